This is an optimization exercise on Yosys and OpenROAD, whose aim is small area and a short achievable clock period, not a production implementation.
Where RTL was checked, it was by simulation tests only, not by an equivalence proof against the original.
The runs stand in the order in which they began. Some may have run side by side, so a run need not build on the results above it, and the first need not be the original design.
Not every run is shown, and edits may drop behaviour that the tests do not exercise.
Function not checked in runs 2 to 6, 14 and 15: the RTL went through the layout flow alone.
The clock cells of runs 19 to 34 come from the design's own scripts or RTL, not from TritonCTS.
The clock port is modelled as an ideal driver, which makes a skipped or thinned clock tree look cheaper than it is; a real chip needs a root buffer or a tree.
Power is estimated from default activity; no workload was simulated.

$ cat run.sh
#!/bin/bash
# synth_recipe.tcl (not shown) runs the flow's synth.tcl, then flattens the netlist and writes it again
# the make line also repeats each setting of config.mk as NAME=value (left out here)
make -C /OpenROAD-flow-scripts/flow DESIGN_CONFIG=/design/flow/config.mk WORK_HOME=/design/flow/orfs CLKGATE_MAP_FILE= SYNTH_SCRIPT=/design/flow/synth_recipe.tcl finish
$ cat config.mk
export PLATFORM = sky130hd
export DESIGN_NAME = fifo
export DESIGN_NICKNAME = fifo
export VERILOG_FILES = /design/flow/design.v
export SDC_FILE = /design/flow/constraint.sdc
export NUM_CORES = 4
export LEC_CHECK = 0
export CAP_MARGIN = 20
export CORE_MARGIN = 2
export CORE_UTILIZATION = 40
export SLEW_MARGIN = 20
$ cat constraint.sdc
create_clock -name core_clock -period 3.0 [get_ports {clK}]
set_input_delay 0.6000 -clock core_clock [delete_from_list [all_inputs] [get_ports {clK}]]
set_output_delay 0.6000 -clock core_clock [all_outputs]
set_load 0.01 [all_outputs]
$ cat design.v
module dpram (
    clK, 
    a_port_WR,
    a_port_ADDR,
    a_port_data_IN,
    a_port_data_OUT,
    b_port_WR,
    b_port_ADDR,
    b_port_data_IN,
    b_port_data_OUT
    );
    parameter DATA = 16;
    parameter ADDR = 5;    input clK;
    input  wire              a_port_WR;
    input  wire [ADDR-1:0]   a_port_ADDR;
    input  wire [DATA-1:0]   a_port_data_IN;
    output reg  [DATA-1:0]   a_port_data_OUT;
    input  wire              b_port_WR;
    input  wire [ADDR-1:0]   b_port_ADDR;
    input  wire [DATA-1:0]   b_port_data_IN;
    output reg  [DATA-1:0]   b_port_data_OUT;
    reg [DATA-1:0] Memory [0:2**ADDR-1];
    always @(posedge clK) begin
        if (a_port_WR) begin
            Memory[a_port_ADDR] <= a_port_data_IN;
        end
    end
    always @(posedge clK) begin
        if (b_port_WR) begin
            Memory[b_port_ADDR] <= b_port_data_IN;
        end
    end
    always @(posedge clK) begin
        a_port_data_OUT <= Memory[a_port_ADDR];
        b_port_data_OUT <= Memory[b_port_ADDR];
    end
endmodule
module fifo (
    clK, 
    fifo_WR,
    fifo_IN,
    fifo_RD,
    fifo_OUT,
    rsT,
    statuS
    );
    parameter DATA = 16;
    parameter ADDR = 5;
    input clK;
    input  wire              fifo_WR;
    input  wire [DATA-1:0]   fifo_IN;
    input  wire              fifo_RD;
    output wire [DATA-1:0]   fifo_OUT;
    input  wire              rsT;
    output wire [1:0]        statuS;
    reg         [ADDR-1:0]   Address_In;
    reg         [ADDR-1:0]   Address_Out;
    reg         [ADDR-1:0]   Diff;
    dpram Fifomem (
        .clK(clK), 
        .a_port_WR(fifo_WR),
        .a_port_ADDR(Address_In),
        .a_port_data_IN(fifo_IN),
        .a_port_data_OUT(),
        .b_port_WR(1'b0),
        .b_port_ADDR(Address_Out),
        .b_port_data_IN({DATA{1'b0}}),
        .b_port_data_OUT(fifo_OUT)
        );
    defparam Fifomem.DATA = DATA;
    defparam Fifomem.ADDR = ADDR;
    assign statuS = Diff;
    always @(posedge clK) begin
        if (rsT) begin
            Address_Out <= 0;
            Address_In  <= 0;
            Diff        <= 0;
        end
        else if (fifo_WR & fifo_RD) begin            
            Address_In <= Address_In + 1;
            Address_Out <= Address_Out + 1;
        end
        else if (fifo_WR) begin
            Address_In <= Address_In + 1;
            Diff       <= Diff + 1;
        end        
        else if (fifo_RD) begin
            Address_Out <= Address_Out + 1;
            Diff        <= Diff - 1;
        end   
    end
endmodule
==> results.yml, run 1 <==
outcome:
  status: "timing/DRC/antenna clean"
setup_path:
  reg2reg_depth: 4
  cp_slowest_cell: "mux4_2"
  path_delay_family: "compound AO/OA/AOI/OAI gates"
  crit_cells: 4
  worst_ep_arrival_time_ps: 2970
  cp-start-kind: "flop"
  cpPeakStageDelay_ps: 580
  critPathKind: "reg2reg"
  crit_chain: "buf_12 -> mux4_2 -> a22oi_1 -> a21oi_1"
  end_kind: "flop"
  critPathMaxFanout: 82
  required_ps: 3450
  critPathBufInv: 1
floorplanning:
  initial_core_util_pct: 40.6
  core_um2: 50400
  die_area_um2: 53000
  ios: 38
  die_h_um: 230
  die_w_um: 230
  row_count: 82
sta:
  setup_viol: 0
  slew_headroom_pct: 43.6
  finalCritPeriodShare_pct: 84.1
  hold_violations: 0
  tns_ps: 0
  fmax_ghz: 0.396
  min_period_ps: 2520
  grt_setup_unrepaired: "no"
  tightest_slew_ps: 843
  fin_ws_ps: 477
  slew_viol_final: 0
  skew_ps: 30.6
drt:
  wl_met2_mm: 20.6
  totalWireLength_mm: 45.4
  wl_met3_mm: 2.60
  top_layer: "met4"
  vias: 9834
  viasPerCell: 5.49
  ant_nets: 0
  wl_met1_mm: 21.4
  drc: 0
  wl_per_cell_um: 25.4
  drt_iter0_drc: 1054
  drtPass1Iterations: 5
placed_design:
  port-buffer-count: 37
  hpwl_mm: 26.8
  placed_cell_area_um2: 22000
  gp_congestion: 0.779
  place_ws_ps: 405
global_routing:
  grt.overflow.total: 0
  grt_util_all_layers_pct: 17.4
  grt_pass1_wl_mm: 67.2
  grt_pass1_vias: 9837
  grt_max_degree: 83
  antenna_found_initial: 0
hold_path:
  whs_path_depth: 2
  hold_path_class: "reg2reg"
cells_and_area:
  area_growth_pct: 16.2
  diodes: 0
  nNetsFinal: 1100
  mostFrequentLayoutCells: "512 x edfxtp_1, 96 x mux4_2, 71 x buf_4"
  fin_area_um2: 23800
  utilization_pct: 47.2
  fillers: 4110
  drive_above_1_share_pct: 24.6
  seq_area_um2: 15900
  layout_commonest_cell: "edfxtp_1"
  multi_input_area_um2: 4260
yosys:
  synthCells: 960
  ys_top_cells_by_area: "edfxtp_1 75%, mux4_2 11%, mux2i_1 3.1%"
  synth_top_cell_by_area: "edfxtp_1"
  synth-simple-area-share_pct: 1.47
  synth_mux_area_share_pct: 13.9
  synth_top_area_share_pct: 75.1
  synth-compound-area-share_pct: 4.47
  ys_ff_latch: 540
  synthesis.nets: 987
  ys_seq_area_share_pct: 77.8
  synth_top_family_by_area: "multiplexers"
  synth-main-ff-cell: "edfxtp_1"
  synth-edff-count: 512
  async_reset_ff_share_pct: 0
  synth_fa_ha_area_share_pct: 0.428
  syn_area_um2: 20500
  ys_warn_count: 2
  syn_area_per_cell_um2: 21.3
  synth_xor_area_share_pct: 0.385
  synth_cell_types: 34
clocking:
  clkSinkCount: 540
  cts_made_buffers: 53
  hold_buffers: 0
  clock-root-buffer: "clkbuf_16"
  htree_levels: 2
  clkSlewWorstSetupHoldPaths_ps: 60
  clk_latency_ps: 610
  cts_tree: "yes"
  cts_resized: 0
  cts_setup_buffers: 0
  cts_max_path_buffers: 3
power_and_ir_drop:
  p_leak_nw: 7.40
  peakVddDrop_uv: 415
  clkPwrFrac_pct: 40.6
  p_sw_share_pct: 21.1
  total_power_w: 0.0162
  power.internal_w: 0.0128
  switching_power_w: 0.00343
  comb_power_share_pct: 7.5
  p_seq_share_pct: 51.9
  power.density_nw_per_um2: 683
run:
  drv_cap: 0
-- per-layer routing --
layer / vias up / global-route usage [%]
met5: - / 0
met1: 5264 / 27.0
li1: 4239 / -
met4: 0 / 4.35
met2: 282 / 25.7
met3: 49 / 2.98
-- cells by family (layout without fill, tap and decap cells) --
group,after synthesis,count (layout)
flip-flops,540,540
multiplexers,161,161
AO/OA/AOI/OAI,118,118
AND/OR/NAND/NOR,68,68
buffers and inverters,57,215
XOR/XNOR,9,9
adder cells (fa/ha/maj),7,7
-- worst reg2reg max path: cells and delay by family, from the launching register on --
kind / cells / cell delay [ps]
AOI/OAI and AO/OA: 2 / 690
muxes: 1 / 650
buffers and inverters: 1 / 530
DFF: 1 / 520
-- synth_stat cells, types with 4 or more instances --
| library cell | n |
|---|---|
| ha_1 | 7 |
| a2111oi_2 | 13 |
| a22o_1 | 15 |
| xor2_1 | 7 |
| a22oi_1 | 16 |
| nand2_1 | 7 |
| buf_2 | 9 |
| o22ai_1 | 15 |
| dfxtp_1 | 28 |
| mux4_2 | 96 |
| edfxtp_1 | 512 |
| o221ai_1 | 16 |
| buf_6 | 4 |
| buf_4 | 8 |
| o21ai_0 | 4 |
| clkbuf_1 | 28 |
| mux2i_1 | 63 |
| nand3b_1 | 4 |
| a21oi_1 | 35 |
| nor2_1 | 45 |
-- sequential cells by signal, indices dropped and copies added, names as in the netlist --
signal                   flops
Fifomem.Memory             512
Diff                         2
Fifomem.b_port_data_OUT     16
Address_In                   5
Address_Out                  5
-- final cells by class --
cell class / instances / share of cell area (%)
Timing Repair Buffer: 112 / 4.13
Tap cell: 672 / 3.53
Multi-Input combinational cell: 363 / 17.9
Sequential cell: 540 / 67.0
Clock inverter: 15 / 0.826
Inverter: 3 / 0.0473
Clock buffer: 85 / 6.54
-- worst paths after layout --
| kind | startpoint | end | slack, ps |
|---|---|---|---|
| min reg2reg | Diff[1]$_SDFFE_PP0P_ | Diff[1]$_SDFFE_PP0P_ | 500 |
| min | Diff[1]$_SDFFE_PP0P_ | Diff[1]$_SDFFE_PP0P_ | 500 |
| max | Address_Out[0]$_SDFFE_PP0P_ | Fifomem.b_port_data_OUT[4]$_DFF_P_ | 480 |
| max reg2reg | Address_Out[0]$_SDFFE_PP0P_ | Fifomem.b_port_data_OUT[4]$_DFF_P_ | 480 |
-- stage by stage --
step,hold WS [ps],std cells
final,504,1790
after detailed placement,492,1690
after CTS,509,1790
after global placement,480,1690
after global routing,540,1790
after floorplan,471,960
-- power groups by stage --
| stage | clock, W | sequential (W) | combinational [W] |
|---|---|---|---|
| finish | 0.00660 | 0.00844 | 0.00121 |
| global route | 0.00703 | 0.00844 | 0.00130 |
| CTS | 0.00675 | 0.00844 | 0.00124 |
| detailed placement | 0 | 0.00860 | 0.00123 |
| global placement | 0 | 0.00860 | 0.00122 |
| floorplan | 0 | 0.00857 | 0.000709 |
==> run 2: changes to the inputs <==
==> design.v (replaced) <==
module dpram (
    clK,
    wr_EN,
    wr_ADDR,
    wr_DATA,
    rd_SEL,
    rd_DATA
    );
    parameter DATA = 16;
    parameter ADDR = 5;
    localparam DEPTH = 1 << ADDR;
    input  wire              clK;
    input  wire              wr_EN;
    input  wire [ADDR-1:0]   wr_ADDR;
    input  wire [DATA-1:0]   wr_DATA;
    input  wire [DEPTH-1:0]  rd_SEL;
    output reg  [DATA-1:0]   rd_DATA;
    reg [DATA-1:0] Memory [0:DEPTH-1];
    integer i;
    always @(posedge clK) begin
        for (i = 0; i < DEPTH; i = i + 1)
            if (wr_EN && wr_ADDR == i)
                Memory[i] <= wr_DATA;
    end
    reg [DATA-1:0] rd_mux;
    always @(*) begin
        rd_mux = {DATA{1'b0}};
        for (i = 0; i < DEPTH; i = i + 1)
            rd_mux = rd_mux | (Memory[i] & {DATA{rd_SEL[i]}});
    end
    always @(posedge clK)
        rd_DATA <= rd_mux;
endmodule
module fifo (
    clK,
    fifo_WR,
    fifo_IN,
    fifo_RD,
    fifo_OUT,
    rsT,
    statuS
    );
    parameter DATA = 16;
    parameter ADDR = 5;
    localparam DEPTH = 1 << ADDR;
    input clK;
    input  wire              fifo_WR;
    input  wire [DATA-1:0]   fifo_IN;
    input  wire              fifo_RD;
    output wire [DATA-1:0]   fifo_OUT;
    input  wire              rsT;
    output wire [1:0]        statuS;
    reg         [ADDR-1:0]   Address_In;
    reg         [DEPTH-1:0]  Read_Sel;
    reg         [1:0]        Diff;
    dpram #(.DATA(DATA), .ADDR(ADDR)) Fifomem (
        .clK(clK),
        .wr_EN(fifo_WR),
        .wr_ADDR(Address_In),
        .wr_DATA(fifo_IN),
        .rd_SEL(Read_Sel),
        .rd_DATA(fifo_OUT)
        );
    assign statuS = Diff;
    always @(posedge clK) begin
        if (rsT) begin
            Address_In <= 0;
            Read_Sel   <= {{(DEPTH-1){1'b0}}, 1'b1};
            Diff       <= 0;
        end
        else begin
            if (fifo_WR)
                Address_In <= Address_In + 1'b1;
            if (fifo_RD)
                Read_Sel <= {Read_Sel[DEPTH-2:0], Read_Sel[DEPTH-1]};
            if (fifo_WR & ~fifo_RD)
                Diff <= Diff + 1'b1;
            else if (fifo_RD & ~fifo_WR)
                Diff <= Diff - 1'b1;
        end
    end
endmodule
--- a/config.mk
+++ b/config.mk
@@ -9,3 +9,3 @@
 export CORE_MARGIN = 2
-export CORE_UTILIZATION = 40
+export CORE_UTILIZATION = 65
 export SLEW_MARGIN = 20
==> results.yml, run 2 <==
outcome:
  status: "timing/DRC/antenna clean"
yosys:
  ys_seq_area_share_pct: 80.9
  synthCells: 1119
  yosysMostFrequentCell: "edfxtp_1"
  synthesis.nets: 1146
  syn_area_per_cell_um2: 18.2
  ys_ff_latch: 567
  synth-edff-count: 512
  synth_top_cell_by_area: "edfxtp_1"
  ys_top_cells_by_area: "edfxtp_1 76%, a22oi_1 9.4%, dfxtp_1 5.4%"
  synth_commonest_cells: "512 x edfxtp_1, 254 x a22oi_1, 65 x nand4_1, 61 x nor2_1, 55 x dfxtp_1"
  ys_warn_count: 3
  synth_top_area_share_pct: 75.5
  synth_cell_types: 31
  syn_area_um2: 20400
  async_reset_ff_share_pct: 0
  synth-main-ff-cell: "edfxtp_1"
power_and_ir_drop:
  power.density_nw_per_um2: 686
  power.internal_w: 0.0125
  p_leak_nw: 7.29
  p_seq_share_pct: 56.0
  p_sw_share_pct: 19.7
  total_power_w: 0.0156
  clkPwrFrac_pct: 40.8
  peakVddDrop_uv: 615
  comb_power_share_pct: 3.2
  switching_power_w: 0.00308
clocking:
  cts_tree: "yes"
  clkSinkCount: 567
  cts_setup_buffers: 0
  htree_levels: 2
  clock-root-buffer: "clkbuf_16"
  cts_made_buffers: 54
  clk_latency_ps: 570
  cts_resized: 0
  hold_buffers: 0
  clkSlewWorstSetupHoldPaths_ps: 60
  cts_max_path_buffers: 3
setup_path:
  crit_chain: "clkdlybuf4s50_1"
  critPathMaxFanout: 3
  end_kind: "primary output"
  cp_slowest_cell: "clkdlybuf4s50_1"
  path_delay_family: "buffers and inverters"
  required_ps: 2400
  worst_ep_arrival_time_ps: 1580
  cpPeakStageDelay_ps: 580
  cp-start-kind: "flop"
  critPathKind: "reg2out"
  critPathBufInv: 1
sta:
  tns_ps: 0
  tightest_slew_ps: 961
  slew_headroom_pct: 35.9
  fmax_ghz: 0.459
  hold_violations: 0
  setup_viol: 0
  whs_ps: 567
  finalCritPeriodShare_pct: 72.6
  grt_setup_unrepaired: "no"
  min_period_ps: 2180
  slew_viol_final: 0
  fin_ws_ps: 821
  skew_ps: 20.6
global_routing:
  antenna_found_initial: 10
  grt.overflow.total: 0
  grt_pass1_wl_mm: 71.4
  grt_max_degree: 40
  grt_pass1_vias: 10600
  grt_util_all_layers_pct: 31.0
cells_and_area:
  reg_top3: "Fifomem.Memory x512, Read_Sel x32, Fifomem.rd_DATA x16"
  mostFrequentLayoutCells: "512 x edfxtp_1, 254 x a22oi_1, 65 x nand4_1"
  largest-register: "Fifomem.Memory"
  layout_commonest_cell: "edfxtp_1"
  drive_above_1_share_pct: 10.0
  nNetsFinal: 1216
  multi_input_area_um2: 3310
  fillers: 1910
  largest_register_ffs: 512
  area_growth_pct: 11.7
  seq_area_um2: 16500
  fin_area_um2: 22700
floorplanning:
  core_um2: 30700
  die_area_um2: 32800
  die_h_um: 181
  initial_core_util_pct: 66.2
  row_count: 64
  ios: 38
  die_w_um: 181
drt:
  vias: 11000
  drt_iter0_drc: 1461
  drtPass1Iterations: 5
  drc: 0
  viasPerCell: 6.76
  totalWireLength_mm: 50.0
  ant_nets: 0
  wl_per_cell_um: 30.7
run:
  drv_cap: 0
placed_design:
  hpwl_mm: 31.7
  gp_congestion: 0.832
  placed_cell_area_um2: 21100
  port-buffer-count: 37
  place_ws_ps: 432
hold_path:
  hold_path_class: "reg2reg"
[run 2: cell types whose count changed in the layout (fill, tap and decap cells not counted), moves of 19 or more]
cell / previous run / this run
a21oi_1: 35 / 1
a22oi_1: 16 / 254
buf_4: 71 / 52
dfxtp_1: 24 / 55
mux2i_1: 63 / 32
mux4_2: 96 / 0
nand4_1: 2 / 65
nor2_1: 38 / 61
[run 2: kinds of logic (layout without fill, tap and decap cells)]
group,after synthesis,count (layout),share of synthesized area [%]
fa+ha+maj,7,7,0.430
simple gates,168,168,4.44
other cells,0,1,0
compound gates,260,260,9.62
buf+inv,80,195,2.80
mux,32,32,1.57
xor+xnor,5,5,0.215
flops,567,567,80.9
[run 2: layer usage]
metal | track usage [%] | vias up | part of all wire [%]
met4 | 9.53 | 4 | 2.9
met1 | 43.1 | 5665 | 38
met3 | 7.14 | 81 | 9.7
met2 | 49.8 | 535 | 49
met5 | 0 | - | 0.064
li1 | - | 4733 | -
[run 2: path summary, 6_finish.rpt]
path                                  start                    endpoint  slack (ps)  depth (start not counted)
setup / recovery       Diff[0]$_SDFFE_PP0P_                   statuS[0]         820                          1
hold / removal         Diff[1]$_SDFFE_PP0P_        Diff[1]$_SDFFE_PP0P_         570                          2
setup reg to reg  Read_Sel[10]$_SDFFE_PP0P_  Fifomem.rd_DATA[9]$_DFF_P_         870                          3
hold reg to reg        Diff[1]$_SDFFE_PP0P_        Diff[1]$_SDFFE_PP0P_         570                          2
[run 2: final cells by class]
type                       instances  area share (%)
clock buffer                      89            6.98
tap                              396            2.18
sequential                       567            72.5
multi-input combinational        472            14.6
inverter                           4          0.0660
clock inverter                    12           0.336
antenna                            1          0.0110
timing repair buffer              90            3.39
[run 2: worst reg2reg max path: cells and delay by family, from the launching register on]
kind	cells	cell delay (ps)
AO/OA/AOI/OAI	1	450
flip-flops	1	530
AND/OR/NAND/NOR	2	1020
[run 2: power by group through the flow]
stage                     clock, W  sequential (W)  combinational (W)
after floorplan                  0         0.00890           0.000155
after global placement           0         0.00891           0.000479
after detailed placement         0         0.00891           0.000486
after CTS                  0.00640         0.00874           0.000487
after global routing       0.00672         0.00875           0.000514
final                      0.00637         0.00874           0.000492
[run 2: per-stage QoR]
step | std cells | utilization, %
after global routing | 1630 | 73.9
final | 1631 | 73.9
after detailed placement | 1529 | 68.5
after global placement | 1529 | 68.5
after CTS | 1630 | 73.9
after floorplan | 1119 | -
==> run 3: changes to the inputs <==
--- a/config.mk
+++ b/config.mk
@@ -9,3 +9,3 @@
 export CORE_MARGIN = 2
-export CORE_UTILIZATION = 65
+export CORE_UTILIZATION = 40
 export SLEW_MARGIN = 20
==> results.yml, run 3 <==
outcome:
  status: "timing/DRC/antenna clean"
drt:
  drtPass1Iterations: 5
  totalWireLength_mm: 52.9
  viasPerCell: 5.71
  wl_per_cell_um: 27.6
  ant_nets: 0
  top_layer: "met5"
  drc: 0
  drt_iter0_drc: 1346
  wl_met2_mm: 24.4
  wl_met1_mm: 22.6
  wl_met3_mm: 4.41
  vias: 10900
sta:
  min_period_ps: 2160
  tns_ps: 0
  slew_headroom_pct: 40.1
  setup_viol: 0
  fmax_ghz: 0.463
  hold_violations: 0
  finalCritPeriodShare_pct: 72.0
  grt_setup_unrepaired: "no"
  slew_viol_final: 0
  skew_ps: 15.5
  tightest_slew_ps: 899
cells_and_area:
  nNetsFinal: 1222
  largest-register: "Fifomem.Memory"
  instances_no_fill: 1916
  reg_top3: "Fifomem.Memory x512, Read_Sel x32, Fifomem.rd_DATA x16"
  drive_above_1_share_pct: 11.3
  largest_register_ffs: 512
  layout_commonest_cell: "edfxtp_1"
  mostFrequentLayoutCells: "512 x edfxtp_1, 254 x a22oi_1, 65 x nand4_1"
  area_growth_pct: 14.2
setup_path:
  worst_ep_arrival_time_ps: 1560
  end_kind: "primary output"
  cp_slowest_cell: "clkdlybuf4s50_1"
  required_ps: 2400
  critPathBufInv: 1
  critPathKind: "reg2out"
  path_delay_family: "buffers and inverters"
  critPathMaxFanout: 3
  crit_chain: "clkdlybuf4s50_1"
  cp-start-kind: "flop"
  cpPeakStageDelay_ps: 560
clocking:
  cts_made_buffers: 56
  hold_buffers: 0
  cts_max_path_buffers: 3
  htree_levels: 2
  clkSinkCount: 567
  cts_resized: 0
  cts_tree: "yes"
  clock-root-buffer: "clkbuf_16"
  cts_setup_buffers: 0
  clkSlewWorstSetupHoldPaths_ps: 60
  clk_latency_ps: 610
yosys:
  ys_top_cells_by_area: "edfxtp_1 76%, a22oi_1 9.4%, dfxtp_1 5.4%"
  synth-edff-count: 512
  synth_cell_types: 31
  synth_top_area_share_pct: 75.5
  yosysMostFrequentCell: "edfxtp_1"
  ys_warn_count: 3
  synth_commonest_cells: "512 x edfxtp_1, 254 x a22oi_1, 65 x nand4_1, 61 x nor2_1, 55 x dfxtp_1"
  syn_area_um2: 20400
  ys_seq_area_share_pct: 80.9
  async_reset_ff_share_pct: 0
  synthCells: 1119
  ys_ff_latch: 567
  synth_top_cell_by_area: "edfxtp_1"
  syn_area_per_cell_um2: 18.2
  synth-main-ff-cell: "edfxtp_1"
  synthesis.nets: 1146
global_routing:
  grt_pass1_wl_mm: 75.5
  grt_max_degree: 40
  grt_util_all_layers_pct: 19.9
  antenna_found_initial: 8
  grt_pass1_vias: 10600
  grt.overflow.total: 0
floorplanning:
  row_count: 82
  ios: 38
  die_w_um: 230
  core_um2: 50200
  initial_core_util_pct: 40.6
  die_h_um: 230
  die_area_um2: 52700
placed_design:
  placed_cells: 1809
  gp_congestion: 0.853
  hpwl_mm: 33.3
  port-buffer-count: 37
run:
  drv_cap: 0
power_and_ir_drop:
  peakVddDrop_uv: 488
  p_leak_nw: 7.37
  power.density_nw_per_um2: 692
hold_path:
  hold_path_class: "in2reg"
## run 3: changes by cell type in the layout (fill, tap and decap cells not counted), sizes merged
| cell | change |
|---|---|
| inv | +2 |
| bufinv | +2 |
| diode | +2 |
| clkbuf | -4 |
| clkinv | +2 |
| clkinvlp | +1 |
| buf | +4 |
## run 3: path summary, 6_finish.rpt
| kind | startpoint | to | slack, ps | cells after the start |
|---|---|---|---|---|
| worst max-delay path | Diff[0]$_SDFFE_PP0P_ | statuS[0] | 840 | 1 |
| worst min-delay path | fifo_RD | Read_Sel[25]$_SDFFE_PP0P_ | 440 | 3 |
| worst max register to register | Read_Sel[15]$_SDFFE_PP0P_ | Fifomem.rd_DATA[7]$_DFF_P_ | 870 | 3 |
| worst min register to register | Diff[1]$_SDFFE_PP0P_ | Diff[1]$_SDFFE_PP0P_ | 510 | 2 |
## run 3: per-layer routing
layer / vias up / track usage [%]
met5: - / 0
met2: 474 / 30.8
met1: 5632 / 28.7
li1: 4744 / -
met4: 6 / 5.84
met3: 79 / 3.95
## run 3: where the power goes
| part | internal, W | switching (W) | total, W |
|---|---|---|---|
| combinational | 0.000165 | 0.000359 | 0.000524 |
| clock | 0.00391 | 0.00292 | 0.00683 |
| sequential | 0.00869 | 0.0000446 | 0.00874 |
## run 3: through the flow
step,hold WS [ps],instance area (um2),total power (W),setup WS (ps),utilization [%]
floorplan,503,20400,0.00906,857,-
global placement,484,21500,0.00942,400,42.8
detailed placement,491,21500,0.00943,413,42.8
CTS,408,23200,0.0162,811,46.3
global route,443,23200,0.0165,778,46.3
finish,437,23300,0.0161,839,46.3
## run 3: final cells by class
cell class / instances / area, um2
Tap cell: 672 / 841
Multi-Input combinational cell: 472 / 3320
Antenna cell: 3 / 7.51
Timing Repair Buffer: 94 / 813
Clock buffer: 85 / 1580
Clock inverter: 19 / 201
Sequential cell: 567 / 16500
Fill cell: 4272 / 26900
Inverter: 4 / 15.0
## run 3: logic make-up after synthesis
logic type | share of synthesized area, %
AO/OA/AOI/OAI | 9.62
adder cells (fa/ha/maj) | 0.430
flip-flops | 80.9
multiplexers | 1.57
buffers and inverters | 2.80
XOR/XNOR | 0.215
AND/OR/NAND/NOR | 4.44
==> run 4: changes to the inputs <==
--- a/design.v
+++ b/design.v
@@ -5,3 +5,3 @@
     wr_DATA,
-    rd_SEL,
+    rd_SELn,
     rd_DATA
@@ -15,19 +15,52 @@
     input  wire [DATA-1:0]   wr_DATA;
-    input  wire [DEPTH-1:0]  rd_SEL;
+    input  wire [DEPTH-1:0]  rd_SELn;
     output reg  [DATA-1:0]   rd_DATA;
-    reg [DATA-1:0] Memory [0:DEPTH-1];
-    integer i;
+    reg  [DATA*DEPTH-1:0] Memory;
+    wire [DATA*DEPTH-1:0] Memory_nxt;
+    wire [DATA-1:0]       rd_mux;
+    genvar r, b;
+    generate
+        for (r = 0; r < DEPTH; r = r + 1) begin : row
+            wire we = wr_EN & (wr_ADDR == r);
+            for (b = 0; b < DATA; b = b + 1) begin : bt
+                dpram_wbit wbit (
+                    .we(we),
+                    .hold(~we),
+                    .d(wr_DATA[b]),
+                    .q(Memory[r*DATA + b]),
+                    .nxt(Memory_nxt[r*DATA + b])
+                    );
+            end
+        end
+        for (b = 0; b < DATA; b = b + 1) begin : col
+            wire [DEPTH-1:0] bits;
+            for (r = 0; r < DEPTH; r = r + 1) begin : pick
+                assign bits[r] = Memory[r*DATA + b];
+            end
+            dpram_rcol #(.DEPTH(DEPTH)) rcol (
+                .bits(bits),
+                .seln(rd_SELn),
+                .y(rd_mux[b])
+                );
+        end
+    endgenerate
     always @(posedge clK) begin
-        for (i = 0; i < DEPTH; i = i + 1)
-            if (wr_EN && wr_ADDR == i)
-                Memory[i] <= wr_DATA;
+        Memory  <= Memory_nxt;
+        rd_DATA <= rd_mux;
     end
-    reg [DATA-1:0] rd_mux;
-    always @(*) begin
-        rd_mux = {DATA{1'b0}};
-        for (i = 0; i < DEPTH; i = i + 1)
-            rd_mux = rd_mux | (Memory[i] & {DATA{rd_SEL[i]}});
-    end
-    always @(posedge clK)
-        rd_DATA <= rd_mux;
+endmodule
+module dpram_wbit (we, hold, d, q, nxt);
+    input  wire we;
+    input  wire hold;
+    input  wire d;
+    input  wire q;
+    output wire nxt;
+    assign nxt = (d & we) | (q & hold);
+endmodule
+module dpram_rcol (bits, seln, y);
+    parameter DEPTH = 32;
+    input  wire [DEPTH-1:0] bits;
+    input  wire [DEPTH-1:0] seln;
+    output wire             y;
+    assign y = &(bits | seln);
 endmodule
@@ -53,3 +86,3 @@
     reg         [ADDR-1:0]   Address_In;
-    reg         [DEPTH-1:0]  Read_Sel;
+    reg         [DEPTH-1:0]  Read_Sel_n;    
     reg         [1:0]        Diff;
@@ -60,3 +93,3 @@
         .wr_DATA(fifo_IN),
-        .rd_SEL(Read_Sel),
+        .rd_SELn(Read_Sel_n),
         .rd_DATA(fifo_OUT)
@@ -67,3 +100,3 @@
             Address_In <= 0;
-            Read_Sel   <= {{(DEPTH-1){1'b0}}, 1'b1};
+            Read_Sel_n <= {{(DEPTH-1){1'b1}}, 1'b0};
             Diff       <= 0;
@@ -74,3 +107,3 @@
             if (fifo_RD)
-                Read_Sel <= {Read_Sel[DEPTH-2:0], Read_Sel[DEPTH-1]};
+                Read_Sel_n <= {Read_Sel_n[DEPTH-2:0], Read_Sel_n[DEPTH-1]};
             if (fifo_WR & ~fifo_RD)
--- a/config.mk
+++ b/config.mk
@@ -9,3 +9,5 @@
 export CORE_MARGIN = 2
-export CORE_UTILIZATION = 40
+export CORE_UTILIZATION = 65
+export SETUP_SLACK_MARGIN = 1.3
 export SLEW_MARGIN = 20
+export SYNTH_HIERARCHICAL = 1
==> results.yml, run 4 <==
outcome:
  status: "timing/DRC/antenna clean"
placed_design:
  port-buffer-count: 37
  hpwl_mm: 37.5
  gp_congestion: 0.981
yosys:
  synth_top_area_share_pct: 58.4
  synthCells: 1709
  ys_warn_count: 8
  yosysMostFrequentCell: "dfxtp_1"
  synth_commonest_cells: "567 x dfxtp_1, 512 x a22o_1, 256 x o22ai_1, 177 x nor2_1, 35 x nand4_1"
  ys_seq_area_share_pct: 58.4
  syn_area_um2: 19400
  synth-main-ff-cell: "dfxtp_1"
  ys_ff_latch: 567
  synthesis.nets: 1731
  async_reset_ff_share_pct: 0
  syn_area_per_cell_um2: 11.4
  synth_cell_types: 33
  synth-edff-count: 0
  synth_top_cell_by_area: "dfxtp_1"
  ys_top_cells_by_area: "dfxtp_1 58%, a22o_1 23%, o22ai_1 8.2%"
clocking:
  clk_latency_ps: 580
  clkSinkCount: 567
  cts_max_path_buffers: 3
  cts_tree: "yes"
  clock-root-buffer: "clkbuf_16"
  cts_made_buffers: 54
  clkSlewWorstSetupHoldPaths_ps: 60
  hold_buffers: 0
  htree_levels: 2
global_routing:
  grt_pass1_wl_mm: 95.7
  antenna_found_initial: 0
  grt_util_all_layers_pct: 39.7
  grt_max_degree: 40
  grt.overflow.total: 0
  grt_pass1_vias: 16200
setup_path:
  cp-start-kind: "flop"
  reg2reg_depth: 4
  cp_slowest_cell: "dfxtp_2"
  crit_cells: 4
  required_ps: 3500
  cpPeakStageDelay_ps: 570
  worst_ep_arrival_time_ps: 2190
  crit_chain: "o22ai_1 -> nor2_1 -> nand4_1 -> nor2_1"
  end_kind: "flop"
  r2r_slack_ps: 1310
  critPathMaxFanout: 18
  cpMostUsedCell: "nor2_1"
  critPathKind: "reg2reg"
  critPathBufInv: 0
  path_delay_family: "simple AND/OR/NAND/NOR gates"
drt:
  totalWireLength_mm: 63.0
  vias: 16900
  wl_per_cell_um: 27.2
  wl_met1_mm: 24.3
  drt_iter0_drc: 1815
  wl_met2_mm: 28.2
  ant_nets: 0
  top_layer: "met4"
  drc: 0
  viasPerCell: 7.28
  wl_met3_mm: 5.72
  drtPass1Iterations: 6
floorplanning:
  core_um2: 29600
  row_count: 63
  ios: 38
  initial_core_util_pct: 65.8
  die_w_um: 177
  die_h_um: 177
  die_area_um2: 31300
cells_and_area:
  largest_register_ffs: 512
  reg_top3: "Fifomem.Memory x512, Read_Sel_n x32, Fifomem.rd_DATA x16"
  diodes: 0
  area_growth_pct: 19.0
  largest-register: "Fifomem.Memory"
  drive_above_1_share_pct: 15.5
  nNetsFinal: 1906
  mostFrequentLayoutCells: "527 x dfxtp_1, 512 x a22o_1, 256 x o22ai_1"
  layout_commonest_cell: "dfxtp_1"
power_and_ir_drop:
  power.density_nw_per_um2: 742
  peakVddDrop_uv: 555
  p_leak_nw: 9.28
sta:
  whs_ps: 474
  slew_viol_final: 0
  tns_ps: 0
  tightest_slew_ps: 513
  skew_ps: 17.0
  min_period_ps: 1690
  fmax_ghz: 0.591
  hold_violations: 0
  grt_setup_unrepaired: "yes"
  slew_headroom_pct: 65.8
  setup_viol: 0
  finalCritPeriodShare_pct: 56.4
hold_path:
  whs_path_depth: 1
  hold_path_class: "reg2reg"
run:
  drv_cap: 0
[run 4: cell types whose count changed after synthesis, moves of 30 or more]
| cell | change |
|---|---|
| a22oi_1 | -254 |
| a211o_1 | +30 |
| nor2_1 | +116 |
| edfxtp_1 | -512 |
| a22o_1 | +512 |
| nand4_1 | -30 |
| o22ai_1 | +256 |
| mux2i_1 | -30 |
| dfxtp_1 | +512 |
[run 4: path summary, 6_finish.rpt]
| kind | startpoint | to |
|---|---|---|
| max | Read_Sel_n[26]$_SDFFE_PP1P_ | Fifomem.rd_DATA[5]$_DFF_P_ |
| min | Fifomem.Memory[477]$_DFF_P_ | Fifomem.Memory[477]$_DFF_P_ |
| max reg2reg | Read_Sel_n[26]$_SDFFE_PP1P_ | Fifomem.rd_DATA[5]$_DFF_P_ |
| min reg2reg | Fifomem.Memory[477]$_DFF_P_ | Fifomem.Memory[477]$_DFF_P_ |
[run 4: repair_timing]
item / CTS / global route
endpoints found under the setup margin: 548 / 180
resized for setup: 124 / 34
buffers inserted: 13 / 1
gates cloned: 2 / 1
pin swaps: 4 / 3
[run 4: cell families (layout without fill, tap and decap cells)]
family / count (synthesis) / in the layout / share of synthesized area, %
buffers and inverters: 21 / 241 / 0.708
XOR/XNOR: 6 / 6 / 0.270
multiplexers: 2 / 2 / 0.103
flip-flops: 567 / 567 / 58.4
AND/OR/NAND/NOR: 310 / 310 / 7.64
AO/OA/AOI/OAI: 801 / 801 / 32.8
adder cells (fa/ha/maj): 2 / 2 / 0.129
[run 4: modules after synthesis, one instance, submodules excluded, excerpt]
module      cells inside  copies in the design  area [um2]  flops+latches
fifo                 135                     1        1490             39
dpram_wbit             1                   512        8.76              0
[run 4: routing by layer]
| layer | vias up | track usage (%) |
|---|---|---|
| met3 | 267 | 7.02 |
| li1 | 7307 | - |
| met5 | - | 0 |
| met2 | 1035 | 59.8 |
| met1 | 8278 | 51.9 |
| met4 | 0 | 27.4 |
[run 4: metrics by stage]
stage / area, um2 / power [W] / worst slack [ps] / instances / util (%)
2_1_floorplan: 19600 / 0.00919 / 1090 / 1709 / -
3_3_place_gp: 20900 / 0.00978 / 304 / 2201 / 70.8
3_5_place_dp: 20900 / 0.00983 / 290 / 2201 / 70.8
4_1_cts: 23100 / 0.0171 / 1300 / 2317 / 78.1
5_1_grt: 23100 / 0.0176 / 1290 / 2319 / 78.3
6_report: 23100 / 0.0172 / 1310 / 2319 / 78.3
[run 4: cell type report]
class | instances | area [um2]
inverter | 1 | 8.76
fill | 1904 | 6430
multi-input combinational | 1121 | 8160
timing repair buffer | 139 | 1120
clock inverter | 25 | 384
sequential | 567 | 11400
tap | 390 | 488
clock buffer | 76 | 1560
[run 4: power by group]
group | switching (W) | leakage, nW | internal, W | total, W
clock network | 0.00290 | 0.956 | 0.00447 | 0.00738
logic | 0.000788 | 3.72 | 0.000640 | 0.00143
registers | 0.000397 | 4.60 | 0.00796 | 0.00836
==> run 5: changes to the inputs <==
--- a/config.mk
+++ b/config.mk
@@ -10,3 +10,3 @@
 export CORE_UTILIZATION = 65
-export SETUP_SLACK_MARGIN = 1.3
+export SETUP_SLACK_MARGIN = 1.6
 export SLEW_MARGIN = 20
==> results.yml, run 5 <==
outcome:
  status: "timing/DRC/antenna clean"
yosys:
  synth-simple-area-share_pct: 7.64
  ys_seq_area_share_pct: 58.4
  synth_fa_ha_area_share_pct: 0.129
  synth_commonest_cells: "567 x dfxtp_1, 512 x a22o_1, 256 x o22ai_1, 177 x nor2_1, 35 x nand4_1"
  synth_top_cell_by_area: "dfxtp_1"
  synth-main-ff-cell: "dfxtp_1"
  syn_area_um2: 19400
  syn_area_per_cell_um2: 11.4
  synthCells: 1709
  synth-compound-area-share_pct: 32.8
  yosysMostFrequentCell: "dfxtp_1"
  ys_top_cells_by_area: "dfxtp_1 58%, a22o_1 23%, o22ai_1 8.2%"
  ys_ff_latch: 567
  synth_xor_area_share_pct: 0.270
  synthesis.nets: 1731
  synth_top_family_by_area: "compound AO/OA/AOI/OAI gates"
  synth_mux_area_share_pct: 0.103
  synth_cell_types: 33
  async_reset_ff_share_pct: 0
  synth-edff-count: 0
  synth_top_area_share_pct: 58.4
  ys_warn_count: 8
power_and_ir_drop:
  p_leak_nw: 10.2
  peakVddDrop_uv: 627
  power.density_nw_per_um2: 675
clocking:
  htree_levels: 2
  clk_latency_ps: 600
  clkSlewWorstSetupHoldPaths_ps: 70
  clkSinkCount: 567
  cts_made_buffers: 54
  clock-root-buffer: "clkbuf_16"
  hold_buffers: 0
  cts_max_path_buffers: 3
  cts_tree: "yes"
sta:
  slew_viol_final: 0
  grt_setup_unrepaired: "yes"
  fmax_ghz: 0.525
  skew_ps: 31.4
  slew_headroom_pct: 35.2
  setup_viol: 0
  finalCritPeriodShare_pct: 63.4
  tns_ps: 0
  min_period_ps: 1900
  hold_violations: 0
  tightest_slew_ps: 972
placed_design:
  hpwl_mm: 38.2
  port-buffer-count: 37
  gp_congestion: 0.951
  placed_cells: 2172
  placed_cell_area_um2: 21000
global_routing:
  grt_pass1_vias: 17000
  grt.overflow.total: 0
  grt_max_degree: 40
  grt_util_all_layers_pct: 44.0
  antenna_found_initial: 4
  grt_pass1_wl_mm: 105
cells_and_area:
  largest_register_ffs: 512
  utilization_pct: 87.0
  mostFrequentLayoutCells: "521 x dfxtp_1, 512 x a22o_1, 241 x o22ai_1"
  layout_commonest_cell: "dfxtp_1"
  reg_top3: "Fifomem.Memory x512, Read_Sel_n x32, Fifomem.rd_DATA x16"
  fin_area_um2: 25700
  area_growth_pct: 32.2
  drive_above_1_share_pct: 25.3
  nNetsFinal: 2028
  instances_no_fill: 2441
  largest-register: "Fifomem.Memory"
drt:
  vias: 19600
  ant_nets: 0
  drc: 0
  wl_per_cell_um: 34.3
  totalWireLength_mm: 83.7
  drtPass1Iterations: 9
  drt_iter0_drc: 3554
  viasPerCell: 8.03
setup_path:
  crit_chain: "buf_12 -> nand4_1 -> buf_6 -> nor2_4 -> clkbuf_16 -> a22o_1"
  cpPeakStageDelay_ps: 420
  required_ps: 3520
  critPathKind: "reg2reg"
  critPathMaxFanout: 8
  critPathBufInv: 3
  path_delay_family: "buffers and inverters"
  cp-start-kind: "flop"
  end_kind: "flop"
  cp_slowest_cell: "dfxtp_4"
  worst_ep_arrival_time_ps: 2420
floorplanning:
  die_h_um: 177
  initial_core_util_pct: 65.8
  row_count: 63
  core_um2: 29600
  ios: 38
  die_w_um: 177
  die_area_um2: 31300
hold_path:
  hold_path_class: "reg2reg"
run:
  drv_cap: 0
==> run 5: changes by cell type in the layout (fill, tap and decap cells not counted), sizes merged <==
cell           change
clkinv             -8
bufinv             -7
buf              +108
clkbuf            +20
inv                -1
clkinvlp           -2
nand2              +5
diode              +5
clkdlybuf4s50      -2
nand3              +4
==> run 5: path summary, 6_finish.rpt <==
kind	from	end	slack (ps)	cells after the start
setup / recovery	Address_In[3]$_SDFFE_PP0P_	Fifomem.Memory[465]$_DFF_P_	1100	6
hold / removal	Fifomem.Memory[409]$_DFF_P_	Fifomem.Memory[409]$_DFF_P_	470	1
setup reg to reg	Address_In[3]$_SDFFE_PP0P_	Fifomem.Memory[465]$_DFF_P_	1100	6
hold reg to reg	Fifomem.Memory[409]$_DFF_P_	Fifomem.Memory[409]$_DFF_P_	470	1
==> run 5: worst reg2reg max path, stage by stage, from the launching register on <==
cell and delay [ps]:
dfxtp_4 420, buf_12 140, nand4_1 370, buf_6 310, nor2_4 230, clkbuf_16 210, a22o_1 160
==> run 5: kinds of logic (layout without fill, tap and decap cells) <==
family / count (synthesis) / count (layout)
buf+inv: 21 / 349
other cells: 0 / 5
compound gates: 801 / 801
fa+ha+maj: 2 / 2
flops: 567 / 567
mux: 2 / 2
simple gates: 310 / 319
xor+xnor: 6 / 6
==> run 5: what timing repair did <==
action / in CTS / in global routing
cloned: 13 / 14
gates resized for setup: 281 / 163
setup endpoints to repair: 584 / 549
pin swaps: 61 / 84
buffers inserted: 62 / 79
==> run 5: layout make-up <==
type | count | area [um2]
repair buffers | 252 | 2820
flip-flops and latches | 567 | 11500
fillers | 1355 | 3850
multi-input cells | 1130 | 9100
inverters | 1 | 30.0
clock inverters | 7 | 88.8
diodes | 5 | 12.5
well taps | 390 | 488
clock buffers | 89 | 1660
==> run 5: stage by stage <==
step	worst slack [ps]	hold WS, ps	total power [W]
floorplan	1260	443	0.00922
global placement	299	456	0.00982
detailed placement	237	455	0.00987
CTS	1270	477	0.0166
global route	1050	488	0.0176
finish	1100	474	0.0174
==> run 5: routing by layer <==
layer | wire (um) | global-route usage (%) | part of all wire (%)
met1 | 28600 | 60.2 | 34
met2 | 34500 | 63.7 | 41
met3 | 13800 | 14.0 | 16
met4 | 6910 | 19.9 | 8.3
met5 | 0 | 0 | 0
==> run 5: power by group <==
group          total, W  internal (W)  switching, W
Sequential      0.00836       0.00795      0.000413
Clock           0.00694       0.00393       0.00301
Combinational   0.00206      0.000869       0.00119
==> run 5: modules after synthesis (local to each module, per instance), a selection <==
module | times used | cell area (um2) | flops+latches
fifo | 1 | 1490 | 39
dpram_wbit | 512 | 8.76 | 0
==> run 6: changes to the inputs <==
--- a/design.v
+++ b/design.v
@@ -86,4 +86,12 @@
     reg         [ADDR-1:0]   Address_In;
-    reg         [DEPTH-1:0]  Read_Sel_n;    
+    reg         [3:0]        Read_Lo;
+    reg         [DEPTH/4-1:0] Read_Hi;
     reg         [1:0]        Diff;
+    wire        [DEPTH-1:0]  read_sel_n;
+    genvar r;
+    generate
+        for (r = 0; r < DEPTH; r = r + 1) begin : rsel
+            assign read_sel_n[r] = ~(Read_Lo[r % 4] & Read_Hi[r / 4]);
+        end
+    endgenerate
     dpram #(.DATA(DATA), .ADDR(ADDR)) Fifomem (
@@ -93,3 +101,3 @@
         .wr_DATA(fifo_IN),
-        .rd_SELn(Read_Sel_n),
+        .rd_SELn(read_sel_n),
         .rd_DATA(fifo_OUT)
@@ -100,3 +108,4 @@
             Address_In <= 0;
-            Read_Sel_n <= {{(DEPTH-1){1'b1}}, 1'b0};
+            Read_Lo    <= 4'b0001;
+            Read_Hi    <= {{(DEPTH/4-1){1'b0}}, 1'b1};
             Diff       <= 0;
@@ -106,4 +115,7 @@
                 Address_In <= Address_In + 1'b1;
-            if (fifo_RD)
-                Read_Sel_n <= {Read_Sel_n[DEPTH-2:0], Read_Sel_n[DEPTH-1]};
+            if (fifo_RD) begin
+                Read_Lo <= {Read_Lo[2:0], Read_Lo[3]};
+                if (Read_Lo[3])
+                    Read_Hi <= {Read_Hi[DEPTH/4-2:0], Read_Hi[DEPTH/4-1]};
+            end
             if (fifo_WR & ~fifo_RD)
--- a/config.mk
+++ b/config.mk
@@ -10,3 +10,3 @@
 export CORE_UTILIZATION = 65
-export SETUP_SLACK_MARGIN = 1.6
+export SETUP_SLACK_MARGIN = 1.3
 export SLEW_MARGIN = 20
==> results.yml, run 6 <==
outcome:
  status: "timing/DRC/antenna clean"
floorplanning:
  die_area_um2: 30300
  initial_core_util_pct: 65.7
  core_um2: 28600
  ios: 38
  die_h_um: 174
  die_w_um: 174
  row_count: 62
setup_path:
  cp-start-kind: "flop"
  critPathMaxFanout: 16
  rr_startpoint: "Read_Hi[1]$_SDFFE_PP0P_"
  reg2reg_depth: 5
  critPathKind: "reg2reg"
  worst_ep_arrival_time_ps: 2270
  required_ps: 3500
  end_kind: "flop"
  r2r_slack_ps: 1230
  reg2reg_to: "Fifomem.rd_DATA[0]$_DFF_P_"
drt:
  drtPass1Iterations: 5
  top_layer: "met5"
  wl_met1_mm: 23.9
  ant_nets: 0
  wl_met2_mm: 28.7
  drt_iter0_drc: 1755
  wl_per_cell_um: 27.5
  viasPerCell: 7.32
  drc: 0
  vias: 16700
  wl_met3_mm: 5.69
  totalWireLength_mm: 62.7
global_routing:
  antenna_found_initial: 0
  grt_pass1_wl_mm: 94.6
  grt_util_all_layers_pct: 39.9
  grt.overflow.total: 0
  grt_max_degree: 33
  grt_pass1_vias: 16100
cells_and_area:
  drive_above_1_share_pct: 16.4
  fillers: 1807
  diodes: 0
  fin_area_um2: 22600
  layout_commonest_cell: "dfxtp_1"
  multi_input_area_um2: 8300
  mostFrequentLayoutCells: "527 x dfxtp_1, 512 x a22o_1, 256 x o22ai_1"
  largest_register_ffs: 512
  nNetsFinal: 1876
  area_growth_pct: 20.2
  reg_top3: "Fifomem.Memory x512, Fifomem.rd_DATA x16, Read_Hi x8"
  seq_area_um2: 11000
  largest-register: "Fifomem.Memory"
yosys:
  synthCells: 1689
  ys_warn_count: 8
  synth_top_cell_by_area: "dfxtp_1"
  synthesis.nets: 1711
  syn_area_per_cell_um2: 11.1
  ys_seq_area_share_pct: 58.3
  yosysMostFrequentCell: "dfxtp_1"
  syn_area_um2: 18800
  ys_ff_latch: 547
  async_reset_ff_share_pct: 0
  synth-main-ff-cell: "dfxtp_1"
  ys_top_cells_by_area: "dfxtp_1 58%, a22o_1 24%, o22ai_1 8.5%"
  synth_cell_types: 31
  synth_top_area_share_pct: 58.3
  synth-edff-count: 0
  synth_commonest_cells: "547 x dfxtp_1, 512 x a22o_1, 256 x o22ai_1, 179 x nor2_1, 77 x nand2_1"
placed_design:
  port-buffer-count: 37
  hpwl_mm: 36.9
  placed_cell_area_um2: 20100
  gp_congestion: 1.04
clocking:
  clkSinkCount: 547
  clk_latency_ps: 590
  clkSlewWorstSetupHoldPaths_ps: 60
  cts_made_buffers: 52
  clock-root-buffer: "clkbuf_16"
  cts_tree: "yes"
  cts_max_path_buffers: 3
  htree_levels: 2
power_and_ir_drop:
  power.density_nw_per_um2: 692
  peakVddDrop_uv: 601
  p_leak_nw: 9.49
sta:
  tightest_slew_ps: 824
  hold_violations: 0
  skew_ps: 22.2
  setup_viol: 0
  slew_viol_final: 0
  finalCritPeriodShare_pct: 59.1
  fmax_ghz: 0.564
  grt_setup_unrepaired: "yes"
  min_period_ps: 1770
  slew_headroom_pct: 45.1
  tns_ps: 0
hold_path:
  hold_path.startpoint: "Fifomem.Memory[455]$_DFF_P_"
  whs_endpoint: "Fifomem.Memory[455]$_DFF_P_"
  hold_path_class: "reg2reg"
  whs_path_depth: 1
run:
  drv_cap: 0
==> run 6: layout make-up <==
cell class	instances	area share (%)
sequential	547	48.7
multi-input combinational	1123	36.7
clock buffer	77	6.76
timing repair buffer	129	4.97
tap	384	2.13
clock inverter	16	0.753
inverter	1	0.0166
==> run 6: how the worst max path moves through the flow <==
stage / start / to / slack, ps / cells past startpoint
floorplan: fifo_WR / Fifomem.Memory[128]$_DFF_P_ / 1090 / 3
CTS: Address_In[1]$_SDFFE_PP0P_ / Fifomem.Memory[2]$_DFF_P_ / 1280 / 5
global placement: fifo_WR / Fifomem.Memory[74]$_DFF_P_ / 360 / 5
detailed placement: fifo_WR / Fifomem.Memory[68]$_DFF_P_ / 370 / 5
finish: Read_Hi[1]$_SDFFE_PP0P_ / Fifomem.rd_DATA[0]$_DFF_P_ / 1230 / 5
global route: Address_In[2]$_SDFFE_PP0P_ / Fifomem.Memory[96]$_DFF_P_ / 1210 / 3
==> run 6: per-stage QoR <==
stage / hold slack [ps] / cells / util, % / total power (W) / setup WS, ps
6_report: 475 / 2277 / 78.9 / 0.0156 / 1230
5_1_grt: 485 / 2277 / 78.9 / 0.0160 / 1210
4_1_cts: 477 / 2273 / 78.4 / 0.0156 / 1280
3_5_place_dp: 455 / 2154 / 70.3 / 0.00914 / 367
3_3_place_gp: 456 / 2154 / 70.3 / 0.00910 / 365
2_1_floorplan: 443 / 1689 / - / 0.00863 / 1090
==> run 6: what timing repair did <==
item / CTS / global route
setup buffers: 21 / 3
hold buffers: 0 / 0
pin swaps: 8 / 4
endpoints found under the setup margin: 546 / 267
cloned: 5 / 1
resized for setup: 196 / 44
==> run 6: cells by family (layout without fill, tap and decap cells) <==
logic type | after synthesis | count (layout) | synth area share, %
xor+xnor | 6 | 6 | 0.280
mux | 4 | 4 | 0.213
fa+ha+maj | 2 | 2 | 0.133
compound gates | 778 | 778 | 32.6
flops | 547 | 547 | 58.3
simple gates | 333 | 333 | 7.98
buf+inv | 19 | 223 | 0.493
==> run 6: metal layers <==
metal / up-vias / GRT usage (%)
li1: 7175 / -
met1: 8088 / 50.6
met2: 1137 / 63.3
met3: 261 / 6.36
met4: 2 / 26.3
met5: - / 2.56
==> run 6: critical path: stages (launching register included) <==
cell and delay [ps]:
dfxtp_2 440, nand2_4 260, o22ai_1 140, nor2_1 360, nand4_1 320, nor2_1 180
==> run 6: report_power, final <==
group          internal (W)  switching [W]  leakage (nW)
sequential          0.00771       0.000270          4.46
combinational      0.000509       0.000598          4.19
clock               0.00377        0.00278         0.842
==> run 6: per-module statistics from Yosys, one instance, submodules excluded, excerpt <==
module / cells / copies in the design / cell area [um2] / flip-flops and latches
fifo: 115 / 1 / 848 / 19
dpram_wbit: 1 / 512 / 8.76 / 0
==> run 7: changes to the inputs <==
--- a/design.v
+++ b/design.v
@@ -3,5 +3,7 @@
     wr_EN,
-    wr_ADDR,
+    wr_LO,
+    wr_HI,
     wr_DATA,
-    rd_SELn,
+    rd_LO,
+    rd_HI,
     rd_DATA
@@ -11,7 +13,10 @@
     localparam DEPTH = 1 << ADDR;
+    localparam GROUPS = DEPTH / 4;
     input  wire              clK;
     input  wire              wr_EN;
-    input  wire [ADDR-1:0]   wr_ADDR;
+    input  wire [3:0]        wr_LO;
+    input  wire [GROUPS-1:0] wr_HI;
     input  wire [DATA-1:0]   wr_DATA;
-    input  wire [DEPTH-1:0]  rd_SELn;
+    input  wire [3:0]        rd_LO;
+    input  wire [GROUPS-1:0] rd_HI;
     output reg  [DATA-1:0]   rd_DATA;
@@ -20,2 +25,3 @@
     wire [DATA-1:0]       rd_mux;
+    wire [DEPTH-1:0]      rd_SELn;      
     genvar r, b;
@@ -23,3 +29,5 @@
         for (r = 0; r < DEPTH; r = r + 1) begin : row
-            wire we = wr_EN & (wr_ADDR == r);
+            wire we   = wr_EN & wr_LO[r % 4] & wr_HI[r / 4];
+            wire hold = ~we;
+            assign rd_SELn[r] = ~(rd_LO[r % 4] & rd_HI[r / 4]);
             for (b = 0; b < DATA; b = b + 1) begin : bt
@@ -27,3 +35,3 @@
                     .we(we),
-                    .hold(~we),
+                    .hold(hold),
                     .d(wr_DATA[b]),
@@ -78,2 +86,3 @@
     localparam DEPTH = 1 << ADDR;
+    localparam GROUPS = DEPTH / 4;
     input clK;
@@ -85,13 +94,7 @@
     output wire [1:0]        statuS;
-    reg         [ADDR-1:0]   Address_In;
+    reg         [3:0]        Write_Lo;
+    reg         [GROUPS-1:0] Write_Hi;
     reg         [3:0]        Read_Lo;
-    reg         [DEPTH/4-1:0] Read_Hi;
+    reg         [GROUPS-1:0] Read_Hi;
     reg         [1:0]        Diff;
-    wire        [DEPTH-1:0]  read_sel_n;
-    genvar r;
-    generate
-        for (r = 0; r < DEPTH; r = r + 1) begin : rsel
-            assign read_sel_n[r] = ~(Read_Lo[r % 4] & Read_Hi[r / 4]);
-        end
-    endgenerate
     dpram #(.DATA(DATA), .ADDR(ADDR)) Fifomem (
@@ -99,5 +102,7 @@
         .wr_EN(fifo_WR),
-        .wr_ADDR(Address_In),
+        .wr_LO(Write_Lo),
+        .wr_HI(Write_Hi),
         .wr_DATA(fifo_IN),
-        .rd_SELn(read_sel_n),
+        .rd_LO(Read_Lo),
+        .rd_HI(Read_Hi),
         .rd_DATA(fifo_OUT)
@@ -107,10 +112,14 @@
         if (rsT) begin
-            Address_In <= 0;
-            Read_Lo    <= 4'b0001;
-            Read_Hi    <= {{(DEPTH/4-1){1'b0}}, 1'b1};
-            Diff       <= 0;
+            Write_Lo <= 4'b0001;
+            Write_Hi <= {{(GROUPS-1){1'b0}}, 1'b1};
+            Read_Lo  <= 4'b0001;
+            Read_Hi  <= {{(GROUPS-1){1'b0}}, 1'b1};
+            Diff     <= 0;
         end
         else begin
-            if (fifo_WR)
-                Address_In <= Address_In + 1'b1;
+            if (fifo_WR) begin
+                Write_Lo <= {Write_Lo[2:0], Write_Lo[3]};
+                if (Write_Lo[3])
+                    Write_Hi <= {Write_Hi[GROUPS-2:0], Write_Hi[GROUPS-1]};
+            end
             if (fifo_RD) begin
@@ -118,3 +127,3 @@
                 if (Read_Lo[3])
-                    Read_Hi <= {Read_Hi[DEPTH/4-2:0], Read_Hi[DEPTH/4-1]};
+                    Read_Hi <= {Read_Hi[GROUPS-2:0], Read_Hi[GROUPS-1]};
             end
==> results.yml, run 7 <==
floorplanning:
  core_um2: 28700
  initial_core_util_pct: 66.0
  die_area_um2: 30500
  die_h_um: 175
  ios: 38
  row_count: 62
  die_w_um: 175
setup_path:
  crit_chain: "nand2_4 -> o22ai_1 -> nor2_1 -> nand4_1 -> nor2_1"
  worst_ep_arrival_time_ps: 2270
  cp_slowest_cell: "dfxtp_4"
  end_kind: "flop"
  cpPeakStageDelay_ps: 430
  path_delay_family: "simple AND/OR/NAND/NOR gates"
  required_ps: 3480
  cp-start-kind: "flop"
  cpMostUsedCell: "nor2_1"
  critPathBufInv: 0
  critPathKind: "reg2reg"
  critPathMaxFanout: 16
placed_design:
  placed_cell_area_um2: 19700
  hpwl_mm: 35.1
  place_ws_ps: 761
  port-buffer-count: 37
  placed_cells: 2108
  gp_congestion: 0.895
global_routing:
  grt.overflow.total: 0
  grt_pass1_wl_mm: 90.3
  grt_max_degree: 59
  grt_pass1_vias: 15400
  grt_util_all_layers_pct: 37.7
  antenna_found_initial: 1
yosys:
  ys_warn_count: 8
  synth_top_area_share_pct: 58.6
  synthCells: 1693
  ys_seq_area_share_pct: 58.6
  ys_top_cells_by_area: "dfxtp_1 59%, a22o_1 24%, o22ai_1 8.5%"
  synth-edff-count: 0
  async_reset_ff_share_pct: 0
  synth_commonest_cells: "554 x dfxtp_1, 512 x a22o_1, 256 x o22ai_1, 151 x nor2_1, 68 x nand2_1"
  yosysMostFrequentCell: "dfxtp_1"
  syn_area_per_cell_um2: 11.2
  synthesis.nets: 1714
  synth_cell_types: 21
  syn_area_um2: 18900
  ys_ff_latch: 554
  synth-main-ff-cell: "dfxtp_1"
  synth_top_cell_by_area: "dfxtp_1"
cells_and_area:
  reg_top3: "Fifomem.Memory x512, Fifomem.rd_DATA x16"
  instances_no_fill: 2216
  area_growth_pct: 15.5
  layout_commonest_cell: "dfxtp_1"
  nNetsFinal: 1812
  fillers: 1927
  diodes: 0
  largest_register_ffs: 512
  multi_input_area_um2: 8120
  largest-register: "Fifomem.Memory"
  fin_area_um2: 21900
  seq_area_um2: 11100
  drive_above_1_share_pct: 13.8
  mostFrequentLayoutCells: "536 x dfxtp_1, 512 x a22o_1, 256 x o22ai_1"
drt:
  drc: 0
  wl_per_cell_um: 26.9
  wl_met2_mm: 27.0
  vias: 16300
  totalWireLength_mm: 59.7
  top_layer: "met4"
  drt_iter0_drc: 2123
  wl_met3_mm: 5.09
  wl_met1_mm: 24.2
  ant_nets: 0
  drtPass1Iterations: 8
  viasPerCell: 7.34
sta:
  fmax_ghz: 0.558
  slew_viol_final: 0
  tns_ps: 0
  tightest_slew_ps: 1020
  setup_viol: 0
  finalCritPeriodShare_pct: 59.8
  fin_ws_ps: 1210
  hold_violations: 0
  min_period_ps: 1790
  skew_ps: 17.4
  grt_setup_unrepaired: "yes"
  slew_headroom_pct: 31.8
hold_path:
  hold_path_class: "reg2reg"
power_and_ir_drop:
  peakVddDrop_uv: 575
  power.density_nw_per_um2: 693
  p_leak_nw: 9.08
clocking:
  cts_tree: "yes"
  htree_levels: 2
  clkSinkCount: 554
  cts_max_path_buffers: 3
  cts_made_buffers: 53
  hold_buffers: 0
  clock-root-buffer: "clkbuf_16"
  clk_latency_ps: 580
  clkSlewWorstSetupHoldPaths_ps: 60
run:
  drv_cap: 0
outcome:
  status: "timing/DRC/antenna clean"
run 7: changes by cell type in the layout (fill, tap and decap cells not counted), moves of 10 or more:
cell | previous run | this run
and3_1 | 0 | 11
nand2_2 | 17 | 5
nand3_2 | 0 | 29
buf_4 | 73 | 26
nor2_1 | 156 | 141
clkdlybuf4s50_1 | 16 | 6
and3_2 | 0 | 21
run 7: final timing paths:
check                              from                          end  slack (ps)  cells past startpoint
max             Read_Lo[1]$_SDFFE_PP0P_  Fifomem.rd_DATA[15]$_DFF_P_        1210                      5
min          Fifomem.Memory[67]$_DFF_P_   Fifomem.Memory[67]$_DFF_P_         470                      1
max reg2reg     Read_Lo[1]$_SDFFE_PP0P_  Fifomem.rd_DATA[15]$_DFF_P_        1210                      5
min reg2reg  Fifomem.Memory[67]$_DFF_P_   Fifomem.Memory[67]$_DFF_P_         470                      1
run 7: what timing repair did:
item / 4_1_cts / 5_1_grt
gates cloned: 0 / 1
gates resized for setup: 162 / 48
setup buffers: 3 / 8
endpoints found under the setup margin: 546 / 181
pin swaps: 5 / 9
run 7: final cells by class:
cell class	count	share of cell area, %
clock buffer	74	6.98
clock inverter	22	0.818
inverter	2	0.0343
multi-input combinational	1116	37.1
sequential	554	50.8
tap	384	2.20
timing repair buffer	64	2.03
run 7: metrics by stage:
step / hold slack (ps) / utilization, % / total power (W)
floorplan: 443 / - / 0.00833
global placement: 456 / 68.6 / 0.00871
detailed placement: 455 / 68.6 / 0.00873
CTS: 476 / 75.8 / 0.0151
global route: 482 / 76.2 / 0.0155
finish: 474 / 76.2 / 0.0152
run 7: modules after synthesis, one instance, submodules excluded, a selection:
module      copies in the design  cell area, um2  cells
dpram_wbit                   512            8.76      1
fifo                           1             942    110
run 7: power breakdown:
| part | leakage, nW | internal (W) | total (W) | switching (W) |
|---|---|---|---|---|
| sequential | 4.50 | 0.00765 | 0.00783 | 0.000188 |
| clock | 0.833 | 0.00372 | 0.00655 | 0.00283 |
| combinational | 3.75 | 0.000311 | 0.000767 | 0.000456 |
run 7: per-layer routing:
layer | vias up | GRT usage (%)
met5 | - | 0
met4 | 0 | 19.7
met3 | 205 | 5.68
met2 | 942 | 59.1
met1 | 8070 | 50.8
li1 | 7057 | -
run 7: cells by family after synthesis:
group | after synthesis | synth area share [%]
flip-flops | 554 | 58.6
AND/OR/NAND/NOR | 320 | 7.48
buffers and inverters | 24 | 0.859
XOR/XNOR | 2 | 0.0925
multiplexers | 6 | 0.317
AO/OA/AOI/OAI | 786 | 32.6
adder cells (fa/ha/maj) | 1 | 0.0661
==> run 8: changes to the inputs <==
--- a/config.mk
+++ b/config.mk
@@ -9,3 +9,3 @@
 export CORE_MARGIN = 2
-export CORE_UTILIZATION = 65
+export CORE_UTILIZATION = 75
 export SETUP_SLACK_MARGIN = 1.3
==> results.yml, run 8 <==
global_routing:
  use_met1_pct: 58.3
  grt_util_all_layers_pct: 46.2
  grt_pass1_wl_mm: 95.1
  grt.overflow.total: 0
  antenna_found_initial: 0
  grt_pass1_vias: 16500
  met3_usage_pct: 8.45
  grt_use_met2_pct: 71.9
  grt_max_degree: 33
  top_usage_layer: "met2"
outcome:
  status: "timing/DRC/antenna clean"
floorplanning:
  die_area_um2: 26500
  ios: 38
  initial_core_util_pct: 75.9
  row_count: 58
  die_w_um: 163
  core_um2: 25000
  die_h_um: 163
drt:
  viasPerCell: 7.95
  vias: 17100
  totalWireLength_mm: 62.3
  ant_nets: 0
  wl_per_cell_um: 29.0
  drt_iter0_drc: 2612
  drc: 0
  drtPass1Iterations: 8
yosys:
  synth_xor_area_share_pct: 0.0925
  synth-edff-count: 0
  ys_seq_area_share_pct: 58.6
  synthCells: 1693
  async_reset_ff_share_pct: 0
  syn_area_um2: 18900
  synth_cell_types: 21
  synth-compound-area-share_pct: 32.6
  synth_top_family_by_area: "compound AO/OA/AOI/OAI gates"
  synth-simple-area-share_pct: 7.48
  ys_warn_count: 8
  synth_top_cell_by_area: "dfxtp_1"
  syn_area_per_cell_um2: 11.2
  synth_commonest_cells: "554 x dfxtp_1, 512 x a22o_1, 256 x o22ai_1, 151 x nor2_1, 68 x nand2_1"
  synth_top_area_share_pct: 58.6
  synth_mux_area_share_pct: 0.317
  ys_top_cells_by_area: "dfxtp_1 59%, a22o_1 24%, o22ai_1 8.5%"
  synth_fa_ha_area_share_pct: 0.0661
  yosysMostFrequentCell: "dfxtp_1"
  ys_ff_latch: 554
  synthesis.nets: 1714
  synth-main-ff-cell: "dfxtp_1"
sta:
  whs_ps: 475
  tns_ps: 0
  fmax_ghz: 0.577
  slew_headroom_pct: 36.6
  skew_ps: 19.9
  min_period_ps: 1730
  tightest_slew_ps: 948
  slew_viol_final: 0
  setup_viol: 0
  finalCritPeriodShare_pct: 57.7
  hold_violations: 0
  grt_setup_unrepaired: "no"
clocking:
  cts_made_buffers: 52
  cts_max_path_buffers: 3
  cts_tree: "yes"
  clkSinkCount: 554
  clock-root-buffer: "clkbuf_16"
  clk_latency_ps: 570
  clkSlewWorstSetupHoldPaths_ps: 60
  htree_levels: 2
cells_and_area:
  largest_register_ffs: 512
  diodes: 0
  fin_area_um2: 21800
  area_growth_pct: 15.2
  reg_top3: "Fifomem.Memory x512, Fifomem.rd_DATA x16"
  drive_above_1_share_pct: 12.9
  largest-register: "Fifomem.Memory"
  nNetsFinal: 1802
  mostFrequentLayoutCells: "536 x dfxtp_1, 512 x a22o_1, 256 x o22ai_1"
  layout_commonest_cell: "dfxtp_1"
  utilization_pct: 87.4
power_and_ir_drop:
  p_leak_nw: 9.03
  power.density_nw_per_um2: 707
  peakVddDrop_uv: 682
  total_power_w: 0.0154
setup_path:
  end_kind: "flop"
  required_ps: 3480
  critPathMaxFanout: 16
  worst_ep_arrival_time_ps: 2220
  critPathKind: "reg2reg"
  cp-start-kind: "flop"
placed_design:
  gp_congestion: 0.959
  port-buffer-count: 37
  placed_cell_area_um2: 19700
  hpwl_mm: 34.9
run:
  drv_cap: 0
hold_path:
  hold_path_class: "reg2reg"
## run 8: metrics by stage
| step | instances | setup slack, ps |
|---|---|---|
| after floorplan | 1693 | 1410 |
| after global placement | 2056 | 712 |
| after detailed placement | 2056 | 621 |
| after CTS | 2147 | 1230 |
| after global routing | 2147 | 1290 |
| final | 2147 | 1270 |
## run 8: routing by layer
| metal | part of all wire, % | routed length [um] | vias to the layer above |
|---|---|---|---|
| met3 | 11 | 7040 | 354 |
| met1 | 36 | 22300 | 8207 |
| met2 | 45 | 27800 | 1477 |
| li1 | - | - | 7040 |
| met5 | 0 | 0 | - |
| met4 | 8.3 | 5170 | 0 |
## run 8: logic make-up (layout without fill, tap and decap cells)
kind of cell,count (synthesis),after routing
AND/OR/NAND/NOR,320,320
flip-flops,554,554
AO/OA/AOI/OAI,786,786
adder cells (fa/ha/maj),1,1
multiplexers,6,6
buffers and inverters,24,148
XOR/XNOR,2,2
## run 8: final cells by class
class / count / area [um2]
sequential: 554 / 11100
multi-input combinational: 1115 / 8100
fill: 1214 / 3150
timing repair buffer: 56 / 429
clock buffer: 76 / 1560
inverter: 2 / 7.51
tap: 330 / 413
clock inverter: 14 / 179
## run 8: worst paths after layout
| check | to | cells after the start | slack, ps | startpoint |
|---|---|---|---|---|
| worst min register to register | Fifomem.Memory[369]$_DFF_P_ | 1 | 480 | Fifomem.Memory[369]$_DFF_P_ |
| worst min-delay path | Fifomem.Memory[369]$_DFF_P_ | 1 | 480 | Fifomem.Memory[369]$_DFF_P_ |
| worst max-delay path | Fifomem.rd_DATA[12]$_DFF_P_ | 5 | 1270 | Read_Lo[1]$_SDFFE_PP0P_ |
| worst max register to register | Fifomem.rd_DATA[12]$_DFF_P_ | 5 | 1270 | Read_Lo[1]$_SDFFE_PP0P_ |
## run 8: worst max-delay path, stage by stage (launching register included)
cell and delay, ps:
dfxtp_4 440, nand2_4 210, o22ai_1 140, nor2_1 330
nand4_1 350, nor2_1 160
## run 8: repair_timing
item | 4_1_cts | 5_1_grt
setup buffers | 1 | 0
gates resized for setup | 174 | 39
gates cloned | 0 | 0
endpoints found under the setup margin | 546 | 275
pin swaps | 0 | 3
hold buffers | 0 | 0
## run 8: power breakdown
part	internal (W)	total, W	switching, W	leakage, nW
registers	0.00765	0.00785	0.000209	4.50
logic	0.000327	0.000803	0.000477	3.68
clock network	0.00394	0.00676	0.00282	0.859
total	0.0119	0.0154	0.00351	9.03
## run 8: modules after synthesis, one instance, submodules excluded, excerpt
module	flip-flops and latches	cells inside
dpram_wbit	0	1
fifo	26	110
==> run 9: changes to the inputs <==
--- a/config.mk
+++ b/config.mk
@@ -9,3 +9,5 @@
 export CORE_MARGIN = 2
-export CORE_UTILIZATION = 75
+export CORE_UTILIZATION = 65
+export CTS_CLUSTER_DIAMETER = 50
+export CTS_CLUSTER_SIZE = 20
 export SETUP_SLACK_MARGIN = 1.3
==> results.yml, run 9 <==
power_and_ir_drop:
  clkPwrFrac_pct: 40.8
  p_leak_nw: 8.86
  p_sw_share_pct: 23.2
  switching_power_w: 0.00338
  comb_power_share_pct: 5.3
  p_seq_share_pct: 53.8
  peakVddDrop_uv: 547
  power.density_nw_per_um2: 674
  power.internal_w: 0.0112
yosys:
  synth_top_area_share_pct: 58.6
  synth_top_cell_by_area: "dfxtp_1"
  synth-main-ff-cell: "dfxtp_1"
  syn_area_um2: 18900
  ys_warn_count: 8
  synth_commonest_cells: "554 x dfxtp_1, 512 x a22o_1, 256 x o22ai_1, 151 x nor2_1, 68 x nand2_1"
  ys_seq_area_share_pct: 58.6
  synth_cell_types: 21
  synthCells: 1693
  syn_area_per_cell_um2: 11.2
  ys_top_cells_by_area: "dfxtp_1 59%, a22o_1 24%, o22ai_1 8.5%"
  synthesis.nets: 1714
  synth-edff-count: 0
  async_reset_ff_share_pct: 0
  ys_ff_latch: 554
  yosysMostFrequentCell: "dfxtp_1"
cells_and_area:
  diodes: 0
  drive_above_1_share_pct: 12.2
  nNetsFinal: 1793
  area_growth_pct: 13.9
  largest_register_ffs: 512
  mostFrequentLayoutCells: "536 x dfxtp_1, 512 x a22o_1, 256 x o22ai_1"
  largest-register: "Fifomem.Memory"
  reg_top3: "Fifomem.Memory x512, Fifomem.rd_DATA x16"
  layout_commonest_cell: "dfxtp_1"
sta:
  grt_setup_unrepaired: "yes"
  setup_viol: 0
  hold_violations: 0
  whs_ps: 477
  tightest_slew_ps: 985
  finalCritPeriodShare_pct: 58.2
  slew_viol_final: 0
  skew_ps: 15.2
  slew_headroom_pct: 34.3
  fmax_ghz: 0.572
  tns_ps: 0
  min_period_ps: 1750
floorplanning:
  initial_core_util_pct: 66.0
  ios: 38
  die_w_um: 175
  row_count: 62
  die_h_um: 175
  die_area_um2: 30500
  core_um2: 28700
global_routing:
  antenna_found_initial: 0
  grt_max_degree: 59
  grt_util_all_layers_pct: 37.3
  grt_pass1_vias: 15200
  grt_pass1_wl_mm: 89.4
  grt.overflow.total: 0
setup_path:
  end_kind: "flop"
  critPathKind: "reg2reg"
  reg2reg_to: "Fifomem.rd_DATA[7]$_DFF_P_"
  required_ps: 3480
  rr_startpoint: "Read_Lo[0]$_SDFFE_PP1P_"
  r2r_slack_ps: 1250
  reg2reg_depth: 6
  critPathMaxFanout: 16
  worst_ep_arrival_time_ps: 2220
  cp-start-kind: "flop"
drt:
  drt_iter0_drc: 1993
  ant_nets: 0
  drc: 0
  totalWireLength_mm: 58.6
  wl_per_cell_um: 26.8
  viasPerCell: 7.41
  drtPass1Iterations: 7
  vias: 16200
clocking:
  clkSlewWorstSetupHoldPaths_ps: 70
  hold_buffers: 0
  clk_latency_ps: 550
  cts_tree: "yes"
  htree_levels: 2
  cts_max_path_buffers: 3
  clkSinkCount: 554
  cts_made_buffers: 41
  clock-root-buffer: "clkbuf_16"
hold_path:
  whs_endpoint: "Fifomem.Memory[31]$_DFF_P_"
  hold_path_class: "reg2reg"
  hold_path.startpoint: "Fifomem.Memory[31]$_DFF_P_"
  whs_path_depth: 1
outcome:
  status: "timing/DRC/antenna clean"
placed_design:
  gp_congestion: 0.895
  port-buffer-count: 37
  hpwl_mm: 35.1
run:
  drv_cap: 0
==> run 9: changes by cell type in the layout (fill, tap and decap cells not counted), sizes merged <==
cell | previous run | this run
clkbuf | 80 | 48
buf | 33 | 35
bufinv | 4 | 7
clkdlybuf4s50 | 17 | 6
nand2 | 68 | 69
inv | 3 | 9
clkinv | 7 | 8
clkinvlp | 2 | 6
clkdlybuf4s15 | 1 | 10
==> run 9: how the worst max path moves through the flow <==
stage                                   from                          end  slack (ps)  cells past startpoint
global route                         fifo_WR   Fifomem.Memory[16]$_DFF_P_        1260                      4
CTS                 Write_Lo[2]$_SDFFE_PP0P_  Fifomem.Memory[109]$_DFF_P_        1050                      2
global placement                     fifo_RD         Diff[1]$_SDFFE_PP0P_         800                      5
finish               Read_Lo[0]$_SDFFE_PP1P_   Fifomem.rd_DATA[7]$_DFF_P_        1250                      6
floorplan                            fifo_RD         Diff[1]$_SDFFE_PP0P_        1410                      5
detailed placement                   fifo_WR   Fifomem.Memory[91]$_DFF_P_         760                      4
==> run 9: modules after synthesis (local to each module, per instance), excerpt <==
module	times used	flops+latches
fifo	1	26
dpram_wbit	512	0
==> run 9: kinds of logic after synthesis <==
kind of cell    after synthesis  synth area share, %
buf+inv                      24                0.859
flops                       554                 58.6
xor+xnor                      2               0.0925
fa+ha+maj                     1               0.0661
mux                           6                0.317
compound gates              786                 32.6
simple gates                320                 7.48
==> run 9: power by group through the flow <==
| stage | clock, W | combinational [W] | sequential [W] |
|---|---|---|---|
| 6_report | 0.00594 | 0.000776 | 0.00782 |
| 5_1_grt | 0.00622 | 0.000816 | 0.00785 |
| 4_1_cts | 0.00591 | 0.000756 | 0.00781 |
| 3_5_place_dp | 0 | 0.000766 | 0.00797 |
| 3_3_place_gp | 0 | 0.000745 | 0.00797 |
| 2_1_floorplan | 0 | 0.000390 | 0.00794 |
==> run 9: metrics by stage <==
stage	instance area [um2]	std cells	util, %	setup WS (ps)	total power, W
3_5_place_dp	19700	2108	68.6	761	0.00873
6_report	21600	2184	75.1	1250	0.0145
3_3_place_gp	19700	2108	68.6	802	0.00871
2_1_floorplan	18900	1693	-	1410	0.00833
4_1_cts	21500	2182	74.8	1050	0.0145
5_1_grt	21600	2184	75.1	1260	0.0149
==> run 9: final cells by class <==
cell class	instances	area (um2)
Sequential cell	554	11100
Clock buffer	43	1040
Multi-Input combinational cell	1116	8100
Fill cell	1970	7140
Inverter	2	7.51
Tap cell	384	480
Clock inverter	28	380
Timing Repair Buffer	57	435
==> run 9: per-layer routing <==
| metal | track usage [%] | wire, um | vias up |
|---|---|---|---|
| li1 | - | - | 6997 |
| met1 | 50.9 | 23800 | 8027 |
| met2 | 58.6 | 26400 | 985 |
| met3 | 4.98 | 5160 | 173 |
| met4 | 18.6 | 3190 | 0 |
| met5 | 0 | 0 | - |
==> run 9: critical path: stages (launching register included) <==
cell and delay, ps:
dfxtp_4 430, nand2_1 110, buf_4 250, o22ai_1 140, nor2_1 230, nand4_1 310
nor2_1 200
==> run 9: timing repair <==
item | in CTS | in global routing
endpoints found under the setup margin | 546 | 220
pin swaps | 5 | 4
cloned | 1 | 0
buffers inserted | 2 | 2
gates resized for setup | 141 | 46
==> run 10: changes to the inputs <==
--- a/config.mk
+++ b/config.mk
@@ -9,3 +9,3 @@
 export CORE_MARGIN = 2
-export CORE_UTILIZATION = 65
+export CORE_UTILIZATION = 75
 export CTS_CLUSTER_DIAMETER = 50
@@ -13,3 +13,3 @@
 export SETUP_SLACK_MARGIN = 1.3
-export SLEW_MARGIN = 20
+export SLEW_MARGIN = 75
 export SYNTH_HIERARCHICAL = 1
==> results.yml, run 10 <==
yosys:
  ys_warn_count: 8
  synth_mux_area_share_pct: 0.317
  yosysMostFrequentCell: "dfxtp_1"
  syn_area_per_cell_um2: 11.2
  synth-edff-count: 0
  ys_ff_latch: 554
  synth_top_area_share_pct: 58.6
  synthCells: 1693
  synth-main-ff-cell: "dfxtp_1"
  synth_top_family_by_area: "compound AO/OA/AOI/OAI gates"
  synth_commonest_cells: "554 x dfxtp_1, 512 x a22o_1, 256 x o22ai_1, 151 x nor2_1, 68 x nand2_1"
  async_reset_ff_share_pct: 0
  ys_seq_area_share_pct: 58.6
  ys_top_cells_by_area: "dfxtp_1 59%, a22o_1 24%, o22ai_1 8.5%"
  synth_cell_types: 21
  synth-simple-area-share_pct: 7.48
  synthesis.nets: 1714
  syn_area_um2: 18900
  synth_fa_ha_area_share_pct: 0.0661
  synth-compound-area-share_pct: 32.6
  synth_top_cell_by_area: "dfxtp_1"
  synth_xor_area_share_pct: 0.0925
drt:
  viasPerCell: 7.97
  drt_iter0_drc: 2858
  ant_nets: 0
  vias: 17000
  totalWireLength_mm: 61.7
  drtPass1Iterations: 8
  wl_per_cell_um: 29.0
  drc: 0
outcome:
  status: "timing/DRC/antenna clean"
cells_and_area:
  nNetsFinal: 1795
  layout_commonest_cell: "dfxtp_1"
  fillers: 1180
  drive_above_1_share_pct: 13.6
  utilization_pct: 87.6
  largest-register: "Fifomem.Memory"
  mostFrequentLayoutCells: "525 x dfxtp_1, 512 x a22o_1, 255 x o22ai_1"
  diodes: 0
  reg_top3: "Fifomem.Memory x512, Fifomem.rd_DATA x16"
  largest_register_ffs: 512
  area_growth_pct: 15.5
sta:
  min_period_ps: 1810
  setup_viol: 0
  tightest_slew_ps: 464
  whs_ps: 403
  slew_viol_final: 0
  tns_ps: 0
  finalCritPeriodShare_pct: 60.2
  hold_violations: 0
  fmax_ghz: 0.553
  grt_setup_unrepaired: "yes"
  fin_ws_ps: 1190
  skew_ps: 19.9
  slew_headroom_pct: 68.9
floorplanning:
  row_count: 58
  die_area_um2: 26500
  ios: 38
  die_w_um: 163
  core_um2: 25000
  initial_core_util_pct: 75.9
  die_h_um: 163
setup_path:
  crit_start: "Read_Lo[2]$_SDFFE_PP0P_"
  cpMostUsedCell: "nor2_1"
  required_ps: 3480
  cp_slowest_cell: "dfxtp_4"
  worst_ep_arrival_time_ps: 2290
  r2r_slack_ps: 1190
  critPathKind: "reg2reg"
  endpoint: "Fifomem.rd_DATA[4]$_DFF_P_"
  reg2reg_to: "Fifomem.rd_DATA[4]$_DFF_P_"
  reg2reg_depth: 5
  critPathMaxFanout: 16
  cp-start-kind: "flop"
  crit_chain: "nand2_4 -> o22ai_1 -> nor2_1 -> nand4_1 -> nor2_1"
  end_kind: "flop"
  cpPeakStageDelay_ps: 440
  rr_startpoint: "Read_Lo[2]$_SDFFE_PP0P_"
global_routing:
  grt_pass1_wl_mm: 92.5
  antenna_found_initial: 0
  grt_util_all_layers_pct: 44.8
  grt_max_degree: 33
  grt.overflow.total: 0
  grt_pass1_vias: 16100
clocking:
  htree_levels: 2
  cts_tree: "yes"
  clock-root-buffer: "clkbuf_16"
  clkSlewWorstSetupHoldPaths_ps: 80
  cts_max_path_buffers: 3
  hold_buffers: 0
  clkSinkCount: 554
  clk_latency_ps: 560
  cts_made_buffers: 39
power_and_ir_drop:
  peakVddDrop_uv: 634
  power.density_nw_per_um2: 656
  p_leak_nw: 8.91
  total_power_w: 0.0143
placed_design:
  gp_congestion: 0.959
  port-buffer-count: 37
  place_ws_ps: 725
  hpwl_mm: 35.4
run:
  drv_cap: 0
hold_path:
  hold_path.startpoint: "rsT"
  hold_path_class: "in2reg"
run 10: cell count changes in the layout (fill, tap and decap cells not counted), moves of 4 or more:
| cell | delta |
|---|---|
| nand3_4 | +32 |
| nand3_2 | -29 |
| buf_6 | +19 |
| buf_4 | -13 |
| dfxtp_1 | -11 |
| and3_1 | -10 |
| clkdlybuf4s15_1 | -10 |
| dfxtp_4 | +10 |
| and3_4 | +9 |
| clkdlybuf4s50_1 | +9 |
| buf_2 | -6 |
| nand2_4 | +5 |
| bufinv_16 | -4 |
run 10: what timing repair did:
action	CTS	global route
pin swaps	1	4
hold endpoints to repair	0	0
gates cloned	0	0
resized for setup	73	19
endpoints found under the setup margin	30	20
buffers inserted	1	0
run 10: how the worst min path moves through the flow:
stage	end	slack, ps	cells after the start
after floorplan	Fifomem.Memory[16]$_DFF_P_	440	1
after global placement	Fifomem.Memory[311]$_DFF_P_	460	1
after detailed placement	Fifomem.Memory[394]$_DFF_P_	460	1
after CTS	Read_Hi[6]$_SDFFE_PP0P_	390	2
after global routing	Write_Lo[1]$_SDFFE_PP0P_	430	2
final	Diff[0]$_SDFFE_PP0P_	400	2
run 10: kinds of logic after synthesis:
logic type / Yosys count
compound gates: 786
flops: 554
simple gates: 320
buf+inv: 24
mux: 6
xor+xnor: 2
fa+ha+maj: 1
run 10: routing by layer:
metal / wire [um] / part of all wire (%) / track usage, %
met3: 6950 / 11 / 9.07
met1: 22000 / 36 / 56.2
met2: 27200 / 44 / 68.6
met4: 5590 / 9.0 / 33.7
met5: 23 / 0.037 / 0
run 10: Yosys stat by module (local to each module, per instance), a selection:
| module | times used | flops+latches |
|---|---|---|
| dpram_wbit | 512 | 0 |
| fifo | 1 | 26 |
run 10: stage by stage:
| stage | instances | instance area, um2 |
|---|---|---|
| after floorplan | 1693 | 18900 |
| after global routing | 2129 | 21900 |
| after CTS | 2123 | 21700 |
| after detailed placement | 2056 | 20300 |
| after global placement | 2056 | 19700 |
| final | 2129 | 21900 |
run 10: area by class of cell:
type                       instances  area [um2]  area share [%]
inverter                           2        7.51          0.0343
clock inverter                    18         221            1.01
timing repair buffer              62         562            2.57
multi-input combinational       1115        8400            38.4
sequential                       554       11200            51.0
tap                              330         413            1.89
clock buffer                      48        1100            5.05
run 10: power by group:
part / internal [W] / leakage [nW] / total, W / switching (W)
Sequential: 0.00763 / 4.50 / 0.00783 / 0.000203
Clock: 0.00294 / 0.640 / 0.00566 / 0.00272
Combinational: 0.000346 / 3.77 / 0.000845 / 0.000498
run 10: worst max-delay path, delay by kind of cell (launching register included):
family          cells  cell delay [ps]
simple gates        4             1150
flops               1              440
compound gates      1              140
==> run 11: changes to the inputs <==
--- a/config.mk
+++ b/config.mk
@@ -13,3 +13,3 @@
 export SETUP_SLACK_MARGIN = 1.3
-export SLEW_MARGIN = 75
+export SLEW_MARGIN = 20
 export SYNTH_HIERARCHICAL = 1
==> results.yml, run 11 <==
floorplanning:
  core_um2: 25000
  die_w_um: 163
  die_h_um: 163
  initial_core_util_pct: 75.9
  die_area_um2: 26500
  ios: 38
  row_count: 58
yosys:
  syn_area_um2: 18900
  async_reset_ff_share_pct: 0
  ys_ff_latch: 554
  synth-edff-count: 0
  syn_area_per_cell_um2: 11.2
  synth-main-ff-cell: "dfxtp_1"
  ys_warn_count: 8
  ys_top_cells_by_area: "dfxtp_1 59%, a22o_1 24%, o22ai_1 8.5%"
  synth_top_area_share_pct: 58.6
  ys_seq_area_share_pct: 58.6
  synth_top_cell_by_area: "dfxtp_1"
  synth_cell_types: 21
  synthCells: 1693
  synthesis.nets: 1714
  synth_commonest_cells: "554 x dfxtp_1, 512 x a22o_1, 256 x o22ai_1, 151 x nor2_1, 68 x nand2_1"
  yosysMostFrequentCell: "dfxtp_1"
setup_path:
  required_ps: 3450
  critPathBufInv: 0
  critPathMaxFanout: 16
  cpPeakStageDelay_ps: 440
  path_delay_family: "simple AND/OR/NAND/NOR gates"
  cp_slowest_cell: "dfxtp_4"
  crit_chain: "nand2_4 -> o22ai_1 -> nor2_1 -> nand4_1 -> nor2_1"
  end_kind: "flop"
  critPathKind: "reg2reg"
  cp-start-kind: "flop"
  worst_ep_arrival_time_ps: 2210
  cpMostUsedCell: "nor2_1"
hold_path:
  hold_path_class: "reg2reg"
power_and_ir_drop:
  peakVddDrop_uv: 623
  power.internal_w: 0.0111
  clkPwrFrac_pct: 39.9
  comb_power_share_pct: 5.6
  p_leak_nw: 8.81
  p_seq_share_pct: 54.5
  p_sw_share_pct: 23.0
  switching_power_w: 0.00331
  power.density_nw_per_um2: 670
  total_power_w: 0.0144
sta:
  finalCritPeriodShare_pct: 58.6
  tns_ps: 0
  min_period_ps: 1760
  hold_violations: 0
  setup_viol: 0
  skew_ps: 15.8
  slew_headroom_pct: 39.8
  tightest_slew_ps: 900
  whs_ps: 477
  grt_setup_unrepaired: "no"
  fmax_ghz: 0.568
  slew_viol_final: 0
drt:
  drc: 0
  vias: 16600
  drtPass1Iterations: 6
  drt_iter0_drc: 2656
  totalWireLength_mm: 59.6
  viasPerCell: 7.82
  wl_per_cell_um: 28.1
  ant_nets: 0
placed_design:
  port-buffer-count: 37
  hpwl_mm: 34.9
  gp_congestion: 0.959
cells_and_area:
  area_growth_pct: 13.3
  nNetsFinal: 1788
  mostFrequentLayoutCells: "536 x dfxtp_1, 512 x a22o_1, 256 x o22ai_1"
  drive_above_1_share_pct: 11.8
  reg_top3: "Fifomem.Memory x512, Fifomem.rd_DATA x16"
  largest-register: "Fifomem.Memory"
  utilization_pct: 85.9
  layout_commonest_cell: "dfxtp_1"
  largest_register_ffs: 512
  diodes: 0
global_routing:
  grt_util_all_layers_pct: 43.5
  antenna_found_initial: 0
  grt_pass1_vias: 15700
  grt_max_degree: 33
  grt_pass1_wl_mm: 89.9
  grt.overflow.total: 0
clocking:
  clock-root-buffer: "clkbuf_16"
  cts_tree: "yes"
  clk_latency_ps: 550
  cts_max_path_buffers: 3
  clkSinkCount: 554
  htree_levels: 2
  clkSlewWorstSetupHoldPaths_ps: 80
  cts_made_buffers: 38
outcome:
  status: "timing/DRC/antenna clean"
run:
  drv_cap: 0
==> run 11: cell counts after synthesis <==
No cell type changed its count.
==> run 11: worst paths after layout <==
path	depth (start not counted)	from	slack [ps]	end
setup / recovery	5	Read_Lo[2]$_SDFFE_PP0P_	1240	Fifomem.rd_DATA[0]$_DFF_P_
hold reg to reg	1	Fifomem.Memory[64]$_DFF_P_	480	Fifomem.Memory[64]$_DFF_P_
hold / removal	1	Fifomem.Memory[64]$_DFF_P_	480	Fifomem.Memory[64]$_DFF_P_
setup reg to reg	5	Read_Lo[2]$_SDFFE_PP0P_	1240	Fifomem.rd_DATA[0]$_DFF_P_
==> run 11: worst register-to-register path: stages (launching register included) <==
cell and delay, ps:
dfxtp_4 440, nand2_4 230, o22ai_1 130, nor2_1 310, nand4_1 300, nor2_1 260
==> run 11: through the flow <==
| stage | cell area, um2 | worst slack, ps | cells |
|---|---|---|---|
| 2_1_floorplan | 18900 | 1410 | 1693 |
| 3_3_place_gp | 19700 | 712 | 2056 |
| 3_5_place_dp | 19700 | 621 | 2056 |
| 4_1_cts | 21400 | 1040 | 2123 |
| 5_1_grt | 21500 | 1280 | 2123 |
| 6_report | 21500 | 1240 | 2123 |
==> run 11: timing repair <==
item,4_1_cts,5_1_grt
pin swaps,1,2
gates resized for setup,141,59
hold buffers,0,0
endpoints found under the setup margin,547,373
buffers inserted,1,0
==> run 11: layer usage <==
layer  wire [um]  up-vias  part of all wire [%]  global-route usage [%]
li1            -     6999                     -                       -
met1       21900     8009                    37                    56.7
met2       26300     1305                    44                    65.5
met3        6560      286                    11                    7.26
met4        4770        0                   8.0                    32.1
met5           0        -                     0                       0
==> run 11: kinds of logic (layout without fill, tap and decap cells) <==
logic type,count (synthesis),in the layout,synth area share [%]
compound gates,786,786,32.6
fa+ha+maj,1,1,0.0661
mux,6,6,0.317
buf+inv,24,124,0.859
simple gates,320,320,7.48
xor+xnor,2,2,0.0925
flops,554,554,58.6
==> run 11: cell type report <==
type | count | area (um2)
clock inverter | 16 | 246
clock buffer | 50 | 1110
inverter | 2 | 7.51
timing repair buffer | 56 | 452
multi-input combinational | 1115 | 8100
tap | 330 | 413
fill | 1333 | 3510
sequential | 554 | 11100
==> run 11: power groups by stage <==
stage / combinational (W) / sequential [W] / clock [W]
5_1_grt: 0.000830 / 0.00786 / 0.00594
4_1_cts: 0.000779 / 0.00783 / 0.00566
6_report: 0.000802 / 0.00784 / 0.00573
3_3_place_gp: 0.000746 / 0.00796 / 0
3_5_place_dp: 0.000778 / 0.00798 / 0
2_1_floorplan: 0.000390 / 0.00794 / 0
==> run 11: Yosys stat by module, one instance, submodules excluded, a selection <==
module	cells	flops+latches	cell area, um2	copies in the design
fifo	110	26	942	1
dpram_wbit	1	0	8.76	512
==> run 12: changes to the inputs <==
--- a/config.mk
+++ b/config.mk
@@ -12,3 +12,3 @@
 export CTS_CLUSTER_SIZE = 20
-export SETUP_SLACK_MARGIN = 1.3
+export SETUP_SLACK_MARGIN = 1.38
 export SLEW_MARGIN = 20
==> results.yml, run 12 <==
outcome:
  status: "timing/DRC/antenna clean"
yosys:
  synth_commonest_cells: "554 x dfxtp_1, 512 x a22o_1, 256 x o22ai_1, 151 x nor2_1, 68 x nand2_1"
  yosysMostFrequentCell: "dfxtp_1"
  syn_area_um2: 18900
  async_reset_ff_share_pct: 0
  synthesis.nets: 1714
  synth_top_cell_by_area: "dfxtp_1"
  syn_area_per_cell_um2: 11.2
  synthCells: 1693
  ys_seq_area_share_pct: 58.6
  synth_top_area_share_pct: 58.6
  synth-edff-count: 0
  synth_cell_types: 21
  ys_top_cells_by_area: "dfxtp_1 59%, a22o_1 24%, o22ai_1 8.5%"
  ys_warn_count: 8
  ys_ff_latch: 554
  synth-main-ff-cell: "dfxtp_1"
floorplanning:
  die_area_um2: 26500
  initial_core_util_pct: 75.9
  ios: 38
  row_count: 58
  die_w_um: 163
  core_um2: 25000
  die_h_um: 163
power_and_ir_drop:
  p_leak_nw: 8.82
  peakVddDrop_uv: 627
  power.density_nw_per_um2: 669
  total_power_w: 0.0144
cells_and_area:
  drive_above_1_share_pct: 12.5
  area_growth_pct: 13.5
  fin_area_um2: 21500
  nNetsFinal: 1789
  layout_commonest_cell: "dfxtp_1"
  largest-register: "Fifomem.Memory"
  reg_top3: "Fifomem.Memory x512, Fifomem.rd_DATA x16"
  largest_register_ffs: 512
  mostFrequentLayoutCells: "531 x dfxtp_1, 512 x a22o_1, 256 x o22ai_1"
  fillers: 1312
sta:
  finalCritPeriodShare_pct: 57.0
  hold_violations: 0
  setup_viol: 0
  skew_ps: 25.2
  fmax_ghz: 0.585
  slew_viol_final: 0
  slew_headroom_pct: 40.3
  tns_ps: 0
  tightest_slew_ps: 893
  min_period_ps: 1710
  grt_setup_unrepaired: "yes"
clocking:
  htree_levels: 2
  cts_made_buffers: 38
  clock-root-buffer: "clkbuf_16"
  cts_max_path_buffers: 3
  cts_tree: "yes"
  hold_buffers: 0
  clk_latency_ps: 550
  clkSinkCount: 554
  clkSlewWorstSetupHoldPaths_ps: 80
drt:
  vias: 16700
  drtPass1Iterations: 7
  drt_iter0_drc: 2654
  ant_nets: 0
  totalWireLength_mm: 60.0
  drc: 0
  viasPerCell: 7.83
  wl_per_cell_um: 28.2
run:
  drv_cap: 0
placed_design:
  placed_cell_area_um2: 19700
  gp_congestion: 0.959
  port-buffer-count: 37
  hpwl_mm: 34.9
setup_path:
  critPathKind: "reg2reg"
  crit_chain: "nand2_4 -> buf_12 -> o22ai_1 -> nor2_1 -> nand4_1 -> nor2_1"
  cp_slowest_cell: "dfxtp_4"
  cp-start-kind: "flop"
  cpPeakStageDelay_ps: 450
  cpMostUsedCell: "nor2_1"
  worst_ep_arrival_time_ps: 2160
  end_kind: "flop"
  required_ps: 3460
  critPathMaxFanout: 11
global_routing:
  top_usage_layer: "met2"
  met3_usage_pct: 8.51
  grt_max_degree: 33
  grt.overflow.total: 0
  use_met1_pct: 56.9
  grt_pass1_vias: 15800
  grt_use_met2_pct: 67.6
  grt_pass1_wl_mm: 91.1
  antenna_found_initial: 2
  grt_util_all_layers_pct: 44.1
hold_path:
  hold_path_class: "reg2reg"
==> run 12: changes by cell type in the layout (fill, tap and decap cells not counted), sizes merged <==
cell,previous run,this run
diode,0,2
dlymetal6s2s,0,1
clkbuf,59,50
clkdlybuf4s50,17,16
buf,23,39
clkdlybuf4s15,6,0
==> run 12: cell families (layout without fill, tap and decap cells) <==
| logic type | Yosys count | count (layout) | synth area share, % |
|---|---|---|---|
| AO/OA/AOI/OAI | 786 | 786 | 32.6 |
| XOR/XNOR | 2 | 2 | 0.0925 |
| adder cells (fa/ha/maj) | 1 | 1 | 0.0661 |
| buffers and inverters | 24 | 125 | 0.859 |
| flip-flops | 554 | 554 | 58.6 |
| multiplexers | 6 | 6 | 0.317 |
| other | 0 | 2 | 0 |
| AND/OR/NAND/NOR | 320 | 320 | 7.48 |
==> run 12: metal layers <==
metal	up-vias	routed length, um
met3	318	6630
met2	1255	26600
met4	0	4720
li1	7005	-
met5	-	0
met1	8077	22000
==> run 12: report_power, final <==
group,switching [W],total [W],internal [W]
combinational,0.000470,0.000798,0.000328
clock,0.00265,0.00574,0.00309
sequential,0.000203,0.00784,0.00764
total,0.00333,0.0144,0.0111
==> run 12: final timing paths <==
kind	to	from	slack, ps	cells after the start
worst max-delay path	Fifomem.rd_DATA[13]$_DFF_P_	Read_Lo[3]$_SDFFE_PP0P_	1290	6
worst min-delay path	Fifomem.Memory[363]$_DFF_P_	Fifomem.Memory[363]$_DFF_P_	480	1
worst max register to register	Fifomem.rd_DATA[13]$_DFF_P_	Read_Lo[3]$_SDFFE_PP0P_	1290	6
worst min register to register	Fifomem.Memory[363]$_DFF_P_	Fifomem.Memory[363]$_DFF_P_	480	1
==> run 12: stage by stage <==
stage,setup slack [ps],utilization (%),std cells,hold WS (ps)
floorplan,1410,-,1693,443
global placement,712,78.9,2056,456
detailed placement,621,78.9,2056,456
CTS,1380,85.8,2124,480
global route,1280,86.1,2124,489
finish,1290,86.1,2126,478
==> run 12: critical path, delay by kind of cell (launching register included) <==
family	cells	cell delay, ps
flops	1	450
compound gates	1	80
buf+inv	1	140
simple gates	4	930
==> run 12: per-module statistics from Yosys (local to each module, per instance), excerpt <==
module	cells	copies in the design	cell area [um2]	flip-flops and latches
dpram_wbit	1	512	8.76	0
fifo	110	1	942	26
==> run 12: repair_timing <==
action	4_1_cts	5_1_grt
setup endpoints to repair	547	259
endpoints found under the hold margin	0	0
pin swaps	2	1
setup buffers	2	0
resized for setup	215	18
==> run 12: area by class of cell <==
type	instances	area, um2	area share (%)
Sequential cell	554	11100	51.8
Multi-Input combinational cell	1115	8130	37.8
Clock buffer	50	1110	5.16
Timing Repair Buffer	57	448	2.08
Tap cell	330	413	1.92
Clock inverter	16	246	1.15
Inverter	2	7.51	0.0349
Antenna cell	2	5.00	0.0233
==> run 13: changes to the inputs <==
--- a/config.mk
+++ b/config.mk
@@ -10,5 +10,6 @@
 export CORE_UTILIZATION = 75
+export CTS_BUF_LIST = sky130_fd_sc_hd__clkbuf_8
 export CTS_CLUSTER_DIAMETER = 50
 export CTS_CLUSTER_SIZE = 20
-export SETUP_SLACK_MARGIN = 1.38
+export SETUP_SLACK_MARGIN = 1.3
 export SLEW_MARGIN = 20
==> results.yml, run 13 <==
drt:
  drtPass1Iterations: 6
  vias: 16500
  viasPerCell: 7.73
  drt_iter0_drc: 2724
  wl_per_cell_um: 27.5
  ant_nets: 0
  drc: 0
  totalWireLength_mm: 58.5
run:
  drv_cap: 0
setup_path:
  reg2reg_depth: 5
  worst_ep_arrival_time_ps: 2280
  critPathMaxFanout: 16
  required_ps: 3500
  end_kind: "flop"
  critPathKind: "reg2reg"
  cp-start-kind: "flop"
power_and_ir_drop:
  p_leak_nw: 8.64
  peakVddDrop_uv: 577
  power.density_nw_per_um2: 619
sta:
  finalCritPeriodShare_pct: 59.2
  slew_viol_final: 0
  hold_violations: 0
  fmax_ghz: 0.563
  skew_ps: 27.1
  grt_setup_unrepaired: "yes"
  slew_headroom_pct: 40.3
  setup_viol: 0
  min_period_ps: 1780
  tightest_slew_ps: 893
  tns_ps: 0
yosys:
  syn_area_um2: 18900
  ys_warn_count: 8
  synthesis.nets: 1714
  ys_top_cells_by_area: "dfxtp_1 59%, a22o_1 24%, o22ai_1 8.5%"
  async_reset_ff_share_pct: 0
  syn_area_per_cell_um2: 11.2
  ys_ff_latch: 554
  synthCells: 1693
  ys_seq_area_share_pct: 58.6
  synth-edff-count: 0
  synth-main-ff-cell: "dfxtp_1"
  synth_top_cell_by_area: "dfxtp_1"
  synth_cell_types: 21
  synth_top_area_share_pct: 58.6
  synth_commonest_cells: "554 x dfxtp_1, 512 x a22o_1, 256 x o22ai_1, 151 x nor2_1, 68 x nand2_1"
  yosysMostFrequentCell: "dfxtp_1"
global_routing:
  grt.overflow.total: 0
  grt_pass1_wl_mm: 88.9
  grt_util_all_layers_pct: 42.9
  antenna_found_initial: 0
  grt_pass1_vias: 15500
  grt_max_degree: 33
floorplanning:
  die_w_um: 163
  core_um2: 25000
  die_area_um2: 26500
  ios: 38
  die_h_um: 163
  initial_core_util_pct: 75.9
  row_count: 58
cells_and_area:
  drive_above_1_share_pct: 12.6
  multi_input_area_um2: 8080
  fillers: 1447
  area_growth_pct: 10.9
  seq_area_um2: 11100
  layout_commonest_cell: "dfxtp_1"
  instances_no_fill: 2128
  largest-register: "Fifomem.Memory"
  reg_top3: "Fifomem.Memory x512, Fifomem.rd_DATA x16"
  diodes: 0
  largest_register_ffs: 512
  mostFrequentLayoutCells: "529 x dfxtp_1, 512 x a22o_1, 256 x o22ai_1"
  nNetsFinal: 1793
clocking:
  clkSlewWorstSetupHoldPaths_ps: 120
  cts_made_buffers: 38
  cts_max_path_buffers: 3
  hold_buffers: 0
  htree_levels: 2
  clk_latency_ps: 610
  clkSinkCount: 554
  cts_tree: "yes"
  clock-root-buffer: "clkbuf_8"
placed_design:
  placed_cells: 2056
  gp_congestion: 0.959
  hpwl_mm: 34.9
  port-buffer-count: 37
hold_path:
  whs_path_depth: 3
  hold_path_class: "in2reg"
outcome:
  status: "timing/DRC/antenna clean"
==> run 13: cell types whose count changed in the layout (fill, tap and decap cells not counted), moves of 3 or more <==
cell	before	now
and3_1	0	3
buf_4	20	24
nand3_4	7	1
clkbuf_8	5	46
clkbuf_16	41	0
nand3_2	25	31
dfxtp_2	18	21
clkbuf_1	4	0
inv_1	2	6
==> run 13: per-layer routing <==
| metal | wire length, um | up-vias | part of all wire [%] | track usage, % |
|---|---|---|---|---|
| li1 | - | 7006 | - | - |
| met1 | 21700 | 7911 | 37 | 56.6 |
| met2 | 26200 | 1225 | 45 | 65.5 |
| met3 | 6130 | 309 | 10 | 7.03 |
| met4 | 4480 | 0 | 7.7 | 28.4 |
| met5 | 0 | - | 0 | 0 |
==> run 13: area by class of cell <==
type / instances / area share (%)
clock inverters: 20 / 1.25
repair buffers: 61 / 2.22
clock buffers: 46 / 3.02
multi-input cells: 1115 / 38.5
flip-flops and latches: 554 / 53.0
well taps: 330 / 1.97
inverters: 2 / 0.0358
==> run 13: worst max-delay path, cell delays in order, from the launching register on <==
cell     delay [ps]
dfxtp_4         450
nand2_4         230
o22ai_1         130
nor2_1          300
nand4_1         310
nor2_1          240
==> run 13: Yosys stat by module (local to each module, per instance), a selection <==
module,cell area (um2),cells,times used,flops+latches
dpram_wbit,8.76,1,512,0
fifo,942,110,1,26
==> run 13: cell families (layout without fill, tap and decap cells) <==
logic type      Yosys count  in the layout  synth area share [%]
compound gates          786            786                  32.6
xor+xnor                  2              2                0.0925
fa+ha+maj                 1              1                0.0661
buf+inv                  24            129                 0.859
flops                   554            554                  58.6
mux                       6              6                 0.317
simple gates            320            320                  7.48
==> run 13: worst paths after layout <==
path                                                  start                          end  slack [ps]
worst min-delay path                                fifo_RD      Read_Lo[3]$_SDFFE_PP0P_         470
worst max register to register      Read_Lo[3]$_SDFFE_PP0P_   Fifomem.rd_DATA[0]$_DFF_P_        1220
worst min register to register  Fifomem.Memory[323]$_DFF_P_  Fifomem.Memory[323]$_DFF_P_         480
worst max-delay path                Read_Lo[3]$_SDFFE_PP0P_   Fifomem.rd_DATA[0]$_DFF_P_        1220
==> run 13: stage by stage <==
stage               util [%]  total power [W]  cell area, um2  hold slack (ps)  setup WS (ps)
finish                  84.1           0.0130           21000              475           1220
global route            84.1           0.0133           21000              498           1290
CTS                     83.4           0.0129           20800              487           1070
detailed placement      78.9          0.00875           19700              456            621
global placement        78.9          0.00871           19700              456            712
floorplan                  -          0.00833           18900              443           1410
==> run 13: report_power, final <==
part / leakage [nW] / internal, W / switching (W)
combinational: 3.67 / 0.000329 / 0.000463
sequential: 4.50 / 0.00764 / 0.000197
clock: 0.471 / 0.00189 / 0.00247
==> run 13: timing repair <==
action | CTS | global route
resized for setup | 170 | 53
endpoints found under the setup margin | 546 | 436
pin swaps | 0 | 4
setup buffers | 0 | 6
==> run 14: changes to the inputs <==
--- a/design.v
+++ b/design.v
@@ -26,6 +26,14 @@
     wire [DEPTH-1:0]      rd_SELn;      
-    genvar r, b;
+    wire [GROUPS-1:0]     wr_grp;
+    genvar r, b, g;
     generate
+        for (g = 0; g < GROUPS; g = g + 1) begin : grp
+            dpram_wgrp wgrp (
+                .en(wr_EN),
+                .sel(wr_HI[g]),
+                .we(wr_grp[g])
+                );
+        end
         for (r = 0; r < DEPTH; r = r + 1) begin : row
-            wire we   = wr_EN & wr_LO[r % 4] & wr_HI[r / 4];
+            wire we   = wr_grp[r / 4] & wr_LO[r % 4];
             wire hold = ~we;
@@ -58,2 +66,8 @@
     end
+endmodule
+module dpram_wgrp (en, sel, we);
+    input  wire en;
+    input  wire sel;
+    output wire we;
+    assign we = en & sel;
 endmodule
--- a/config.mk
+++ b/config.mk
@@ -10,3 +10,2 @@
 export CORE_UTILIZATION = 75
-export CTS_BUF_LIST = sky130_fd_sc_hd__clkbuf_8
 export CTS_CLUSTER_DIAMETER = 50
==> results.yml, run 14 <==
outcome:
  status: "timing/DRC/antenna clean"
placed_design:
  place_ws_ps: 406
  hpwl_mm: 35.0
  port-buffer-count: 37
  gp_congestion: 0.970
floorplanning:
  core_um2: 25000
  die_area_um2: 26500
  ios: 38
  initial_core_util_pct: 75.7
  die_w_um: 163
  die_h_um: 163
  row_count: 58
cells_and_area:
  drive_above_1_share_pct: 12.4
  layout_commonest_cell: "dfxtp_1"
  largest-register: "Fifomem.Memory"
  mostFrequentLayoutCells: "538 x dfxtp_1, 512 x a22o_1, 256 x o22ai_1"
  nNetsFinal: 1833
  utilization_pct: 86.7
  largest_register_ffs: 512
  fillers: 1250
  reg_top3: "Fifomem.Memory x512, Fifomem.rd_DATA x16"
  area_growth_pct: 14.5
setup_path:
  path_delay_family: "simple AND/OR/NAND/NOR gates"
  required_ps: 3470
  critPathKind: "reg2reg"
  critPathBufInv: 0
  worst_ep_arrival_time_ps: 2250
  cp_slowest_cell: "dfxtp_1"
  crit_chain: "nand2_4 -> o22ai_1 -> nor2_2 -> nand4_1 -> nor2_1"
  cp-start-kind: "flop"
  cpPeakStageDelay_ps: 440
  end_kind: "flop"
  critPathMaxFanout: 16
sta:
  hold_violations: 0
  tns_ps: 0
  fmax_ghz: 0.562
  fin_ws_ps: 1220
  grt_setup_unrepaired: "yes"
  tightest_slew_ps: 873
  skew_ps: 17.7
  slew_viol_final: 0
  setup_viol: 0
  min_period_ps: 1780
  slew_headroom_pct: 41.6
  finalCritPeriodShare_pct: 59.3
power_and_ir_drop:
  peakVddDrop_uv: 602
  p_leak_nw: 9.10
  power.density_nw_per_um2: 653
yosys:
  synth_top_area_share_pct: 58.7
  async_reset_ff_share_pct: 0
  synthCells: 1694
  ys_top_cells_by_area: "dfxtp_1 59%, a22o_1 24%, o22ai_1 8.5%"
  synth-main-ff-cell: "dfxtp_1"
  synthesis.nets: 1715
  ys_seq_area_share_pct: 58.7
  ys_ff_latch: 554
  synth-edff-count: 0
  syn_area_um2: 18900
  ys_warn_count: 8
  yosysMostFrequentCell: "dfxtp_1"
  syn_area_per_cell_um2: 11.2
  synth_commonest_cells: "554 x dfxtp_1, 512 x a22o_1, 256 x o22ai_1, 151 x nor2_1, 100 x nand2_1"
  synth_cell_types: 20
  synth_top_cell_by_area: "dfxtp_1"
drt:
  totalWireLength_mm: 61.2
  vias: 16800
  drc: 0
  viasPerCell: 7.78
  wl_per_cell_um: 28.3
  ant_nets: 0
  drtPass1Iterations: 6
  drt_iter0_drc: 2696
run:
  drv_cap: 0
global_routing:
  grt.overflow.total: 0
  grt_pass1_vias: 16000
  antenna_found_initial: 0
  grt_max_degree: 33
  grt_pass1_wl_mm: 91.1
  grt_util_all_layers_pct: 44.0
hold_path:
  hold_path_class: "in2reg"
clocking:
  clk_latency_ps: 560
  htree_levels: 2
  clkSinkCount: 554
  clock-root-buffer: "clkbuf_16"
  clkSlewWorstSetupHoldPaths_ps: 80
  cts_tree: "yes"
  cts_made_buffers: 39
  cts_max_path_buffers: 3
==> run 14: cell types whose count changed after synthesis, sizes merged <==
cell and delta:
nand2 +32, and2 +40, buf -3, and3 -32
nand3 -32, clkbuf -4
==> run 14: cell families (layout without fill, tap and decap cells) <==
family,after synthesis,count (layout),synth area share [%]
flops,554,554,58.7
fa+ha+maj,1,1,0.0662
buf+inv,17,157,0.589
xor+xnor,2,2,0.0927
simple gates,328,328,7.57
mux,6,6,0.318
other cells,0,1,0
compound gates,786,786,32.7
==> run 14: final timing paths <==
check	startpoint	end	slack, ps	depth (start not counted)
setup / recovery	Read_Hi[7]$_SDFFE_PP0P_	Fifomem.rd_DATA[14]$_DFF_P_	1220	5
hold / removal	fifo_WR	Write_Lo[0]$_SDFFE_PP1P_	450	4
setup reg to reg	Read_Hi[7]$_SDFFE_PP0P_	Fifomem.rd_DATA[14]$_DFF_P_	1220	5
hold reg to reg	Write_Hi[5]$_SDFFE_PP0P_	Write_Hi[6]$_SDFFE_PP0P_	480	2
==> run 14: layout make-up <==
type	instances	area, um2	share of cell area (%)
multi-input combinational	1123	8050	37.2
timing repair buffer	92	773	3.57
sequential	554	11100	51.4
antenna	1	2.50	0.0116
inverter	2	7.51	0.0347
clock buffer	45	1070	4.95
tap	330	413	1.91
clock inverter	18	199	0.920
==> run 14: report_power, final <==
part	total (W)	internal, W	switching, W
clock	0.00549	0.00280	0.00269
combinational	0.000791	0.000331	0.000460
sequential	0.00784	0.00764	0.000205
==> run 14: modules after synthesis, one instance, submodules excluded, a selection <==
module | cells inside | cell area, um2
dpram_wgrp | 1 | 6.26
dpram_wbit | 1 | 8.76
fifo | 110 | 942
==> run 14: per-layer routing <==
| metal | wire (um) | vias up | part of all wire, % | track usage (%) |
|---|---|---|---|---|
| met5 | 0 | - | 0 | 0 |
| met4 | 4800 | 0 | 7.8 | 30.9 |
| met3 | 6700 | 323 | 11 | 8.17 |
| met2 | 27600 | 1366 | 45 | 67.7 |
| met1 | 22100 | 8115 | 36 | 56.4 |
| li1 | - | 7035 | - | - |
==> run 14: repair_timing <==
action / in CTS / in global routing
resized for setup: 163 / 50
setup endpoints to repair: 540 / 383
buffers inserted: 1 / 4
pin swaps: 1 / 3
cloned: 0 / 1
hold buffers: 0 / 0
==> run 14: worst reg2reg max path: cells and delay by family (launching register included) <==
family             cells  cell delay [ps]
DFF                    1              440
AOI/OAI and AO/OA      1              170
and+or+nand+nor        4             1090
==> run 14: per-stage QoR <==
step	instance area (um2)	instances	hold WS (ps)	total power (W)
after floorplan	18900	1694	440	0.00832
after global placement	19900	2095	452	0.00870
after detailed placement	19900	2095	455	0.00874
after CTS	21500	2159	479	0.0140
after global routing	21600	2164	476	0.0144
final	21600	2165	446	0.0141
==> run 15: changes to the inputs <==
--- a/config.mk
+++ b/config.mk
@@ -9,6 +9,6 @@
 export CORE_MARGIN = 2
-export CORE_UTILIZATION = 75
+export CORE_UTILIZATION = 70
 export CTS_CLUSTER_DIAMETER = 50
 export CTS_CLUSTER_SIZE = 20
-export SETUP_SLACK_MARGIN = 1.3
+export SETUP_SLACK_MARGIN = 1.35
 export SLEW_MARGIN = 20
==> results.yml, run 15 <==
cells_and_area:
  nNetsFinal: 1844
  seq_area_um2: 11100
  fillers: 1623
  mostFrequentLayoutCells: "536 x dfxtp_1, 512 x a22o_1, 256 x o22ai_1"
  reg_top3: "Fifomem.Memory x512, Fifomem.rd_DATA x16"
  largest_register_ffs: 512
  area_growth_pct: 14.7
  multi_input_area_um2: 8030
  largest-register: "Fifomem.Memory"
  drive_above_1_share_pct: 12.8
  diodes: 0
  instances_no_fill: 2192
  layout_commonest_cell: "dfxtp_1"
yosys:
  syn_area_um2: 18900
  synth-compound-area-share_pct: 32.7
  synth_top_area_share_pct: 58.7
  async_reset_ff_share_pct: 0
  synth_xor_area_share_pct: 0.0927
  synth-simple-area-share_pct: 7.57
  synth_fa_ha_area_share_pct: 0.0662
  synth_top_family_by_area: "compound AO/OA/AOI/OAI gates"
  synthesis.nets: 1715
  ys_top_cells_by_area: "dfxtp_1 59%, a22o_1 24%, o22ai_1 8.5%"
  synth-edff-count: 0
  yosysMostFrequentCell: "dfxtp_1"
  synth-main-ff-cell: "dfxtp_1"
  synth_mux_area_share_pct: 0.318
  synth_top_cell_by_area: "dfxtp_1"
  ys_warn_count: 8
  synth_commonest_cells: "554 x dfxtp_1, 512 x a22o_1, 256 x o22ai_1, 151 x nor2_1, 100 x nand2_1"
  synthCells: 1694
  synth_cell_types: 20
  ys_ff_latch: 554
  syn_area_per_cell_um2: 11.2
  ys_seq_area_share_pct: 58.7
floorplanning:
  initial_core_util_pct: 70.7
  row_count: 60
  die_w_um: 168
  ios: 38
  die_h_um: 168
  core_um2: 26700
  die_area_um2: 28300
drt:
  drt_iter0_drc: 2036
  drc: 0
  wl_per_cell_um: 27.0
  vias: 16300
  ant_nets: 0
  drtPass1Iterations: 7
  viasPerCell: 7.44
  totalWireLength_mm: 59.2
sta:
  whs_ps: 473
  fmax_ghz: 0.585
  skew_ps: 19.8
  hold_violations: 0
  grt_setup_unrepaired: "yes"
  finalCritPeriodShare_pct: 57.0
  setup_viol: 0
  slew_viol_final: 0
  fin_ws_ps: 1290
  tightest_slew_ps: 987
  tns_ps: 0
  slew_headroom_pct: 34.2
  min_period_ps: 1710
hold_path:
  whs_endpoint: "Write_Hi[1]$_SDFFE_PP0P_"
  hold_path_class: "reg2reg"
  whs_path_depth: 2
  hold_path.startpoint: "Write_Hi[1]$_SDFFE_PP0P_"
clocking:
  clkSinkCount: 554
  htree_levels: 2
  cts_max_path_buffers: 3
  hold_buffers: 0
  clkSlewWorstSetupHoldPaths_ps: 80
  clk_latency_ps: 550
  cts_made_buffers: 39
  cts_tree: "yes"
  clock-root-buffer: "clkbuf_16"
setup_path:
  critPathMaxFanout: 16
  required_ps: 3440
  end_kind: "flop"
  rr_startpoint: "Read_Lo[2]$_SDFFE_PP0P_"
  worst_ep_arrival_time_ps: 2150
  reg2reg_depth: 5
  reg2reg_to: "Fifomem.rd_DATA[5]$_DFF_P_"
  r2r_slack_ps: 1290
  cp-start-kind: "flop"
  critPathKind: "reg2reg"
global_routing:
  grt_pass1_wl_mm: 90.0
  grt_pass1_vias: 15300
  grt_max_degree: 33
  grt.overflow.total: 0
  grt_util_all_layers_pct: 40.7
  antenna_found_initial: 0
outcome:
  status: "timing/DRC/antenna clean"
power_and_ir_drop:
  peakVddDrop_uv: 695
  power.density_nw_per_um2: 655
  p_leak_nw: 9.03
placed_design:
  place_ws_ps: 452
  placed_cells: 2119
  hpwl_mm: 35.2
  port-buffer-count: 37
  gp_congestion: 0.915
run:
  drv_cap: 0
-- run 15: cell families (layout without fill, tap and decap cells) --
group	after synthesis	in the layout
fa+ha+maj	1	1
buf+inv	17	173
simple gates	328	329
mux	6	6
compound gates	786	786
flops	554	554
xor+xnor	2	2
-- run 15: worst max path at each step --
stage	from	end	slack, ps	cells after the start
5_1_grt	Read_Hi[3]$_SDFFE_PP0P_	Fifomem.rd_DATA[3]$_DFF_P_	1250	5
4_1_cts	Read_Lo[3]$_SDFFE_PP0P_	Fifomem.rd_DATA[3]$_DFF_P_	1310	5
3_3_place_gp	fifo_WR	Fifomem.Memory[439]$_DFF_P_	490	4
3_5_place_dp	fifo_WR	Fifomem.Memory[439]$_DFF_P_	450	4
6_report	Read_Lo[2]$_SDFFE_PP0P_	Fifomem.rd_DATA[5]$_DFF_P_	1290	5
2_1_floorplan	fifo_RD	Diff[1]$_SDFFE_PP0P_	1410	5
-- run 15: timing repair --
| action | in CTS | in global routing |
|---|---|---|
| setup buffers | 1 | 2 |
| pin swaps | 0 | 4 |
| gates cloned | 1 | 0 |
| resized for setup | 157 | 37 |
| setup endpoints to repair | 536 | 203 |
-- run 15: stage by stage --
step | util, % | instance area (um2) | power (W)
5_1_grt | 81.1 | 21700 | 0.0145
2_1_floorplan | - | 18900 | 0.00832
4_1_cts | 80.6 | 21600 | 0.0141
6_report | 81.1 | 21700 | 0.0142
3_5_place_dp | 75.0 | 20000 | 0.00875
3_3_place_gp | 75.0 | 20000 | 0.00872
-- run 15: final cells by class --
type	count	area share, %
clock buffer	50	5.12
clock inverter	19	1.04
inverter	2	0.0346
multi-input combinational	1124	37.0
sequential	554	51.3
tap	341	1.97
timing repair buffer	102	3.50
-- run 15: critical path, stage by stage, from the launching register on --
cell and delay (ps):
dfxtp_4 450, nand2_4 220, o22ai_1 120, nor2_1 250
nand4_1 250, nor2_1 300
-- run 15: Yosys stat by module (local to each module, per instance), a selection --
module | copies in the design | area (um2) | flip-flops and latches
dpram_wgrp | 8 | 6.26 | 0
dpram_wbit | 512 | 8.76 | 0
fifo | 1 | 942 | 26
-- run 15: layer usage --
metal	track usage, %	wire (um)	vias up
met2	62.0	26300	1151
met1	54.3	22400	7830
met3	7.43	6240	243
li1	-	-	7074
met4	24.9	4240	0
met5	0	0	-
-- run 15: power breakdown --
part,total (W),switching (W),internal (W)
Clock,0.00559,0.00265,0.00294
Combinational,0.000799,0.000472,0.000327
Sequential,0.00782,0.000186,0.00764
==> run 16: changes to the inputs <==
--- a/design.v
+++ b/design.v
@@ -6,4 +6,3 @@
     wr_DATA,
-    rd_LO,
-    rd_HI,
+    rd_SELn,
     rd_DATA
@@ -19,4 +18,3 @@
     input  wire [DATA-1:0]   wr_DATA;
-    input  wire [3:0]        rd_LO;
-    input  wire [GROUPS-1:0] rd_HI;
+    input  wire [DEPTH-1:0]  rd_SELn;      
     output reg  [DATA-1:0]   rd_DATA;
@@ -25,3 +23,2 @@
     wire [DATA-1:0]       rd_mux;
-    wire [DEPTH-1:0]      rd_SELn;      
     wire [GROUPS-1:0]     wr_grp;
@@ -39,3 +36,2 @@
             wire hold = ~we;
-            assign rd_SELn[r] = ~(rd_LO[r % 4] & rd_HI[r / 4]);
             for (b = 0; b < DATA; b = b + 1) begin : bt
@@ -110,4 +106,3 @@
     reg         [GROUPS-1:0] Write_Hi;
-    reg         [3:0]        Read_Lo;
-    reg         [GROUPS-1:0] Read_Hi;
+    reg         [DEPTH-1:0]  Read_Sel_n;
     reg         [1:0]        Diff;
@@ -119,4 +114,3 @@
         .wr_DATA(fifo_IN),
-        .rd_LO(Read_Lo),
-        .rd_HI(Read_Hi),
+        .rd_SELn(Read_Sel_n),
         .rd_DATA(fifo_OUT)
@@ -128,4 +122,3 @@
             Write_Hi <= {{(GROUPS-1){1'b0}}, 1'b1};
-            Read_Lo  <= 4'b0001;
-            Read_Hi  <= {{(GROUPS-1){1'b0}}, 1'b1};
+            Read_Sel_n <= {{(DEPTH-1){1'b1}}, 1'b0};
             Diff     <= 0;
@@ -138,7 +131,4 @@
             end
-            if (fifo_RD) begin
-                Read_Lo <= {Read_Lo[2:0], Read_Lo[3]};
-                if (Read_Lo[3])
-                    Read_Hi <= {Read_Hi[GROUPS-2:0], Read_Hi[GROUPS-1]};
-            end
+            if (fifo_RD)
+                Read_Sel_n <= {Read_Sel_n[DEPTH-2:0], Read_Sel_n[DEPTH-1]};
             if (fifo_WR & ~fifo_RD)
==> results.yml, run 16 <==
floorplanning:
  core_um2: 27600
  initial_core_util_pct: 70.6
  ios: 38
  row_count: 61
  die_h_um: 171
  die_area_um2: 29200
  die_w_um: 171
cells_and_area:
  layout_commonest_cell: "dfxtp_1"
  largest_register_ffs: 512
  fin_area_um2: 22400
  mostFrequentLayoutCells: "538 x dfxtp_1, 512 x a22o_1, 256 x o22ai_1"
  area_growth_pct: 15.0
  drive_above_1_share_pct: 12.4
  nNetsFinal: 1884
  diodes: 0
  instances_no_fill: 2271
  largest-register: "Fifomem.Memory"
  reg_top3: "Fifomem.Memory x512, Read_Sel_n x32, Fifomem.rd_DATA x16"
placed_design:
  placed_cells: 2187
  placed_cell_area_um2: 20800
  gp_congestion: 0.914
  hpwl_mm: 35.4
  place_ws_ps: 518
  port-buffer-count: 37
yosys:
  synth_commonest_cells: "574 x dfxtp_1, 512 x a22o_1, 256 x o22ai_1, 149 x nor2_1, 70 x and2_1"
  synth-edff-count: 0
  synthCells: 1714
  ys_warn_count: 8
  synthesis.nets: 1735
  ys_top_cells_by_area: "dfxtp_1 59%, a22o_1 23%, o22ai_1 8.2%"
  ys_seq_area_share_pct: 59.0
  synth_cell_types: 21
  ys_ff_latch: 574
  yosysMostFrequentCell: "dfxtp_1"
  syn_area_um2: 19500
  synth_top_area_share_pct: 59.0
  async_reset_ff_share_pct: 0
  syn_area_per_cell_um2: 11.4
  synth-main-ff-cell: "dfxtp_1"
  synth_top_cell_by_area: "dfxtp_1"
power_and_ir_drop:
  p_seq_share_pct: 53.7
  peakVddDrop_uv: 496
  p_leak_nw: 9.00
  switching_power_w: 0.00384
  power.internal_w: 0.0114
  p_sw_share_pct: 25.1
  clkPwrFrac_pct: 38.8
  comb_power_share_pct: 7.4
  power.density_nw_per_um2: 682
drt:
  ant_nets: 0
  drtPass1Iterations: 6
  drt_iter0_drc: 1881
  viasPerCell: 7.33
  totalWireLength_mm: 59.9
  drc: 0
  wl_per_cell_um: 26.4
  vias: 16600
hold_path:
  hold_path_class: "reg2reg"
  whs_path_depth: 2
  whs_endpoint: "Write_Hi[2]$_SDFFE_PP0P_"
  hold_path.startpoint: "Write_Hi[2]$_SDFFE_PP0P_"
sta:
  tightest_slew_ps: 845
  fin_ws_ps: 1290
  slew_headroom_pct: 43.7
  min_period_ps: 1710
  hold_violations: 0
  tns_ps: 0
  skew_ps: 16.4
  slew_viol_final: 0
  finalCritPeriodShare_pct: 56.9
  setup_viol: 0
  whs_ps: 476
  grt_setup_unrepaired: "no"
  fmax_ghz: 0.586
setup_path:
  critPathKind: "reg2reg"
  worst_ep_arrival_time_ps: 2160
  cp-start-kind: "flop"
  required_ps: 3450
  crit_chain: "o22ai_1 -> nor2_1 -> nand4_1 -> nor2_1"
  reg2reg_depth: 4
  critPathMaxFanout: 18
  r2r_slack_ps: 1290
  end_kind: "flop"
  rr_startpoint: "Read_Sel_n[18]$_SDFFE_PP1P_"
  cpMostUsedCell: "nor2_1"
  cpPeakStageDelay_ps: 500
  cp_slowest_cell: "dfxtp_4"
  reg2reg_to: "Fifomem.rd_DATA[2]$_DFF_P_"
clocking:
  cts_max_path_buffers: 3
  clkSlewWorstSetupHoldPaths_ps: 80
  clkSinkCount: 574
  clk_latency_ps: 560
  cts_tree: "yes"
  clock-root-buffer: "clkbuf_16"
  cts_made_buffers: 42
  htree_levels: 2
run:
  drv_cap: 0
global_routing:
  grt.overflow.total: 0
  grt_pass1_wl_mm: 90.2
  grt_util_all_layers_pct: 39.9
  grt_max_degree: 47
  antenna_found_initial: 1
  grt_pass1_vias: 15800
outcome:
  status: "timing/DRC/antenna clean"
[run 16: through the flow]
step | utilization, % | total power (W)
after floorplan | - | 0.00890
after global placement | 75.2 | 0.00940
after detailed placement | 75.2 | 0.00944
after CTS | 80.7 | 0.0152
after global routing | 81.1 | 0.0156
final | 81.1 | 0.0153
[run 16: layer usage]
metal  global-route usage (%)  wire, um  vias up
li1                         -         -     7227
met1                     50.8     23000     8158
met2                     63.5     27700     1020
met3                     6.36      5100      229
met4                     25.9      4110        2
met5                        0        13        -
[run 16: worst max-delay path by stage]
stage	start	slack [ps]	to	cells past startpoint
detailed placement	fifo_WR	520	Fifomem.Memory[280]$_DFF_P_	5
global route	Write_Lo[0]$_SDFFE_PP1P_	1350	Fifomem.Memory[261]$_DFF_P_	2
global placement	fifo_WR	590	Fifomem.Memory[21]$_DFF_P_	5
finish	Read_Sel_n[18]$_SDFFE_PP1P_	1290	Fifomem.rd_DATA[2]$_DFF_P_	4
floorplan	fifo_RD	1390	Diff[1]$_SDFFE_PP0P_	5
CTS	Diff[0]$_SDFFE_PP0P_	1290	statuS[0]	1
[run 16: layout make-up]
type	instances	area [um2]
fill	1706	5220
clock buffer	53	1230
sequential	574	11600
multi-input combinational	1121	7950
inverter	2	21.3
tap	378	473
timing repair buffer	121	963
timing repair inverter	1	6.26
clock inverter	21	216
[run 16: kinds of logic (layout without fill, tap and decap cells)]
| family | after synthesis | in the layout | share of synthesized area (%) |
|---|---|---|---|
| AOI/OAI and AO/OA | 809 | 809 | 32.9 |
| xor gates and xnor gates | 2 | 2 | 0.0899 |
| adders and majority gates | 1 | 1 | 0.0642 |
| buffers and inverters | 19 | 198 | 0.578 |
| DFF | 574 | 574 | 59.0 |
| muxes | 4 | 4 | 0.205 |
| and+or+nand+nor | 305 | 305 | 7.24 |
[run 16: modules after synthesis (local to each module, per instance), a selection]
module / flops+latches / cell area, um2
fifo: 46 / 1680
dpram_wbit: 0 / 8.76
dpram_wgrp: 0 / 6.26
[run 16: timing repair]
action,in CTS,in global routing
resized for setup,143,20
gates cloned,1,2
hold buffers,0,0
setup buffers,1,6
pin swaps,0,3
endpoints found under the setup margin,515,160
[run 16: worst max-delay path, delay by kind of cell, from the launching register on]
family          cells  cell delay, ps
compound gates      1             140
simple gates        3             950
flops               1             500
[run 16: power groups by stage]
stage	logic (W)	clock network, W	registers [W]
after global placement	0.00104	0	0.00836
after detailed placement	0.00107	0	0.00837
final	0.00113	0.00594	0.00822
after CTS	0.00109	0.00590	0.00821
after global routing	0.00118	0.00619	0.00825
after floorplan	0.000642	0	0.00825
==> run 17: changes to the inputs <==
--- a/config.mk
+++ b/config.mk
@@ -12,3 +12,3 @@
 export CTS_CLUSTER_SIZE = 20
-export SETUP_SLACK_MARGIN = 1.35
+export SETUP_SLACK_MARGIN = 1.45
 export SLEW_MARGIN = 20
==> results.yml, run 17 <==
outcome:
  status: "timing/DRC/antenna clean"
floorplanning:
  initial_core_util_pct: 70.6
  die_h_um: 171
  ios: 38
  die_w_um: 171
  core_um2: 27600
  row_count: 61
  die_area_um2: 29200
clocking:
  cts_max_path_buffers: 3
  htree_levels: 2
  hold_buffers: 0
  clkSinkCount: 574
  clock-root-buffer: "clkbuf_16"
  clkSlewWorstSetupHoldPaths_ps: 80
  clk_latency_ps: 560
  cts_made_buffers: 42
  cts_tree: "yes"
yosys:
  yosysMostFrequentCell: "dfxtp_1"
  synth_top_cell_by_area: "dfxtp_1"
  ys_ff_latch: 574
  ys_seq_area_share_pct: 59.0
  async_reset_ff_share_pct: 0
  syn_area_um2: 19500
  synth_commonest_cells: "574 x dfxtp_1, 512 x a22o_1, 256 x o22ai_1, 149 x nor2_1, 70 x and2_1"
  synth_top_area_share_pct: 59.0
  syn_area_per_cell_um2: 11.4
  synth-edff-count: 0
  ys_top_cells_by_area: "dfxtp_1 59%, a22o_1 23%, o22ai_1 8.2%"
  synth_cell_types: 21
  ys_warn_count: 8
  synth-main-ff-cell: "dfxtp_1"
  synthCells: 1714
  synthesis.nets: 1735
setup_path:
  end_kind: "flop"
  reg2reg_depth: 4
  worst_ep_arrival_time_ps: 2070
  reg2reg_to: "Fifomem.rd_DATA[3]$_DFF_P_"
  critPathKind: "reg2reg"
  r2r_slack_ps: 1400
  rr_startpoint: "Read_Sel_n[21]$_SDFFE_PP1P_"
  critPathMaxFanout: 18
  cp-start-kind: "flop"
  required_ps: 3470
power_and_ir_drop:
  peakVddDrop_uv: 552
  power.internal_w: 0.0114
  p_sw_share_pct: 25.1
  switching_power_w: 0.00382
  total_power_w: 0.0152
  p_seq_share_pct: 54.0
  power.density_nw_per_um2: 680
  p_leak_nw: 8.91
  clkPwrFrac_pct: 38.4
  comb_power_share_pct: 7.7
sta:
  finalCritPeriodShare_pct: 53.3
  hold_violations: 0
  tightest_slew_ps: 845
  skew_ps: 21.8
  tns_ps: 0
  min_period_ps: 1600
  grt_setup_unrepaired: "yes"
  fmax_ghz: 0.626
  setup_viol: 0
  slew_headroom_pct: 43.7
  slew_viol_final: 0
drt:
  totalWireLength_mm: 59.2
  drtPass1Iterations: 5
  drc: 0
  wl_met3_mm: 4.83
  wl_met2_mm: 26.7
  wl_met1_mm: 23.1
  top_layer: "met4"
  drt_iter0_drc: 1765
  ant_nets: 0
  viasPerCell: 7.24
  vias: 16400
  wl_per_cell_um: 26.1
cells_and_area:
  fillers: 1758
  largest_register_ffs: 512
  layout_commonest_cell: "dfxtp_1"
  reg_top3: "Fifomem.Memory x512, Read_Sel_n x32, Fifomem.rd_DATA x16"
  diodes: 0
  area_growth_pct: 14.7
  largest-register: "Fifomem.Memory"
  mostFrequentLayoutCells: "528 x dfxtp_1, 512 x a22o_1, 256 x o22ai_1"
  drive_above_1_share_pct: 12.6
  nNetsFinal: 1881
  utilization_pct: 80.9
hold_path:
  whs_path_depth: 2
  hold_path_class: "reg2reg"
  whs_endpoint: "Write_Hi[2]$_SDFFE_PP0P_"
  hold_path.startpoint: "Write_Hi[1]$_SDFFE_PP0P_"
global_routing:
  grt_pass1_vias: 15500
  antenna_found_initial: 0
  grt_pass1_wl_mm: 89.8
  grt_util_all_layers_pct: 39.9
  grt.overflow.total: 0
  grt_max_degree: 47
placed_design:
  hpwl_mm: 35.9
  port-buffer-count: 37
  gp_congestion: 0.892
run:
  drv_cap: 0
[run 17: per-module statistics from Yosys (local to each module, per instance), excerpt]
| module | cell area [um2] | times used | flops+latches |
|---|---|---|---|
| dpram_wbit | 8.76 | 512 | 0 |
| dpram_wgrp | 6.26 | 8 | 0 |
| fifo | 1680 | 1 | 46 |
[run 17: worst max-delay path, stage by stage, from the launching register on]
cell and delay, ps:
dfxtp_2 590, o22ai_1 150, nor2_1 250, nand4_1 320, nor2_1 190
[run 17: how the worst max path moves through the flow]
stage | from | end | slack, ps | depth (start not counted)
after floorplan | fifo_RD | Diff[1]$_SDFFE_PP0P_ | 1460 | 6
after global placement | fifo_WR | Fifomem.Memory[260]$_DFF_P_ | 350 | 4
after detailed placement | fifo_WR | Fifomem.Memory[271]$_DFF_P_ | 310 | 4
after CTS | Fifomem.rd_DATA[10]$_DFF_P_ | fifo_OUT[10] | 1380 | 1
after global routing | Diff[1]$_SDFFE_PP0P_ | statuS[1] | 1390 | 1
final | Read_Sel_n[21]$_SDFFE_PP1P_ | Fifomem.rd_DATA[3]$_DFF_P_ | 1400 | 4
[run 17: cells by family (layout without fill, tap and decap cells)]
group | after synthesis | after routing | synth area share [%]
multiplexers | 4 | 4 | 0.205
buffers and inverters | 19 | 194 | 0.578
XOR/XNOR | 2 | 2 | 0.0899
flip-flops | 574 | 574 | 59.0
AO/OA/AOI/OAI | 809 | 809 | 32.9
AND/OR/NAND/NOR | 305 | 305 | 7.24
adder cells (fa/ha/maj) | 1 | 1 | 0.0642
[run 17: layer usage]
| layer | GRT usage [%] | vias to the layer above |
|---|---|---|
| li1 | - | 7194 |
| met1 | 52.7 | 7987 |
| met2 | 62.4 | 988 |
| met3 | 5.18 | 239 |
| met4 | 25.7 | 0 |
| met5 | 0 | - |
[run 17: metrics by stage]
stage	area, um2	hold WS, ps	std cells	setup WS (ps)
finish	22400	466	2267	1400
global route	22400	485	2267	1390
CTS	22300	467	2267	1380
detailed placement	20800	456	2192	308
global placement	20800	453	2192	355
floorplan	19500	440	1714	1460
[run 17: final cells by class]
type	count	area (um2)	area share (%)
flip-flops and latches	574	11600	51.9
multi-input cells	1121	7930	35.5
clock buffers	46	1110	4.95
repair buffers	119	956	4.28
well taps	378	473	2.12
clock inverters	27	284	1.27
inverters	2	7.51	0.0336
[run 17: repair_timing]
item,in CTS,in global routing
resized for setup,144,29
setup buffers,2,0
endpoints found under the setup margin,579,34
[run 17: power groups by stage]
stage                     sequential [W]  clock [W]  combinational (W)
after detailed placement         0.00837          0            0.00111
after global placement           0.00836          0            0.00108
after global routing             0.00824    0.00612            0.00122
after CTS                        0.00820    0.00582            0.00113
final                            0.00820    0.00583            0.00117
after floorplan                  0.00825          0           0.000644
==> run 18: changes to the inputs <==
--- a/config.mk
+++ b/config.mk
@@ -12,3 +12,3 @@
 export CTS_CLUSTER_SIZE = 20
-export SETUP_SLACK_MARGIN = 1.45
+export SETUP_SLACK_MARGIN = 1.6
 export SLEW_MARGIN = 20
==> results.yml, run 18 <==
clocking:
  cts_tree: "yes"
  cts_made_buffers: 42
  clock-root-buffer: "clkbuf_16"
  htree_levels: 2
  clkSinkCount: 574
  cts_max_path_buffers: 3
  clkSlewWorstSetupHoldPaths_ps: 80
  clk_latency_ps: 560
yosys:
  synth_top_area_share_pct: 59.0
  synth-main-ff-cell: "dfxtp_1"
  ys_seq_area_share_pct: 59.0
  async_reset_ff_share_pct: 0
  synth_cell_types: 21
  ys_top_cells_by_area: "dfxtp_1 59%, a22o_1 23%, o22ai_1 8.2%"
  syn_area_um2: 19500
  synth_top_cell_by_area: "dfxtp_1"
  yosysMostFrequentCell: "dfxtp_1"
  ys_ff_latch: 574
  synth_commonest_cells: "574 x dfxtp_1, 512 x a22o_1, 256 x o22ai_1, 149 x nor2_1, 70 x and2_1"
  synth-edff-count: 0
  syn_area_per_cell_um2: 11.4
  synthesis.nets: 1735
  synthCells: 1714
  ys_warn_count: 8
global_routing:
  antenna_found_initial: 0
  grt_util_all_layers_pct: 40.0
  grt_max_degree: 47
  grt.overflow.total: 0
  grt_pass1_wl_mm: 89.6
  grt_pass1_vias: 15400
floorplanning:
  initial_core_util_pct: 70.6
  core_um2: 27600
  die_area_um2: 29200
  die_h_um: 171
  ios: 38
  die_w_um: 171
  row_count: 61
sta:
  grt_setup_unrepaired: "yes"
  setup_viol: 0
  slew_headroom_pct: 45.3
  min_period_ps: 1610
  tightest_slew_ps: 820
  fmax_ghz: 0.622
  skew_ps: 27.3
  hold_violations: 0
  finalCritPeriodShare_pct: 53.6
  slew_viol_final: 0
  tns_ps: 0
placed_design:
  port-buffer-count: 37
  placed_cells: 2144
  gp_congestion: 0.916
  hpwl_mm: 35.4
setup_path:
  reg2reg_to: "Fifomem.rd_DATA[15]$_DFF_P_"
  critPathMaxFanout: 3
  r2r_slack_ps: 1500
  end_kind: "primary output"
  required_ps: 2400
  path_delay_family: "flip-flops"
  cp_slowest_cell: "dfxtp_2"
  cpPeakStageDelay_ps: 350
  cp-start-kind: "flop"
  critPathKind: "reg2out"
  crit_chain: "buf_6"
  worst_ep_arrival_time_ps: 1010
  rr_startpoint: "Read_Sel_n[21]$_SDFFE_PP1P_"
  reg2reg_depth: 4
  critPathBufInv: 1
cells_and_area:
  nNetsFinal: 1869
  largest_register_ffs: 512
  diodes: 0
  mostFrequentLayoutCells: "530 x dfxtp_1, 512 x a22o_1, 256 x o22ai_1"
  layout_commonest_cell: "dfxtp_1"
  reg_top3: "Fifomem.Memory x512, Read_Sel_n x32, Fifomem.rd_DATA x16"
  area_growth_pct: 15.7
  largest-register: "Fifomem.Memory"
  instances_no_fill: 2255
  drive_above_1_share_pct: 15.5
drt:
  viasPerCell: 7.40
  vias: 16700
  drtPass1Iterations: 5
  ant_nets: 0
  drt_iter0_drc: 1983
  wl_per_cell_um: 27.2
  drc: 0
  totalWireLength_mm: 61.3
outcome:
  status: "timing/DRC/antenna clean"
hold_path:
  hold_path.startpoint: "Write_Hi[3]$_SDFFE_PP0P_"
  whs_path_depth: 2
  whs_endpoint: "Write_Hi[4]$_SDFFE_PP0P_"
  hold_path_class: "reg2reg"
power_and_ir_drop:
  power.density_nw_per_um2: 678
  peakVddDrop_uv: 596
  p_leak_nw: 9.01
run:
  drv_cap: 0
-- run 18: cells by family (layout without fill, tap and decap cells) --
logic type,Yosys count,after routing,share of synthesized area (%)
DFF,574,574,59.0
muxes,4,4,0.205
xor gates and xnor gates,2,2,0.0899
adders and majority gates,1,1,0.0642
AOI/OAI and AO/OA,809,809,32.9
buffers and inverters,19,179,0.578
and+or+nand+nor,305,308,7.24
-- run 18: worst reg2reg max path: cells and delay by family, from the launching register on --
family | cells | cell delay (ps)
compound gates | 1 | 190
flops | 1 | 520
simple gates | 3 | 700
-- run 18: worst max path at each step --
stage	end	slack, ps	cells after the start	startpoint
floorplan	Diff[1]$_SDFFE_PP0P_	1500	6	fifo_RD
global placement	Fifomem.Memory[491]$_DFF_P_	550	4	fifo_WR
detailed placement	Fifomem.Memory[492]$_DFF_P_	510	4	fifo_WR
CTS	statuS[1]	1390	1	Diff[1]$_SDFFE_PP0P_
global route	statuS[1]	1360	1	Diff[1]$_SDFFE_PP0P_
finish	statuS[1]	1390	1	Diff[1]$_SDFFE_PP0P_
-- run 18: area by class of cell --
class	count	area [um2]
well taps	378	473
clock inverters	27	298
flip-flops and latches	574	11600
repair inverters	1	6.26
multi-input cells	1124	8170
fillers	1700	5070
clock buffers	46	1100
inverters	2	15.0
repair buffers	103	863
-- run 18: metal layers --
metal / GRT usage, % / wire [um] / vias up
li1: - / - / 7165
met1: 52.7 / 23500 / 8075
met2: 61.0 / 27100 / 1166
met3: 6.22 / 5650 / 287
met4: 27.7 / 4990 / 0
met5: 0 / 0 / -
-- run 18: Yosys stat by module (local to each module, per instance), excerpt --
| module | cell area (um2) | times used | flip-flops and latches |
|---|---|---|---|
| dpram_wbit | 8.76 | 512 | 0 |
| dpram_wgrp | 6.26 | 8 | 0 |
| fifo | 1680 | 1 | 46 |
-- run 18: report_power, final --
group	total, W	leakage, nW	internal (W)	switching, W
Sequential	0.00818	4.66	0.00788	0.000301
Clock	0.00584	0.672	0.00300	0.00284
Combinational	0.00127	3.68	0.000538	0.000733
-- run 18: timing repair --
action | CTS | global route
gates cloned | 1 | 3
hold buffers | 0 | 0
setup endpoints to repair | 557 | 251
pin swaps | 7 | 11
setup buffers | 22 | 12
gates resized for setup | 181 | 40
-- run 18: stage by stage --
step | hold slack (ps) | power [W] | util (%) | instance area, um2 | setup slack, ps
5_1_grt | 489 | 0.0157 | 81.6 | 22600 | 1360
2_1_floorplan | 440 | 0.00891 | - | 19600 | 1500
3_3_place_gp | 452 | 0.00943 | 74.6 | 20600 | 551
4_1_cts | 468 | 0.0152 | 80.7 | 22300 | 1390
6_report | 475 | 0.0153 | 81.6 | 22600 | 1390
3_5_place_dp | 455 | 0.00947 | 74.6 | 20600 | 512
==> run 19: changes to the inputs <==
==> flow/run.sh (new file) <==
#!/bin/bash
# Layout flow: the standard flow (standard.sh), except that the clock
# tree is the fixed two-stage tree of flow/clocktree.tcl (clock port -> one
# clkbuf_16 per quadrant -> one clkbuf_16 per cluster of about 23
# flip-flops) instead of TritonCTS's three-stage tree. flow/pre_cts.tcl puts
# it in place of clock_tree_synthesis inside ORFS's CTS step.
set -euo pipefail
W=$(pwd)
export PRE_CTS_TCL="$W/flow/pre_cts.tcl"
bash standard.sh PRE_CTS_TCL="$W/flow/pre_cts.tcl" finish > "$W/standard_flow.log" 2>&1
==> flow/clocktree.tcl (new file) <==
# Two-stage clock tree: clK -> 4 root clkbufs (one per quadrant of the
# flip-flops) -> leaf clkbufs (a grid of nx by ny per quadrant) -> flip-flops.
# Each group is split by x into nx columns of equal count, then each column
# by y into ny groups of equal count; buffers sit at their group centroid.
proc grid_split {pts nx ny} {
  set pts [lsort -integer -index 1 $pts]
  set n [llength $pts]
  set out {}
  for {set c 0} {$c < $nx} {incr c} {
    set col [lrange $pts [expr {$c*$n/$nx}] [expr {($c+1)*$n/$nx - 1}]]
    set col [lsort -integer -index 2 $col]
    set m [llength $col]
    for {set r 0} {$r < $ny} {incr r} {
      lappend out [lrange $col [expr {$r*$m/$ny}] [expr {($r+1)*$m/$ny - 1}]]
    }
  }
  return $out
}
proc centroid {cl} {
  set x 0; set y 0
  foreach p $cl { set x [expr {$x + [lindex $p 1]}]; set y [expr {$y + [lindex $p 2]}] }
  return [list [expr {$x / [llength $cl]}] [expr {$y / [llength $cl]}]]
}
proc build_tree {nx ny rootm leafm} {
  set block [ord::get_db_block]
  set db [ord::get_db]
  set clk [$block findNet clK]
  set pts {}
  foreach it [$clk getITerms] {
    set bb [[$it getInst] getBBox]
    lappend pts [list $it [expr {([$bb xMin]+[$bb xMax])/2}] [expr {([$bb yMin]+[$bb yMax])/2}]]
  }
  set lm [$db findMaster $leafm]
  set rm [$db findMaster $rootm]
  set q 0; set k 0
  foreach quad [grid_split $pts 2 2] {
    set root [odb::dbInst_create $block $rm clkroot_$q]
    set rnet [odb::dbNet_create $block clknet_root_$q]
    $rnet setSigType CLOCK
    [$root findITerm A] connect $clk
    [$root findITerm X] connect $rnet
    set c [centroid $quad]
    $root setLocation [lindex $c 0] [lindex $c 1]
    $root setPlacementStatus PLACED
    foreach cl [grid_split $quad $nx $ny] {
      set c [centroid $cl]
      set b [odb::dbInst_create $block $lm clkleaf_$k]
      $b setLocation [lindex $c 0] [lindex $c 1]
      $b setPlacementStatus PLACED
      set net [odb::dbNet_create $block clknet_leaf_$k]
      $net setSigType CLOCK
      [$b findITerm A] connect $rnet
      [$b findITerm X] connect $net
      foreach p $cl {
        set it [lindex $p 0]
        $it disconnect
        $it connect $net
      }
      incr k
    }
    incr q
  }
}
==> flow/pre_cts.tcl (new file) <==
# Sourced by ORFS's cts.tcl before it calls clock_tree_synthesis: replaces
# that command with a fixed two-stage clock tree (clocktree.tcl). Everything
# else in the CTS step (legalisation, timing repair) runs as usual.
source [file join [file dirname [info script]] clocktree.tcl]
rename clock_tree_synthesis tritoncts_clock_tree_synthesis
proc clock_tree_synthesis {args} {
  build_tree 2 3 sky130_fd_sc_hd__clkbuf_16 sky130_fd_sc_hd__clkbuf_16
  catch {global_connect}
  set_propagated_clock [all_clocks]
}
==> standard.sh (new file) <==
#!/bin/bash
# synth_recipe.tcl (not shown) runs the flow's synth.tcl, then flattens the netlist and writes it again
# the make line also repeats each setting of config.mk as NAME=value (left out here)
make -C /OpenROAD-flow-scripts/flow DESIGN_CONFIG=/design/flow/config.mk WORK_HOME=/design/flow/orfs CLKGATE_MAP_FILE= SYNTH_SCRIPT=/design/flow/synth_recipe.tcl "${@:-finish}"
--- a/config.mk
+++ b/config.mk
@@ -10,5 +10,3 @@
 export CORE_UTILIZATION = 70
-export CTS_CLUSTER_DIAMETER = 50
-export CTS_CLUSTER_SIZE = 20
-export SETUP_SLACK_MARGIN = 1.6
+export SETUP_SLACK_MARGIN = 1.45
 export SLEW_MARGIN = 20
removed: run.sh
==> results.yml, run 19 <==
hold_path:
  whs_endpoint: "Write_Hi[2]$_SDFFE_PP0P_"
  whs_path_depth: 2
  hold_path_class: "reg2reg"
  hold_path.startpoint: "Write_Hi[2]$_SDFFE_PP0P_"
floorplanning:
  die_w_um: 171
  die_area_um2: 29200
  initial_core_util_pct: 70.6
  row_count: 61
  die_h_um: 171
  ios: 38
  core_um2: 27600
power_and_ir_drop:
  peakVddDrop_uv: 414
  p_leak_nw: 8.56
  p_sw_share_pct: 23.8
  clkPwrFrac_pct: 29.2
  total_power_w: 0.0132
  switching_power_w: 0.00315
  comb_power_share_pct: 8.7
  p_seq_share_pct: 62.2
  power.density_nw_per_um2: 610
  power.internal_w: 0.0101
drt:
  wl_per_cell_um: 26.1
  drt_iter0_drc: 1740
  ant_nets: 0
  vias: 16100
  drtPass1Iterations: 5
  viasPerCell: 7.27
  drc: 0
  totalWireLength_mm: 57.9
setup_path:
  cpMostUsedCell: "nor2_1"
  cp-start-kind: "flop"
  critPathKind: "reg2reg"
  r2r_slack_ps: 1400
  cpPeakStageDelay_ps: 600
  reg2reg_to: "Fifomem.rd_DATA[11]$_DFF_P_"
  cp_slowest_cell: "dfxtp_2"
  required_ps: 3270
  worst_ep_arrival_time_ps: 1880
  crit_chain: "o22ai_1 -> nor2_1 -> nand4_1 -> nor2_1"
  end_kind: "flop"
  rr_startpoint: "Read_Sel_n[11]$_SDFFE_PP1P_"
  critPathMaxFanout: 18
  reg2reg_depth: 4
global_routing:
  grt_pass1_vias: 15000
  grt.overflow.total: 0
  grt_pass1_wl_mm: 87.3
  grt_max_degree: 47
  antenna_found_initial: 0
  grt_util_all_layers_pct: 38.4
yosys:
  ys_seq_area_share_pct: 59.0
  syn_area_um2: 19500
  ys_warn_count: 8
  yosysMostFrequentCell: "dfxtp_1"
  synthCells: 1714
  syn_area_per_cell_um2: 11.4
  synth-main-ff-cell: "dfxtp_1"
  synth_top_area_share_pct: 59.0
  synth-edff-count: 0
  ys_ff_latch: 574
  ys_top_cells_by_area: "dfxtp_1 59%, a22o_1 23%, o22ai_1 8.2%"
  synth_commonest_cells: "574 x dfxtp_1, 512 x a22o_1, 256 x o22ai_1, 149 x nor2_1, 70 x and2_1"
  async_reset_ff_share_pct: 0
  synth_cell_types: 21
  synth_top_cell_by_area: "dfxtp_1"
  synthesis.nets: 1735
cells_and_area:
  drive_above_1_share_pct: 9.17
  area_growth_pct: 10.9
  largest_register_ffs: 512
  fin_area_um2: 21600
  layout_commonest_cell: "dfxtp_1"
  fillers: 1894
  nNetsFinal: 1865
  diodes: 0
  reg_top3: "Fifomem.Memory x512, Read_Sel_n x32, Fifomem.rd_DATA x16"
  mostFrequentLayoutCells: "539 x dfxtp_1, 512 x a22o_1, 256 x o22ai_1"
  largest-register: "Fifomem.Memory"
  utilization_pct: 78.3
clocking:
  cts_resized: 94
  cts_setup_buffers: 0
  clkSlewWorstSetupHoldPaths_ps: 90
  hold_buffers: 0
  clk_latency_ps: 340
outcome:
  status: "timing/DRC/antenna clean"
placed_design:
  hpwl_mm: 35.9
  gp_congestion: 0.892
  port-buffer-count: 37
  placed_cell_area_um2: 20800
sta:
  tightest_slew_ps: 833
  finalCritPeriodShare_pct: 53.4
  tns_ps: 0
  slew_viol_final: 0
  slew_headroom_pct: 44.4
  hold_violations: 0
  setup_viol: 0
  min_period_ps: 1600
  fmax_ghz: 0.624
  skew_ps: 11.7
  grt_setup_unrepaired: "yes"
run:
  drv_cap: 0
-- run 19: changes by cell type in the layout (fill, tap and decap cells not counted), sizes merged --
cell / previous run / this run
clkbuf: 46 / 33
inv: 14 / 2
clkinv: 8 / 0
dlygate4sd2: 0 / 6
clkdlybuf4s15: 2 / 7
clkinvlp: 5 / 0
and2: 73 / 70
bufinv: 3 / 0
buf: 85 / 83
-- run 19: worst max-delay path by stage --
| stage | endpoint | slack [ps] | from | depth (start not counted) |
|---|---|---|---|---|
| 2_1_floorplan | Diff[1]$_SDFFE_PP0P_ | 1460 | fifo_RD | 6 |
| 5_1_grt | Fifomem.rd_DATA[11]$_DFF_P_ | 1390 | Read_Sel_n[11]$_SDFFE_PP1P_ | 4 |
| 6_report | Fifomem.rd_DATA[11]$_DFF_P_ | 1400 | Read_Sel_n[11]$_SDFFE_PP1P_ | 4 |
| 3_5_place_dp | Fifomem.Memory[271]$_DFF_P_ | 310 | fifo_WR | 4 |
| 4_1_cts | Fifomem.Memory[368]$_DFF_P_ | 1440 | fifo_WR | 5 |
| 3_3_place_gp | Fifomem.Memory[260]$_DFF_P_ | 350 | fifo_WR | 4 |
-- run 19: cell type report --
type | instances | area, um2 | share of cell area [%]
Sequential cell | 574 | 11600 | 53.6
Multi-Input combinational cell | 1121 | 7940 | 36.7
Timing Repair Buffer | 117 | 923 | 4.27
Buffer | 28 | 701 | 3.24
Tap cell | 378 | 473 | 2.19
Inverter | 2 | 7.51 | 0.0347
-- run 19: critical path: cells and delay by family, from the launching register on --
kind	cells	cell delay [ps]
flip-flops	1	600
AO/OA/AOI/OAI	1	160
AND/OR/NAND/NOR	3	760
-- run 19: cells by family after synthesis --
| logic type | after synthesis | synth area share [%] |
|---|---|---|
| adder cells (fa/ha/maj) | 1 | 0.0642 |
| multiplexers | 4 | 0.205 |
| AND/OR/NAND/NOR | 305 | 7.24 |
| AO/OA/AOI/OAI | 809 | 32.9 |
| buffers and inverters | 19 | 0.578 |
| flip-flops | 574 | 59.0 |
| XOR/XNOR | 2 | 0.0899 |
-- run 19: power groups by stage --
stage	registers [W]	logic (W)	clock network, W
3_3_place_gp	0.00836	0.00108	0
3_5_place_dp	0.00837	0.00111	0
5_1_grt	0.00824	0.00120	0.00411
2_1_floorplan	0.00825	0.000644	0
6_report	0.00820	0.00115	0.00385
4_1_cts	0.00820	0.00112	0.00385
-- run 19: modules after synthesis, one instance, submodules excluded, a selection --
module | cell area (um2) | times used
fifo | 1680 | 1
dpram_wbit | 8.76 | 512
dpram_wgrp | 6.26 | 8
-- run 19: routing by layer --
| layer | track usage, % | wire length, um | part of all wire [%] | up-vias |
|---|---|---|---|---|
| met2 | 61.1 | 26200 | 45 | 1011 |
| met4 | 22.0 | 4080 | 7.1 | 0 |
| li1 | - | - | - | 7137 |
| met3 | 3.38 | 4940 | 8.5 | 202 |
| met1 | 51.9 | 22600 | 39 | 7793 |
| met5 | 0 | 0 | 0 | - |
-- run 19: stage by stage --
| step | worst slack, ps | instances | hold WS (ps) |
|---|---|---|---|
| CTS | 1440 | 2220 | 476 |
| floorplan | 1460 | 1714 | 440 |
| finish | 1400 | 2220 | 476 |
| global route | 1390 | 2220 | 488 |
| detailed placement | 308 | 2192 | 456 |
| global placement | 355 | 2192 | 453 |
==> run 20: changes to the inputs <==
--- a/config.mk
+++ b/config.mk
@@ -10,3 +10,3 @@
 export CORE_UTILIZATION = 70
-export SETUP_SLACK_MARGIN = 1.45
+export SETUP_SLACK_MARGIN = 1.6
 export SLEW_MARGIN = 20
==> results.yml, run 20 <==
yosys:
  ys_seq_area_share_pct: 59.0
  ys_top_cells_by_area: "dfxtp_1 59%, a22o_1 23%, o22ai_1 8.2%"
  synth-main-ff-cell: "dfxtp_1"
  yosysMostFrequentCell: "dfxtp_1"
  synth_top_cell_by_area: "dfxtp_1"
  synth_top_area_share_pct: 59.0
  syn_area_um2: 19500
  syn_area_per_cell_um2: 11.4
  ys_ff_latch: 574
  synth-edff-count: 0
  synthesis.nets: 1735
  ys_warn_count: 8
  synth_cell_types: 21
  async_reset_ff_share_pct: 0
  synth_commonest_cells: "574 x dfxtp_1, 512 x a22o_1, 256 x o22ai_1, 149 x nor2_1, 70 x and2_1"
  synthCells: 1714
cells_and_area:
  reg_top3: "Fifomem.Memory x512, Read_Sel_n x32, Fifomem.rd_DATA x16"
  area_growth_pct: 12.7
  largest_register_ffs: 512
  layout_commonest_cell: "dfxtp_1"
  drive_above_1_share_pct: 13.6
  nNetsFinal: 1857
  largest-register: "Fifomem.Memory"
  mostFrequentLayoutCells: "531 x dfxtp_1, 512 x a22o_1, 256 x o22ai_1"
sta:
  slew_viol_final: 0
  fmax_ghz: 0.680
  tightest_slew_ps: 839
  skew_ps: 15.5
  min_period_ps: 1470
  setup_viol: 0
  hold_violations: 0
  grt_setup_unrepaired: "yes"
  slew_headroom_pct: 44.1
  whs_ps: 479
  tns_ps: 0
  finalCritPeriodShare_pct: 49.0
drt:
  ant_nets: 0
  viasPerCell: 7.42
  totalWireLength_mm: 59.4
  drc: 0
  drtPass1Iterations: 5
  wl_per_cell_um: 26.8
  vias: 16400
  drt_iter0_drc: 1808
setup_path:
  critPathKind: "reg2reg"
  cpPeakStageDelay_ps: 470
  cpMostUsedCell: "nor2_1"
  cp_slowest_cell: "dfxtp_4"
  required_ps: 3280
  end_kind: "flop"
  critPathMaxFanout: 7
  worst_ep_arrival_time_ps: 1750
  crit_chain: "buf_8 -> o22ai_1 -> nor2_1 -> nand4_1 -> nor2_1"
  cp-start-kind: "flop"
floorplanning:
  row_count: 61
  die_area_um2: 29200
  initial_core_util_pct: 70.6
  die_h_um: 171
  ios: 38
  core_um2: 27600
  die_w_um: 171
global_routing:
  grt_max_degree: 47
  grt.overflow.total: 0
  grt_pass1_wl_mm: 88.4
  grt_pass1_vias: 15300
  grt_util_all_layers_pct: 38.9
  antenna_found_initial: 2
clocking:
  clkSlewWorstSetupHoldPaths_ps: 100
  clk_latency_ps: 350
  hold_buffers: 0
power_and_ir_drop:
  power.density_nw_per_um2: 608
  peakVddDrop_uv: 491
  p_leak_nw: 8.80
hold_path:
  hold_path_class: "reg2reg"
placed_design:
  port-buffer-count: 37
  gp_congestion: 0.916
  hpwl_mm: 35.4
run:
  drv_cap: 0
outcome:
  status: "timing/DRC/antenna clean"
run 20: cell count changes in the layout (fill, tap and decap cells not counted), sizes merged:
cell,delta
buf,+6
inv,+1
clkdlybuf4s15,-7
clkbuf,-3
and2,+1
dlygate4sd2,-6
diode,+1
run 20: routing by layer:
metal	vias to the layer above	global-route usage, %	part of all wire (%)
li1	7119	-	-
met1	8046	51.8	39
met2	1022	61.1	45
met3	226	5.23	8.5
met4	0	23.0	7.1
met5	-	0	0
run 20: logic make-up (layout without fill, tap and decap cells):
group                    Yosys count  count (layout)  share of synthesized area [%]
AO/OA/AOI/OAI                    809             809                           32.9
flip-flops                       574             574                           59.0
AND/OR/NAND/NOR                  305             306                           7.24
buffers and inverters             19             138                          0.578
multiplexers                       4               4                          0.205
XOR/XNOR                           2               2                         0.0899
adder cells (fa/ha/maj)            1               1                         0.0642
other                              0               1                              0
run 20: worst paths after layout:
check	end	start	depth (start not counted)	slack (ps)
worst max register to register	Fifomem.rd_DATA[12]$_DFF_P_	Read_Sel_n[24]$_SDFFE_PP1P_	5	1530
worst min register to register	Write_Hi[5]$_SDFFE_PP0P_	Write_Hi[4]$_SDFFE_PP0P_	2	480
worst min-delay path	Write_Hi[5]$_SDFFE_PP0P_	Write_Hi[4]$_SDFFE_PP0P_	2	480
worst max-delay path	Fifomem.rd_DATA[12]$_DFF_P_	Read_Sel_n[24]$_SDFFE_PP1P_	5	1530
run 20: through the flow:
| step | util, % | instance area [um2] | worst slack (ps) | std cells | power (W) |
|---|---|---|---|---|---|
| floorplan | - | 19600 | 1500 | 1714 | 0.00891 |
| global route | 79.5 | 22000 | 1550 | 2212 | 0.0137 |
| detailed placement | 74.6 | 20600 | 512 | 2144 | 0.00947 |
| finish | 79.5 | 22000 | 1530 | 2213 | 0.0134 |
| global placement | 74.6 | 20600 | 551 | 2144 | 0.00943 |
| CTS | 78.4 | 21700 | 1600 | 2189 | 0.0132 |
run 20: layout make-up:
cell class,instances,area (um2)
buffer,28,701
timing repair inverter,1,6.26
timing repair buffer,107,935
tap,378,473
antenna,1,2.50
multi-input combinational,1122,8210
fill,1786,5650
sequential,574,11600
inverter,2,15.0
run 20: per-module statistics from Yosys (local to each module, per instance), a selection:
module / times used / cells inside
fifo: 1 / 166
dpram_wbit: 512 / 1
dpram_wgrp: 8 / 1
run 20: report_power, final:
part	switching, W	internal [W]	total (W)
registers	0.000300	0.00788	0.00818
clock network	0.00222	0.00169	0.00390
logic	0.000720	0.000551	0.00127
total	0.00324	0.0101	0.0134
run 20: critical path: cells and delay by family (launching register included):
kind / cells / cell delay [ps]
AO/OA/AOI/OAI: 1 / 90
buffers and inverters: 1 / 180
flip-flops: 1 / 470
AND/OR/NAND/NOR: 3 / 650
run 20: repair_timing:
item,4_1_cts,5_1_grt
gates cloned,2,0
resized for setup,221,40
pin swaps,6,15
buffers inserted,15,23
setup endpoints to repair,592,146
==> run 21: changes to the inputs <==
--- a/config.mk
+++ b/config.mk
@@ -10,3 +10,3 @@
 export CORE_UTILIZATION = 70
-export SETUP_SLACK_MARGIN = 1.6
+export SETUP_SLACK_MARGIN = 1.75
 export SLEW_MARGIN = 20
==> results.yml, run 21 <==
outcome:
  status: "timing/DRC/antenna clean"
drt:
  ant_nets: 0
  wl_per_cell_um: 35.3
  vias: 19000
  totalWireLength_mm: 81.7
  drt_iter0_drc: 3427
  drtPass1Iterations: 7
  viasPerCell: 8.20
  drc: 0
global_routing:
  grt_pass1_wl_mm: 102
  antenna_found_initial: 2
  grt_util_all_layers_pct: 46.4
  grt_pass1_vias: 16700
  grt.overflow.total: 0
  grt_max_degree: 47
cells_and_area:
  largest-register: "Fifomem.Memory"
  drive_above_1_share_pct: 21.8
  layout_commonest_cell: "dfxtp_1"
  largest_register_ffs: 512
  multi_input_area_um2: 8880
  area_growth_pct: 23.5
  seq_area_um2: 11600
  mostFrequentLayoutCells: "526 x dfxtp_1, 512 x a22o_1, 229 x o22ai_1"
  nNetsFinal: 1957
  fillers: 1295
  reg_top3: "Fifomem.Memory x512, Read_Sel_n x32, Fifomem.rd_DATA x16"
power_and_ir_drop:
  p_leak_nw: 9.92
  comb_power_share_pct: 13.1
  p_seq_share_pct: 58.2
  clkPwrFrac_pct: 28.7
  switching_power_w: 0.00367
  power.internal_w: 0.0104
  p_sw_share_pct: 26.2
  peakVddDrop_uv: 459
  total_power_w: 0.0141
  power.density_nw_per_um2: 584
sta:
  skew_ps: 28.3
  finalCritPeriodShare_pct: 60.5
  slew_viol_final: 0
  slew_headroom_pct: 41.6
  setup_viol: 0
  tightest_slew_ps: 876
  grt_setup_unrepaired: "yes"
  hold_violations: 0
  tns_ps: 0
  fmax_ghz: 0.551
  min_period_ps: 1810
yosys:
  ys_top_cells_by_area: "dfxtp_1 59%, a22o_1 23%, o22ai_1 8.2%"
  synth_top_area_share_pct: 59.0
  ys_seq_area_share_pct: 59.0
  ys_warn_count: 8
  ys_ff_latch: 574
  syn_area_per_cell_um2: 11.4
  synthCells: 1714
  yosysMostFrequentCell: "dfxtp_1"
  synth_commonest_cells: "574 x dfxtp_1, 512 x a22o_1, 256 x o22ai_1, 149 x nor2_1, 70 x and2_1"
  synth-main-ff-cell: "dfxtp_1"
  synthesis.nets: 1735
  synth_top_cell_by_area: "dfxtp_1"
  synth-edff-count: 0
  async_reset_ff_share_pct: 0
  syn_area_um2: 19500
  synth_cell_types: 21
floorplanning:
  core_um2: 27600
  die_w_um: 171
  die_area_um2: 29200
  row_count: 61
  ios: 38
  initial_core_util_pct: 70.6
  die_h_um: 171
setup_path:
  cp-start-kind: "flop"
  critPathMaxFanout: 4
  end_kind: "flop"
  required_ps: 3280
  cpPeakStageDelay_ps: 470
  worst_ep_arrival_time_ps: 2090
  critPathKind: "reg2reg"
  cp_slowest_cell: "dfxtp_4"
  crit_chain: "buf_4 -> o22ai_1 -> nor2_2 -> nand4_1 -> nor2_1"
hold_path:
  hold_path_class: "reg2reg"
placed_design:
  hpwl_mm: 35.3
  gp_congestion: 0.875
  port-buffer-count: 37
clocking:
  clkSlewWorstSetupHoldPaths_ps: 100
  hold_buffers: 0
  clk_latency_ps: 370
run:
  drv_cap: 0
run 21: modules after synthesis, one instance, submodules excluded, excerpt:
module | flops+latches | cells | area [um2] | copies in the design
dpram_wbit | 0 | 1 | 8.76 | 512
fifo | 46 | 166 | 1680 | 1
dpram_wgrp | 0 | 1 | 6.26 | 8
run 21: layer usage:
layer	GRT usage [%]	up-vias	part of all wire, %
met3	10.1	708	15
met1	56.9	8940	33
met4	37.9	2	12
met5	0	-	0.013
li1	-	7382	-
met2	70.6	1960	40
run 21: power groups by stage:
| stage | Sequential, W | Combinational (W) | Clock [W] |
|---|---|---|---|
| after floorplan | 0.00826 | 0.000660 | 0 |
| after global placement | 0.00835 | 0.00106 | 0 |
| after detailed placement | 0.00837 | 0.00109 | 0 |
| after CTS | 0.00815 | 0.00148 | 0.00387 |
| after global routing | 0.00820 | 0.00184 | 0.00418 |
| final | 0.00818 | 0.00184 | 0.00403 |
run 21: layout make-up:
type	instances	area share, %
antenna	3	0.0312
buffer	28	2.91
inverter	2	0.0832
multi-input combinational	1151	36.9
sequential	574	48.3
tap	378	1.96
timing repair buffer	179	9.79
run 21: cell families (layout without fill, tap and decap cells):
kind of cell / count (synthesis) / after routing / synth area share, %
multiplexers: 4 / 4 / 0.205
XOR/XNOR: 2 / 2 / 0.0899
adder cells (fa/ha/maj): 1 / 1 / 0.0642
flip-flops: 574 / 574 / 59.0
buffers and inverters: 19 / 209 / 0.578
AND/OR/NAND/NOR: 305 / 335 / 7.24
AO/OA/AOI/OAI: 809 / 809 / 32.9
other: 0 / 3 / 0
run 21: worst paths after layout:
check / from / end / slack [ps] / depth (start not counted)
worst max register to register: Read_Sel_n[14]$_SDFFE_PP1P_ / Fifomem.rd_DATA[10]$_DFF_P_ / 1190 / 5
worst min register to register: Fifomem.Memory[270]$_DFF_P_ / Fifomem.Memory[270]$_DFF_P_ / 480 / 1
worst min-delay path: Fifomem.Memory[270]$_DFF_P_ / Fifomem.Memory[270]$_DFF_P_ / 480 / 1
worst max-delay path: Read_Sel_n[14]$_SDFFE_PP1P_ / Fifomem.rd_DATA[10]$_DFF_P_ / 1190 / 5
run 21: worst max-delay path, delay by kind of cell (launching register included):
family	cells	cell delay, ps
AOI/OAI and AO/OA	1	130
and+or+nand+nor	3	970
buffers and inverters	1	160
DFF	1	470
run 21: repair_timing:
action	in CTS	in global routing
buffers inserted	51	50
cloned	19	29
gates resized for setup	324	105
setup endpoints to repair	592	401
pin swaps	35	83
run 21: through the flow:
| step | util, % | instance area (um2) | setup WS [ps] | hold WS [ps] | cells |
|---|---|---|---|---|---|
| 6_report | 87.1 | 24100 | 1190 | 481 | 2315 |
| 5_1_grt | 87.1 | 24100 | 1250 | 493 | 2313 |
| 4_1_cts | 83.3 | 23000 | 1600 | 482 | 2233 |
| 3_5_place_dp | 74.7 | 20600 | 682 | 455 | 2135 |
| 3_3_place_gp | 74.7 | 20600 | 680 | 456 | 2135 |
| 2_1_floorplan | - | 19800 | 1520 | 443 | 1714 |
==> run 22: changes to the inputs <==
--- a/flow/clocktree.tcl
+++ b/flow/clocktree.tcl
@@ -23,3 +23,6 @@
 }
-proc build_tree {nx ny rootm leafm} {
+# Flip-flops whose instance name matches early_pat are wired to their
+# quadrant's root buffer instead of to a leaf buffer, so their clock comes one
+# stage earlier (useful skew for paths between registers that they start).
+proc build_tree {nx ny rootm leafm {early_pat ""}} {
   set block [ord::get_db_block]
@@ -44,3 +47,13 @@
     $root setPlacementStatus PLACED
-    foreach cl [grid_split $quad $nx $ny] {
+    set late {}
+    foreach p $quad {
+      set it [lindex $p 0]
+      if {$early_pat ne "" && [string match $early_pat [[$it getInst] getName]]} {
+        $it disconnect
+        $it connect $rnet
+      } else {
+        lappend late $p
+      }
+    }
+    foreach cl [grid_split $late $nx $ny] {
       set c [centroid $cl]
--- a/flow/pre_cts.tcl
+++ b/flow/pre_cts.tcl
@@ -6,3 +6,3 @@
 proc clock_tree_synthesis {args} {
-  build_tree 2 3 sky130_fd_sc_hd__clkbuf_16 sky130_fd_sc_hd__clkbuf_16
+  build_tree 2 3 sky130_fd_sc_hd__clkbuf_16 sky130_fd_sc_hd__clkbuf_16 {Read_Sel_n*}
   catch {global_connect}
--- a/config.mk
+++ b/config.mk
@@ -10,3 +10,3 @@
 export CORE_UTILIZATION = 70
-export SETUP_SLACK_MARGIN = 1.75
+export SETUP_SLACK_MARGIN = 1.6
 export SLEW_MARGIN = 20
==> results.yml, run 22 <==
yosys:
  synth_top_area_share_pct: 59.0
  synth_commonest_cells: "574 x dfxtp_1, 512 x a22o_1, 256 x o22ai_1, 149 x nor2_1, 70 x and2_1"
  synth_cell_types: 21
  ys_warn_count: 8
  synth_top_cell_by_area: "dfxtp_1"
  synth-main-ff-cell: "dfxtp_1"
  ys_top_cells_by_area: "dfxtp_1 59%, a22o_1 23%, o22ai_1 8.2%"
  syn_area_um2: 19500
  syn_area_per_cell_um2: 11.4
  synthesis.nets: 1735
  synth-edff-count: 0
  synthCells: 1714
  yosysMostFrequentCell: "dfxtp_1"
  ys_ff_latch: 574
  ys_seq_area_share_pct: 59.0
  async_reset_ff_share_pct: 0
cells_and_area:
  reg_top3: "Fifomem.Memory x512, Read_Sel_n x32, Fifomem.rd_DATA x16"
  drive_above_1_share_pct: 11.4
  largest_register_ffs: 512
  area_growth_pct: 11.0
  fin_area_um2: 21600
  largest-register: "Fifomem.Memory"
  fillers: 1840
  nNetsFinal: 1825
  diodes: 0
  seq_area_um2: 11600
  mostFrequentLayoutCells: "529 x dfxtp_1, 512 x a22o_1, 256 x o22ai_1"
  multi_input_area_um2: 8200
  layout_commonest_cell: "dfxtp_1"
floorplanning:
  row_count: 61
  initial_core_util_pct: 70.6
  die_h_um: 171
  ios: 38
  core_um2: 27600
  die_w_um: 171
  die_area_um2: 29200
power_and_ir_drop:
  total_power_w: 0.0133
  power.internal_w: 0.0101
  clkPwrFrac_pct: 29.5
  comb_power_share_pct: 8.8
  power.density_nw_per_um2: 615
  p_sw_share_pct: 24.3
  p_leak_nw: 8.63
  peakVddDrop_uv: 530
  p_seq_share_pct: 61.7
  switching_power_w: 0.00324
sta:
  slew_viol_final: 0
  setup_viol: 0
  min_period_ps: 1470
  tns_ps: 0
  tightest_slew_ps: 845
  fin_ws_ps: 1530
  finalCritPeriodShare_pct: 49.0
  fmax_ghz: 0.680
  skew_ps: 202
  grt_setup_unrepaired: "yes"
  slew_headroom_pct: 43.7
  hold_violations: 0
outcome:
  status: "timing/DRC/antenna clean"
drt:
  wl_per_cell_um: 27.0
  viasPerCell: 7.43
  vias: 16200
  drt_iter0_drc: 1943
  ant_nets: 0
  totalWireLength_mm: 58.8
  drc: 0
  drtPass1Iterations: 6
setup_path:
  path_delay_family: "simple AND/OR/NAND/NOR gates"
  cpPeakStageDelay_ps: 600
  cpMostUsedCell: "nor2_1"
  crit_chain: "o22ai_1 -> nor2_1 -> nand4_1 -> nor2_1"
  critPathMaxFanout: 18
  critPathBufInv: 0
  worst_ep_arrival_time_ps: 1750
  required_ps: 3280
  cp-start-kind: "flop"
  critPathKind: "reg2reg"
  cp_slowest_cell: "dfxtp_2"
  end_kind: "flop"
global_routing:
  grt_max_degree: 47
  antenna_found_initial: 1
  grt_pass1_wl_mm: 87.8
  grt_pass1_vias: 15100
  grt_util_all_layers_pct: 38.6
  grt.overflow.total: 0
placed_design:
  hpwl_mm: 35.4
  placed_cell_area_um2: 20600
  gp_congestion: 0.916
  place_ws_ps: 512
  port-buffer-count: 37
clocking:
  clk_latency_ps: 380
  clkSlewWorstSetupHoldPaths_ps: 130
  hold_buffers: 0
hold_path:
  hold_path_class: "reg2reg"
run:
  drv_cap: 0
==> run 22: cell counts after synthesis <==
Identical to the previous run, type by type.
==> run 22: kinds of logic after synthesis <==
logic type	share of synthesized area, %
AO/OA/AOI/OAI	32.9
XOR/XNOR	0.0899
adder cells (fa/ha/maj)	0.0642
buffers and inverters	0.578
flip-flops	59.0
multiplexers	0.205
AND/OR/NAND/NOR	7.24
==> run 22: layout make-up <==
| type | instances | area share [%] |
|---|---|---|
| repair buffers | 71 | 3.07 |
| plain buffers | 28 | 3.24 |
| flip-flops and latches | 574 | 53.5 |
| multi-input cells | 1126 | 37.9 |
| inverters | 2 | 0.0694 |
| well taps | 378 | 2.19 |
| repair inverters | 1 | 0.0289 |
==> run 22: path summary, 6_finish.rpt <==
check	start	to	slack (ps)	cells past startpoint
worst min register to register	Write_Hi[0]$_SDFFE_PP1P_	Write_Hi[1]$_SDFFE_PP0P_	480	2
worst max register to register	Read_Sel_n[28]$_SDFFE_PP1P_	Fifomem.rd_DATA[14]$_DFF_P_	1530	4
worst max-delay path	Read_Sel_n[28]$_SDFFE_PP1P_	Fifomem.rd_DATA[14]$_DFF_P_	1530	4
worst min-delay path	Write_Hi[0]$_SDFFE_PP1P_	Write_Hi[1]$_SDFFE_PP0P_	480	2
==> run 22: metal layers <==
| layer | wire (um) | share of wire, % | up-vias | global-route usage (%) |
|---|---|---|---|---|
| met2 | 26500 | 45 | 890 | 60.4 |
| met1 | 23800 | 41 | 8043 | 52.7 |
| met4 | 3870 | 6.6 | 0 | 21.9 |
| met5 | 0 | 0 | - | 0 |
| met3 | 4640 | 7.9 | 202 | 4.12 |
| li1 | - | - | 7052 | - |
==> run 22: tightest hold or removal path: stages, from the launching register on <==
cell and delay (ps):
dfxtp_1 330, nand2_1 60, a21oi_1 50
==> run 22: power groups by stage <==
stage | logic, W | registers [W] | clock network [W]
CTS | 0.00112 | 0.00820 | 0.00387
global placement | 0.00108 | 0.00835 | 0
floorplan | 0.000650 | 0.00825 | 0
finish | 0.00118 | 0.00821 | 0.00392
detailed placement | 0.00110 | 0.00836 | 0
global route | 0.00122 | 0.00824 | 0.00414
==> run 22: modules after synthesis (local to each module, per instance), a selection <==
module	cells inside	flops+latches	copies in the design	area, um2
dpram_wbit	1	0	512	8.76
dpram_wgrp	1	0	8	6.26
fifo	166	46	1	1680
==> run 22: timing repair <==
action,in CTS,in global routing
pin swaps,0,2
resized for setup,192,36
setup endpoints to repair,592,324
buffers inserted,1,1
cloned,4,2
==> run 22: metrics by stage <==
step | instances | hold WS [ps] | util [%]
after global routing | 2180 | 490 | 78.3
after detailed placement | 2144 | 455 | 74.6
after floorplan | 1714 | 440 | -
after CTS | 2177 | 481 | 77.8
final | 2180 | 480 | 78.3
after global placement | 2144 | 452 | 74.6
==> run 23: changes to the inputs <==
--- a/design.v
+++ b/design.v
@@ -118,2 +118,30 @@
     assign statuS = Diff;
+    wire read_shift = fifo_RD & ~rsT;
+    wire read_hold  = ~fifo_RD & ~rsT;
+    wire [DEPTH-1:0] read_sel_n_nxt;
+    wire             read_sel_0;
+    fifo_ring_bit ring0 (
+        .shift(read_shift),
+        .hold(read_hold),
+        .set(rsT),
+        .prev(~Read_Sel_n[DEPTH-1]),
+        .cur(~Read_Sel_n[0]),
+        .nxt(read_sel_0)
+        );
+    assign read_sel_n_nxt[0] = ~read_sel_0;
+    genvar r;
+    generate
+        for (r = 1; r < DEPTH; r = r + 1) begin : ring
+            fifo_ring_bit rbit (
+                .shift(read_shift),
+                .hold(read_hold),
+                .set(rsT),
+                .prev(Read_Sel_n[r-1]),
+                .cur(Read_Sel_n[r]),
+                .nxt(read_sel_n_nxt[r])
+                );
+        end
+    endgenerate
+    always @(posedge clK)
+        Read_Sel_n <= read_sel_n_nxt;
     always @(posedge clK) begin
@@ -122,3 +150,2 @@
             Write_Hi <= {{(GROUPS-1){1'b0}}, 1'b1};
-            Read_Sel_n <= {{(DEPTH-1){1'b1}}, 1'b0};
             Diff     <= 0;
@@ -131,4 +158,2 @@
             end
-            if (fifo_RD)
-                Read_Sel_n <= {Read_Sel_n[DEPTH-2:0], Read_Sel_n[DEPTH-1]};
             if (fifo_WR & ~fifo_RD)
@@ -140 +165,10 @@
 endmodule
+module fifo_ring_bit (shift, hold, set, prev, cur, nxt);
+    input  wire shift;
+    input  wire hold;
+    input  wire set;
+    input  wire prev;
+    input  wire cur;
+    output wire nxt;
+    assign nxt = set | (shift & prev) | (hold & cur);
+endmodule
--- a/flow/run.sh
+++ b/flow/run.sh
@@ -5,3 +5,6 @@
 # flip-flops) instead of TritonCTS's three-stage tree. flow/pre_cts.tcl puts
-# it in place of clock_tree_synthesis inside ORFS's CTS step.
+# it in place of clock_tree_synthesis inside ORFS's CTS step. The
+# read-pointer flip-flops (Read_Sel_n) hang on the root buffers, one stage
+# earlier than the rest: useful skew for the read mux paths they start.
+# Port buffers are buf_2 instead of the delay buffer buffer_ports picks.
 set -euo pipefail
@@ -9,2 +12,3 @@
 export PRE_CTS_TCL="$W/flow/pre_cts.tcl"
-bash standard.sh PRE_CTS_TCL="$W/flow/pre_cts.tcl" finish > "$W/standard_flow.log" 2>&1
+export BUFFER_PORTS_ARGS="-buffer_cell sky130_fd_sc_hd__buf_2"
+bash standard.sh PRE_CTS_TCL="$PRE_CTS_TCL" BUFFER_PORTS_ARGS="$BUFFER_PORTS_ARGS" finish > "$W/standard_flow.log" 2>&1
--- a/flow/pre_cts.tcl
+++ b/flow/pre_cts.tcl
@@ -6,3 +6,3 @@
 proc clock_tree_synthesis {args} {
-  build_tree 2 3 sky130_fd_sc_hd__clkbuf_16 sky130_fd_sc_hd__clkbuf_16 {Read_Sel_n*}
+  build_tree 2 3 sky130_fd_sc_hd__clkbuf_16 sky130_fd_sc_hd__clkbuf_16
   catch {global_connect}
==> results.yml, run 23 <==
drt:
  wl_per_cell_um: 29.3
  drtPass1Iterations: 5
  drt_iter0_drc: 2170
  ant_nets: 0
  viasPerCell: 7.72
  drc: 0
  vias: 16700
  totalWireLength_mm: 63.3
cells_and_area:
  largest_register_ffs: 512
  nNetsFinal: 1839
  fillers: 1605
  area_growth_pct: 13.8
  largest-register: "Fifomem.Memory"
  mostFrequentLayoutCells: "531 x dfxtp_1, 512 x a22o_1, 248 x o22ai_1"
  layout_commonest_cell: "dfxtp_1"
  reg_top3: "Fifomem.Memory x512, Read_Sel_n x32, Fifomem.rd_DATA x16"
  drive_above_1_share_pct: 16.9
yosys:
  ys_top_cells_by_area: "dfxtp_1 60%, a22o_1 23%, o22ai_1 8.3%"
  synthesis.nets: 1698
  async_reset_ff_share_pct: 0
  syn_area_um2: 19300
  ys_seq_area_share_pct: 59.5
  ys_warn_count: 8
  synth_top_area_share_pct: 59.5
  ys_ff_latch: 574
  syn_area_per_cell_um2: 11.5
  synth_cell_types: 20
  synthCells: 1677
  synth-edff-count: 0
  yosysMostFrequentCell: "dfxtp_1"
  synth_commonest_cells: "574 x dfxtp_1, 512 x a22o_1, 256 x o22ai_1, 150 x nor2_1, 50 x nand2_1"
  synth-main-ff-cell: "dfxtp_1"
  synth_top_cell_by_area: "dfxtp_1"
sta:
  tightest_slew_ps: 930
  finalCritPeriodShare_pct: 54.7
  fmax_ghz: 0.610
  grt_setup_unrepaired: "yes"
  tns_ps: 0
  hold_violations: 0
  min_period_ps: 1640
  slew_headroom_pct: 38.0
  setup_viol: 0
  skew_ps: 18.6
  slew_viol_final: 0
setup_path:
  end_kind: "flop"
  critPathMaxFanout: 8
  required_ps: 3280
  r2r_slack_ps: 1360
  worst_ep_arrival_time_ps: 1920
  critPathKind: "reg2reg"
  reg2reg_depth: 5
  cp-start-kind: "flop"
power_and_ir_drop:
  total_power_w: 0.0135
  switching_power_w: 0.00331
  power.density_nw_per_um2: 613
  peakVddDrop_uv: 472
  p_sw_share_pct: 24.6
  power.internal_w: 0.0102
  p_seq_share_pct: 61.2
  clkPwrFrac_pct: 29.2
  p_leak_nw: 8.72
  comb_power_share_pct: 9.6
floorplanning:
  ios: 38
  core_um2: 27000
  initial_core_util_pct: 71.4
  die_w_um: 170
  row_count: 60
  die_area_um2: 28900
  die_h_um: 170
global_routing:
  grt_pass1_vias: 15200
  grt_use_met2_pct: 62.9
  antenna_found_initial: 0
  grt_util_all_layers_pct: 39.6
  grt_max_degree: 45
  grt_pass1_wl_mm: 89.4
  met3_usage_pct: 4.37
  use_met1_pct: 53.0
  top_usage_layer: "met2"
  grt.overflow.total: 0
placed_design:
  port-buffer-count: 37
  hpwl_mm: 35.7
  gp_congestion: 0.918
clocking:
  clk_latency_ps: 350
  hold_buffers: 0
  clkSlewWorstSetupHoldPaths_ps: 90
run:
  drv_cap: 0
hold_path:
  whs_path_depth: 1
  hold_path_class: "reg2reg"
outcome:
  status: "timing/DRC/antenna clean"
run 23: final timing paths:
path                                                   from                          end
worst max-delay path                 Read_Sel_n[20]$_DFF_P_   Fifomem.rd_DATA[4]$_DFF_P_
worst min-delay path            Fifomem.Memory[410]$_DFF_P_  Fifomem.Memory[410]$_DFF_P_
worst max register to register       Read_Sel_n[20]$_DFF_P_   Fifomem.rd_DATA[4]$_DFF_P_
worst min register to register  Fifomem.Memory[410]$_DFF_P_  Fifomem.Memory[410]$_DFF_P_
run 23: through the flow:
stage	instance area (um2)	util [%]	std cells	setup slack, ps	hold WS, ps
final	22000	81.3	2158	1360	483
after global routing	22000	81.3	2157	1420	491
after CTS	21200	78.5	2096	1550	478
after detailed placement	20100	74.5	2056	987	455
after global placement	20100	74.5	2056	1020	451
after floorplan	19500	-	1677	1480	434
run 23: timing repair:
item                       4_1_cts  5_1_grt
setup buffers                   11       58
gates cloned                     1        3
setup endpoints to repair      568      119
gates resized for setup        112       77
pin swaps                        9       45
run 23: layout make-up:
cell class / count / area [um2] / area share (%)
Tap cell: 341 / 427 / 1.94
Sequential cell: 574 / 11600 / 52.9
Antenna cell: 1 / 2.50 / 0.0114
Timing Repair Buffer: 114 / 916 / 4.17
Inverter: 5 / 22.5 / 0.102
Multi-Input combinational cell: 1095 / 8280 / 37.7
Buffer: 28 / 701 / 3.19
run 23: worst max-delay path: stages (launching register included):
cell and delay (ps):
dfxtp_4 420, buf_4 210, o22ai_1 120, nor2_2 290, nand4_1 310, nor2_1 200
run 23: Yosys stat by module (local to each module, per instance), excerpt:
module	times used	flip-flops and latches	cells inside	area, um2
fifo_ring_bit	32	0	1	10.0
dpram_wbit	512	0	1	8.76
dpram_wgrp	8	0	1	6.26
fifo	1	46	97	1180
run 23: power by group through the flow:
stage / combinational [W] / clock [W] / sequential [W]
floorplan: 0.000612 / 0 / 0.00829
global placement: 0.000938 / 0 / 0.00842
detailed placement: 0.000971 / 0 / 0.00843
CTS: 0.00102 / 0.00386 / 0.00826
global route: 0.00133 / 0.00414 / 0.00827
finish: 0.00130 / 0.00393 / 0.00824
run 23: kinds of logic after synthesis:
family                     count (synthesis)  share of synthesized area (%)
and+or+nand+nor                          275                           6.32
adders and majority gates                  1                         0.0648
AOI/OAI and AO/OA                        810                           33.4
buffers and inverters                     12                          0.415
muxes                                      3                          0.156
DFF                                      574                           59.5
xor gates and xnor gates                   2                         0.0907
run 23: layer usage:
metal	wire [um]	share of wire (%)
met1	24300	38
met2	28000	44
met3	6020	9.5
met4	4950	7.8
met5	0	0
==> run 24: changes to the inputs <==
--- a/flow/pre_cts.tcl
+++ b/flow/pre_cts.tcl
@@ -6,3 +6,3 @@
 proc clock_tree_synthesis {args} {
-  build_tree 2 3 sky130_fd_sc_hd__clkbuf_16 sky130_fd_sc_hd__clkbuf_16
+  build_tree 2 3 sky130_fd_sc_hd__clkbuf_16 sky130_fd_sc_hd__clkbuf_16 {Read_Sel_n*}
   catch {global_connect}
--- a/config.mk
+++ b/config.mk
@@ -10,3 +10,3 @@
 export CORE_UTILIZATION = 70
-export SETUP_SLACK_MARGIN = 1.6
+export SETUP_SLACK_MARGIN = 1.55
 export SLEW_MARGIN = 20
==> results.yml, run 24 <==
cells_and_area:
  diodes: 0
  largest-register: "Fifomem.Memory"
  largest_register_ffs: 512
  fillers: 1748
  drive_above_1_share_pct: 11.3
  layout_commonest_cell: "dfxtp_1"
  area_growth_pct: 9.51
  nNetsFinal: 1776
  reg_top3: "Fifomem.Memory x512, Read_Sel_n x32, Fifomem.rd_DATA x16"
  mostFrequentLayoutCells: "535 x dfxtp_1, 512 x a22o_1, 256 x o22ai_1"
setup_path:
  cpMostUsedCell: "nor2_1"
  path_delay_family: "simple AND/OR/NAND/NOR gates"
  rr_startpoint: "Read_Sel_n[14]$_DFF_P_"
  worst_ep_arrival_time_ps: 1780
  required_ps: 3310
  reg2reg_to: "Fifomem.rd_DATA[9]$_DFF_P_"
  cpPeakStageDelay_ps: 660
  end_kind: "flop"
  crit_chain: "o22ai_1 -> nor2_1 -> nand4_1 -> nor2_1"
  critPathBufInv: 0
  reg2reg_depth: 4
  critPathKind: "reg2reg"
  cp_slowest_cell: "dfxtp_2"
  critPathMaxFanout: 18
  r2r_slack_ps: 1530
  cp-start-kind: "flop"
power_and_ir_drop:
  power.density_nw_per_um2: 625
  p_seq_share_pct: 62.7
  comb_power_share_pct: 7.7
  clkPwrFrac_pct: 29.6
  power.internal_w: 0.0100
  peakVddDrop_uv: 486
  p_sw_share_pct: 24.0
  p_leak_nw: 8.35
  switching_power_w: 0.00317
sta:
  tightest_slew_ps: 950
  slew_headroom_pct: 36.6
  setup_viol: 0
  skew_ps: 205
  min_period_ps: 1470
  tns_ps: 0
  finalCritPeriodShare_pct: 49.1
  grt_setup_unrepaired: "yes"
  hold_violations: 0
  fin_ws_ps: 1530
  fmax_ghz: 0.678
  slew_viol_final: 0
yosys:
  ys_seq_area_share_pct: 59.5
  syn_area_per_cell_um2: 11.5
  synth_commonest_cells: "574 x dfxtp_1, 512 x a22o_1, 256 x o22ai_1, 150 x nor2_1, 50 x nand2_1"
  syn_area_um2: 19300
  async_reset_ff_share_pct: 0
  synth_top_area_share_pct: 59.5
  ys_top_cells_by_area: "dfxtp_1 60%, a22o_1 23%, o22ai_1 8.3%"
  synth-main-ff-cell: "dfxtp_1"
  yosysMostFrequentCell: "dfxtp_1"
  ys_ff_latch: 574
  synth_top_cell_by_area: "dfxtp_1"
  synth-edff-count: 0
  ys_warn_count: 8
  synth_cell_types: 20
  synthCells: 1677
  synthesis.nets: 1698
drt:
  top_layer: "met4"
  wl_per_cell_um: 27.4
  wl_met2_mm: 26.4
  drc: 0
  viasPerCell: 7.60
  drt_iter0_drc: 1789
  ant_nets: 0
  wl_met1_mm: 22.7
  vias: 15900
  drtPass1Iterations: 6
  wl_met3_mm: 4.60
  totalWireLength_mm: 57.4
floorplanning:
  ios: 38
  initial_core_util_pct: 71.4
  die_w_um: 170
  die_h_um: 170
  row_count: 60
  core_um2: 27000
  die_area_um2: 28900
run:
  drv_cap: 0
placed_design:
  hpwl_mm: 34.6
  gp_congestion: 0.908
  place_ws_ps: 743
  port-buffer-count: 37
global_routing:
  grt_util_all_layers_pct: 38.8
  grt.overflow.total: 0
  antenna_found_initial: 0
  grt_pass1_vias: 15300
  grt_max_degree: 45
  grt_pass1_wl_mm: 88.1
hold_path:
  hold_path.startpoint: "Fifomem.Memory[24]$_DFF_P_"
  hold_path_class: "reg2reg"
  whs_endpoint: "Fifomem.Memory[24]$_DFF_P_"
  whs_path_depth: 1
clocking:
  clk_latency_ps: 380
  clkSlewWorstSetupHoldPaths_ps: 120
outcome:
  status: "timing/DRC/antenna clean"
## run 24: changes by cell type in the layout (fill, tap and decap cells not counted), moves of 11 or more
cell,delta
nor2_1,+32
dfxtp_4,-25
dfxtp_2,+21
nor2_2,-27
buf_4,-49
buf_6,-11
## run 24: cell families after synthesis
logic type                 synth area share [%]
AOI/OAI and AO/OA                          33.4
xor gates and xnor gates                 0.0907
adders and majority gates                0.0648
buffers and inverters                     0.415
DFF                                        59.5
muxes                                     0.156
and+or+nand+nor                            6.32
## run 24: per-module statistics from Yosys, one instance, submodules excluded, a selection
module         flip-flops and latches  cells inside  times used
dpram_wbit                          0             1         512
dpram_wgrp                          0             1           8
fifo                               46            97           1
fifo_ring_bit                       0             1          32
## run 24: what timing repair did
action / in CTS / in global routing
endpoints found under the setup margin: 562 / 512
gates resized for setup: 145 / 46
hold buffers: 0 / 0
setup buffers: 8 / 0
cloned: 2 / 0
pin swaps: 4 / 0
## run 24: power by group through the flow
stage	registers, W	logic, W	clock network, W
5_1_grt	0.00832	0.00107	0.00413
3_3_place_gp	0.00841	0.000927	0
4_1_cts	0.00826	0.000980	0.00387
3_5_place_dp	0.00842	0.000955	0
2_1_floorplan	0.00829	0.000603	0
6_report	0.00828	0.00102	0.00391
## run 24: per-layer routing
| metal | vias up | GRT usage [%] |
|---|---|---|
| met1 | 7883 | 51.4 |
| li1 | 6972 | - |
| met2 | 867 | 62.4 |
| met3 | 188 | 5.05 |
| met5 | - | 0 |
| met4 | 0 | 20.6 |
## run 24: cell type report
class	count	area (um2)	area share, %
Sequential cell	574	11600	54.7
Multi-Input combinational cell	1093	8080	38.2
Buffer	28	701	3.31
Tap cell	341	427	2.02
Timing Repair Buffer	53	352	1.66
Inverter	5	22.5	0.107
## run 24: worst max path at each step
stage / slack, ps / to / start / cells after the start
floorplan: 1470 / Read_Sel_n[0]$_DFF_P_ / rsT / 4
global placement: 730 / Fifomem.Memory[463]$_DFF_P_ / fifo_WR / 4
detailed placement: 740 / Fifomem.Memory[452]$_DFF_P_ / fifo_WR / 4
CTS: 1450 / Fifomem.Memory[122]$_DFF_P_ / fifo_WR / 4
global route: 1500 / Fifomem.rd_DATA[15]$_DFF_P_ / Read_Sel_n[30]$_DFF_P_ / 4
finish: 1530 / Fifomem.rd_DATA[9]$_DFF_P_ / Read_Sel_n[14]$_DFF_P_ / 4
## run 24: stage by stage
step                hold slack (ps)  util [%]  area [um2]  instances  total power (W)
CTS                             474      77.7       21000       2094           0.0131
global route                    489      78.2       21100       2094           0.0135
floorplan                       434         -       19400       1677          0.00889
finish                          478      78.2       21100       2094           0.0132
detailed placement              455      73.8       20000       2056          0.00938
global placement                453      73.8       20000       2056          0.00934
==> run 25: changes to the inputs <==
--- a/flow/run.sh
+++ b/flow/run.sh
@@ -3,4 +3,4 @@
 # tree is the fixed two-stage tree of flow/clocktree.tcl (clock port -> one
-# clkbuf_16 per quadrant -> one clkbuf_16 per cluster of about 23
-# flip-flops) instead of TritonCTS's three-stage tree. flow/pre_cts.tcl puts
+# clkbuf_16 per quadrant -> one clkbuf_8 per strip of about 16 flip-flops)
+# instead of TritonCTS's three-stage tree. flow/pre_cts.tcl puts
 # it in place of clock_tree_synthesis inside ORFS's CTS step. The
--- a/flow/pre_cts.tcl
+++ b/flow/pre_cts.tcl
@@ -6,3 +6,3 @@
 proc clock_tree_synthesis {args} {
-  build_tree 2 3 sky130_fd_sc_hd__clkbuf_16 sky130_fd_sc_hd__clkbuf_16 {Read_Sel_n*}
+  build_tree 1 8 sky130_fd_sc_hd__clkbuf_16 sky130_fd_sc_hd__clkbuf_8 {Read_Sel_n*}
   catch {global_connect}
--- a/config.mk
+++ b/config.mk
@@ -10,3 +10,3 @@
 export CORE_UTILIZATION = 70
-export SETUP_SLACK_MARGIN = 1.55
+export SETUP_SLACK_MARGIN = 1.6
 export SLEW_MARGIN = 20
==> results.yml, run 25 <==
drt:
  drc: 0
  vias: 16200
  wl_per_cell_um: 28.4
  viasPerCell: 7.68
  drtPass1Iterations: 6
  ant_nets: 0
  totalWireLength_mm: 60.1
  drt_iter0_drc: 2040
global_routing:
  grt_pass1_wl_mm: 90.0
  grt_util_all_layers_pct: 39.9
  antenna_found_initial: 0
  grt_pass1_vias: 15100
  grt_max_degree: 45
  grt.overflow.total: 0
floorplanning:
  ios: 38
  die_w_um: 170
  row_count: 60
  die_area_um2: 28900
  initial_core_util_pct: 71.4
  die_h_um: 170
  core_um2: 27000
yosys:
  synth_commonest_cells: "574 x dfxtp_1, 512 x a22o_1, 256 x o22ai_1, 150 x nor2_1, 50 x nand2_1"
  syn_area_um2: 19300
  syn_area_per_cell_um2: 11.5
  yosysMostFrequentCell: "dfxtp_1"
  synthesis.nets: 1698
  synth-edff-count: 0
  synth-main-ff-cell: "dfxtp_1"
  ys_top_cells_by_area: "dfxtp_1 60%, a22o_1 23%, o22ai_1 8.3%"
  ys_seq_area_share_pct: 59.5
  synth_cell_types: 20
  synth_top_area_share_pct: 59.5
  synthCells: 1677
  synth_top_cell_by_area: "dfxtp_1"
  ys_warn_count: 8
  async_reset_ff_share_pct: 0
  ys_ff_latch: 574
sta:
  grt_setup_unrepaired: "yes"
  min_period_ps: 1450
  slew_viol_final: 0
  tightest_slew_ps: 960
  finalCritPeriodShare_pct: 48.5
  tns_ps: 0
  skew_ps: 219
  setup_viol: 0
  slew_headroom_pct: 36.0
  fmax_ghz: 0.687
  hold_violations: 0
setup_path:
  cpPeakStageDelay_ps: 510
  critPathKind: "reg2reg"
  critPathMaxFanout: 18
  crit_chain: "o22ai_1 -> nor2_1 -> nand4_1 -> nor2_1"
  cp_slowest_cell: "dfxtp_4"
  reg2reg_depth: 4
  rr_startpoint: "Read_Sel_n[22]$_DFF_P_"
  r2r_slack_ps: 1550
  required_ps: 3280
  crit_start: "Read_Sel_n[22]$_DFF_P_"
  cp-start-kind: "flop"
  endpoint: "Fifomem.rd_DATA[0]$_DFF_P_"
  cpMostUsedCell: "nor2_1"
  reg2reg_to: "Fifomem.rd_DATA[0]$_DFF_P_"
  end_kind: "flop"
  worst_ep_arrival_time_ps: 1730
power_and_ir_drop:
  switching_power_w: 0.00323
  peakVddDrop_uv: 413
  p_seq_share_pct: 64.6
  clkPwrFrac_pct: 27.1
  p_sw_share_pct: 25.2
  power.density_nw_per_um2: 605
  power.internal_w: 0.00959
  comb_power_share_pct: 8.3
  p_leak_nw: 8.37
cells_and_area:
  fin_area_um2: 21200
  nNetsFinal: 1795
  fillers: 1779
  largest-register: "Fifomem.Memory"
  seq_area_um2: 11600
  multi_input_area_um2: 8140
  instances_no_fill: 2114
  area_growth_pct: 9.77
  drive_above_1_share_pct: 12.8
  reg_top3: "Fifomem.Memory x512, Read_Sel_n x32, Fifomem.rd_DATA x16"
  mostFrequentLayoutCells: "530 x dfxtp_1, 512 x a22o_1, 256 x o22ai_1"
  layout_commonest_cell: "dfxtp_1"
  largest_register_ffs: 512
clocking:
  clkSlewWorstSetupHoldPaths_ps: 110
  clk_latency_ps: 370
hold_path:
  hold_path_class: "reg2reg"
placed_design:
  placed_cells: 2056
  port-buffer-count: 37
  hpwl_mm: 35.7
  placed_cell_area_um2: 20100
  gp_congestion: 0.918
run:
  drv_cap: 0
outcome:
  status: "timing/DRC/antenna clean"
## run 25: cell types whose count changed in the layout (fill, tap and decap cells not counted), sizes merged
| cell | before | now |
|---|---|---|
| clkbuf | 29 | 38 |
| buf | 52 | 56 |
| nor2 | 152 | 153 |
| and2 | 41 | 46 |
| diode | 0 | 1 |
## run 25: layer usage
metal,up-vias,global-route usage [%],routed length [um]
met5,-,0,0
met4,0,21.4,4040
met2,1116,62.0,26500
li1,6994,-,-
met3,202,3.58,5650
met1,7924,55.8,23800
## run 25: kinds of logic after synthesis
family	Yosys count	synth area share, %
xor gates and xnor gates	2	0.0907
adders and majority gates	1	0.0648
DFF	574	59.5
and+or+nand+nor	275	6.32
muxes	3	0.156
AOI/OAI and AO/OA	810	33.4
buffers and inverters	12	0.415
## run 25: cell type report
cell class	instances	area share [%]
Sequential cell	574	54.7
Inverter	5	0.106
Multi-Input combinational cell	1099	38.4
Buffer	36	2.55
Timing Repair Buffer	58	2.18
Tap cell	341	2.01
Antenna cell	1	0.0118
## run 25: power groups by stage
stage	clock network, W	logic [W]	registers [W]
finish	0.00347	0.00107	0.00828
global route	0.00370	0.00111	0.00832
CTS	0.00338	0.000995	0.00827
detailed placement	0	0.000971	0.00843
global placement	0	0.000938	0.00842
floorplan	0	0.000612	0.00829
## run 25: through the flow
step                worst slack (ps)  power, W  hold WS [ps]  util, %
detailed placement               987   0.00940           455     74.5
CTS                             1510    0.0126           474     77.4
finish                          1550    0.0128           482     78.4
global route                    1550    0.0131           497     78.4
floorplan                       1480   0.00890           434        -
global placement                1020   0.00936           451     74.5
## run 25: critical path: cells and delay by family, from the launching register on
family	cells	cell delay (ps)
simple gates	3	890
flops	1	510
compound gates	1	150
## run 25: what timing repair did
item	CTS	global route
pin swaps	4	7
hold buffers	0	0
gates resized for setup	77	44
setup buffers	5	7
setup endpoints to repair	579	240
gates cloned	4	5
## run 25: worst min-delay path by stage
stage	cells after the start	slack (ps)	to	start
finish	2	480	Write_Hi[6]$_SDFFE_PP0P_	Write_Hi[5]$_SDFFE_PP0P_
global route	1	500	Fifomem.Memory[111]$_DFF_P_	Fifomem.Memory[111]$_DFF_P_
CTS	2	470	Write_Hi[4]$_SDFFE_PP0P_	Write_Hi[3]$_SDFFE_PP0P_
detailed placement	1	460	Fifomem.Memory[502]$_DFF_P_	Fifomem.Memory[502]$_DFF_P_
global placement	2	450	Write_Hi[3]$_SDFFE_PP0P_	Write_Hi[2]$_SDFFE_PP0P_
floorplan	2	430	Write_Hi[1]$_SDFFE_PP0P_	Write_Hi[0]$_SDFFE_PP1P_
## run 25: modules after synthesis (local to each module, per instance), excerpt
| module | cells inside | copies in the design | area (um2) |
|---|---|---|---|
| dpram_wbit | 1 | 512 | 8.76 |
| dpram_wgrp | 1 | 8 | 6.26 |
| fifo | 97 | 1 | 1180 |
| fifo_ring_bit | 1 | 32 | 10.0 |
==> run 26: changes to the inputs <==
--- a/config.mk
+++ b/config.mk
@@ -10,3 +10,3 @@
 export CORE_UTILIZATION = 70
-export SETUP_SLACK_MARGIN = 1.6
+export SETUP_SLACK_MARGIN = 1.68
 export SLEW_MARGIN = 20
==> results.yml, run 26 <==
outcome:
  status: "timing/DRC/antenna clean"
cells_and_area:
  layout_commonest_cell: "dfxtp_1"
  largest_register_ffs: 512
  area_growth_pct: 11.8
  reg_top3: "Fifomem.Memory x512, Read_Sel_n x32, Fifomem.rd_DATA x16"
  nNetsFinal: 1820
  diodes: 0
  mostFrequentLayoutCells: "525 x dfxtp_1, 512 x a22o_1, 256 x o22ai_1"
  largest-register: "Fifomem.Memory"
  drive_above_1_share_pct: 14.5
  instances_no_fill: 2138
floorplanning:
  initial_core_util_pct: 71.4
  die_area_um2: 28900
  die_w_um: 170
  row_count: 60
  core_um2: 27000
  ios: 38
  die_h_um: 170
setup_path:
  r2r_slack_ps: 1590
  required_ps: 2400
  critPathBufInv: 1
  path_delay_family: "flip-flops"
  end_kind: "primary output"
  critPathMaxFanout: 1
  cpPeakStageDelay_ps: 430
  cp_slowest_cell: "dfxtp_4"
  critPathKind: "reg2out"
  cp-start-kind: "flop"
  worst_ep_arrival_time_ps: 930
  crit_chain: "buf_6"
sta:
  setup_viol: 0
  tightest_slew_ps: 939
  slew_viol_final: 0
  hold_violations: 0
  whs_ps: 482
  slew_headroom_pct: 37.4
  min_period_ps: 1530
  skew_ps: 227
  finalCritPeriodShare_pct: 51.1
  grt_setup_unrepaired: "yes"
  tns_ps: 0
  fmax_ghz: 0.652
yosys:
  synth_top_cell_by_area: "dfxtp_1"
  ys_ff_latch: 574
  synthCells: 1677
  synth_commonest_cells: "574 x dfxtp_1, 512 x a22o_1, 256 x o22ai_1, 150 x nor2_1, 50 x nand2_1"
  ys_top_cells_by_area: "dfxtp_1 60%, a22o_1 23%, o22ai_1 8.3%"
  ys_warn_count: 8
  yosysMostFrequentCell: "dfxtp_1"
  synth_top_area_share_pct: 59.5
  async_reset_ff_share_pct: 0
  syn_area_per_cell_um2: 11.5
  synth_cell_types: 20
  syn_area_um2: 19300
  synthesis.nets: 1698
  ys_seq_area_share_pct: 59.5
  synth-main-ff-cell: "dfxtp_1"
  synth-edff-count: 0
global_routing:
  grt_pass1_wl_mm: 91.5
  grt.overflow.total: 0
  grt_pass1_vias: 15300
  antenna_found_initial: 0
  grt_util_all_layers_pct: 40.8
  grt_max_degree: 39
placed_design:
  hpwl_mm: 36.3
  gp_congestion: 0.924
  port-buffer-count: 37
  placed_cells: 2056
drt:
  ant_nets: 0
  top_layer: "met4"
  wl_per_cell_um: 30.0
  wl_met3_mm: 6.81
  totalWireLength_mm: 64.2
  viasPerCell: 7.85
  wl_met1_mm: 24.4
  drtPass1Iterations: 7
  drt_iter0_drc: 2523
  vias: 16800
  wl_met2_mm: 27.8
  drc: 0
power_and_ir_drop:
  peakVddDrop_uv: 383
  power.density_nw_per_um2: 599
  p_leak_nw: 8.62
run:
  drv_cap: 0
clocking:
  clk_latency_ps: 380
  clkSlewWorstSetupHoldPaths_ps: 110
hold_path:
  hold_path_class: "reg2reg"
==> run 26: cell types whose count changed in the layout (fill, tap and decap cells not counted), moves of 2 or more <==
cell | before | now
dfxtp_4 | 21 | 33
and2_4 | 42 | 52
buf_6 | 10 | 20
nand2_4 | 23 | 32
and2_2 | 4 | 12
nand2_2 | 9 | 1
dfxtp_2 | 23 | 16
dfxtp_1 | 530 | 525
buf_2 | 26 | 22
buf_12 | 3 | 6
nor2_2 | 5 | 3
==> run 26: layout make-up <==
| type | count | area, um2 |
|---|---|---|
| flip-flops and latches | 574 | 11600 |
| multi-input cells | 1116 | 8340 |
| fillers | 1696 | 5440 |
| repair buffers | 66 | 618 |
| plain buffers | 36 | 541 |
| well taps | 341 | 427 |
| inverters | 5 | 22.5 |
==> run 26: layer usage <==
layer / vias to the layer above / global-route usage [%]
met4: 0 / 22.6
met1: 8099 / 56.4
met3: 276 / 3.88
li1: 7078 / -
met2: 1322 / 63.5
met5: - / 0
==> run 26: kinds of logic after synthesis <==
family / count (synthesis) / share of synthesized area [%]
multiplexers: 3 / 0.156
buffers and inverters: 12 / 0.415
adder cells (fa/ha/maj): 1 / 0.0648
XOR/XNOR: 2 / 0.0907
flip-flops: 574 / 59.5
AND/OR/NAND/NOR: 275 / 6.32
AO/OA/AOI/OAI: 810 / 33.4
==> run 26: modules after synthesis (local to each module, per instance), a selection <==
| module | flip-flops and latches | times used | cells inside | area [um2] |
|---|---|---|---|---|
| fifo_ring_bit | 0 | 32 | 1 | 10.0 |
| dpram_wgrp | 0 | 8 | 1 | 6.26 |
| dpram_wbit | 0 | 512 | 1 | 8.76 |
| fifo | 46 | 1 | 97 | 1180 |
==> run 26: metrics by stage <==
step                      power (W)  utilization, %  setup WS, ps  instance area, um2
after detailed placement    0.00941            74.6          1090               20200
after global routing         0.0132            79.9          1460               21600
after CTS                    0.0127            78.5          1490               21200
after global placement      0.00938            74.6          1090               20200
final                        0.0129            79.9          1470               21600
after floorplan             0.00890               -          1480               19600
==> run 26: final timing paths <==
path | start | to | cells after the start
setup / recovery | Fifomem.rd_DATA[2]$_DFF_P_ | fifo_OUT[2] | 1
hold / removal | Fifomem.Memory[411]$_DFF_P_ | Fifomem.Memory[411]$_DFF_P_ | 1
setup reg to reg | Read_Sel_n[10]$_DFF_P_ | Fifomem.rd_DATA[5]$_DFF_P_ | 4
hold reg to reg | Fifomem.Memory[411]$_DFF_P_ | Fifomem.Memory[411]$_DFF_P_ | 1
==> run 26: report_power, final <==
part | internal, W | total [W] | switching [W]
clock network | 0.00122 | 0.00351 | 0.00230
registers | 0.00789 | 0.00827 | 0.000379
logic | 0.000497 | 0.00114 | 0.000641
==> run 26: timing repair <==
action                     4_1_cts  5_1_grt
hold buffers                     0        0
buffers inserted                 7       12
resized for setup              132       36
gates cloned                     4       23
setup endpoints to repair      588      332
pin swaps                        5       24
==> run 27: changes to the inputs <==
--- a/config.mk
+++ b/config.mk
@@ -9,4 +9,4 @@
 export CORE_MARGIN = 2
-export CORE_UTILIZATION = 70
-export SETUP_SLACK_MARGIN = 1.68
+export CORE_UTILIZATION = 75
+export SETUP_SLACK_MARGIN = 1.6
 export SLEW_MARGIN = 20
==> results.yml, run 27 <==
outcome:
  status: "timing/DRC/antenna clean"
yosys:
  synthCells: 1677
  synth-main-ff-cell: "dfxtp_1"
  syn_area_um2: 19300
  syn_area_per_cell_um2: 11.5
  synth_commonest_cells: "574 x dfxtp_1, 512 x a22o_1, 256 x o22ai_1, 150 x nor2_1, 50 x nand2_1"
  yosysMostFrequentCell: "dfxtp_1"
  ys_seq_area_share_pct: 59.5
  async_reset_ff_share_pct: 0
  synth_top_cell_by_area: "dfxtp_1"
  synth-edff-count: 0
  synth_top_area_share_pct: 59.5
  ys_top_cells_by_area: "dfxtp_1 60%, a22o_1 23%, o22ai_1 8.3%"
  synth_cell_types: 20
  synthesis.nets: 1698
  ys_ff_latch: 574
  ys_warn_count: 8
hold_path:
  hold_path_class: "reg2reg"
  hold_path.startpoint: "Fifomem.Memory[450]$_DFF_P_"
  whs_path_depth: 1
  whs_endpoint: "Fifomem.Memory[450]$_DFF_P_"
setup_path:
  r2r_slack_ps: 1510
  end_kind: "flop"
  critPathKind: "reg2reg"
  critPathMaxFanout: 14
  worst_ep_arrival_time_ps: 1740
  reg2reg_to: "Fifomem.rd_DATA[0]$_DFF_P_"
  cp-start-kind: "flop"
  required_ps: 3260
  reg2reg_depth: 5
  rr_startpoint: "Read_Sel_n[21]$_DFF_P_"
sta:
  grt_setup_unrepaired: "yes"
  hold_violations: 0
  finalCritPeriodShare_pct: 49.5
  slew_headroom_pct: 38.1
  min_period_ps: 1490
  tightest_slew_ps: 928
  tns_ps: 0
  setup_viol: 0
  fmax_ghz: 0.673
  skew_ps: 224
  slew_viol_final: 0
global_routing:
  grt_pass1_wl_mm: 88.0
  grt_pass1_vias: 15000
  grt_max_degree: 45
  grt_util_all_layers_pct: 41.9
  antenna_found_initial: 0
  grt.overflow.total: 0
cells_and_area:
  fillers: 1464
  layout_commonest_cell: "dfxtp_1"
  nNetsFinal: 1783
  largest-register: "Fifomem.Memory"
  diodes: 0
  largest_register_ffs: 512
  mostFrequentLayoutCells: "525 x dfxtp_1, 512 x a22o_1, 256 x o22ai_1"
  area_growth_pct: 9.00
  drive_above_1_share_pct: 12.4
  reg_top3: "Fifomem.Memory x512, Read_Sel_n x32, Fifomem.rd_DATA x16"
power_and_ir_drop:
  total_power_w: 0.0128
  power.internal_w: 0.00958
  peakVddDrop_uv: 439
  p_sw_share_pct: 25.1
  p_seq_share_pct: 64.7
  p_leak_nw: 8.20
  comb_power_share_pct: 8.2
  switching_power_w: 0.00321
  clkPwrFrac_pct: 27.0
  power.density_nw_per_um2: 608
drt:
  wl_per_cell_um: 28.3
  drc: 0
  totalWireLength_mm: 59.1
  drt_iter0_drc: 2535
  vias: 16400
  drtPass1Iterations: 8
  viasPerCell: 7.86
  ant_nets: 0
floorplanning:
  die_area_um2: 27000
  ios: 38
  initial_core_util_pct: 76.5
  die_w_um: 164
  row_count: 58
  die_h_um: 164
  core_um2: 25300
run:
  drv_cap: 0
placed_design:
  gp_congestion: 0.923
  hpwl_mm: 34.8
  port-buffer-count: 37
clocking:
  clkSlewWorstSetupHoldPaths_ps: 100
  hold_buffers: 0
  clk_latency_ps: 380
[run 27: cell counts after synthesis]
No cell type changed its count.
[run 27: cell type report]
type | count | area (um2) | area share (%)
Timing Repair Buffer | 52 | 453 | 2.15
Buffer | 36 | 541 | 2.57
Inverter | 5 | 22.5 | 0.107
Multi-Input combinational cell | 1093 | 8040 | 38.2
Tap cell | 330 | 413 | 1.96
Sequential cell | 574 | 11600 | 55.0
[run 27: layer usage]
layer | global-route usage, % | up-vias | wire length [um]
li1 | - | 6966 | -
met1 | 58.1 | 7963 | 22600
met2 | 63.3 | 1247 | 25900
met3 | 5.30 | 248 | 6190
met4 | 24.8 | 0 | 4380
met5 | 0 | - | 0
[run 27: logic make-up after synthesis]
| kind of cell | after synthesis | synth area share [%] |
|---|---|---|
| xor gates and xnor gates | 2 | 0.0907 |
| muxes | 3 | 0.156 |
| and+or+nand+nor | 275 | 6.32 |
| AOI/OAI and AO/OA | 810 | 33.4 |
| buffers and inverters | 12 | 0.415 |
| adders and majority gates | 1 | 0.0648 |
| DFF | 574 | 59.5 |
[run 27: how the worst max path moves through the flow]
stage / startpoint / endpoint / slack [ps]
final: Read_Sel_n[21]$_DFF_P_ / Fifomem.rd_DATA[0]$_DFF_P_ / 1510
after global routing: Read_Sel_n[21]$_DFF_P_ / Fifomem.rd_DATA[0]$_DFF_P_ / 1520
after CTS: rsT / Read_Sel_n[0]$_DFF_P_ / 1540
after detailed placement: fifo_WR / Fifomem.Memory[103]$_DFF_P_ / 960
after global placement: fifo_WR / Fifomem.Memory[99]$_DFF_P_ / 1040
after floorplan: rsT / Read_Sel_n[0]$_DFF_P_ / 1480
[run 27: critical path, cell delays in order (launching register included)]
cell	delay [ps]
dfxtp_2	530
buf_4	230
o22ai_1	110
nor2_1	240
nand4_1	180
nor2_1	290
[run 27: per-stage QoR]
| step | setup slack, ps | util [%] | area, um2 | hold WS, ps | std cells |
|---|---|---|---|---|---|
| floorplan | 1480 | - | 19500 | 434 | 1677 |
| global placement | 1040 | 79.6 | 20100 | 449 | 2043 |
| detailed placement | 956 | 79.6 | 20100 | 455 | 2043 |
| CTS | 1540 | 82.6 | 20900 | 476 | 2087 |
| global route | 1520 | 83.3 | 21000 | 498 | 2090 |
| finish | 1510 | 83.3 | 21000 | 485 | 2090 |
[run 27: per-module statistics from Yosys, one instance, submodules excluded, excerpt]
module,cell area (um2),flip-flops and latches
dpram_wbit,8.76,0
dpram_wgrp,6.26,0
fifo,1180,46
fifo_ring_bit,10.0,0
[run 27: repair_timing]
item / in CTS / in global routing
setup buffers: 6 / 2
pin swaps: 4 / 5
gates resized for setup: 74 / 34
gates cloned: 2 / 1
endpoints found under the setup margin: 581 / 222
[run 27: power groups by stage]
stage                     clock network, W  logic (W)  registers (W)
after global routing               0.00368    0.00109        0.00832
after CTS                          0.00336   0.000992        0.00826
final                              0.00346    0.00105        0.00828
after detailed placement                 0   0.000962        0.00842
after floorplan                          0   0.000612        0.00829
after global placement                   0   0.000924        0.00841
==> run 28: changes to the inputs <==
--- a/config.mk
+++ b/config.mk
@@ -9,4 +9,4 @@
 export CORE_MARGIN = 2
-export CORE_UTILIZATION = 75
-export SETUP_SLACK_MARGIN = 1.6
+export CORE_UTILIZATION = 70
+export SETUP_SLACK_MARGIN = 1.5
 export SLEW_MARGIN = 20
==> results.yml, run 28 <==
sta:
  grt_setup_unrepaired: "yes"
  hold_violations: 0
  min_period_ps: 1540
  skew_ps: 207
  finalCritPeriodShare_pct: 51.2
  setup_viol: 0
  fmax_ghz: 0.651
  tightest_slew_ps: 859
  tns_ps: 0
  slew_headroom_pct: 42.7
  slew_viol_final: 0
setup_path:
  rr_startpoint: "Read_Sel_n[24]$_DFF_P_"
  end_kind: "flop"
  required_ps: 3050
  worst_ep_arrival_time_ps: 1580
  cp-start-kind: "primary input"
  r2r_slack_ps: 1480
  endpoint: "Read_Sel_n[4]$_DFF_P_"
  critPathKind: "in2reg"
  crit_start: "fifo_RD"
  critPathMaxFanout: 16
  reg2reg_depth: 4
  reg2reg_to: "Fifomem.rd_DATA[9]$_DFF_P_"
drt:
  totalWireLength_mm: 56.7
  ant_nets: 0
  drtPass1Iterations: 6
  drt_iter0_drc: 1713
  wl_per_cell_um: 27.1
  drc: 0
  vias: 15900
  viasPerCell: 7.58
cells_and_area:
  largest-register: "Fifomem.Memory"
  area_growth_pct: 7.76
  diodes: 0
  layout_commonest_cell: "dfxtp_1"
  instances_no_fill: 2091
  utilization_pct: 77.0
  mostFrequentLayoutCells: "537 x dfxtp_1, 512 x a22o_1, 256 x o22ai_1"
  nNetsFinal: 1773
  largest_register_ffs: 512
  drive_above_1_share_pct: 10.9
  reg_top3: "Fifomem.Memory x512, Read_Sel_n x32, Fifomem.rd_DATA x16"
placed_design:
  port-buffer-count: 37
  gp_congestion: 0.905
  placed_cells: 2051
  hpwl_mm: 33.9
power_and_ir_drop:
  p_leak_nw: 8.16
  p_seq_share_pct: 65.1
  peakVddDrop_uv: 517
  power.internal_w: 0.00956
  clkPwrFrac_pct: 27.2
  p_sw_share_pct: 24.9
  comb_power_share_pct: 7.7
  switching_power_w: 0.00317
  total_power_w: 0.0127
  power.density_nw_per_um2: 612
yosys:
  synthCells: 1677
  synthesis.nets: 1698
  yosysMostFrequentCell: "dfxtp_1"
  ys_warn_count: 8
  async_reset_ff_share_pct: 0
  synth_cell_types: 20
  synth_top_cell_by_area: "dfxtp_1"
  ys_ff_latch: 574
  synth-edff-count: 0
  synth-main-ff-cell: "dfxtp_1"
  syn_area_um2: 19300
  ys_top_cells_by_area: "dfxtp_1 60%, a22o_1 23%, o22ai_1 8.3%"
  synth_top_area_share_pct: 59.5
  synth_commonest_cells: "574 x dfxtp_1, 512 x a22o_1, 256 x o22ai_1, 150 x nor2_1, 50 x nand2_1"
  ys_seq_area_share_pct: 59.5
  syn_area_per_cell_um2: 11.5
clocking:
  hold_buffers: 0
  clk_latency_ps: 370
  clkSlewWorstSetupHoldPaths_ps: 110
global_routing:
  met3_usage_pct: 4.53
  grt_util_all_layers_pct: 37.9
  grt.overflow.total: 0
  antenna_found_initial: 0
  grt_use_met2_pct: 58.8
  grt_pass1_wl_mm: 86.6
  grt_pass1_vias: 14800
  top_usage_layer: "met2"
  grt_max_degree: 45
  use_met1_pct: 51.8
outcome:
  status: "timing/DRC/antenna clean"
floorplanning:
  core_um2: 27000
  ios: 38
  die_area_um2: 28900
  die_h_um: 170
  row_count: 60
  initial_core_util_pct: 71.4
  die_w_um: 170
hold_path:
  hold_path_class: "reg2reg"
run:
  drv_cap: 0
run 28: cell counts after synthesis:
Identical to the previous run, type by type.
run 28: cell families after synthesis:
| kind of cell | after synthesis | share of synthesized area [%] |
|---|---|---|
| buffers and inverters | 12 | 0.415 |
| XOR/XNOR | 2 | 0.0907 |
| AND/OR/NAND/NOR | 275 | 6.32 |
| multiplexers | 3 | 0.156 |
| adder cells (fa/ha/maj) | 1 | 0.0648 |
| AO/OA/AOI/OAI | 810 | 33.4 |
| flip-flops | 574 | 59.5 |
run 28: area by class of cell:
class                           count  area (um2)
Buffer                             36         541
Fill cell                        1837        6220
Inverter                            5        18.8
Multi-Input combinational cell   1093        8020
Sequential cell                   574       11500
Tap cell                          341         427
Timing Repair Buffer               42         254
run 28: worst max-delay path, cell delays in order:
cell and delay (ps):
buf_2 150, inv_1 240, nor2_4 80, buf_12 150
a221o_1 350
run 28: routing by layer:
layer / wire length [um] / part of all wire, % / vias to the layer above
met3: 4450 / 7.8 / 177
met1: 23200 / 41 / 7808
met4: 3850 / 6.8 / 0
met2: 25300 / 45 / 930
li1: - / - / 6937
met5: 0 / 0 / -
run 28: Yosys stat by module (local to each module, per instance), a selection:
module | cells | times used | cell area [um2] | flip-flops and latches
fifo_ring_bit | 1 | 32 | 10.0 | 0
fifo | 97 | 1 | 1180 | 46
dpram_wbit | 1 | 512 | 8.76 | 0
dpram_wgrp | 1 | 8 | 6.26 | 0
run 28: what timing repair did:
action | 4_1_cts | 5_1_grt
setup endpoints to repair | 560 | 326
buffers inserted | 0 | 2
pin swaps | 1 | 3
gates cloned | 0 | 2
endpoints found under the hold margin | 0 | 0
resized for setup | 135 | 30
run 28: metrics by stage:
stage	hold WS [ps]	cell area [um2]	worst slack, ps
after floorplan	434	19300	1440
after global placement	448	19900	789
after detailed placement	455	19900	710
after CTS	468	20700	1420
after global routing	466	20800	1440
final	472	20800	1460
run 28: worst min-delay path by stage:
stage / depth (start not counted) / startpoint / slack [ps] / to
2_1_floorplan: 2 / Write_Hi[0]$_SDFFE_PP1P_ / 430 / Write_Hi[1]$_SDFFE_PP0P_
3_3_place_gp: 2 / Write_Hi[6]$_SDFFE_PP0P_ / 450 / Write_Hi[7]$_SDFFE_PP0P_
3_5_place_dp: 1 / Fifomem.Memory[20]$_DFF_P_ / 460 / Fifomem.Memory[20]$_DFF_P_
4_1_cts: 2 / Write_Hi[5]$_SDFFE_PP0P_ / 470 / Write_Hi[6]$_SDFFE_PP0P_
5_1_grt: 2 / Write_Hi[5]$_SDFFE_PP0P_ / 470 / Write_Hi[6]$_SDFFE_PP0P_
6_report: 2 / Write_Hi[5]$_SDFFE_PP0P_ / 470 / Write_Hi[6]$_SDFFE_PP0P_
run 28: power groups by stage:
stage | Combinational [W] | Sequential [W] | Clock [W]
after CTS | 0.000937 | 0.00827 | 0.00338
after detailed placement | 0.000929 | 0.00842 | 0
after global routing | 0.00103 | 0.00833 | 0.00371
after global placement | 0.000907 | 0.00841 | 0
after floorplan | 0.000599 | 0.00829 | 0
final | 0.000977 | 0.00829 | 0.00347
==> run 29: changes to the inputs <==
--- a/config.mk
+++ b/config.mk
@@ -10,3 +10,3 @@
 export CORE_UTILIZATION = 70
-export SETUP_SLACK_MARGIN = 1.5
+export SETUP_SLACK_MARGIN = 1.55
 export SLEW_MARGIN = 20
==> results.yml, run 29 <==
drt:
  wl_per_cell_um: 27.4
  ant_nets: 0
  totalWireLength_mm: 57.4
  viasPerCell: 7.61
  drt_iter0_drc: 1876
  drc: 0
  vias: 16000
  drtPass1Iterations: 7
cells_and_area:
  drive_above_1_share_pct: 11.6
  largest_register_ffs: 512
  area_growth_pct: 8.06
  nNetsFinal: 1781
  largest-register: "Fifomem.Memory"
  reg_top3: "Fifomem.Memory x512, Read_Sel_n x32, Fifomem.rd_DATA x16"
  diodes: 0
  fillers: 1840
  fin_area_um2: 20900
  layout_commonest_cell: "dfxtp_1"
  mostFrequentLayoutCells: "534 x dfxtp_1, 512 x a22o_1, 256 x o22ai_1"
setup_path:
  crit_chain: "o22ai_1 -> nor2_1 -> nand4_1 -> nor2_1"
  cpMostUsedCell: "nor2_1"
  reg2reg_depth: 4
  required_ps: 3270
  cpPeakStageDelay_ps: 630
  cp-start-kind: "flop"
  cp_slowest_cell: "dfxtp_2"
  worst_ep_arrival_time_ps: 1730
  critPathKind: "reg2reg"
  critPathMaxFanout: 17
  end_kind: "flop"
yosys:
  ys_ff_latch: 574
  synth_top_area_share_pct: 59.5
  async_reset_ff_share_pct: 0
  syn_area_per_cell_um2: 11.5
  synth-main-ff-cell: "dfxtp_1"
  ys_warn_count: 8
  synthesis.nets: 1698
  synthCells: 1677
  ys_seq_area_share_pct: 59.5
  syn_area_um2: 19300
  synth_cell_types: 20
  yosysMostFrequentCell: "dfxtp_1"
  ys_top_cells_by_area: "dfxtp_1 60%, a22o_1 23%, o22ai_1 8.3%"
  synth-edff-count: 0
  synth_top_cell_by_area: "dfxtp_1"
  synth_commonest_cells: "574 x dfxtp_1, 512 x a22o_1, 256 x o22ai_1, 150 x nor2_1, 50 x nand2_1"
sta:
  min_period_ps: 1460
  setup_viol: 0
  tightest_slew_ps: 964
  hold_violations: 0
  grt_setup_unrepaired: "yes"
  tns_ps: 0
  fmax_ghz: 0.687
  skew_ps: 209
  slew_viol_final: 0
  finalCritPeriodShare_pct: 48.5
  slew_headroom_pct: 35.7
power_and_ir_drop:
  peakVddDrop_uv: 396
  p_leak_nw: 8.09
  power.density_nw_per_um2: 612
floorplanning:
  core_um2: 27000
  die_area_um2: 28900
  initial_core_util_pct: 71.4
  die_w_um: 170
  ios: 38
  row_count: 60
  die_h_um: 170
run:
  drv_cap: 0
hold_path:
  whs_path_depth: 2
  hold_path_class: "reg2reg"
global_routing:
  grt.overflow.total: 0
  grt_max_degree: 45
  antenna_found_initial: 0
  grt_pass1_wl_mm: 88.1
  grt_pass1_vias: 15100
  grt_util_all_layers_pct: 38.8
clocking:
  clkSlewWorstSetupHoldPaths_ps: 110
  clk_latency_ps: 370
placed_design:
  placed_cell_area_um2: 20000
  gp_congestion: 0.908
  port-buffer-count: 37
  hpwl_mm: 34.6
outcome:
  status: "timing/DRC/antenna clean"
==> run 29: path summary, 6_finish.rpt <==
path	startpoint	endpoint	slack, ps
max reg2reg	Read_Sel_n[9]$_DFF_P_	Fifomem.rd_DATA[1]$_DFF_P_	1540
max	Read_Sel_n[9]$_DFF_P_	Fifomem.rd_DATA[1]$_DFF_P_	1540
min reg2reg	Write_Hi[1]$_SDFFE_PP0P_	Write_Hi[1]$_SDFFE_PP0P_	480
min	Write_Hi[1]$_SDFFE_PP0P_	Write_Hi[1]$_SDFFE_PP0P_	480
==> run 29: cells by family after synthesis <==
logic type / after synthesis / share of synthesized area, %
AOI/OAI and AO/OA: 810 / 33.4
xor gates and xnor gates: 2 / 0.0907
adders and majority gates: 1 / 0.0648
buffers and inverters: 12 / 0.415
DFF: 574 / 59.5
muxes: 3 / 0.156
and+or+nand+nor: 275 / 6.32
==> run 29: per-module statistics from Yosys (local to each module, per instance), excerpt <==
module | copies in the design | cells | flip-flops and latches | cell area (um2)
fifo | 1 | 97 | 46 | 1180
fifo_ring_bit | 32 | 1 | 0 | 10.0
dpram_wbit | 512 | 1 | 0 | 8.76
dpram_wgrp | 8 | 1 | 0 | 6.26
==> run 29: repair_timing <==
item / 4_1_cts / 5_1_grt
pin swaps: 3 / 2
hold buffers: 0 / 0
resized for setup: 149 / 21
gates cloned: 2 / 0
setup buffers: 5 / 0
setup endpoints to repair: 562 / 385
==> run 29: report_power, final <==
group / internal, W / switching [W]
combinational: 0.000456 / 0.000558
clock: 0.00122 / 0.00226
sequential: 0.00790 / 0.000383
==> run 29: layer usage <==
layer	share of wire (%)	GRT usage [%]	wire length [um]	vias up
met4	6.3	19.5	3620	0
li1	-	-	-	6958
met2	45	61.1	25700	943
met1	41	53.0	23300	7898
met3	8.3	4.93	4780	165
met5	0	0	0	-
==> run 29: layout make-up <==
class	instances	area, um2	share of cell area, %
Buffer	36	541	2.59
Inverter	5	22.5	0.108
Multi-Input combinational cell	1093	8000	38.3
Sequential cell	574	11600	55.4
Tap cell	341	427	2.04
Timing Repair Buffer	50	317	1.52
==> run 29: through the flow <==
| step | util (%) | power (W) | hold WS [ps] | instances | setup WS, ps |
|---|---|---|---|---|---|
| after floorplan | - | 0.00889 | 434 | 1677 | 1470 |
| after global placement | 73.8 | 0.00934 | 453 | 2056 | 735 |
| after detailed placement | 73.8 | 0.00938 | 455 | 2056 | 743 |
| after CTS | 77.0 | 0.0126 | 481 | 2099 | 1490 |
| after global routing | 77.2 | 0.0131 | 495 | 2099 | 1540 |
| final | 77.2 | 0.0128 | 481 | 2099 | 1540 |
==> run 29: critical path, delay by kind of cell (launching register included) <==
| kind | cells | cell delay (ps) |
|---|---|---|
| AOI/OAI and AO/OA | 1 | 200 |
| DFF | 1 | 630 |
| and+or+nand+nor | 3 | 720 |
==> run 30: changes to the inputs <==
--- a/config.mk
+++ b/config.mk
@@ -9,3 +9,3 @@
 export CORE_MARGIN = 2
-export CORE_UTILIZATION = 70
+export CORE_UTILIZATION = 75
 export SETUP_SLACK_MARGIN = 1.55
==> results.yml, run 30 <==
setup_path:
  end_kind: "flop"
  rr_startpoint: "Read_Sel_n[9]$_DFF_P_"
  crit_start: "Read_Sel_n[9]$_DFF_P_"
  reg2reg_to: "Fifomem.rd_DATA[2]$_DFF_P_"
  endpoint: "Fifomem.rd_DATA[2]$_DFF_P_"
  r2r_slack_ps: 1470
  critPathMaxFanout: 15
  worst_ep_arrival_time_ps: 1830
  reg2reg_depth: 4
  cp-start-kind: "flop"
  critPathKind: "reg2reg"
  required_ps: 3300
yosys:
  synth-main-ff-cell: "dfxtp_1"
  synth_commonest_cells: "574 x dfxtp_1, 512 x a22o_1, 256 x o22ai_1, 150 x nor2_1, 50 x nand2_1"
  ys_top_cells_by_area: "dfxtp_1 60%, a22o_1 23%, o22ai_1 8.3%"
  synth_top_area_share_pct: 59.5
  syn_area_um2: 19300
  synth-edff-count: 0
  syn_area_per_cell_um2: 11.5
  yosysMostFrequentCell: "dfxtp_1"
  synth_cell_types: 20
  ys_ff_latch: 574
  synth_top_cell_by_area: "dfxtp_1"
  synthesis.nets: 1698
  ys_seq_area_share_pct: 59.5
  ys_warn_count: 8
  synthCells: 1677
  async_reset_ff_share_pct: 0
floorplanning:
  ios: 38
  row_count: 58
  initial_core_util_pct: 76.5
  die_h_um: 164
  die_area_um2: 27000
  die_w_um: 164
  core_um2: 25300
power_and_ir_drop:
  p_leak_nw: 8.11
  power.density_nw_per_um2: 613
  peakVddDrop_uv: 462
clocking:
  clkSlewWorstSetupHoldPaths_ps: 110
  clk_latency_ps: 370
  hold_buffers: 0
cells_and_area:
  mostFrequentLayoutCells: "531 x dfxtp_1, 512 x a22o_1, 256 x o22ai_1"
  largest-register: "Fifomem.Memory"
  area_growth_pct: 8.18
  nNetsFinal: 1781
  reg_top3: "Fifomem.Memory x512, Read_Sel_n x32, Fifomem.rd_DATA x16"
  drive_above_1_share_pct: 11.9
  largest_register_ffs: 512
  diodes: 0
  layout_commonest_cell: "dfxtp_1"
  utilization_pct: 82.7
sta:
  slew_headroom_pct: 39.3
  grt_setup_unrepaired: "yes"
  finalCritPeriodShare_pct: 51.0
  slew_viol_final: 0
  setup_viol: 0
  min_period_ps: 1530
  hold_violations: 0
  tightest_slew_ps: 911
  skew_ps: 210
  tns_ps: 0
  fmax_ghz: 0.653
placed_design:
  gp_congestion: 0.924
  hpwl_mm: 34.7
  port-buffer-count: 37
drt:
  vias: 16300
  ant_nets: 0
  viasPerCell: 7.79
  totalWireLength_mm: 57.9
  drc: 0
  drt_iter0_drc: 2070
  wl_per_cell_um: 27.7
  drtPass1Iterations: 8
global_routing:
  grt_util_all_layers_pct: 41.4
  grt_max_degree: 45
  grt_pass1_vias: 15400
  grt.overflow.total: 0
  grt_pass1_wl_mm: 87.9
  antenna_found_initial: 0
hold_path:
  hold_path.startpoint: "Fifomem.Memory[109]$_DFF_P_"
  whs_path_depth: 1
  hold_path_class: "reg2reg"
outcome:
  status: "timing/DRC/antenna clean"
run:
  drv_cap: 0
==> run 30: cell count changes in the layout (fill, tap and decap cells not counted), moves of 3 or more <==
cell and delta:
dfxtp_4 -3, and2_4 +4, buf_4 -5, buf_6 +3
and2_2 -4, dfxtp_2 +6, dfxtp_1 -3
==> run 30: worst min-delay path by stage <==
stage / end / slack (ps)
after floorplan: Write_Hi[1]$_SDFFE_PP0P_ / 430
after global placement: Write_Hi[3]$_SDFFE_PP0P_ / 450
after detailed placement: Fifomem.Memory[390]$_DFF_P_ / 460
after CTS: Write_Hi[4]$_SDFFE_PP0P_ / 470
after global routing: Fifomem.Memory[387]$_DFF_P_ / 500
final: Fifomem.Memory[109]$_DFF_P_ / 480
==> run 30: final cells by class <==
class                   instances  area [um2]
plain buffers                  36         541
fillers                      1498        4370
inverters                       5        22.5
multi-input cells            1093        8010
flip-flops and latches        574       11600
well taps                     330         413
repair buffers                 50         340
==> run 30: routing by layer <==
| metal | vias up | track usage [%] | routed length, um | share of wire, % |
|---|---|---|---|---|
| li1 | 6961 | - | - | - |
| met1 | 7880 | 56.4 | 22300 | 38 |
| met2 | 1152 | 62.8 | 25400 | 44 |
| met3 | 268 | 4.77 | 5470 | 9.4 |
| met4 | 0 | 27.4 | 4770 | 8.2 |
| met5 | - | 0 | 0 | 0 |
==> run 30: logic make-up after synthesis <==
kind of cell,share of synthesized area (%)
compound gates,33.4
flops,59.5
simple gates,6.32
buf+inv,0.415
mux,0.156
xor+xnor,0.0907
fa+ha+maj,0.0648
==> run 30: through the flow <==
step | instance area, um2 | std cells | power [W] | worst slack (ps) | hold WS, ps
after CTS | 20800 | 2085 | 0.0126 | 1460 | 468
after detailed placement | 19900 | 2044 | 0.00938 | 782 | 455
final | 20900 | 2088 | 0.0128 | 1470 | 484
after global placement | 19900 | 2044 | 0.00932 | 825 | 453
after global routing | 20900 | 2088 | 0.0131 | 1440 | 496
after floorplan | 19400 | 1677 | 0.00889 | 1470 | 434
==> run 30: Yosys stat by module, one instance, submodules excluded, a selection <==
module	copies in the design	flip-flops and latches	cells inside	area, um2
dpram_wgrp	8	0	1	6.26
dpram_wbit	512	0	1	8.76
fifo_ring_bit	32	0	1	10.0
fifo	1	46	97	1180
==> run 30: where the power goes <==
part	switching, W	internal (W)
clock network	0.00225	0.00122
registers	0.000387	0.00790
logic	0.000585	0.000460
==> run 30: timing repair <==
| item | 4_1_cts | 5_1_grt |
|---|---|---|
| endpoints found under the setup margin | 570 | 515 |
| hold endpoints to repair | 0 | 0 |
| setup buffers | 3 | 2 |
| cloned | 2 | 1 |
| pin swaps | 3 | 3 |
| resized for setup | 143 | 37 |
==> run 30: worst max-delay path, cell delays in order, from the launching register on <==
cell,delay [ps]
dfxtp_2,620
o22ai_1,190
nor2_1,280
nand4_1,330
nor2_1,220
==> run 31: changes to the inputs <==
--- a/config.mk
+++ b/config.mk
@@ -9,3 +9,3 @@
 export CORE_MARGIN = 2
-export CORE_UTILIZATION = 75
+export CORE_UTILIZATION = 72
 export SETUP_SLACK_MARGIN = 1.55
==> results.yml, run 31 <==
sta:
  slew_viol_final: 0
  tns_ps: 0
  tightest_slew_ps: 903
  grt_setup_unrepaired: "yes"
  hold_violations: 0
  min_period_ps: 1510
  fmax_ghz: 0.664
  setup_viol: 0
  slew_headroom_pct: 39.8
  fin_ws_ps: 1490
  skew_ps: 213
  finalCritPeriodShare_pct: 50.2
placed_design:
  hpwl_mm: 34.4
  place_ws_ps: 726
  port-buffer-count: 37
  gp_congestion: 0.893
setup_path:
  cpMostUsedCell: "nor2_1"
  crit_chain: "buf_4 -> o22ai_1 -> nor2_1 -> nand4_1 -> nor2_1"
  worst_ep_arrival_time_ps: 1760
  critPathKind: "reg2reg"
  critPathMaxFanout: 16
  cp_slowest_cell: "dfxtp_2"
  critPathBufInv: 1
  required_ps: 3250
  cpPeakStageDelay_ps: 580
  path_delay_family: "simple AND/OR/NAND/NOR gates"
  end_kind: "flop"
  cp-start-kind: "flop"
yosys:
  synthCells: 1677
  syn_area_per_cell_um2: 11.5
  ys_seq_area_share_pct: 59.5
  async_reset_ff_share_pct: 0
  ys_top_cells_by_area: "dfxtp_1 60%, a22o_1 23%, o22ai_1 8.3%"
  synth-edff-count: 0
  synth-main-ff-cell: "dfxtp_1"
  synth_top_cell_by_area: "dfxtp_1"
  ys_warn_count: 8
  yosysMostFrequentCell: "dfxtp_1"
  syn_area_um2: 19300
  ys_ff_latch: 574
  synthesis.nets: 1698
  synth_commonest_cells: "574 x dfxtp_1, 512 x a22o_1, 256 x o22ai_1, 150 x nor2_1, 50 x nand2_1"
  synth_cell_types: 20
  synth_top_area_share_pct: 59.5
drt:
  drtPass1Iterations: 8
  ant_nets: 0
  vias: 16200
  totalWireLength_mm: 57.2
  drt_iter0_drc: 2214
  wl_per_cell_um: 27.3
  drc: 0
  viasPerCell: 7.73
cells_and_area:
  utilization_pct: 79.7
  mostFrequentLayoutCells: "534 x dfxtp_1, 512 x a22o_1, 256 x o22ai_1"
  reg_top3: "Fifomem.Memory x512, Read_Sel_n x32, Fifomem.rd_DATA x16"
  area_growth_pct: 8.12
  fillers: 1682
  largest_register_ffs: 512
  diodes: 0
  drive_above_1_share_pct: 11.6
  largest-register: "Fifomem.Memory"
  nNetsFinal: 1782
  layout_commonest_cell: "dfxtp_1"
clocking:
  hold_buffers: 0
  clk_latency_ps: 370
  clkSlewWorstSetupHoldPaths_ps: 110
global_routing:
  grt_pass1_wl_mm: 88.4
  grt_util_all_layers_pct: 39.4
  grt.overflow.total: 0
  grt_pass1_vias: 15600
  antenna_found_initial: 0
  grt_max_degree: 45
floorplanning:
  die_w_um: 168
  die_h_um: 168
  row_count: 59
  core_um2: 26200
  ios: 38
  initial_core_util_pct: 73.7
  die_area_um2: 28100
power_and_ir_drop:
  power.density_nw_per_um2: 610
  peakVddDrop_uv: 330
  p_leak_nw: 8.09
outcome:
  status: "timing/DRC/antenna clean"
hold_path:
  hold_path_class: "reg2reg"
run:
  drv_cap: 0
-- run 31: modules after synthesis (local to each module, per instance), a selection --
module / copies in the design / cell area (um2) / flip-flops and latches
fifo: 1 / 1180 / 46
dpram_wgrp: 8 / 6.26 / 0
fifo_ring_bit: 32 / 10.0 / 0
dpram_wbit: 512 / 8.76 / 0
-- run 31: path summary, 6_finish.rpt --
check,to,cells past startpoint,from,slack [ps]
worst min register to register,Write_Hi[1]$_SDFFE_PP0P_,2,Write_Hi[0]$_SDFFE_PP1P_,480
worst max register to register,Fifomem.rd_DATA[6]$_DFF_P_,5,Read_Sel_n[14]$_DFF_P_,1490
worst min-delay path,Write_Hi[1]$_SDFFE_PP0P_,2,Write_Hi[0]$_SDFFE_PP1P_,480
worst max-delay path,Fifomem.rd_DATA[6]$_DFF_P_,5,Read_Sel_n[14]$_DFF_P_,1490
-- run 31: area by class of cell --
class,instances,area (um2),share of cell area (%)
repair buffers,51,355,1.70
multi-input cells,1093,7980,38.2
inverters,5,22.5,0.108
flip-flops and latches,574,11600,55.4
plain buffers,36,541,2.59
well taps,335,419,2.01
-- run 31: tightest hold or removal path, cell delays in order, from the launching register on --
cell and delay, ps:
dfxtp_1 340, nand2_1 60, a21oi_1 50
-- run 31: report_power, final --
part	switching [W]	internal, W	total [W]
logic	0.000569	0.000456	0.00103
clock network	0.00222	0.00122	0.00344
registers	0.000372	0.00790	0.00828
total	0.00316	0.00958	0.0127
-- run 31: per-layer routing --
layer	GRT usage, %	wire [um]	vias up	part of all wire [%]
met1	53.4	22500	7896	39
met4	21.6	3850	0	6.7
li1	-	-	6981	-
met3	4.77	5380	208	9.4
met5	0	0	-	0
met2	62.0	25500	1109	45
-- run 31: metrics by stage --
stage | total power, W | instances | hold WS, ps | instance area (um2)
detailed placement | 0.00937 | 2050 | 455 | 19900
CTS | 0.0126 | 2092 | 473 | 20800
finish | 0.0127 | 2094 | 479 | 20900
global placement | 0.00933 | 2050 | 448 | 19900
global route | 0.0131 | 2094 | 493 | 20900
floorplan | 0.00889 | 1677 | 434 | 19400
-- run 31: cell families after synthesis --
| family | count (synthesis) | synth area share, % |
|---|---|---|
| AOI/OAI and AO/OA | 810 | 33.4 |
| DFF | 574 | 59.5 |
| muxes | 3 | 0.156 |
| buffers and inverters | 12 | 0.415 |
| adders and majority gates | 1 | 0.0648 |
| and+or+nand+nor | 275 | 6.32 |
| xor gates and xnor gates | 2 | 0.0907 |
-- run 31: repair_timing --
action / 4_1_cts / 5_1_grt
endpoints found under the setup margin: 569 / 382
pin swaps: 3 / 8
gates cloned: 2 / 1
setup buffers: 4 / 1
gates resized for setup: 131 / 32
==> run 32: changes to the inputs <==
--- a/config.mk
+++ b/config.mk
@@ -9,3 +9,3 @@
 export CORE_MARGIN = 2
-export CORE_UTILIZATION = 72
+export CORE_UTILIZATION = 65
 export SETUP_SLACK_MARGIN = 1.55
==> results.yml, run 32 <==
outcome:
  status: "timing/DRC/antenna clean"
sta:
  fmax_ghz: 0.664
  grt_setup_unrepaired: "yes"
  min_period_ps: 1510
  tightest_slew_ps: 863
  finalCritPeriodShare_pct: 50.2
  slew_viol_final: 0
  skew_ps: 207
  slew_headroom_pct: 42.5
  setup_viol: 0
  hold_violations: 0
  tns_ps: 0
placed_design:
  gp_congestion: 0.906
  port-buffer-count: 37
  hpwl_mm: 34.9
yosys:
  synth_fa_ha_area_share_pct: 0.0648
  synth-edff-count: 0
  ys_warn_count: 8
  syn_area_per_cell_um2: 11.5
  ys_ff_latch: 574
  synth_xor_area_share_pct: 0.0907
  syn_area_um2: 19300
  synth-simple-area-share_pct: 6.32
  synth_mux_area_share_pct: 0.156
  async_reset_ff_share_pct: 0
  yosysMostFrequentCell: "dfxtp_1"
  ys_top_cells_by_area: "dfxtp_1 60%, a22o_1 23%, o22ai_1 8.3%"
  synthCells: 1677
  synth-main-ff-cell: "dfxtp_1"
  synth-compound-area-share_pct: 33.4
  ys_seq_area_share_pct: 59.5
  synth_top_area_share_pct: 59.5
  synthesis.nets: 1698
  synth_top_family_by_area: "compound AO/OA/AOI/OAI gates"
  synth_cell_types: 20
  synth_top_cell_by_area: "dfxtp_1"
  synth_commonest_cells: "574 x dfxtp_1, 512 x a22o_1, 256 x o22ai_1, 150 x nor2_1, 50 x nand2_1"
drt:
  drt_iter0_drc: 1427
  viasPerCell: 7.29
  wl_per_cell_um: 26.8
  vias: 15700
  ant_nets: 0
  drc: 0
  drtPass1Iterations: 5
  totalWireLength_mm: 57.6
global_routing:
  grt.overflow.total: 0
  grt_pass1_vias: 14800
  antenna_found_initial: 0
  grt_pass1_wl_mm: 87.5
  grt_max_degree: 45
  grt_util_all_layers_pct: 35.8
clocking:
  clk_latency_ps: 370
  hold_buffers: 0
  clkSlewWorstSetupHoldPaths_ps: 110
cells_and_area:
  largest_register_ffs: 512
  diodes: 0
  drive_above_1_share_pct: 11.6
  area_growth_pct: 8.85
  reg_top3: "Fifomem.Memory x512, Read_Sel_n x32, Fifomem.rd_DATA x16"
  utilization_pct: 71.3
  mostFrequentLayoutCells: "536 x dfxtp_1, 512 x a22o_1, 256 x o22ai_1"
  nNetsFinal: 1785
  largest-register: "Fifomem.Memory"
  layout_commonest_cell: "dfxtp_1"
floorplanning:
  die_w_um: 176
  die_h_um: 176
  ios: 38
  die_area_um2: 31100
  initial_core_util_pct: 65.5
  row_count: 63
  core_um2: 29500
setup_path:
  critPathMaxFanout: 18
  cpMostUsedCell: "nor2_1"
  worst_ep_arrival_time_ps: 1800
  critPathKind: "reg2reg"
  end_kind: "flop"
  r2r_slack_ps: 1490
  required_ps: 3290
  cpPeakStageDelay_ps: 610
  crit_chain: "o22ai_1 -> nor2_1 -> nand4_1 -> nor2_1"
  cp_slowest_cell: "dfxtp_2"
  cp-start-kind: "flop"
power_and_ir_drop:
  p_leak_nw: 8.21
  peakVddDrop_uv: 366
  power.density_nw_per_um2: 607
hold_path:
  hold_path_class: "reg2reg"
run:
  drv_cap: 0
[run 32: cells by family (layout without fill, tap and decap cells)]
kind of cell,Yosys count,count (layout)
AOI/OAI and AO/OA,810,810
xor gates and xnor gates,2,2
adders and majority gates,1,1
buffers and inverters,12,94
DFF,574,574
muxes,3,3
and+or+nand+nor,275,278
[run 32: cell type report]
class                           instances  area (um2)
Sequential cell                       574       11600
Fill cell                            2161        8460
Multi-Input combinational cell       1094        8030
Buffer                                 36         541
Tap cell                              390         488
Timing Repair Buffer                   53         365
Inverter                                5        22.5
[run 32: power breakdown]
part | switching [W] | internal (W)
Combinational | 0.000550 | 0.000454
Sequential | 0.000381 | 0.00790
Clock | 0.00225 | 0.00122
[run 32: per-stage QoR]
stage	setup WS, ps	instances	total power (W)	cell area (um2)	hold WS, ps
after detailed placement	715	2104	0.00937	20000	455
after CTS	1420	2146	0.0127	20800	473
after global placement	771	2104	0.00934	20000	455
after floorplan	1470	1677	0.00889	19400	434
final	1490	2152	0.0128	21000	481
after global routing	1510	2152	0.0131	21000	490
[run 32: final timing paths]
kind / start / end / cells past startpoint
setup / recovery: Read_Sel_n[28]$_DFF_P_ / Fifomem.rd_DATA[13]$_DFF_P_ / 4
setup reg to reg: Read_Sel_n[28]$_DFF_P_ / Fifomem.rd_DATA[13]$_DFF_P_ / 4
hold reg to reg: Write_Hi[0]$_SDFFE_PP1P_ / Write_Hi[1]$_SDFFE_PP0P_ / 2
hold / removal: Write_Hi[0]$_SDFFE_PP1P_ / Write_Hi[1]$_SDFFE_PP0P_ / 2
[run 32: routing by layer]
metal	wire (um)	vias to the layer above	global-route usage, %
met5	0	-	0
met4	3220	0	16.0
met3	3850	147	3.64
met2	26300	766	56.7
met1	24200	7799	49.9
li1	-	6983	-
[run 32: what timing repair did]
item                       CTS  global route
cloned                       2             2
setup endpoints to repair  569           540
gates resized for setup    136            44
buffers inserted             4             4
pin swaps                    3             4
[run 32: per-module statistics from Yosys, one instance, submodules excluded, a selection]
module,flops+latches,copies in the design,cell area (um2)
dpram_wbit,0,512,8.76
fifo_ring_bit,0,32,10.0
dpram_wgrp,0,8,6.26
fifo,46,1,1180
[run 32: critical path, delay by kind of cell, from the launching register on]
family / cells / cell delay, ps
AOI/OAI and AO/OA: 1 / 160
DFF: 1 / 610
and+or+nand+nor: 3 / 860
==> run 33: changes to the inputs <==
--- a/config.mk
+++ b/config.mk
@@ -9,3 +9,3 @@
 export CORE_MARGIN = 2
-export CORE_UTILIZATION = 65
+export CORE_UTILIZATION = 70
 export SETUP_SLACK_MARGIN = 1.55
@@ -13 +13,2 @@
 export SYNTH_HIERARCHICAL = 1
+export TNS_END_PERCENT = 30
==> results.yml, run 33 <==
yosys:
  synth_top_cell_by_area: "dfxtp_1"
  synth-edff-count: 0
  yosysMostFrequentCell: "dfxtp_1"
  synth_commonest_cells: "574 x dfxtp_1, 512 x a22o_1, 256 x o22ai_1, 150 x nor2_1, 50 x nand2_1"
  synth_cell_types: 20
  ys_warn_count: 8
  synthesis.nets: 1698
  ys_ff_latch: 574
  syn_area_per_cell_um2: 11.5
  synthCells: 1677
  synth_top_area_share_pct: 59.5
  syn_area_um2: 19300
  ys_seq_area_share_pct: 59.5
  async_reset_ff_share_pct: 0
  ys_top_cells_by_area: "dfxtp_1 60%, a22o_1 23%, o22ai_1 8.3%"
  synth-main-ff-cell: "dfxtp_1"
placed_design:
  gp_congestion: 0.889
  hpwl_mm: 34.2
  port-buffer-count: 37
floorplanning:
  core_um2: 27000
  die_w_um: 170
  ios: 38
  initial_core_util_pct: 71.4
  die_h_um: 170
  die_area_um2: 28900
  row_count: 60
drt:
  viasPerCell: 7.56
  totalWireLength_mm: 56.9
  vias: 15800
  ant_nets: 0
  drt_iter0_drc: 1670
  drc: 0
  wl_per_cell_um: 27.2
  drtPass1Iterations: 5
sta:
  setup_viol: 0
  whs_ps: 453
  hold_violations: 0
  tns_ps: 0
  min_period_ps: 1510
  skew_ps: 223
  slew_headroom_pct: 37.1
  slew_viol_final: 0
  grt_setup_unrepaired: "yes"
  finalCritPeriodShare_pct: 50.2
  tightest_slew_ps: 943
  fmax_ghz: 0.664
hold_path:
  whs_path_depth: 2
  hold_path_class: "reg2reg"
cells_and_area:
  drive_above_1_share_pct: 11.1
  mostFrequentLayoutCells: "537 x dfxtp_1, 512 x a22o_1, 256 x o22ai_1"
  reg_top3: "Fifomem.Memory x512, Read_Sel_n x32, Fifomem.rd_DATA x16"
  layout_commonest_cell: "dfxtp_1"
  largest_register_ffs: 512
  nNetsFinal: 1776
  area_growth_pct: 8.07
  largest-register: "Fifomem.Memory"
  diodes: 0
global_routing:
  grt_pass1_vias: 15000
  grt_pass1_wl_mm: 87.0
  grt_max_degree: 45
  antenna_found_initial: 0
  grt_util_all_layers_pct: 38.3
  grt.overflow.total: 0
run:
  drv_cap: 0
clocking:
  clk_latency_ps: 370
  clkSlewWorstSetupHoldPaths_ps: 110
power_and_ir_drop:
  power.density_nw_per_um2: 611
  p_leak_nw: 8.13
  total_power_w: 0.0127
  peakVddDrop_uv: 386
setup_path:
  reg2reg_depth: 4
  end_kind: "flop"
  cp-start-kind: "flop"
  critPathMaxFanout: 18
  critPathKind: "reg2reg"
  worst_ep_arrival_time_ps: 1790
  required_ps: 3290
outcome:
  status: "timing/DRC/antenna clean"
[run 33: cell counts after synthesis]
Identical to the previous run, type by type.
[run 33: worst paths after layout]
path / slack [ps] / endpoint / start
worst max-delay path: 1490 / Fifomem.rd_DATA[6]$_DFF_P_ / Read_Sel_n[15]$_DFF_P_
worst min register to register: 450 / Write_Hi[2]$_SDFFE_PP0P_ / Write_Hi[1]$_SDFFE_PP0P_
worst min-delay path: 450 / Write_Hi[2]$_SDFFE_PP0P_ / Write_Hi[1]$_SDFFE_PP0P_
worst max register to register: 1490 / Fifomem.rd_DATA[6]$_DFF_P_ / Read_Sel_n[15]$_DFF_P_
[run 33: per-stage QoR]
| stage | util (%) | setup slack [ps] | std cells | instance area [um2] |
|---|---|---|---|---|
| finish | 77.2 | 1490 | 2094 | 20900 |
| global route | 77.2 | 1490 | 2094 | 20900 |
| detailed placement | 73.6 | 732 | 2052 | 19900 |
| global placement | 73.6 | 771 | 2052 | 19900 |
| CTS | 76.4 | 1460 | 2090 | 20600 |
| floorplan | - | 1470 | 1677 | 19300 |
[run 33: cell families after synthesis]
logic type	share of synthesized area, %
adder cells (fa/ha/maj)	0.0648
XOR/XNOR	0.0907
flip-flops	59.5
multiplexers	0.156
AND/OR/NAND/NOR	6.32
AO/OA/AOI/OAI	33.4
buffers and inverters	0.415
[run 33: repair_timing]
| item | in CTS | in global routing |
|---|---|---|
| buffers inserted | 0 | 3 |
| setup endpoints to repair | 567 | 545 |
| cloned | 2 | 1 |
| hold buffers | 0 | 0 |
| gates resized for setup | 108 | 66 |
| pin swaps | 2 | 5 |
[run 33: report_power, final]
part           switching [W]  internal [W]  leakage [nW]
Clock                0.00224       0.00122         0.279
Combinational       0.000552      0.000448          3.19
Sequential          0.000381       0.00790          4.66
[run 33: layout make-up]
| type | instances | area, um2 |
|---|---|---|
| plain buffers | 36 | 541 |
| fillers | 1826 | 6160 |
| inverters | 5 | 22.5 |
| multi-input cells | 1093 | 8000 |
| flip-flops and latches | 574 | 11600 |
| well taps | 341 | 427 |
| repair buffers | 45 | 313 |
[run 33: per-layer routing]
layer / track usage [%] / wire [um] / up-vias
met1: 52.8 / 23300 / 7736
met2: 59.2 / 24600 / 948
met5: 0 / 0 / -
met4: 23.0 / 4240 / 0
li1: - / - / 6957
met3: 3.37 / 4730 / 198
[run 33: Yosys stat by module, one instance, submodules excluded, excerpt]
module | copies in the design | cell area (um2) | cells
dpram_wbit | 512 | 8.76 | 1
dpram_wgrp | 8 | 6.26 | 1
fifo | 1 | 1180 | 97
fifo_ring_bit | 32 | 10.0 | 1
[run 33: worst max-delay path, stage by stage (launching register included)]
cell	delay, ps
dfxtp_2	610
o22ai_1	190
nor2_1	260
nand4_1	350
nor2_1	200
==> run 34: changes to the inputs <==
--- a/config.mk
+++ b/config.mk
@@ -13,2 +13,2 @@
 export SYNTH_HIERARCHICAL = 1
-export TNS_END_PERCENT = 30
+export TNS_END_PERCENT = 60
==> results.yml, run 34 <==
hold_path:
  whs_endpoint: "Write_Hi[2]$_SDFFE_PP0P_"
  hold_path.startpoint: "Write_Hi[1]$_SDFFE_PP0P_"
  whs_path_depth: 2
  hold_path_class: "reg2reg"
setup_path:
  critPathKind: "reg2reg"
  cp-start-kind: "flop"
  crit_chain: "o22ai_1 -> nor2_1 -> nand4_1 -> nor2_1"
  reg2reg_to: "Fifomem.rd_DATA[8]$_DFF_P_"
  r2r_slack_ps: 1470
  cpPeakStageDelay_ps: 650
  rr_startpoint: "Read_Sel_n[24]$_DFF_P_"
  critPathMaxFanout: 18
  cpMostUsedCell: "nor2_1"
  end_kind: "flop"
  reg2reg_depth: 4
  cp_slowest_cell: "dfxtp_2"
  required_ps: 3280
  worst_ep_arrival_time_ps: 1810
yosys:
  synth-edff-count: 0
  yosysMostFrequentCell: "dfxtp_1"
  synth-main-ff-cell: "dfxtp_1"
  synthCells: 1677
  ys_seq_area_share_pct: 59.5
  synth_cell_types: 20
  syn_area_per_cell_um2: 11.5
  ys_warn_count: 8
  async_reset_ff_share_pct: 0
  ys_top_cells_by_area: "dfxtp_1 60%, a22o_1 23%, o22ai_1 8.3%"
  synth_top_cell_by_area: "dfxtp_1"
  synthesis.nets: 1698
  ys_ff_latch: 574
  synth_commonest_cells: "574 x dfxtp_1, 512 x a22o_1, 256 x o22ai_1, 150 x nor2_1, 50 x nand2_1"
  synth_top_area_share_pct: 59.5
  syn_area_um2: 19300
drt:
  ant_nets: 0
  top_layer: "met4"
  drtPass1Iterations: 5
  totalWireLength_mm: 56.9
  wl_per_cell_um: 27.1
  drc: 0
  wl_met2_mm: 24.9
  wl_met3_mm: 4.92
  wl_met1_mm: 22.9
  vias: 15900
  viasPerCell: 7.57
  drt_iter0_drc: 1660
sta:
  tns_ps: 0
  slew_viol_final: 0
  grt_setup_unrepaired: "yes"
  fmax_ghz: 0.653
  min_period_ps: 1530
  hold_violations: 0
  setup_viol: 0
  skew_ps: 223
  slew_headroom_pct: 38.8
  finalCritPeriodShare_pct: 51.0
  tightest_slew_ps: 917
  fin_ws_ps: 1470
global_routing:
  antenna_found_initial: 0
  grt_pass1_vias: 15000
  grt.overflow.total: 0
  grt_max_degree: 45
  grt_util_all_layers_pct: 38.3
  grt_pass1_wl_mm: 87.0
floorplanning:
  die_h_um: 170
  die_w_um: 170
  core_um2: 27000
  row_count: 60
  initial_core_util_pct: 71.4
  ios: 38
  die_area_um2: 28900
cells_and_area:
  largest-register: "Fifomem.Memory"
  nNetsFinal: 1776
  diodes: 0
  fillers: 1813
  drive_above_1_share_pct: 11.1
  mostFrequentLayoutCells: "537 x dfxtp_1, 512 x a22o_1, 256 x o22ai_1"
  fin_area_um2: 20900
  reg_top3: "Fifomem.Memory x512, Read_Sel_n x32, Fifomem.rd_DATA x16"
  layout_commonest_cell: "dfxtp_1"
  utilization_pct: 77.5
  largest_register_ffs: 512
  area_growth_pct: 8.42
power_and_ir_drop:
  p_leak_nw: 8.25
  power.density_nw_per_um2: 609
  p_sw_share_pct: 25.0
  power.internal_w: 0.00957
  peakVddDrop_uv: 385
  comb_power_share_pct: 7.9
  p_seq_share_pct: 65.0
  clkPwrFrac_pct: 27.2
  total_power_w: 0.0128
  switching_power_w: 0.00318
clocking:
  hold_buffers: 0
  clk_latency_ps: 370
  clkSlewWorstSetupHoldPaths_ps: 110
placed_design:
  place_ws_ps: 732
  port-buffer-count: 37
  hpwl_mm: 34.2
  placed_cell_area_um2: 19900
  gp_congestion: 0.889
outcome:
  status: "timing/DRC/antenna clean"
run:
  drv_cap: 0
==> run 34: power groups by stage <==
stage               logic, W  registers [W]  clock network [W]
global route         0.00106        0.00832            0.00372
global placement    0.000913        0.00841                  0
finish               0.00100        0.00829            0.00347
CTS                 0.000949        0.00826            0.00337
detailed placement  0.000936        0.00842                  0
floorplan           0.000601        0.00829                  0
==> run 34: cells by family (layout without fill, tap and decap cells) <==
group	Yosys count	after routing	synth area share [%]
and+or+nand+nor	275	277	6.32
AOI/OAI and AO/OA	810	810	33.4
adders and majority gates	1	1	0.0648
muxes	3	3	0.156
buffers and inverters	12	86	0.415
DFF	574	574	59.5
xor gates and xnor gates	2	2	0.0907
==> run 34: critical path: cells and delay by family (launching register included) <==
| family | cells | cell delay (ps) |
|---|---|---|
| AOI/OAI and AO/OA | 1 | 160 |
| DFF | 1 | 650 |
| and+or+nand+nor | 3 | 810 |
==> run 34: per-stage QoR <==
| stage | hold WS, ps | std cells |
|---|---|---|
| finish | 454 | 2094 |
| global route | 474 | 2094 |
| CTS | 448 | 2090 |
| detailed placement | 455 | 2052 |
| global placement | 451 | 2052 |
| floorplan | 434 | 1677 |
==> run 34: layout make-up <==
class                   instances  area (um2)  share of cell area (%)
inverters                       5        22.5                   0.108
multi-input cells            1093        8070                    38.5
flip-flops and latches        574       11600                    55.3
repair buffers                 45         310                    1.48
plain buffers                  36         541                    2.58
well taps                     341         427                    2.04
==> run 34: layer usage <==
layer | global-route usage (%) | up-vias
li1 | - | 6945
met1 | 53.0 | 7715
met2 | 59.2 | 1001
met3 | 3.33 | 197
met4 | 22.9 | 0
met5 | 0 | -
==> run 34: worst max-delay path by stage <==
stage	start	end	slack (ps)	cells past startpoint
after CTS	fifo_WR	Fifomem.Memory[46]$_DFF_P_	1460	4
after global placement	fifo_WR	Fifomem.Memory[34]$_DFF_P_	770	4
after global routing	Write_Lo[3]$_SDFFE_PP0P_	Fifomem.Memory[434]$_DFF_P_	1480	2
final	Read_Sel_n[24]$_DFF_P_	Fifomem.rd_DATA[8]$_DFF_P_	1470	4
after detailed placement	fifo_WR	Fifomem.Memory[42]$_DFF_P_	730	4
after floorplan	rsT	Read_Sel_n[0]$_DFF_P_	1470	4
==> run 34: modules after synthesis, one instance, submodules excluded, excerpt <==
module	times used	cells	flops+latches	area (um2)
dpram_wbit	512	1	0	8.76
dpram_wgrp	8	1	0	6.26
fifo	1	97	46	1180
fifo_ring_bit	32	1	0	10.0
==> run 34: repair_timing <==
item	in CTS	in global routing
cloned	2	1
gates resized for setup	114	75
pin swaps	2	4
setup endpoints to repair	567	549
setup buffers	0	3

separate check: timing with driven ports:
No port has a modelled driver above. Below, the same layouts with a new extraction and two added sets of constraints. Step 1, drivers: a clkbuf_16 drives clK and a buf_2 each remaining input, both assumed. Step 2 times the ports against the registers' clock, not the clock port: input delays grow and output delays shrink by t, the midpoint of the rising clock arrivals with the driver on. Slacks: ideal ports / drivers / drivers and shift; pairs: ideal ports / drivers.
run | shift t [ns] | slack for setup (ns) | clock arrival spread, ns
run 1 | 0.649 | 0.477 / 0.477 / 0.477 | 0.034 / 0.033
run 2 | 0.613 | 0.821 / 0.768 / 0.354 | 0.021 / 0.022
run 3 | 0.665 | 0.839 / 0.781 / 0.330 | 0.017 / 0.017
run 4 | 0.625 | 1.309 / 1.286 / 0.790 | 0.022 / 0.022
run 5 | 0.643 | 1.097 / 1.097 / 0.642 | 0.032 / 0.031
run 6 | 0.630 | 1.228 / 1.228 / 0.677 | 0.026 / 0.026
run 7 | 0.625 | 1.207 / 1.207 / 0.753 | 0.019 / 0.019
run 8 | 0.615 | 1.268 / 1.254 / 0.704 | 0.022 / 0.022
run 9 | 0.593 | 1.253 / 1.253 / 0.731 | 0.015 / 0.015
run 10 | 0.601 | 1.193 / 1.193 / 0.843 | 0.020 / 0.020
run 11 | 0.596 | 1.241 / 1.241 / 0.741 | 0.018 / 0.018
run 12 | 0.597 | 1.291 / 1.291 / 0.775 | 0.027 / 0.027
run 13 | 0.637 | 1.223 / 1.223 / 0.757 | 0.028 / 0.028
run 14 | 0.602 | 1.222 / 1.222 / 0.886 | 0.018 / 0.018
run 15 | 0.593 | 1.290 / 1.290 / 0.934 | 0.020 / 0.020
run 16 | 0.611 | 1.293 / 1.293 / 0.893 | 0.017 / 0.017
run 17 | 0.599 | 1.402 / 1.349 / 0.987 | 0.022 / 0.023
run 18 | 0.603 | 1.391 / 1.335 / 1.020 | 0.031 / 0.031
run 19 | 0.459 | 1.397 / 1.353 / 1.149 | 0.015 / 0.015
run 20 | 0.466 | 1.529 / 1.479 / 1.243 | 0.019 / 0.019
run 21 | 0.491 | 1.186 / 1.186 / 1.111 | 0.031 / 0.031
run 22 | 0.395 | 1.530 / 1.460 / 1.292 | 0.206 / 0.207
run 23 | 0.455 | 1.360 / 1.360 / 1.084 | 0.018 / 0.019
run 24 | 0.387 | 1.526 / 1.455 / 1.270 | 0.205 / 0.204
run 25 | 0.376 | 1.545 / 1.458 / 1.280 | 0.221 / 0.220
run 26 | 0.382 | 1.467 / 1.354 / 1.230 | 0.228 / 0.228
run 27 | 0.374 | 1.515 / 1.450 / 1.256 | 0.225 / 0.224
run 28 | 0.380 | 1.464 / 1.419 / 1.177 | 0.213 / 0.213
run 29 | 0.378 | 1.544 / 1.455 / 1.283 | 0.217 / 0.218
run 30 | 0.375 | 1.469 / 1.448 / 1.240 | 0.212 / 0.212
run 31 | 0.381 | 1.495 / 1.468 / 1.189 | 0.216 / 0.216
run 32 | 0.382 | 1.493 / 1.462 / 1.253 | 0.212 / 0.212
run 33 | 0.376 | 1.494 / 1.428 / 1.263 | 0.223 / 0.223
run 34 | 0.373 | 1.469 / 1.424 / 1.219 | 0.224 / 0.224
After both steps every run listed still meets setup and hold. For run 8, which loses most, drivers alone change the setup slack by -0.014 ns; drivers and shift together by -0.564 ns.
